This design comes from an exercise in tuning for small area, a short achievable clock period and few clock cycles per item on the open sky130 flow, not from production work. At most, simulation tests tie the RTL to the original design; equivalence was not proved. Order is by start time. A run may have started before the one above it ended, and the first run may already hold edits. Not every run is shown, and edits may drop behaviour that the tests do not exercise. Only the layout flow was run in runs 2 to 8, 17, 20, 21, 24, 25, 28 and 29; the RTL was not checked for function there. No driver is modelled on the clock port, so clocking that relies on it looks cheaper here than on a real chip.

## flow/run.sh

```bash
#!/bin/bash
# synth_recipe.tcl (not shown) runs the flow's synth.tcl, then flattens the netlist and writes it again
# the make line also repeats each setting of config.mk as NAME=value (left out here)
make -C /OpenROAD-flow-scripts/flow DESIGN_CONFIG=/design/flow/config.mk WORK_HOME=/design/flow/orfs CLKGATE_MAP_FILE= SYNTH_SCRIPT=/design/flow/synth_recipe.tcl finish
```

## flow/config.mk

```make
export PLATFORM = sky130hd
export DESIGN_NAME = upsample_accelerator
export DESIGN_NICKNAME = upsample_accelerator
export VERILOG_FILES = /design/flow/design.v
export SDC_FILE = /design/flow/constraint.sdc
export NUM_CORES = 4
export LEC_CHECK = 0
export CAP_MARGIN = 20
export CORE_MARGIN = 2
export CORE_UTILIZATION = 40
export PLACE_DENSITY = 0.6
export SLEW_MARGIN = 20
```

## flow/constraint.sdc

```tcl
create_clock -name core_clock -period 13.0 [get_ports {clk}]
set_input_delay 2.6000 -clock core_clock [delete_from_list [all_inputs] [get_ports {clk}]]
set_output_delay 2.6000 -clock core_clock [all_outputs]
set_load 0.01 [all_outputs]
```

## flow/design.v

```verilog
module upsample_accelerator #(
    parameter integer DATA_WIDTH = 24,
    parameter integer MAX_WIDTH = 1920,
    parameter integer MAX_HEIGHT = 1080
)(
    input wire clk,
    input wire rst_n,
    input wire [DATA_WIDTH-1:0] input_pixel,
    input wire input_valid,
    output wire input_ready,
    input wire input_sof,       
    input wire input_eol,       
    output wire [DATA_WIDTH-1:0] output_pixel,
    output wire output_valid,
    input wire output_ready,
    output wire output_sof,
    output wire output_eol,
    input wire [1:0] scale_factor,     
    input wire [1:0] interp_method,    
    input wire [15:0] input_width,
    input wire [15:0] input_height
);
    wire bil  = (interp_method == 2'b01);
    wire sf3  = (scale_factor == 2'b11);
    wire stat = ~bil | sf3;                  
    wire [3:0] kk = (scale_factor == 2'b00) ? 4'd4 :
                    (scale_factor == 2'b01) ? 4'd2 :
                    (scale_factor == 2'b10) ? 4'd1 : 4'd8;
    reg [1:0] zc;         
    reg       ir;         
    reg       busy;       
    reg       full;       
    reg [2:0] step;
    reg       ov;         
    reg       pend;       
    reg       have;       
    reg       eolc, sofc;
    reg       ffirst;     
    reg [2:0] cb;         
    reg [23:0] p0, p1, p2, p3;
    reg [2:0]  eb;        
    reg        efirst;    
    reg [21:0] xr_v0;     
    reg [21:0] yr_d;      
    reg [21:0] u;         
    reg [21:0] d;
    reg [18:0] base;
    reg [7:0]  hi;
    reg [2:0]  a;         
    reg [15:0] xrem;      
    reg [15:0] yrem;      
    wire zf  = (zc != 2'd0);
    wire acc = input_valid & ir;
    always @(posedge clk) begin
        if (acc | zf) begin
            p0 <= p1;
            p1 <= p2;
            p2 <= p3;
            p3 <= input_pixel & {24{ir}};
        end
    end
    wire [3:0] cb_sum = {1'b0, cb} + kk;
    wire       cb_blk = cb_sum[3];
    wire       f_end  = cb_blk & (yrem == 16'd1);
    always @(posedge clk or negedge rst_n) begin
        if (!rst_n) begin
            cb <= 3'd0;
            ffirst <= 1'b1;
        end else if (acc) begin
            cb <= cb_sum[2:0];
            ffirst <= f_end;
        end
    end
    always @(posedge clk) begin
        if (zf | (acc & f_end))
            yrem <= input_height;
        else if (acc & cb_blk)
            yrem <= yrem - 16'd1;
        if (acc) begin
            eb <= stat ? 3'd0 : cb;
            efirst <= ffirst;
        end
    end
    wire s0 = (step == 3'd0);
    wire s1 = (step == 3'd1);
    wire s2 = (step == 3'd2);
    wire s3 = (step == 3'd3);
    wire s4 = (step == 3'd4);
    wire bit_sel = (s0 & eb[2]) | (s1 & eb[1]) | (s2 & eb[0]);
    wire [21:0] x_opa = s0 ? 22'd0 : (s1 | s2) ? {xr_v0[20:0], 1'b0} : xr_v0;
    wire [21:0] x_opb = bit_sel ? p2[21:0] : p0[21:0];
    wire [21:0] x_sum = x_opa + x_opb;
    wire [21:0] y_opa = s0 ? 22'd0 : (s1 | s2) ? {yr_d[20:0], 1'b0} : yr_d;
    wire [21:0] y_opb = s4 ? ~xr_v0 : (bit_sel ? p3[21:0] : p1[21:0]);
    wire [21:0] y_sum = y_opa + y_opb + {21'd0, s4};
    always @(posedge clk) begin
        if (busy) begin
            if (!s4) xr_v0 <= x_sum;
            yr_d <= y_sum;
        end
    end
    wire ho  = full & (~have | (ov & eolc));    
    wire adv = ov & ~eolc;                      
    wire [3:0] a_sum  = {1'b0, a} + kk;
    wire       a_blk  = a_sum[3];                
    wire [2:0] a_n    = a_sum[2:0];
    wire [3:0] an_sum = {1'b0, a_n} + kk;
    wire       an_blk = an_sum[3];               
    wire       xl_n   = a_blk ? (xrem == 16'd2) : (xrem == 16'd1);
    wire [21:0] dk = (scale_factor == 2'b00) ? {d[19:0], 2'b00} :
                     (scale_factor == 2'b01) ? {d[20:0], 1'b0} : d;
    always @(posedge clk) begin
        if (ho) begin
            u    <= {xr_v0[18:0], 3'b000};
            base <= xr_v0[18:0];
            d    <= yr_d;
            hi   <= bil ? 8'd0 : p0[23:16];
            a    <= 3'd0;
            xrem <= input_width;
        end else if (adv) begin
            if (!stat)
                u <= a_blk ? {base, 3'b000} : (u + dk);
            a <= a_n;
            if (a_blk) xrem <= xrem - 16'd1;
        end
    end
    wire pend_n = (pend | ov) & ~output_ready;
    wire have_n = ho | (have & ~(ov & eolc));
    wire ov_n   = have_n & ~pend_n;
    wire busy_n = acc | (busy & ~s4);
    wire full_n = (busy & s4) | (full & ~ho);
    wire [1:0] zc_n = zf ? zc - 2'd1 : 2'd0;
    wire eolc_n = ho ? (sf3 & (input_width == 16'd1)) : adv ? (an_blk & xl_n) : eolc;
    wire ho_n   = full_n & (~have_n | (ov_n & eolc_n));
    wire ir_n   = (zc_n == 2'd0) & ~busy_n & (~full_n | ho_n);
    always @(posedge clk or negedge rst_n) begin
        if (!rst_n) begin
            zc <= 2'd3;
            ir <= 1'b0;
            busy <= 1'b0;
            full <= 1'b0;
            step <= 3'd0;
            ov <= 1'b0;
            pend <= 1'b0;
            have <= 1'b0;
            eolc <= 1'b0;
            sofc <= 1'b0;
        end else begin
            zc <= zc_n;
            ir <= ir_n;
            busy <= busy_n;
            full <= full_n;
            step <= acc ? 3'd0 : busy ? step + 3'd1 : step;
            ov <= ov_n;
            pend <= pend_n;
            have <= have_n;
            eolc <= eolc_n;
            sofc <= ho ? efirst : adv ? 1'b0 : sofc;
        end
    end
    assign input_ready  = ir;
    assign output_valid = ov;
    assign output_sof   = sofc;
    assign output_eol   = eolc;
    assign output_pixel = {hi, u[21:6]};
endmodule
```

==> results.py, run 1 <==
metrics = {
    "drt": {
        "vias": 10100,
        "antenna_left": 0,
        "routed_wl_um": 31200,
        "drt_iter0_markers": 636,
        "first_pass_iters": 6,
        "viasPerCell": 5.26,
        "wl_per_cell_um": 16.2,
        "drc": 0,
    },
    "status": {
        "status": "timing/DRC/antenna clean",
    },
    "floorplanning": {
        "die_h_um": 197,
        "rows": 70,
        "dieWidth_um": 197,
        "die_area_um2": 38900,
        "num_io_pins": 94,
        "start_util_pct": 40.7,
        "design.core.area_um2": 36700,
    },
    "cells_and_area": {
        "final_common_cell": "edfxtp_1",
        "drive_gt1_share_pct": 8.98,
        "fin_area_um2": 17400,
        "final_cell_mix": "edfxtp_1, nand2_1, a21oi_1",
        "area_growth_pct": 16.5,
        "antennaDiodeCount": 0,
        "nNetsFinal": 1587,
    },
    "global_route": {
        "grt_pass1_vias": 9628,
        "overflow": 0,
        "grt_pass1_wl_um": 50200,
        "grt_util_all_layers_pct": 16.1,
        "antenna_found_initial": 0,
        "grt_max_degree": 88,
    },
    "yosys": {
        "synth.net_count": 1516,
        "synth-async-reset-ratio_pct": 6.37,
        "netlist_area_um2": 14900,
        "yosysUniqueCellTypes": 67,
        "synth_seq_cells": 267,
        "syn_inst": 1364,
        "syn_area_per_cell_um2": 10.9,
        "synth_flop_cell": "edfxtp_1",
        "synth_warnings": 1,
        "synth_edf_count": 244,
        "ys_seq_area_share_pct": 52.8,
    },
    "worst_hold_path": {
        "holdCritPathClass": "reg2reg",
    },
    "worst_setup_path": {
        "crit_path_cell_trace": "clkdlybuf4s50_1 -> buf_4 -> nand2b_1 -> inv_1 -> a22o_1 -> fa_1 -> a211oi_1 -> o21ai_0 -> a21oi_1 -> o21ai_0 -> a21oi_1 -> xor2_1 -> o21ai_0",
        "arrival_ns": 5.90,
        "cp-end-kind": "flip-flop",
        "cp_num_buf_inv": 3,
        "cp_common_cell": "o21ai_0",
        "path_delay_family": "compound AO/OA/AOI/OAI gates",
        "crit_fanout": 46,
        "critical_path_class": "in2reg",
        "worstPathRequired_ns": 13.30,
        "critPathMaxStageDelay_ns": 0.46,
        "crit_path_start_kind": "input pin",
        "cpMaxStageDelayCell": "clkdlybuf4s50_1",
    },
    "clock_tree": {
        "numCtsBuffers": 30,
        "numClockSinks": 267,
        "htreeDepth": 1,
        "clk-insertion-delay-late_ns": 0.56,
        "clk_pin_slew_ns": 0.06,
        "cts_root_buf": "clkbuf_16",
        "post_cts_buffers": 0,
        "cts_tree": "done",
        "postCtsHoldBufs": 0,
        "ctsLongestPathBuffers": 3,
        "cts-resized-gates": 0,
    },
    "timing": {
        "fmax_mhz": 178,
        "period_share_pct": 43.1,
        "setup_violations": 0,
        "grt_setup_unrepaired": "false",
        "finClkSkew_ns": 0.0149,
        "slew_viol_final": 0,
        "fin_tns_setup_ns": 0,
        "hold_viol_final": 0,
        "slew_headroom_pct": 30.9,
        "tightest_slew_ns": 1.04,
        "period_minus_slack_ns": 5.61,
    },
    "placed_design": {
        "gp_congestion": 0.882,
        "dp_hpwl_um": 22600,
        "place_area_um2": 16200,
        "port_buffers": 91,
    },
    "job": {
        "cap_violations": 0,
    },
}
==> synth_stat cells, types with 5 or more instances <==
| library cell | instances | area share [%] |
|---|---|---|
| edfxtp_1 | 244 | 49 |
| nand2_1 | 191 | 4.8 |
| a21oi_1 | 118 | 4.0 |
| o21ai_0 | 104 | 3.5 |
| ha_1 | 80 | 6.7 |
| nor2_1 | 77 | 1.9 |
| xnor2_1 | 60 | 3.5 |
| clkbuf_1 | 44 | 1.1 |
| mux2_2 | 44 | 3.3 |
| and2_1 | 38 | 1.6 |
| xor2_1 | 31 | 1.8 |
| inv_1 | 27 | 0.68 |
| nor3_1 | 27 | 0.91 |
| mux2i_1 | 24 | 1.6 |
| a21o_1 | 23 | 1.2 |
| buf_4 | 16 | 0.80 |
| a211oi_1 | 14 | 0.70 |
| dfrtp_1 | 14 | 2.3 |
| nand3_1 | 14 | 0.47 |
| a22oi_1 | 10 | 0.50 |
| nand4_1 | 10 | 0.42 |
| nor2b_1 | 10 | 0.42 |
| nor4_1 | 10 | 0.42 |
| o21a_1 | 10 | 0.50 |
| nand2b_1 | 8 | 0.34 |
| o21bai_1 | 8 | 0.40 |
| or3_1 | 8 | 0.34 |
| a31oi_1 | 7 | 0.29 |
| and3_1 | 7 | 0.29 |
| a22o_1 | 6 | 0.35 |
| dfxtp_1 | 6 | 0.80 |
| fa_1 | 6 | 0.80 |
| o211ai_1 | 5 | 0.25 |
==> area by class of cell <==
class                   instances  area [um^2]
clock buffers                  35          801
clock inverters                20          353
fillers                      3316        19300
inverters                      28          106
multi-input cells            1003         6660
flip-flops and latches        267         7880
well taps                     468          586
repair buffers                105         1020
==> worst register-to-register path, stage by stage (launching register included) <==
cell,delay (ns)
dfrtp_1,0.42
inv_1,0.09
ha_1,0.23
a222oi_1,0.46
nor2_4,0.03
buf_4,0.30
mux2_2,0.37
nand2_1,0.07
o21ai_0,0.13
fa_1,0.50
inv_1,0.10
fa_1,0.27
nor2b_4,0.06
o31a_1,0.28
o41a_1,0.41
a221o_2,0.41
a221o_1,0.32
a21oi_2,0.16
xnor2_1,0.08
==> layer usage <==
metal / GRT usage [%] / part of all wire, % / wire length, um
met1: 24.2 / 50 / 15500
met2: 24.9 / 44 / 13700
met3: 1.91 / 4.6 / 1420
met4: 3.76 / 1.6 / 505
met5: 0 / 0 / 0
==> path summary, 6_finish.rpt <==
| check | from | end | cells past startpoint | slack [ns] |
|---|---|---|---|---|
| min in group asynchronous | rst_n | step[1]$_DFFE_PN0P_ | 1 | 2.52 |
| worst max-delay path | scale_factor[1] | u[20]$_DFFE_PP_ | 13 | 7.39 |
| worst max register to register | step[0]$_DFFE_PN0P_ | yr_d[20]$_DFFE_PP_ | 18 | 8.10 |
| max in group asynchronous | rst_n | busy$_DFF_PN0_ | 1 | 9.96 |
| worst min-delay path | p2[22]$_DFFE_PP_ | p1[22]$_DFFE_PP_ | 0 | 0.42 |
| worst min register to register | p2[22]$_DFFE_PP_ | p1[22]$_DFFE_PP_ | 0 | 0.42 |
==> flip-flops by register name, indices dropped and copies added (netlist names), 2 cells and up <==
signal / cells
p3: 24
xr_v0: 22
yrem: 16
a: 3
step: 3
p0: 24
p1: 24
base: 19
u: 22
xrem: 16
eb: 3
cb: 3
zc: 2
d: 22
hi: 8
p2: 24
yr_d: 22
==> cells by family (layout without fill, tap and decap cells) <==
| logic type | count (synthesis) | after routing | share of synthesized area [%] |
|---|---|---|---|
| DFF | 267 | 267 | 52.8 |
| xor gates and xnor gates | 92 | 92 | 5.45 |
| muxes | 68 | 68 | 4.93 |
| buffers and inverters | 94 | 188 | 2.79 |
| AOI/OAI and AO/OA | 342 | 342 | 13.8 |
| and+or+nand+nor | 415 | 415 | 12.7 |
| adders and majority gates | 86 | 86 | 7.51 |
==> per-stage QoR <==
stage | util (%) | setup slack, ns | cells | hold slack [ns]
floorplan | - | 7.26 | 1364 | 0.400
global placement | 44.3 | 6.73 | 1871 | 0.401
detailed placement | 44.3 | 6.78 | 1871 | 0.405
CTS | 47.4 | 7.37 | 1926 | 0.419
global route | 47.4 | 7.04 | 1926 | 0.424
finish | 47.4 | 7.39 | 1926 | 0.418
Testbench counts, summed over its fixed seeds: cycles 15,336, items 14,904.
Power of run 1 is not shown: the default activity estimate is doubtful for this run.
==> run 2: changes to the inputs <==
--- a/flow/design.v
+++ b/flow/design.v
@@ -20,12 +20,15 @@
     input wire [15:0] input_width,
     input wire [15:0] input_height
 );
-    wire bil  = (interp_method == 2'b01);
-    wire sf3  = (scale_factor == 2'b11);
-    wire stat = ~bil | sf3;                  
-    wire [3:0] kk = (scale_factor == 2'b00) ? 4'd4 :
-                    (scale_factor == 2'b01) ? 4'd2 :
-                    (scale_factor == 2'b10) ? 4'd1 : 4'd8;
+    reg       bil, sf3, stat;
+    reg [3:0] kk;         
+    always @(posedge clk) begin
+        bil  <= (interp_method == 2'b01);
+        sf3  <= (scale_factor == 2'b11);
+        stat <= (interp_method != 2'b01) | (scale_factor == 2'b11);
+        kk   <= {scale_factor == 2'b11, scale_factor == 2'b00,
+                 scale_factor == 2'b01, scale_factor == 2'b10};
+    end
     reg [1:0] zc;         
     reg       ir;         
     reg       busy;       
@@ -43,7 +46,7 @@
     reg [21:0] xr_v0;     
     reg [21:0] yr_d;      
     reg [21:0] u;         
-    reg [21:0] d;
+    reg [21:0] d;         
     reg [18:0] base;
     reg [7:0]  hi;
     reg [2:0]  a;         
@@ -107,19 +110,17 @@
     wire [3:0] an_sum = {1'b0, a_n} + kk;
     wire       an_blk = an_sum[3];               
     wire       xl_n   = a_blk ? (xrem == 16'd2) : (xrem == 16'd1);
-    wire [21:0] dk = (scale_factor == 2'b00) ? {d[19:0], 2'b00} :
-                     (scale_factor == 2'b01) ? {d[20:0], 1'b0} : d;
     always @(posedge clk) begin
         if (ho) begin
             u    <= {xr_v0[18:0], 3'b000};
             base <= xr_v0[18:0];
-            d    <= yr_d;
+            d    <= kk[2] ? {yr_d[19:0], 2'b00} : kk[1] ? {yr_d[20:0], 1'b0} : yr_d;
             hi   <= bil ? 8'd0 : p0[23:16];
             a    <= 3'd0;
             xrem <= input_width;
         end else if (adv) begin
             if (!stat)
-                u <= a_blk ? {base, 3'b000} : (u + dk);
+                u <= a_blk ? {base, 3'b000} : (u + d);
             a <= a_n;
             if (a_blk) xrem <= xrem - 16'd1;
         end
==> results.py, run 2 <==
metrics = {
    "timing": {
        "period_share_pct": 39.3,
        "fin_tns_setup_ns": 0,
        "slew_headroom_pct": 34.0,
        "setup_violations": 0,
        "period_minus_slack_ns": 5.10,
        "hold_viol_final": 0,
        "fmax_mhz": 196,
        "grt_setup_unrepaired": "false",
        "tightest_slew_ns": 0.989,
        "slew_viol_final": 0,
        "finClkSkew_ns": 0.0124,
    },
    "cells_and_area": {
        "area_growth_pct": 15.2,
        "nNetsFinal": 1610,
        "drive_gt1_share_pct": 8.98,
        "final_common_cell": "edfxtp_1",
        "antennaDiodeCount": 0,
        "postLayoutCoreUtil_pct": 46.7,
        "final_cell_mix": "edfxtp_1, nand2_1, o21ai_0",
    },
    "clock_tree": {
        "numClockSinks": 273,
        "clk-insertion-delay-late_ns": 0.56,
        "post_cts_buffers": 0,
        "cts_tree": "done",
        "numCtsBuffers": 31,
        "clk_pin_slew_ns": 0.06,
        "htreeDepth": 1,
        "ctsLongestPathBuffers": 3,
        "cts-resized-gates": 0,
        "postCtsHoldBufs": 0,
        "cts_root_buf": "clkbuf_16",
    },
    "yosys": {
        "netlist_area_um2": 15300,
        "synthTopCellsByCount": "edfxtp_1, nand2_1, o21ai_0",
        "synth_warnings": 1,
        "synth_edf_count": 244,
        "ys_seq_area_share_pct": 52.3,
        "synth_area_leaders": "edfxtp_1, ha_1, nand2_1",
        "synth_seq_cells": 273,
        "yosysTopAreaCellShare_pct": 47.9,
        "yosysUniqueCellTypes": 69,
        "yosys.area.top_type": "edfxtp_1",
        "synth.net_count": 1544,
        "syn_inst": 1392,
        "syn_area_per_cell_um2": 11.0,
        "yosysMostFrequentCell": "edfxtp_1",
        "synth-async-reset-ratio_pct": 6.23,
        "synth_flop_cell": "edfxtp_1",
    },
    "floorplanning": {
        "rows": 71,
        "start_util_pct": 40.6,
        "die_h_um": 199,
        "dieWidth_um": 199,
        "die_area_um2": 39800,
        "num_io_pins": 94,
        "design.core.area_um2": 37700,
    },
    "job": {
        "cap_violations": 0,
    },
    "worst_setup_path": {
        "arrival_ns": 5.40,
        "r2r_slack_ns": 7.90,
        "crit_path_start_kind": "flip-flop",
        "worstPathRequired_ns": 13.30,
        "crit_fanout": 43,
        "cp-end-kind": "flip-flop",
        "critical_path_class": "reg2reg",
    },
    "global_route": {
        "grt_util_all_layers_pct": 15.8,
        "grt_pass1_vias": 9835,
        "overflow": 0,
        "antenna_found_initial": 0,
        "grt_pass1_wl_um": 50500,
        "grt_max_degree": 73,
    },
    "drt": {
        "vias": 10200,
        "viasPerCell": 5.10,
        "drc": 0,
        "routed_wl_um": 31300,
        "drt_iter0_markers": 649,
        "antenna_left": 0,
        "wl_per_cell_um": 15.7,
        "first_pass_iters": 7,
    },
    "status": {
        "status": "timing/DRC/antenna clean",
    },
    "worst_hold_path": {
        "holdCritPathClass": "reg2reg",
    },
    "placed_design": {
        "gp_congestion": 0.912,
        "dp_hpwl_um": 22500,
        "port_buffers": 91,
    },
}
## run 2: cells by family (layout without fill, tap and decap cells)
logic type / count (synthesis) / in the layout / share of synthesized area [%]
fa+ha+maj: 86 / 86 / 7.33
xor+xnor: 87 / 87 / 4.99
simple gates: 415 / 415 / 12.5
mux: 86 / 86 / 6.33
buf+inv: 110 / 199 / 3.20
flops: 273 / 273 / 52.3
compound gates: 335 / 335 / 13.3
## run 2: per-layer routing
layer | track usage (%) | up-vias | wire length (um)
li1 | - | 5207 | -
met1 | 23.4 | 4731 | 15700
met2 | 25.0 | 171 | 13800
met3 | 1.89 | 41 | 1350
met4 | 3.32 | 0 | 524
met5 | 0 | - | 0
## run 2: cell type report
type / count / area (um^2)
Clock buffer: 45 / 901
Clock inverter: 11 / 104
Fill cell: 3440 / 20100
Inverter: 42 / 159
Multi-Input combinational cell: 1009 / 6820
Sequential cell: 273 / 8000
Tap cell: 511 / 639
Timing Repair Buffer: 101 / 986
## run 2: stage by stage
step / cell area, um^2 / hold WS [ns] / setup slack [ns] / instances
after global routing: 17600 / 0.423 / 7.55 / 1992
after global placement: 16600 / 0.401 / 7.86 / 1936
after detailed placement: 16600 / 0.405 / 7.78 / 1936
final: 17600 / 0.417 / 7.90 / 1992
after CTS: 17600 / 0.419 / 7.87 / 1992
after floorplan: 15300 / 0.400 / 7.75 / 1392
## run 2: worst paths after layout
path                       cells past startpoint                 from                  to
max reg2reg                                   18  step[0]$_DFFE_PN0P_  yr_d[18]$_DFFE_PP_
min in group asynchronous                      1                rst_n   cb[0]$_DFFE_PN0P_
min                                            0     p2[23]$_DFFE_PP_    p1[23]$_DFFE_PP_
max                                           18  step[0]$_DFFE_PN0P_  yr_d[18]$_DFFE_PP_
min reg2reg                                    0     p2[23]$_DFFE_PP_    p1[23]$_DFFE_PP_
max in group asynchronous                      1                rst_n      busy$_DFF_PN0_
## run 2: critical path, stage by stage, from the launching register on
cell	delay, ns
dfrtp_1	0.41
inv_1	0.08
ha_1	0.26
a222oi_1	0.64
nor2_4	0.04
buf_4	0.31
mux2_2	0.35
nand2_1	0.07
o21ai_0	0.13
fa_1	0.49
inv_1	0.10
fa_1	0.21
nor2b_1	0.06
o31a_1	0.28
o21a_1	0.19
o31a_1	0.32
o21ai_0	0.48
a311oi_1	0.20
xor2_1	0.17
Power of run 2 is not shown: the default activity estimate is doubtful for this run.
==> run 3: changes to the inputs <==
--- a/flow/design.v
+++ b/flow/design.v
@@ -20,20 +20,19 @@
     input wire [15:0] input_width,
     input wire [15:0] input_height
 );
-    reg       bil, sf3, stat;
+    reg       bil;
     reg [3:0] kk;         
     always @(posedge clk) begin
         bil  <= (interp_method == 2'b01);
-        sf3  <= (scale_factor == 2'b11);
-        stat <= (interp_method != 2'b01) | (scale_factor == 2'b11);
         kk   <= {scale_factor == 2'b11, scale_factor == 2'b00,
                  scale_factor == 2'b01, scale_factor == 2'b10};
     end
+    wire sf3  = kk[3];
+    wire stat = ~bil | sf3;                  
     reg [1:0] zc;         
     reg       ir;         
-    reg       busy;       
+    reg [4:0] st;         
     reg       full;       
-    reg [2:0] step;
     reg       ov;         
     reg       pend;       
     reg       have;       
@@ -41,7 +40,6 @@
     reg       ffirst;     
     reg [2:0] cb;         
     reg [23:0] p0, p1, p2, p3;
-    reg [2:0]  eb;        
     reg        efirst;    
     reg [21:0] xr_v0;     
     reg [21:0] yr_d;      
@@ -62,6 +60,12 @@
             p3 <= input_pixel & {24{ir}};
         end
     end
+    wire s0 = st[0];
+    wire s1 = st[1];
+    wire s2 = st[2];
+    wire s3 = st[3];
+    wire s4 = st[4];
+    wire busy = |st;
     wire [3:0] cb_sum = {1'b0, cb} + kk;
     wire       cb_blk = cb_sum[3];
     wire       f_end  = cb_blk & (yrem == 16'd1);
@@ -69,33 +73,28 @@
         if (!rst_n) begin
             cb <= 3'd0;
             ffirst <= 1'b1;
-        end else if (acc) begin
+        end else if (s4) begin
             cb <= cb_sum[2:0];
             ffirst <= f_end;
         end
     end
     always @(posedge clk) begin
-        if (zf | (acc & f_end))
+        if (zf | (s4 & f_end))
             yrem <= input_height;
-        else if (acc & cb_blk)
+        else if (s4 & cb_blk)
             yrem <= yrem - 16'd1;
-        if (acc) begin
-            eb <= stat ? 3'd0 : cb;
+        if (s4)
             efirst <= ffirst;
-        end
     end
-    wire s0 = (step == 3'd0);
-    wire s1 = (step == 3'd1);
-    wire s2 = (step == 3'd2);
-    wire s3 = (step == 3'd3);
-    wire s4 = (step == 3'd4);
+    wire [2:0] eb = stat ? 3'd0 : cb;
     wire bit_sel = (s0 & eb[2]) | (s1 & eb[1]) | (s2 & eb[0]);
     wire [21:0] x_opa = s0 ? 22'd0 : (s1 | s2) ? {xr_v0[20:0], 1'b0} : xr_v0;
     wire [21:0] x_opb = bit_sel ? p2[21:0] : p0[21:0];
     wire [21:0] x_sum = x_opa + x_opb;
     wire [21:0] y_opa = s0 ? 22'd0 : (s1 | s2) ? {yr_d[20:0], 1'b0} : yr_d;
     wire [21:0] y_opb = s4 ? ~xr_v0 : (bit_sel ? p3[21:0] : p1[21:0]);
-    wire [21:0] y_sum = y_opa + y_opb + {21'd0, s4};
+    wire [22:0] y_sc  = {y_opa, 1'b1} + {y_opb, s4};
+    wire [21:0] y_sum = y_sc[22:1];
     always @(posedge clk) begin
         if (busy) begin
             if (!s4) xr_v0 <= x_sum;
@@ -128,8 +127,8 @@
     wire pend_n = (pend | ov) & ~output_ready;
     wire have_n = ho | (have & ~(ov & eolc));
     wire ov_n   = have_n & ~pend_n;
-    wire busy_n = acc | (busy & ~s4);
-    wire full_n = (busy & s4) | (full & ~ho);
+    wire busy_n = acc | s0 | s1 | s2 | s3;
+    wire full_n = s4 | (full & ~ho);
     wire [1:0] zc_n = zf ? zc - 2'd1 : 2'd0;
     wire eolc_n = ho ? (sf3 & (input_width == 16'd1)) : adv ? (an_blk & xl_n) : eolc;
     wire ho_n   = full_n & (~have_n | (ov_n & eolc_n));
@@ -138,9 +137,8 @@
         if (!rst_n) begin
             zc <= 2'd3;
             ir <= 1'b0;
-            busy <= 1'b0;
+            st <= 5'd0;
             full <= 1'b0;
-            step <= 3'd0;
             ov <= 1'b0;
             pend <= 1'b0;
             have <= 1'b0;
@@ -149,9 +147,8 @@
         end else begin
             zc <= zc_n;
             ir <= ir_n;
-            busy <= busy_n;
+            st <= {st[3:0], acc};
             full <= full_n;
-            step <= acc ? 3'd0 : busy ? step + 3'd1 : step;
             ov <= ov_n;
             pend <= pend_n;
             have <= have_n;
==> results.py, run 3 <==
metrics = {
    "yosys": {
        "synthTopCellsByCount": "edfxtp_1, nand2_1, a21oi_1",
        "syn_inst": 1362,
        "ys_seq_area_share_pct": 52.9,
        "synth_flop_cell": "edfxtp_1",
        "synth-async-reset-ratio_pct": 6.67,
        "yosysMostFrequentCell": "edfxtp_1",
        "synth.net_count": 1510,
        "netlist_area_um2": 15000,
        "synth_seq_cells": 270,
        "yosysTopAreaCellShare_pct": 48.4,
        "synth_area_leaders": "edfxtp_1, ha_1, a21oi_1",
        "yosys.area.top_type": "edfxtp_1",
        "synth_edf_count": 241,
        "synth_warnings": 1,
        "yosysUniqueCellTypes": 76,
        "syn_area_per_cell_um2": 11.0,
    },
    "timing": {
        "period_minus_slack_ns": 4.63,
        "finClkSkew_ns": 0.0126,
        "tightest_slew_ns": 0.938,
        "hold_viol_final": 0,
        "grt_setup_unrepaired": "false",
        "fin_tns_setup_ns": 0,
        "slew_headroom_pct": 37.4,
        "slew_viol_final": 0,
        "setup_violations": 0,
        "worst_hold_slack_ns": 0.396,
        "period_share_pct": 35.6,
        "fmax_mhz": 216,
    },
    "status": {
        "status": "timing/DRC/antenna clean",
    },
    "global_route": {
        "grt_pass1_vias": 10000,
        "grt_util_all_layers_pct": 16.5,
        "grt_max_degree": 74,
        "grt_pass1_wl_um": 51700,
        "overflow": 0,
        "antenna_found_initial": 0,
    },
    "worst_setup_path": {
        "crit_path_start_kind": "flip-flop",
        "crit_path_cell_trace": "clkdlybuf4s50_1",
        "critPathMaxStageDelay_ns": 0.77,
        "cpMaxStageDelayCell": "dfrtp_1",
        "cp_num_buf_inv": 1,
        "critical_path_class": "reg2out",
        "path_delay_family": "flip-flops",
        "worstPathRequired_ns": 10.40,
        "crit_fanout": 26,
        "r2r_start": "st[0]$_DFF_PN0_",
        "crit_path_start": "ir$_DFF_PN0_",
        "cp-end-kind": "output pin",
        "arrival_ns": 2.03,
    },
    "drt": {
        "wl_per_cell_um": 16.7,
        "drt_iter0_markers": 722,
        "antenna_left": 0,
        "drc": 0,
        "vias": 10100,
        "viasPerCell": 5.29,
        "routed_wl_um": 31900,
        "first_pass_iters": 7,
    },
    "cells_and_area": {
        "nNetsFinal": 1572,
        "final_common_cell": "edfxtp_1",
        "drive_gt1_share_pct": 7.73,
        "stdcell_count": 1917,
        "final_cell_mix": "edfxtp_1, nand2_1, a21oi_1",
        "fillers": 3296,
        "area_growth_pct": 16.0,
        "antennaDiodeCount": 0,
    },
    "worst_hold_path": {
        "holdCritPathClass": "reg2reg",
        "hp-start": "st[3]$_DFF_PN0_",
    },
    "placed_design": {
        "dp_hpwl_um": 22500,
        "gp_congestion": 0.866,
        "dp.cells": 1859,
        "port_buffers": 91,
    },
    "clock_tree": {
        "htreeDepth": 1,
        "cts_tree": "done",
        "clk-insertion-delay-late_ns": 0.59,
        "cts-resized-gates": 0,
        "cts_root_buf": "clkbuf_16",
        "post_cts_buffers": 0,
        "clk_pin_slew_ns": 0.06,
        "numCtsBuffers": 31,
        "numClockSinks": 270,
        "postCtsHoldBufs": 0,
        "ctsLongestPathBuffers": 3,
    },
    "floorplanning": {
        "die_area_um2": 39000,
        "rows": 70,
        "design.core.area_um2": 36700,
        "die_h_um": 197,
        "dieWidth_um": 197,
        "start_util_pct": 40.8,
        "num_io_pins": 94,
    },
    "job": {
        "cap_violations": 0,
    },
}
run 3: routing by layer:
metal	wire [um]	track usage, %	vias to the layer above
li1	-	-	5112
met1	16000	24.0	4803
met2	14000	25.9	188
met3	1310	2.51	45
met4	597	3.73	0
met5	0	0	-
run 3: worst reg2reg max path, delay by kind of cell, from the launching register on:
| kind | cells | cell delay, ns |
|---|---|---|
| DFF | 1 | 0.32 |
| AOI/OAI and AO/OA | 10 | 2.21 |
| and+or+nand+nor | 2 | 0.25 |
| adders and majority gates | 1 | 0.47 |
| buffers and inverters | 2 | 0.98 |
| xor gates and xnor gates | 1 | 0.11 |
run 3: cells by family (layout without fill, tap and decap cells):
kind of cell / after synthesis / in the layout / synth area share [%]
buf+inv: 100 / 187 / 3.22
fa+ha+maj: 82 / 82 / 7.11
simple gates: 419 / 419 / 13.5
flops: 270 / 270 / 52.9
mux: 52 / 52 / 3.72
xor+xnor: 81 / 81 / 4.74
compound gates: 358 / 358 / 14.9
run 3: area by class of cell:
class	instances	area, um^2	area share [%]
flip-flops and latches	270	7910	45.6
multi-input cells	992	6600	38.0
repair buffers	101	986	5.68
clock buffers	36	795	4.58
well taps	468	586	3.37
clock inverters	22	380	2.19
inverters	28	106	0.613
run 3: final timing paths:
path | endpoint | slack, ns | depth (start not counted)
max reg2reg | yr_d[21]$_DFFE_PP_ | 8.40 | 16
min | st[4]$_DFF_PN0_ | 0.40 | 0
min in group asynchronous | st[0]$_DFF_PN0_ | 2.51 | 1
min reg2reg | st[4]$_DFF_PN0_ | 0.40 | 0
max | input_ready | 8.37 | 1
max in group asynchronous | st[4]$_DFF_PN0_ | 9.91 | 1
run 3: per-stage QoR:
step           setup WS [ns]  utilization [%]  instance area, um^2
6_report                8.37             47.3                17400
4_1_cts                 8.28             47.3                17400
3_5_place_dp            8.18             44.1                16200
2_1_floorplan           7.44                -                15000
5_1_grt                 7.95             47.3                17400
3_3_place_gp            8.24             44.1                16200
Power of run 3 is not shown: the default activity estimate is doubtful for this run.
==> run 4: changes to the inputs <==
==> flow/flow/run.sh (new file) <==
#!/bin/bash
set -euo pipefail
bash standard.sh "BUFFER_PORTS_ARGS=-buffer_cell sky130_fd_sc_hd__buf_4" finish > standard.log 2>&1
==> flow/standard.sh (new file) <==
#!/bin/bash
# synth_recipe.tcl (not shown) runs the flow's synth.tcl, then flattens the netlist and writes it again
# the make line also repeats each setting of config.mk as NAME=value (left out here)
make -C /OpenROAD-flow-scripts/flow DESIGN_CONFIG=/design/flow/config.mk WORK_HOME=/design/flow/orfs CLKGATE_MAP_FILE= SYNTH_SCRIPT=/design/flow/synth_recipe.tcl "${@:-finish}"
removed: flow/run.sh
==> results.py, run 4 <==
metrics = {
    "timing": {
        "fmax_mhz": 221,
        "period_share_pct": 34.9,
        "fin_tns_setup_ns": 0,
        "slew_headroom_pct": 31.3,
        "setup_violations": 0,
        "hold_viol_final": 0,
        "grt_setup_unrepaired": "false",
        "slew_viol_final": 0,
        "finClkSkew_ns": 0.0204,
        "period_minus_slack_ns": 4.53,
        "tightest_slew_ns": 1.03,
    },
    "cells_and_area": {
        "area_growth_pct": 13.4,
        "final_cell_mix": "edfxtp_1, nand2_1, a21oi_1",
        "final_common_cell": "edfxtp_1",
        "antennaDiodeCount": 0,
        "drive_gt1_share_pct": 13.8,
        "nNetsFinal": 1571,
    },
    "worst_setup_path": {
        "arrival_ns": 4.85,
        "cpMaxStageDelayCell": "buf_4",
        "critPathMaxStageDelay_ns": 0.55,
        "crit_fanout": 66,
        "r2r_slack_ns": 8.47,
        "crit_path_cell_trace": "buf_4 -> a222oi_1 -> nor2_4 -> buf_4 -> nor2b_1 -> a211oi_1 -> a21oi_1 -> fa_1 -> a211oi_2 -> o21ai_1 -> a21o_1 -> a211o_1 -> a21o_1 -> a21o_1 -> a21oi_2 -> xnor2_1",
        "cp-end-kind": "flip-flop",
        "path_delay_family": "compound AO/OA/AOI/OAI gates",
        "worstPathRequired_ns": 13.31,
        "cp_num_buf_inv": 2,
        "crit_path_start_kind": "flip-flop",
        "cp_common_cell": "a21o_1",
        "critical_path_class": "reg2reg",
    },
    "global_route": {
        "overflow": 0,
        "grt_pass1_vias": 9812,
        "antenna_found_initial": 0,
        "grt_pass1_wl_um": 51100,
        "grt_max_degree": 85,
        "grt_util_all_layers_pct": 16.2,
    },
    "floorplanning": {
        "die_h_um": 197,
        "die_area_um2": 39000,
        "design.core.area_um2": 36700,
        "rows": 70,
        "start_util_pct": 40.8,
        "dieWidth_um": 197,
        "num_io_pins": 94,
    },
    "clock_tree": {
        "ctsLongestPathBuffers": 3,
        "clk_pin_slew_ns": 0.06,
        "clk-insertion-delay-late_ns": 0.56,
        "numCtsBuffers": 30,
        "numClockSinks": 270,
        "postCtsHoldBufs": 0,
        "htreeDepth": 1,
        "cts_root_buf": "clkbuf_16",
        "cts-resized-gates": 0,
        "post_cts_buffers": 0,
        "cts_tree": "done",
    },
    "worst_hold_path": {
        "holdCritPathClass": "reg2reg",
    },
    "yosys": {
        "yosysMostFrequentCell": "edfxtp_1",
        "ys_seq_area_share_pct": 52.9,
        "syn_area_per_cell_um2": 11.0,
        "synth_warnings": 1,
        "synth-async-reset-ratio_pct": 6.67,
        "yosysUniqueCellTypes": 76,
        "synth_edf_count": 241,
        "synth_area_leaders": "edfxtp_1, ha_1, a21oi_1",
        "yosys.area.top_type": "edfxtp_1",
        "synth.net_count": 1510,
        "synth_flop_cell": "edfxtp_1",
        "synthTopCellsByCount": "edfxtp_1, nand2_1, a21oi_1",
        "netlist_area_um2": 15000,
        "yosysTopAreaCellShare_pct": 48.4,
        "syn_inst": 1362,
        "synth_seq_cells": 270,
    },
    "placed_design": {
        "port_buffers": 91,
        "gp_congestion": 0.855,
        "dp_hpwl_um": 22700,
    },
    "drt": {
        "drc": 0,
        "drt_iter0_markers": 779,
        "wl_per_cell_um": 16.6,
        "routed_wl_um": 31800,
        "first_pass_iters": 5,
        "antenna_left": 0,
        "vias": 10100,
        "viasPerCell": 5.30,
    },
    "job": {
        "cap_violations": 0,
    },
    "status": {
        "status": "timing/DRC/antenna clean",
    },
}
[run 4: layout make-up]
type	count	area, um^2
clock buffers	43	852
clock inverters	12	159
fillers	3325	19700
inverters	28	106
multi-input cells	992	6600
flip-flops and latches	270	7910
well taps	468	586
repair buffers	101	758
[run 4: cell families after synthesis]
logic type / Yosys count / share of synthesized area [%]
flops: 270 / 52.9
buf+inv: 100 / 3.22
xor+xnor: 81 / 4.74
compound gates: 358 / 14.9
simple gates: 419 / 13.5
fa+ha+maj: 82 / 7.11
mux: 52 / 3.72
[run 4: stage by stage]
step / area, um^2 / util (%) / hold slack [ns] / worst slack (ns) / cells
finish: 17000 / 46.2 / 0.384 / 8.47 / 1914
global route: 17000 / 46.2 / 0.407 / 8.06 / 1914
CTS: 17000 / 46.2 / 0.389 / 8.48 / 1914
detailed placement: 16000 / 43.5 / 0.368 / 8.49 / 1859
global placement: 16000 / 43.5 / 0.358 / 8.45 / 1859
floorplan: 15000 / - / 0.348 / 7.44 / 1362
[run 4: worst paths after layout]
check | startpoint | end | cells past startpoint
setup / recovery | st[0]$_DFF_PN0_ | yr_d[11]$_DFFE_PP_ | 16
hold / removal | st[3]$_DFF_PN0_ | st[4]$_DFF_PN0_ | 0
setup reg to reg | st[0]$_DFF_PN0_ | yr_d[11]$_DFFE_PP_ | 16
hold reg to reg | st[3]$_DFF_PN0_ | st[4]$_DFF_PN0_ | 0
max in group asynchronous | rst_n | zc[0]$_DFF_PN1_ | 1
min in group asynchronous | rst_n | pend$_DFF_PN0_ | 1
[run 4: layer usage]
layer,share of wire (%),GRT usage (%)
met4,1.8,3.37
met3,3.9,2.07
met2,44,25.1
met5,0,0
met1,51,24.4
Power of run 4 is not shown: the default activity estimate is doubtful for this run.
==> run 5: changes to the inputs <==
--- a/flow/design.v
+++ b/flow/design.v
@@ -29,7 +29,7 @@
     end
     wire sf3  = kk[3];
     wire stat = ~bil | sf3;                  
-    reg [1:0] zc;         
+    reg [2:0] zc;         
     reg       ir;         
     reg [4:0] st;         
     reg       full;       
@@ -50,14 +50,14 @@
     reg [2:0]  a;         
     reg [15:0] xrem;      
     reg [15:0] yrem;      
-    wire zf  = (zc != 2'd0);
+    wire zf  = zc[0];
     wire acc = input_valid & ir;
     always @(posedge clk) begin
         if (acc | zf) begin
             p0 <= p1;
             p1 <= p2;
             p2 <= p3;
-            p3 <= input_pixel & {24{ir}};
+            p3 <= zf ? 24'd0 : input_pixel;
         end
     end
     wire s0 = st[0];
@@ -86,12 +86,17 @@
         if (s4)
             efirst <= ffirst;
     end
+    reg bit_sel;          
+    reg dbl;              
     wire [2:0] eb = stat ? 3'd0 : cb;
-    wire bit_sel = (s0 & eb[2]) | (s1 & eb[1]) | (s2 & eb[0]);
-    wire [21:0] x_opa = s0 ? 22'd0 : (s1 | s2) ? {xr_v0[20:0], 1'b0} : xr_v0;
+    always @(posedge clk) begin
+        bit_sel <= (acc & eb[2]) | (s0 & eb[1]) | (s1 & eb[0]);
+        dbl     <= s0 | s1;
+    end
+    wire [21:0] x_opa = s0 ? 22'd0 : dbl ? {xr_v0[20:0], 1'b0} : xr_v0;
     wire [21:0] x_opb = bit_sel ? p2[21:0] : p0[21:0];
     wire [21:0] x_sum = x_opa + x_opb;
-    wire [21:0] y_opa = s0 ? 22'd0 : (s1 | s2) ? {yr_d[20:0], 1'b0} : yr_d;
+    wire [21:0] y_opa = s0 ? 22'd0 : dbl ? {yr_d[20:0], 1'b0} : yr_d;
     wire [21:0] y_opb = s4 ? ~xr_v0 : (bit_sel ? p3[21:0] : p1[21:0]);
     wire [22:0] y_sc  = {y_opa, 1'b1} + {y_opb, s4};
     wire [21:0] y_sum = y_sc[22:1];
@@ -129,13 +134,13 @@
     wire ov_n   = have_n & ~pend_n;
     wire busy_n = acc | s0 | s1 | s2 | s3;
     wire full_n = s4 | (full & ~ho);
-    wire [1:0] zc_n = zf ? zc - 2'd1 : 2'd0;
+    wire [2:0] zc_n = {1'b0, zc[2:1]};
     wire eolc_n = ho ? (sf3 & (input_width == 16'd1)) : adv ? (an_blk & xl_n) : eolc;
     wire ho_n   = full_n & (~have_n | (ov_n & eolc_n));
-    wire ir_n   = (zc_n == 2'd0) & ~busy_n & (~full_n | ho_n);
+    wire ir_n   = ~zc[1] & ~busy_n & (~full_n | ho_n);
     always @(posedge clk or negedge rst_n) begin
         if (!rst_n) begin
-            zc <= 2'd3;
+            zc <= 3'b111;
             ir <= 1'b0;
             st <= 5'd0;
             full <= 1'b0;
==> flow/run.sh (new file) <==
#!/bin/bash
# synth_recipe.tcl (not shown) runs the flow's synth.tcl, then flattens the netlist and writes it again
# the make line also repeats each setting of config.mk as NAME=value (left out here)
make -C /OpenROAD-flow-scripts/flow DESIGN_CONFIG=/design/flow/config.mk WORK_HOME=/design/flow/orfs CLKGATE_MAP_FILE= SYNTH_SCRIPT=/design/flow/synth_recipe.tcl finish
removed: flow/flow/run.sh
removed: flow/standard.sh
==> results.py, run 5 <==
metrics = {
    "global_route": {
        "grt_pass1_vias": 9655,
        "grt_pass1_wl_um": 49100,
        "antenna_found_initial": 0,
        "grt_util_all_layers_pct": 15.6,
        "overflow": 0,
        "grt_max_degree": 77,
    },
    "worst_setup_path": {
        "arrival_ns": 4.47,
        "crit_fanout": 76,
        "cp-end-kind": "flip-flop",
        "worstPathRequired_ns": 13.16,
        "cpMaxStageDelayCell": "buf_4",
        "crit_path_start_kind": "input pin",
        "critPathMaxStageDelay_ns": 0.76,
        "crit_path_cell_trace": "clkdlybuf4s50_1 -> and2_1 -> or2_4 -> buf_4",
        "critical_path_class": "in2reg",
        "r2r.worst_path.cells": 13,
    },
    "timing": {
        "fin_tns_setup_ns": 0,
        "period_minus_slack_ns": 4.31,
        "setup_violations": 0,
        "tightest_slew_ns": 1.02,
        "finClkSkew_ns": 0.0146,
        "period_share_pct": 33.1,
        "grt_setup_unrepaired": "false",
        "hold_viol_final": 0,
        "worst_slack_ns": 8.69,
        "fmax_mhz": 232,
        "slew_viol_final": 0,
        "slew_headroom_pct": 31.8,
        "worst_hold_slack_ns": 0.355,
    },
    "placed_design": {
        "dp.cells": 1796,
        "port_buffers": 91,
        "dp_hpwl_um": 21500,
        "pre_cts_ws_ns": 8.08,
        "gp_congestion": 0.851,
    },
    "yosys": {
        "synth_area_leaders": "edfxtp_1, ha_1, mux2i_1",
        "synthTopCellsByCount": "edfxtp_1, nor2_1, a21oi_1",
        "synth_flop_cell": "edfxtp_1",
        "ys_seq_area_share_pct": 53.7,
        "yosysTopAreaCellShare_pct": 48.8,
        "synth.net_count": 1436,
        "netlist_area_um2": 14800,
        "synth_seq_cells": 273,
        "yosys.area.top_type": "edfxtp_1",
        "yosysMostFrequentCell": "edfxtp_1",
        "syn_area_per_cell_um2": 11.5,
        "synth-async-reset-ratio_pct": 6.96,
        "syn_inst": 1288,
        "synth_warnings": 1,
        "synth_edf_count": 241,
        "yosysUniqueCellTypes": 67,
    },
    "cells_and_area": {
        "antennaDiodeCount": 0,
        "nNetsFinal": 1509,
        "final_cell_mix": "edfxtp_1, nor2_1, clkdlybuf4s50_1",
        "drive_gt1_share_pct": 7.44,
        "final_common_cell": "edfxtp_1",
        "stdcell_count": 1852,
        "area_growth_pct": 15.2,
        "fillers": 3340,
    },
    "drt": {
        "first_pass_iters": 4,
        "wl_per_cell_um": 16.3,
        "drt_iter0_markers": 517,
        "antenna_left": 0,
        "routed_wl_um": 30100,
        "drc": 0,
        "vias": 9612,
        "viasPerCell": 5.19,
    },
    "floorplanning": {
        "start_util_pct": 40.5,
        "die_area_um2": 38700,
        "design.core.area_um2": 36600,
        "die_h_um": 197,
        "dieWidth_um": 197,
        "num_io_pins": 94,
        "rows": 70,
    },
    "clock_tree": {
        "cts_tree": "done",
        "cts_root_buf": "clkbuf_16",
        "postCtsHoldBufs": 0,
        "clk_pin_slew_ns": 0.06,
        "numCtsBuffers": 31,
        "clk-insertion-delay-late_ns": 0.55,
        "cts-resized-gates": 0,
        "htreeDepth": 1,
        "ctsLongestPathBuffers": 3,
        "numClockSinks": 273,
        "post_cts_buffers": 0,
    },
    "worst_hold_path": {
        "holdCritPathClass": "reg2reg",
        "min_path_cells": 0,
    },
    "status": {
        "status": "timing/DRC/antenna clean",
    },
    "job": {
        "cap_violations": 0,
    },
}
-- run 5: cell count changes after synthesis, moves of 6 or more --
cell	previous run	this run
a21oi_1	139	87
nand2_1	158	83
xor2_1	29	35
inv_1	27	33
and2_1	29	6
buf_2	7	1
nand2b_1	16	8
nor2b_1	46	63
mux2i_1	26	69
nor2_1	83	109
nand3_1	22	11
-- run 5: layout make-up --
class	count	area [um^2]	share of cell area, %
clock inverter	16	115	0.673
tap	468	586	3.42
multi-input combinational	921	6470	37.8
sequential	273	7980	46.7
inverter	33	124	0.724
timing repair buffer	101	986	5.76
clock buffer	40	841	4.92
-- run 5: cells by family after synthesis --
| family | after synthesis | share of synthesized area, % |
|---|---|---|
| AND/OR/NAND/NOR | 340 | 11.0 |
| AO/OA/AOI/OAI | 319 | 13.7 |
| flip-flops | 273 | 53.7 |
| buffers and inverters | 94 | 2.79 |
| multiplexers | 93 | 6.47 |
| XOR/XNOR | 86 | 5.07 |
| adder cells (fa/ha/maj) | 82 | 7.17 |
| other | 1 | 0.0253 |
-- run 5: worst paths after layout --
kind                            startpoint  slack [ns]                  to
hold reg to reg            zc[2]$_DFF_PN1_        0.35     zc[1]$_DFF_PN1_
max in group asynchronous            rst_n        9.85     st[4]$_DFF_PN0_
setup / recovery               input_valid        8.69    p2[15]$_DFFE_PP_
min in group asynchronous            rst_n        2.55     st[0]$_DFF_PN0_
setup reg to reg           bit_sel$_DFF_P_        8.94  yr_d[20]$_DFFE_PP_
hold / removal             zc[2]$_DFF_PN1_        0.35     zc[1]$_DFF_PN1_
-- run 5: per-stage QoR --
stage	util [%]	cell area (um^2)
after floorplan	-	14800
after global placement	44.1	16100
after detailed placement	44.1	16100
after CTS	46.7	17100
after global routing	46.7	17100
final	46.7	17100
-- run 5: per-layer routing --
metal,GRT usage [%],routed length (um),up-vias
li1,-,-,4932
met1,22.4,15200,4526
met2,25.3,13600,118
met3,2.17,893,36
met4,3.34,458,0
met5,0,0,-
-- run 5: critical path: cells and delay by family --
| family | cells | cell delay (ns) |
|---|---|---|
| AND/OR/NAND/NOR | 2 | 0.57 |
| buffers and inverters | 2 | 1.21 |
Power of run 5 is not shown: the default activity estimate is doubtful for this run.
==> run 6: changes to the inputs <==
--- a/flow/design.v
+++ b/flow/design.v
@@ -29,7 +29,7 @@
     end
     wire sf3  = kk[3];
     wire stat = ~bil | sf3;                  
-    reg [2:0] zc;         
+    reg [1:0] zc;         
     reg       ir;         
     reg [4:0] st;         
     reg       full;       
@@ -50,14 +50,14 @@
     reg [2:0]  a;         
     reg [15:0] xrem;      
     reg [15:0] yrem;      
-    wire zf  = zc[0];
+    wire zf  = (zc != 2'd0);
     wire acc = input_valid & ir;
     always @(posedge clk) begin
         if (acc | zf) begin
             p0 <= p1;
             p1 <= p2;
             p2 <= p3;
-            p3 <= zf ? 24'd0 : input_pixel;
+            p3 <= input_pixel & {24{ir}};
         end
     end
     wire s0 = st[0];
@@ -86,17 +86,12 @@
         if (s4)
             efirst <= ffirst;
     end
-    reg bit_sel;          
-    reg dbl;              
     wire [2:0] eb = stat ? 3'd0 : cb;
-    always @(posedge clk) begin
-        bit_sel <= (acc & eb[2]) | (s0 & eb[1]) | (s1 & eb[0]);
-        dbl     <= s0 | s1;
-    end
-    wire [21:0] x_opa = s0 ? 22'd0 : dbl ? {xr_v0[20:0], 1'b0} : xr_v0;
+    wire bit_sel = (s0 & eb[2]) | (s1 & eb[1]) | (s2 & eb[0]);
+    wire [21:0] x_opa = s0 ? 22'd0 : (s1 | s2) ? {xr_v0[20:0], 1'b0} : xr_v0;
     wire [21:0] x_opb = bit_sel ? p2[21:0] : p0[21:0];
     wire [21:0] x_sum = x_opa + x_opb;
-    wire [21:0] y_opa = s0 ? 22'd0 : dbl ? {yr_d[20:0], 1'b0} : yr_d;
+    wire [21:0] y_opa = s0 ? 22'd0 : (s1 | s2) ? {yr_d[20:0], 1'b0} : yr_d;
     wire [21:0] y_opb = s4 ? ~xr_v0 : (bit_sel ? p3[21:0] : p1[21:0]);
     wire [22:0] y_sc  = {y_opa, 1'b1} + {y_opb, s4};
     wire [21:0] y_sum = y_sc[22:1];
@@ -134,13 +129,13 @@
     wire ov_n   = have_n & ~pend_n;
     wire busy_n = acc | s0 | s1 | s2 | s3;
     wire full_n = s4 | (full & ~ho);
-    wire [2:0] zc_n = {1'b0, zc[2:1]};
+    wire [1:0] zc_n = zf ? zc - 2'd1 : 2'd0;
     wire eolc_n = ho ? (sf3 & (input_width == 16'd1)) : adv ? (an_blk & xl_n) : eolc;
     wire ho_n   = full_n & (~have_n | (ov_n & eolc_n));
-    wire ir_n   = ~zc[1] & ~busy_n & (~full_n | ho_n);
+    wire ir_n   = (zc_n == 2'd0) & ~busy_n & (~full_n | ho_n);
     always @(posedge clk or negedge rst_n) begin
         if (!rst_n) begin
-            zc <= 3'b111;
+            zc <= 2'd3;
             ir <= 1'b0;
             st <= 5'd0;
             full <= 1'b0;
==> flow/flow/run.sh (new file) <==
#!/bin/bash
set -euo pipefail
bash standard.sh "BUFFER_PORTS_ARGS=-buffer_cell sky130_fd_sc_hd__buf_4" SETUP_SLACK_MARGIN=9.2 finish > standard.log 2>&1
==> flow/standard.sh (new file) <==
#!/bin/bash
# synth_recipe.tcl (not shown) runs the flow's synth.tcl, then flattens the netlist and writes it again
# the make line also repeats each setting of config.mk as NAME=value (left out here)
make -C /OpenROAD-flow-scripts/flow DESIGN_CONFIG=/design/flow/config.mk WORK_HOME=/design/flow/orfs CLKGATE_MAP_FILE= SYNTH_SCRIPT=/design/flow/synth_recipe.tcl "${@:-finish}"
removed: flow/run.sh
==> results.py, run 6 <==
metrics = {
    "timing": {
        "tightest_slew_ns": 0.931,
        "worst_slack_ns": 9.21,
        "period_minus_slack_ns": 3.79,
        "hold_viol_final": 0,
        "period_share_pct": 29.2,
        "slew_headroom_pct": 37.9,
        "finClkSkew_ns": 0.0322,
        "fin_tns_setup_ns": 0,
        "fmax_mhz": 264,
        "setup_violations": 0,
        "grt_setup_unrepaired": "true",
        "slew_viol_final": 0,
    },
    "cells_and_area": {
        "antennaDiodeCount": 0,
        "drive_gt1_share_pct": 22.1,
        "area_growth_pct": 19.9,
        "final_common_cell": "edfxtp_1",
        "final_cell_mix": "edfxtp_1, nand2_1, buf_4",
        "nNetsFinal": 1621,
        "stdcell_count": 1964,
    },
    "worst_setup_path": {
        "r2r.worst_path.cells": 16,
        "crit_fanout": 2,
        "reg2reg_to": "yr_d[19]$_DFFE_PP_",
        "cpMaxStageDelayCell": "dfrtp_4",
        "crit_path_start_kind": "flip-flop",
        "crit_path_start": "ir$_DFF_PN0_",
        "crit_cells": 1,
        "path_delay_family": "flip-flops",
        "cp_num_buf_inv": 1,
        "critPathMaxStageDelay_ns": 0.51,
        "cp-end-kind": "output pin",
        "arrival_ns": 1.19,
        "endpoint": "input_ready",
        "r2r_slack_ns": 9.21,
        "crit_path_cell_trace": "buf_6",
        "r2r_start": "st[0]$_DFF_PN0_",
        "critical_path_class": "reg2out",
        "worstPathRequired_ns": 10.40,
    },
    "clock_tree": {
        "cts_tree": "done",
        "cts_root_buf": "clkbuf_16",
        "numCtsBuffers": 30,
        "numClockSinks": 270,
        "htreeDepth": 1,
        "clk-insertion-delay-late_ns": 0.58,
        "ctsLongestPathBuffers": 3,
        "clk_pin_slew_ns": 0.06,
    },
    "yosys": {
        "synth.net_count": 1510,
        "ys_seq_area_share_pct": 52.9,
        "yosysMostFrequentCell": "edfxtp_1",
        "netlist_area_um2": 15000,
        "synth_area_leaders": "edfxtp_1, ha_1, a21oi_1",
        "synthTopCellsByCount": "edfxtp_1, nand2_1, a21oi_1",
        "synth-async-reset-ratio_pct": 6.67,
        "syn_area_per_cell_um2": 11.0,
        "yosysTopAreaCellShare_pct": 48.4,
        "synth_warnings": 1,
        "synth_edf_count": 241,
        "yosysUniqueCellTypes": 76,
        "synth_seq_cells": 270,
        "syn_inst": 1362,
        "synth_flop_cell": "edfxtp_1",
        "yosys.area.top_type": "edfxtp_1",
    },
    "worst_hold_path": {
        "hp-start": "st[3]$_DFF_PN0_",
        "holdCritPathClass": "reg2reg",
    },
    "drt": {
        "viasPerCell": 5.31,
        "m1WireLength_um": 16700,
        "dr.max_layer_used": "met4",
        "first_pass_iters": 5,
        "routed_wl_um": 34200,
        "antenna_left": 0,
        "vias": 10400,
        "wl_met2_um": 15600,
        "wl_met3_um": 1180,
        "wl_per_cell_um": 17.4,
        "drc": 0,
        "drt_iter0_markers": 453,
    },
    "global_route": {
        "antenna_found_initial": 0,
        "grt_pass1_vias": 10400,
        "grt_max_degree": 76,
        "overflow": 0,
        "grt_util_all_layers_pct": 17.3,
        "grt_pass1_wl_um": 54100,
    },
    "placed_design": {
        "pre_cts_ws_ns": 8.50,
        "port_buffers": 91,
        "dp_hpwl_um": 22800,
        "gp_congestion": 0.900,
        "dp.cells": 1858,
    },
    "floorplanning": {
        "num_io_pins": 94,
        "die_h_um": 197,
        "rows": 70,
        "die_area_um2": 39000,
        "start_util_pct": 40.8,
        "dieWidth_um": 197,
        "design.core.area_um2": 36700,
    },
    "status": {
        "status": "timing/DRC/antenna clean",
    },
    "job": {
        "cap_violations": 0,
    },
}
run 6: cell types whose count changed after synthesis, moves of 17 or more:
cell     change
nand2_1     +75
and2_1      +23
a21oi_1     +52
nor2b_1     -17
mux2i_1     -43
nor2_1      -26
run 6: cells by family after synthesis:
logic type	share of synthesized area [%]
buf+inv	3.22
flops	52.9
mux	3.72
xor+xnor	4.74
simple gates	13.5
compound gates	14.9
fa+ha+maj	7.11
run 6: through the flow:
| stage | hold slack (ns) | instance area, um^2 | utilization (%) |
|---|---|---|---|
| after floorplan | 0.348 | 15000 | - |
| after global placement | 0.356 | 16000 | 43.5 |
| after detailed placement | 0.355 | 16000 | 43.5 |
| after CTS | 0.387 | 17400 | 47.5 |
| after global routing | 0.408 | 17900 | 48.9 |
| final | 0.391 | 17900 | 48.9 |
run 6: how the worst min path moves through the flow:
stage                            endpoint  slack [ns]  depth (start not counted)
after CTS                 st[4]$_DFF_PN0_        0.39                          0
after detailed placement  st[4]$_DFF_PN0_        0.36                          0
after floorplan           st[4]$_DFF_PN0_        0.35                          0
after global routing      st[4]$_DFF_PN0_        0.41                          0
final                     st[4]$_DFF_PN0_        0.39                          0
after global placement    st[4]$_DFF_PN0_        0.36                          0
run 6: repair_timing:
item | CTS | global route
hold buffers | 0 | 0
buffers inserted | 24 | 21
gates cloned | 4 | 2
gates resized for setup | 46 | 72
endpoints found under the setup margin | 34 | 101
pin swaps | 14 | 34
run 6: area by class of cell:
cell class | instances | area [um^2]
Clock buffer | 35 | 769
Fill cell | 3281 | 18800
Clock inverter | 20 | 216
Multi-Input combinational cell | 992 | 7040
Timing Repair Buffer | 151 | 1300
Tap cell | 468 | 586
Sequential cell | 270 | 7920
Inverter | 28 | 106
run 6: layer usage:
layer | GRT usage (%) | vias to the layer above
met1 | 24.8 | 4985
met4 | 3.95 | 0
li1 | - | 5207
met2 | 28.1 | 192
met5 | 0 | -
met3 | 2.08 | 47
Power of run 6 is not shown: the default activity estimate is doubtful for this run.
==> run 7: changes to the inputs <==
--- a/flow/design.v
+++ b/flow/design.v
@@ -29,7 +29,7 @@
     end
     wire sf3  = kk[3];
     wire stat = ~bil | sf3;                  
-    reg [1:0] zc;         
+    reg [2:0] zc;         
     reg       ir;         
     reg [4:0] st;         
     reg       full;       
@@ -50,14 +50,14 @@
     reg [2:0]  a;         
     reg [15:0] xrem;      
     reg [15:0] yrem;      
-    wire zf  = (zc != 2'd0);
+    wire zf  = zc[0];
     wire acc = input_valid & ir;
     always @(posedge clk) begin
         if (acc | zf) begin
             p0 <= p1;
             p1 <= p2;
             p2 <= p3;
-            p3 <= input_pixel & {24{ir}};
+            p3 <= zf ? 24'd0 : input_pixel;
         end
     end
     wire s0 = st[0];
@@ -86,12 +86,17 @@
         if (s4)
             efirst <= ffirst;
     end
+    reg bit_sel;          
+    reg dbl;              
     wire [2:0] eb = stat ? 3'd0 : cb;
-    wire bit_sel = (s0 & eb[2]) | (s1 & eb[1]) | (s2 & eb[0]);
-    wire [21:0] x_opa = s0 ? 22'd0 : (s1 | s2) ? {xr_v0[20:0], 1'b0} : xr_v0;
+    always @(posedge clk) begin
+        bit_sel <= (acc & eb[2]) | (s0 & eb[1]) | (s1 & eb[0]);
+        dbl     <= s0 | s1;
+    end
+    wire [21:0] x_opa = s0 ? 22'd0 : dbl ? {xr_v0[20:0], 1'b0} : xr_v0;
     wire [21:0] x_opb = bit_sel ? p2[21:0] : p0[21:0];
     wire [21:0] x_sum = x_opa + x_opb;
-    wire [21:0] y_opa = s0 ? 22'd0 : (s1 | s2) ? {yr_d[20:0], 1'b0} : yr_d;
+    wire [21:0] y_opa = s0 ? 22'd0 : dbl ? {yr_d[20:0], 1'b0} : yr_d;
     wire [21:0] y_opb = s4 ? ~xr_v0 : (bit_sel ? p3[21:0] : p1[21:0]);
     wire [22:0] y_sc  = {y_opa, 1'b1} + {y_opb, s4};
     wire [21:0] y_sum = y_sc[22:1];
@@ -129,13 +134,13 @@
     wire ov_n   = have_n & ~pend_n;
     wire busy_n = acc | s0 | s1 | s2 | s3;
     wire full_n = s4 | (full & ~ho);
-    wire [1:0] zc_n = zf ? zc - 2'd1 : 2'd0;
+    wire [2:0] zc_n = {1'b0, zc[2:1]};
     wire eolc_n = ho ? (sf3 & (input_width == 16'd1)) : adv ? (an_blk & xl_n) : eolc;
     wire ho_n   = full_n & (~have_n | (ov_n & eolc_n));
-    wire ir_n   = (zc_n == 2'd0) & ~busy_n & (~full_n | ho_n);
+    wire ir_n   = ~zc[1] & ~busy_n & (~full_n | ho_n);
     always @(posedge clk or negedge rst_n) begin
         if (!rst_n) begin
-            zc <= 2'd3;
+            zc <= 3'b111;
             ir <= 1'b0;
             st <= 5'd0;
             full <= 1'b0;
==> results.py, run 7 <==
metrics = {
    "status": {
        "status": "timing/DRC/antenna clean",
    },
    "global_route": {
        "grt_max_degree": 81,
        "grt_pass1_vias": 9754,
        "overflow": 0,
        "grt_util_all_layers_pct": 15.6,
        "grt_pass1_wl_um": 48800,
        "antenna_found_initial": 0,
    },
    "clock_tree": {
        "numClockSinks": 273,
        "numCtsBuffers": 31,
        "htreeDepth": 1,
        "clk_pin_slew_ns": 0.06,
        "cts_root_buf": "clkbuf_16",
        "clk-insertion-delay-late_ns": 0.56,
        "cts_tree": "done",
        "ctsLongestPathBuffers": 3,
    },
    "drt": {
        "drc": 0,
        "antenna_left": 0,
        "viasPerCell": 5.22,
        "drt_iter0_markers": 523,
        "wl_per_cell_um": 16.2,
        "routed_wl_um": 30000,
        "vias": 9683,
        "first_pass_iters": 5,
    },
    "floorplanning": {
        "start_util_pct": 40.5,
        "dieWidth_um": 197,
        "rows": 70,
        "design.core.area_um2": 36600,
        "num_io_pins": 94,
        "die_h_um": 197,
        "die_area_um2": 38700,
    },
    "cells_and_area": {
        "nNetsFinal": 1510,
        "area_growth_pct": 14.4,
        "final_common_cell": "edfxtp_1",
        "antennaDiodeCount": 0,
        "multiInputGateArea_um2": 6510,
        "fillers": 3333,
        "seq_area_um2": 7990,
        "drive_gt1_share_pct": 14.6,
        "final_cell_mix": "edfxtp_1, nor2_1, buf_4",
    },
    "worst_setup_path": {
        "path_delay_family": "flip-flops",
        "crit_path_cell_trace": "buf_6",
        "cp-end-kind": "output pin",
        "worstPathRequired_ns": 10.40,
        "crit_fanout": 2,
        "critical_path_class": "reg2out",
        "critPathMaxStageDelay_ns": 0.46,
        "crit_path_start_kind": "flip-flop",
        "arrival_ns": 1.17,
        "cpMaxStageDelayCell": "edfxtp_1",
        "cp_num_buf_inv": 1,
    },
    "timing": {
        "fmax_mhz": 265,
        "slew_viol_final": 0,
        "period_share_pct": 29.0,
        "fin_tns_setup_ns": 0,
        "slew_headroom_pct": 34.6,
        "grt_setup_unrepaired": "true",
        "hold_viol_final": 0,
        "setup_violations": 0,
        "finClkSkew_ns": 0.0158,
        "tightest_slew_ns": 0.981,
        "period_minus_slack_ns": 3.77,
    },
    "yosys": {
        "synth_compound_area_share_pct": 13.7,
        "synthTopCellsByCount": "edfxtp_1, nor2_1, a21oi_1",
        "synth_xor_area_share_pct": 5.07,
        "synth.net_count": 1436,
        "synthAdderAreaFrac_pct": 7.17,
        "muxShareOfSynthArea_pct": 6.47,
        "synth_edf_count": 241,
        "netlist_area_um2": 14800,
        "synth-async-reset-ratio_pct": 6.96,
        "synth_warnings": 1,
        "synth_area_leaders": "edfxtp_1, ha_1, mux2i_1",
        "ys_seq_area_share_pct": 53.7,
        "syn_area_per_cell_um2": 11.5,
        "synthSimpleGateAreaFrac_pct": 11.0,
        "synth_seq_cells": 273,
        "syn_inst": 1288,
        "synth_top_family_by_area": "compound AO/OA/AOI/OAI gates",
        "yosysUniqueCellTypes": 67,
        "yosysTopAreaCellShare_pct": 48.8,
        "yosysMostFrequentCell": "edfxtp_1",
        "synth_flop_cell": "edfxtp_1",
        "yosys.area.top_type": "edfxtp_1",
    },
    "placed_design": {
        "dp_hpwl_um": 21500,
        "gp_congestion": 0.880,
        "port_buffers": 91,
    },
    "worst_hold_path": {
        "holdCritPathClass": "reg2reg",
    },
    "job": {
        "cap_violations": 0,
    },
}
[run 7: timing repair]
action	in CTS	in global routing
buffers inserted	1	1
setup endpoints to repair	9	93
pin swaps	0	0
resized for setup	6	11
hold buffers	0	0
[run 7: layer usage]
| metal | global-route usage, % | part of all wire, % | vias up |
|---|---|---|---|
| met5 | 0 | 0 | - |
| met4 | 4.32 | 2.1 | 0 |
| met3 | 2.04 | 3.1 | 43 |
| met2 | 25.4 | 45 | 139 |
| met1 | 21.9 | 50 | 4573 |
| li1 | - | - | 4928 |
[run 7: cells by family (layout without fill, tap and decap cells)]
logic type      Yosys count  after routing
fa+ha+maj                82             82
compound gates          319            319
mux                      93             93
xor+xnor                 86             86
buf+inv                  94            193
other cells               1              1
simple gates            340            340
flops                   273            273
[run 7: path summary, 6_finish.rpt]
check | start | end | slack [ns] | cells after the start
min in group asynchronous | rst_n | eolc$_DFF_PN0_ | 1.91 | 1
worst max register to register | st[4]$_DFF_PN0_ | yr_d[21]$_DFFE_PP_ | 9.37 | 12
worst min-delay path | zc[2]$_DFF_PN1_ | zc[1]$_DFF_PN1_ | 0.36 | 0
worst min register to register | zc[2]$_DFF_PN1_ | zc[1]$_DFF_PN1_ | 0.36 | 0
max in group asynchronous | rst_n | zc[2]$_DFF_PN1_ | 10.83 | 1
worst max-delay path | u[16]$_DFFE_PP_ | output_pixel[10] | 9.23 | 1
[run 7: stage by stage]
| stage | cells | setup slack (ns) | hold slack [ns] | util (%) | area, um^2 |
|---|---|---|---|---|---|
| 6_report | 1855 | 9.23 | 0.356 | 46.4 | 17000 |
| 5_1_grt | 1855 | 9.13 | 0.363 | 46.4 | 17000 |
| 4_1_cts | 1854 | 9.20 | 0.357 | 46.2 | 16900 |
| 3_5_place_dp | 1795 | 8.62 | 0.349 | 43.5 | 15900 |
| 3_3_place_gp | 1795 | 8.65 | 0.346 | 43.5 | 15900 |
| 2_1_floorplan | 1288 | 9.12 | 0.345 | - | 14800 |
[run 7: final cells by class]
| class | count | area share (%) |
|---|---|---|
| flip-flops and latches | 273 | 47.0 |
| clock inverters | 13 | 0.589 |
| well taps | 468 | 3.45 |
| clock buffers | 45 | 5.18 |
| inverters | 33 | 0.729 |
| multi-input cells | 921 | 38.3 |
| repair buffers | 102 | 4.69 |
Power of run 7 is not shown: the default activity estimate is doubtful for this run.
==> run 8: changes to the inputs <==
--- a/flow/design.v
+++ b/flow/design.v
@@ -31,7 +31,7 @@
     wire stat = ~bil | sf3;                  
     reg [2:0] zc;         
     reg       ir;         
-    reg [4:0] st;         
+    reg [7:0] st;         
     reg       full;       
     reg       ov;         
     reg       pend;       
@@ -51,6 +51,7 @@
     reg [15:0] xrem;      
     reg [15:0] yrem;      
     wire zf  = zc[0];
+    wire full_n;
     wire acc = input_valid & ir;
     always @(posedge clk) begin
         if (acc | zf) begin
@@ -60,11 +61,7 @@
             p3 <= zf ? 24'd0 : input_pixel;
         end
     end
-    wire s0 = st[0];
-    wire s1 = st[1];
-    wire s2 = st[2];
-    wire s3 = st[3];
-    wire s4 = st[4];
+    wire s4 = st[7];                         
     wire busy = |st;
     wire [3:0] cb_sum = {1'b0, cb} + kk;
     wire       cb_blk = cb_sum[3];
@@ -88,23 +85,26 @@
     end
     reg bit_sel;          
     reg dbl;              
+    reg zro;              
+    reg xph;              
+    reg sub;              
     wire [2:0] eb = stat ? 3'd0 : cb;
     always @(posedge clk) begin
-        bit_sel <= (acc & eb[2]) | (s0 & eb[1]) | (s1 & eb[0]);
-        dbl     <= s0 | s1;
+        bit_sel <= ((acc | st[3]) & eb[2]) | ((st[0] | st[4]) & eb[1]) | ((st[1] | st[5]) & eb[0]);
+        dbl     <= st[0] | st[1] | st[4] | st[5];
+        zro     <= acc | st[3];
+        xph     <= acc | st[0] | st[1] | st[2];
+        sub     <= full_n;
     end
-    wire [21:0] x_opa = s0 ? 22'd0 : dbl ? {xr_v0[20:0], 1'b0} : xr_v0;
-    wire [21:0] x_opb = bit_sel ? p2[21:0] : p0[21:0];
-    wire [21:0] x_sum = x_opa + x_opb;
-    wire [21:0] y_opa = s0 ? 22'd0 : dbl ? {yr_d[20:0], 1'b0} : yr_d;
-    wire [21:0] y_opb = s4 ? ~xr_v0 : (bit_sel ? p3[21:0] : p1[21:0]);
-    wire [22:0] y_sc  = {y_opa, 1'b1} + {y_opb, s4};
-    wire [21:0] y_sum = y_sc[22:1];
+    wire [21:0] e_opa = zro ? 22'd0 : dbl ? {yr_d[20:0], 1'b0} : yr_d;
+    wire [21:0] e_pa  = xph ? p0[21:0] : p1[21:0];
+    wire [21:0] e_pb  = xph ? p2[21:0] : p3[21:0];
+    wire [21:0] e_opb = sub ? ~xr_v0 : (bit_sel ? e_pb : e_pa);
+    wire [22:0] e_sc  = {e_opa, 1'b1} + {e_opb, sub};
+    wire [21:0] e_sum = e_sc[22:1];
     always @(posedge clk) begin
-        if (busy) begin
-            if (!s4) xr_v0 <= x_sum;
-            yr_d <= y_sum;
-        end
+        if (st[3]) xr_v0 <= e_sum;
+        if (busy) yr_d <= e_sum;
     end
     wire ho  = full & (~have | (ov & eolc));    
     wire adv = ov & ~eolc;                      
@@ -118,7 +118,7 @@
         if (ho) begin
             u    <= {xr_v0[18:0], 3'b000};
             base <= xr_v0[18:0];
-            d    <= kk[2] ? {yr_d[19:0], 2'b00} : kk[1] ? {yr_d[20:0], 1'b0} : yr_d;
+            d    <= kk[2] ? {e_sum[19:0], 2'b00} : kk[1] ? {e_sum[20:0], 1'b0} : e_sum;
             hi   <= bil ? 8'd0 : p0[23:16];
             a    <= 3'd0;
             xrem <= input_width;
@@ -132,8 +132,8 @@
     wire pend_n = (pend | ov) & ~output_ready;
     wire have_n = ho | (have & ~(ov & eolc));
     wire ov_n   = have_n & ~pend_n;
-    wire busy_n = acc | s0 | s1 | s2 | s3;
-    wire full_n = s4 | (full & ~ho);
+    wire busy_n = acc | (|st[6:0]);
+    assign full_n = s4 | (full & ~ho);
     wire [2:0] zc_n = {1'b0, zc[2:1]};
     wire eolc_n = ho ? (sf3 & (input_width == 16'd1)) : adv ? (an_blk & xl_n) : eolc;
     wire ho_n   = full_n & (~have_n | (ov_n & eolc_n));
@@ -142,7 +142,7 @@
         if (!rst_n) begin
             zc <= 3'b111;
             ir <= 1'b0;
-            st <= 5'd0;
+            st <= 8'd0;
             full <= 1'b0;
             ov <= 1'b0;
             pend <= 1'b0;
@@ -152,7 +152,7 @@
         end else begin
             zc <= zc_n;
             ir <= ir_n;
-            st <= {st[3:0], acc};
+            st <= {st[6:0], acc};
             full <= full_n;
             ov <= ov_n;
             pend <= pend_n;
==> results.py, run 8 <==
metrics = {
    "cells_and_area": {
        "fin_area_um2": 16400,
        "nNetsFinal": 1364,
        "drive_gt1_share_pct": 18.7,
        "antennaDiodeCount": 0,
        "final_cell_mix": "edfxtp_1, buf_4, nor2_1",
        "area_growth_pct": 17.7,
        "final_common_cell": "edfxtp_1",
    },
    "placed_design": {
        "port_buffers": 91,
        "gp_congestion": 0.870,
        "dp_hpwl_um": 19300,
        "place_area_um2": 15000,
    },
    "global_route": {
        "overflow": 0,
        "antenna_found_initial": 0,
        "grt_pass1_wl_um": 45800,
        "grt_max_degree": 87,
        "grt_pass1_vias": 8687,
        "grt_util_all_layers_pct": 15.6,
    },
    "worst_setup_path": {
        "crit_fanout": 5,
        "cp-end-kind": "flip-flop",
        "critical_path_class": "reg2reg",
        "crit_path_start_kind": "flip-flop",
        "arrival_ns": 4.05,
        "worstPathRequired_ns": 13.29,
    },
    "floorplanning": {
        "die_area_um2": 36300,
        "dieWidth_um": 190,
        "design.core.area_um2": 34400,
        "rows": 68,
        "start_util_pct": 40.5,
        "die_h_um": 190,
        "num_io_pins": 94,
    },
    "yosys": {
        "yosysMostFrequentCell": "edfxtp_1",
        "netlist_area_um2": 13900,
        "yosysUniqueCellTypes": 61,
        "synth_seq_cells": 279,
        "ys_seq_area_share_pct": 58.3,
        "syn_area_per_cell_um2": 12.1,
        "synthTopCellsByCount": "edfxtp_1, nor2_1, o21ai_0",
        "syn_inst": 1146,
        "yosys.area.top_type": "edfxtp_1",
        "synth_area_leaders": "edfxtp_1, ha_1, mux4_2",
        "synth_edf_count": 241,
        "synth_warnings": 1,
        "yosysTopAreaCellShare_pct": 52.0,
        "synth.net_count": 1272,
        "synth_flop_cell": "edfxtp_1",
        "synth-async-reset-ratio_pct": 7.89,
    },
    "clock_tree": {
        "cts_tree": "done",
        "cts_root_buf": "clkbuf_16",
        "numCtsBuffers": 31,
        "postCtsHoldBufs": 0,
        "clk-insertion-delay-late_ns": 0.55,
        "ctsLongestPathBuffers": 3,
        "numClockSinks": 279,
        "htreeDepth": 1,
        "clk_pin_slew_ns": 0.06,
    },
    "timing": {
        "fin_tns_setup_ns": 0,
        "period_share_pct": 28.9,
        "slew_headroom_pct": 33.7,
        "hold_viol_final": 0,
        "period_minus_slack_ns": 3.76,
        "finClkSkew_ns": 0.00684,
        "tightest_slew_ns": 0.987,
        "setup_violations": 0,
        "worst_hold_slack_ns": 0.358,
        "fmax_mhz": 266,
        "slew_viol_final": 0,
        "grt_setup_unrepaired": "true",
    },
    "drt": {
        "viasPerCell": 5.16,
        "antenna_left": 0,
        "routed_wl_um": 28000,
        "first_pass_iters": 5,
        "wl_per_cell_um": 16.3,
        "drt_iter0_markers": 650,
        "vias": 8855,
        "drc": 0,
    },
    "status": {
        "status": "timing/DRC/antenna clean",
    },
    "worst_hold_path": {
        "holdCritPathClass": "reg2reg",
    },
    "job": {
        "cap_violations": 0,
    },
}
==> run 8: cells by family (layout without fill, tap and decap cells) <==
kind of cell / Yosys count / after routing / share of synthesized area (%)
AND/OR/NAND/NOR: 329 / 329 / 11.3
multiplexers: 63 / 63 / 6.54
other: 1 / 1 / 0.0270
buffers and inverters: 87 / 203 / 2.78
adder cells (fa/ha/maj): 60 / 60 / 5.61
XOR/XNOR: 67 / 67 / 4.22
flip-flops: 279 / 279 / 58.3
AO/OA/AOI/OAI: 260 / 260 / 11.2
==> run 8: worst paths after layout <==
kind / to / slack (ns) / start / cells past startpoint
max in group asynchronous: ffirst$_DFFE_PN1P_ / 10.76 / rst_n / 1
max reg2reg: d[20]$_DFFE_PP_ / 9.24 / xph$_DFF_P_ / 12
min in group asynchronous: st[3]$_DFF_PN0_ / 1.95 / rst_n / 1
max: d[20]$_DFFE_PP_ / 9.24 / xph$_DFF_P_ / 12
min reg2reg: zc[1]$_DFF_PN1_ / 0.36 / zc[2]$_DFF_PN1_ / 0
min: zc[1]$_DFF_PN1_ / 0.36 / zc[2]$_DFF_PN1_ / 0
==> run 8: routing by layer <==
layer	GRT usage (%)	wire length, um
met5	0	0
met4	3.55	397
met3	1.93	877
met2	24.0	12600
met1	23.5	14100
==> run 8: cell type report <==
cell class | count | area, um^2
clock buffer | 36 | 795
clock inverter | 21 | 269
fill | 3153 | 18000
inverter | 29 | 113
multi-input combinational | 780 | 5570
sequential | 279 | 8120
tap | 455 | 569
timing repair buffer | 117 | 937
==> run 8: what timing repair did <==
item                                    in CTS  in global routing
resized for setup                           17                 26
hold endpoints to repair                     0                  0
pin swaps                                    7                 13
setup buffers                                7                  8
endpoints found under the setup margin      35                103
cloned                                       1                  1
==> run 8: stage by stage <==
step | worst slack, ns | utilization (%) | cells
6_report | 9.24 | 47.6 | 1717
5_1_grt | 9.07 | 47.6 | 1717
4_1_cts | 9.17 | 47.1 | 1708
3_5_place_dp | 8.33 | 43.5 | 1643
3_3_place_gp | 8.39 | 43.5 | 1643
2_1_floorplan | 9.12 | - | 1146
==> run 8: worst max-delay path, cell delays in order, from the launching register on <==
cell     delay (ns)
dfxtp_4        0.40
buf_12         0.13
mux4_2         0.49
nand2_1        0.09
o21ai_0        0.10
ha_2           0.23
or3_4          0.38
o31ai_4        0.30
a21oi_4        0.09
a311o_1        0.39
nor3b_2        0.17
a311o_2        0.42
a221o_1        0.32
Power of run 8 is not shown: the default activity estimate is doubtful for this run.
==> run 9: changes to the inputs <==
--- a/flow/design.v
+++ b/flow/design.v
@@ -29,7 +29,10 @@
     end
     wire sf3  = kk[3];
     wire stat = ~bil | sf3;                  
-    reg [2:0] zc;         
+    reg [1:0] zc;         
+    reg       skip;       
+    reg       zr;         
+    reg       zs;         
     reg       ir;         
     reg [7:0] st;         
     reg       full;       
@@ -62,6 +65,7 @@
         end
     end
     wire s4 = st[7];                         
+    wire rdone = s4 | (acc & skip);          
     wire busy = |st;
     wire [3:0] cb_sum = {1'b0, cb} + kk;
     wire       cb_blk = cb_sum[3];
@@ -70,17 +74,17 @@
         if (!rst_n) begin
             cb <= 3'd0;
             ffirst <= 1'b1;
-        end else if (s4) begin
+        end else if (rdone) begin
             cb <= cb_sum[2:0];
             ffirst <= f_end;
         end
     end
     always @(posedge clk) begin
-        if (zf | (s4 & f_end))
+        if (zf | (rdone & f_end))
             yrem <= input_height;
-        else if (s4 & cb_blk)
+        else if (rdone & cb_blk)
             yrem <= yrem - 16'd1;
-        if (s4)
+        if (rdone)
             efirst <= ffirst;
     end
     reg bit_sel;          
@@ -116,14 +120,14 @@
     wire       xl_n   = a_blk ? (xrem == 16'd2) : (xrem == 16'd1);
     always @(posedge clk) begin
         if (ho) begin
-            u    <= {xr_v0[18:0], 3'b000};
+            u    <= {xr_v0[18:0] & {19{~zr}}, 3'b000};
             base <= xr_v0[18:0];
             d    <= kk[2] ? {e_sum[19:0], 2'b00} : kk[1] ? {e_sum[20:0], 1'b0} : e_sum;
-            hi   <= bil ? 8'd0 : p0[23:16];
+            hi   <= (bil | zr) ? 8'd0 : p0[23:16];
             a    <= 3'd0;
             xrem <= input_width;
         end else if (adv) begin
-            if (!stat)
+            if (!stat & !zs)
                 u <= a_blk ? {base, 3'b000} : (u + d);
             a <= a_n;
             if (a_blk) xrem <= xrem - 16'd1;
@@ -132,15 +136,18 @@
     wire pend_n = (pend | ov) & ~output_ready;
     wire have_n = ho | (have & ~(ov & eolc));
     wire ov_n   = have_n & ~pend_n;
-    wire busy_n = acc | (|st[6:0]);
-    assign full_n = s4 | (full & ~ho);
-    wire [2:0] zc_n = {1'b0, zc[2:1]};
+    wire busy_n = (acc & ~skip) | (|st[6:0]);
+    assign full_n = rdone | (full & ~ho);
+    wire [1:0] zc_n = {1'b0, zc[1]};
     wire eolc_n = ho ? (sf3 & (input_width == 16'd1)) : adv ? (an_blk & xl_n) : eolc;
     wire ho_n   = full_n & (~have_n | (ov_n & eolc_n));
     wire ir_n   = ~zc[1] & ~busy_n & (~full_n | ho_n);
     always @(posedge clk or negedge rst_n) begin
         if (!rst_n) begin
-            zc <= 3'b111;
+            zc <= 2'b11;
+            skip <= 1'b1;
+            zr <= 1'b0;
+            zs <= 1'b0;
             ir <= 1'b0;
             st <= 8'd0;
             full <= 1'b0;
@@ -151,8 +158,11 @@
             sofc <= 1'b0;
         end else begin
             zc <= zc_n;
+            skip <= skip & ~acc;
+            zr <= (acc & skip) | (zr & ~ho);
+            zs <= ho ? zr : zs;
             ir <= ir_n;
-            st <= {st[6:0], acc};
+            st <= {st[6:0], acc & ~skip};
             full <= full_n;
             ov <= ov_n;
             pend <= pend_n;
==> results.py, run 9 <==
metrics = {
    "clock_tree": {
        "ctsLongestPathBuffers": 3,
        "cts_root_buf": "clkbuf_16",
        "htreeDepth": 1,
        "numCtsBuffers": 31,
        "clk-insertion-delay-late_ns": 0.56,
        "numClockSinks": 281,
        "cts_tree": "done",
        "clk_pin_slew_ns": 0.06,
    },
    "worst_setup_path": {
        "worstPathRequired_ns": 13.45,
        "cp_num_buf_inv": 1,
        "crit_path_cell_trace": "buf_6 -> or4b_4 -> or4_4 -> a21oi_4 -> o21ai_2 -> a2111oi_2",
        "arrival_ns": 4.28,
        "r2r_start": "xph$_DFF_P_",
        "crit_path_start": "input_width[12]",
        "critical_path_class": "in2reg",
        "crit_path_start_kind": "input pin",
        "crit_fanout": 2,
        "path_delay_family": "simple AND/OR/NAND/NOR gates",
        "cp-end-kind": "flip-flop",
        "critPathMaxStageDelay_ns": 0.55,
        "cpMaxStageDelayCell": "or4_4",
    },
    "yosys": {
        "synth-async-reset-ratio_pct": 8.54,
        "synth_warnings": 1,
        "synth_flop_cell": "edfxtp_1",
        "yosysMostFrequentCell": "edfxtp_1",
        "ys_seq_area_share_pct": 58.5,
        "synth_area_leaders": "edfxtp_1, ha_1, dfrtp_1",
        "synth.net_count": 1273,
        "synthTopCellsByCount": "edfxtp_1, nand2_1, nor2_1",
        "yosys.area.top_type": "edfxtp_1",
        "yosysUniqueCellTypes": 65,
        "yosysTopAreaCellShare_pct": 51.9,
        "syn_area_per_cell_um2": 12.2,
        "synth_edf_count": 241,
        "netlist_area_um2": 13900,
        "syn_inst": 1147,
        "synth_seq_cells": 281,
    },
    "timing": {
        "setup_violations": 0,
        "worst_slack_ns": 9.17,
        "tightest_slew_ns": 1.07,
        "period_share_pct": 29.5,
        "slew_headroom_pct": 28.6,
        "fmax_mhz": 261,
        "hold_viol_final": 0,
        "slew_viol_final": 0,
        "grt_setup_unrepaired": "true",
        "period_minus_slack_ns": 3.83,
        "fin_tns_setup_ns": 0,
        "worst_hold_slack_ns": 0.377,
        "finClkSkew_ns": 0.0107,
    },
    "global_route": {
        "grt_pass1_wl_um": 47100,
        "grt_max_degree": 89,
        "grt_util_all_layers_pct": 16.1,
        "antenna_found_initial": 0,
        "grt_pass1_vias": 8861,
        "overflow": 0,
    },
    "drt": {
        "drt_iter0_markers": 525,
        "vias": 9019,
        "antenna_left": 0,
        "drc": 0,
        "viasPerCell": 5.24,
        "routed_wl_um": 29600,
        "wl_per_cell_um": 17.2,
        "first_pass_iters": 5,
    },
    "worst_hold_path": {
        "hp-start": "zc[1]$_DFF_PN1_",
        "holdCritPathClass": "reg2reg",
    },
    "placed_design": {
        "port_buffers": 91,
        "dp_hpwl_um": 19700,
        "pre_cts_ws_ns": 8.42,
        "gp_congestion": 0.813,
        "dp.cells": 1644,
    },
    "floorplanning": {
        "die_h_um": 191,
        "num_io_pins": 94,
        "dieWidth_um": 191,
        "die_area_um2": 36400,
        "start_util_pct": 40.5,
        "design.core.area_um2": 34500,
        "rows": 68,
    },
    "cells_and_area": {
        "final_cell_mix": "edfxtp_1, buf_4, nand2_1",
        "drive_gt1_share_pct": 21.0,
        "final_common_cell": "edfxtp_1",
        "nNetsFinal": 1371,
        "area_growth_pct": 18.4,
        "stdcell_count": 1722,
        "antennaDiodeCount": 0,
    },
    "job": {
        "cap_violations": 0,
    },
    "status": {
        "status": "timing/DRC/antenna clean",
    },
}
-- run 9: changes by cell type after synthesis, sizes merged, moves of 5 or more --
cell	change
nand2	+27
and2	+9
o21ai	-9
a22oi	-13
nor2b	-13
a21oi	-11
a22o	+6
xor2	-7
or2	-5
-- run 9: what timing repair did --
item,in CTS,in global routing
setup endpoints to repair,27,18
buffers inserted,0,20
hold buffers,0,0
resized for setup,23,42
pin swaps,8,32
endpoints found under the hold margin,0,0
gates cloned,1,2
-- run 9: cell families (layout without fill, tap and decap cells) --
family                     count (synthesis)  in the layout  synth area share [%]
and+or+nand+nor                          357            357                  12.2
DFF                                      281            281                  58.5
xor gates and xnor gates                  60             60                  3.77
AOI/OAI and AO/OA                        240            240                  10.6
adders and majority gates                 61             61                  5.67
other                                      1              1                0.0269
muxes                                     63             63                  6.51
buffers and inverters                     84            204                  2.70
-- run 9: area by class of cell --
cell class,count,area [um^2]
Timing Repair Buffer,125,1040
Clock inverter,13,61.3
Fill cell,3101,17900
Clock buffer,42,878
Multi-Input combinational cell,782,5700
Tap cell,455,569
Inverter,24,93.8
Sequential cell,281,8170
-- run 9: through the flow --
stage          cell area, um^2  utilization [%]
2_1_floorplan            14100                -
3_3_place_gp             15100             43.8
3_5_place_dp             15100             43.8
4_1_cts                  16200             46.9
5_1_grt                  16500             47.9
6_report                 16500             47.9
-- run 9: worst register-to-register path, delay by kind of cell, from the launching register on --
kind	cells	cell delay [ns]
buffers and inverters	2	0.30
AOI/OAI and AO/OA	6	1.09
adders and majority gates	1	0.39
muxes	1	0.56
and+or+nand+nor	5	0.74
DFF	1	0.39
-- run 9: per-layer routing --
layer	vias up	routed length [um]	track usage, %
li1	4441	-	-
met1	4391	14700	23.7
met2	146	13100	24.9
met3	41	1220	2.52
met4	0	515	4.03
met5	-	0	0
-- run 9: worst paths after layout --
kind / slack, ns / cells past startpoint / to
min reg2reg: 0.38 / 0 / zc[0]$_DFF_PN1_
min in group asynchronous: 1.94 / 1 / st[0]$_DFF_PN0_
max: 9.17 / 6 / ir$_DFF_PN0_
max in group asynchronous: 10.77 / 1 / skip$_DFF_PN1_
max reg2reg: 9.28 / 15 / d[21]$_DFFE_PP_
min: 0.38 / 0 / zc[0]$_DFF_PN1_
Testbench counts for the RTL of run 9, summed over its fixed seeds: cycles 15,263, items 14,904.
Power of run 9 is not shown: the default activity estimate is doubtful for this run.
==> run 10: changes to the inputs <==
--- a/flow/design.v
+++ b/flow/design.v
@@ -35,6 +35,7 @@
     reg       zs;         
     reg       ir;         
     reg [7:0] st;         
+    reg       wt;         
     reg       full;       
     reg       ov;         
     reg       pend;       
@@ -66,7 +67,6 @@
     end
     wire s4 = st[7];                         
     wire rdone = s4 | (acc & skip);          
-    wire busy = |st;
     wire [3:0] cb_sum = {1'b0, cb} + kk;
     wire       cb_blk = cb_sum[3];
     wire       f_end  = cb_blk & (yrem == 16'd1);
@@ -90,25 +90,23 @@
     reg bit_sel;          
     reg dbl;              
     reg zro;              
-    reg xph;              
     reg sub;              
     wire [2:0] eb = stat ? 3'd0 : cb;
+    wire go_a = ho;                          
+    wire go_b = acc & ~skip;                 
     always @(posedge clk) begin
-        bit_sel <= ((acc | st[3]) & eb[2]) | ((st[0] | st[4]) & eb[1]) | ((st[1] | st[5]) & eb[0]);
+        bit_sel <= ((go_a | go_b) & eb[2]) | ((st[0] | st[4]) & eb[1]) | ((st[1] | st[5]) & eb[0]);
         dbl     <= st[0] | st[1] | st[4] | st[5];
-        zro     <= acc | st[3];
-        xph     <= acc | st[0] | st[1] | st[2];
+        zro     <= go_a | go_b;
         sub     <= full_n;
     end
     wire [21:0] e_opa = zro ? 22'd0 : dbl ? {yr_d[20:0], 1'b0} : yr_d;
-    wire [21:0] e_pa  = xph ? p0[21:0] : p1[21:0];
-    wire [21:0] e_pb  = xph ? p2[21:0] : p3[21:0];
-    wire [21:0] e_opb = sub ? ~xr_v0 : (bit_sel ? e_pb : e_pa);
+    wire [21:0] e_opb = sub ? ~xr_v0 : (bit_sel ? p3[21:0] : p1[21:0]);
     wire [22:0] e_sc  = {e_opa, 1'b1} + {e_opb, sub};
     wire [21:0] e_sum = e_sc[22:1];
     always @(posedge clk) begin
         if (st[3]) xr_v0 <= e_sum;
-        if (busy) yr_d <= e_sum;
+        if (|st) yr_d <= e_sum;
     end
     wire ho  = full & (~have | (ov & eolc));    
     wire adv = ov & ~eolc;                      
@@ -136,12 +134,11 @@
     wire pend_n = (pend | ov) & ~output_ready;
     wire have_n = ho | (have & ~(ov & eolc));
     wire ov_n   = have_n & ~pend_n;
-    wire busy_n = (acc & ~skip) | (|st[6:0]);
     assign full_n = rdone | (full & ~ho);
     wire [1:0] zc_n = {1'b0, zc[1]};
     wire eolc_n = ho ? (sf3 & (input_width == 16'd1)) : adv ? (an_blk & xl_n) : eolc;
-    wire ho_n   = full_n & (~have_n | (ov_n & eolc_n));
-    wire ir_n   = ~zc[1] & ~busy_n & (~full_n | ho_n);
+    wire wt_n   = (st[3] | wt) & ~acc;
+    wire ir_n   = st[2] | wt_n | (skip & ~acc & ~zc[1]);
     always @(posedge clk or negedge rst_n) begin
         if (!rst_n) begin
             zc <= 2'b11;
@@ -150,6 +147,7 @@
             zs <= 1'b0;
             ir <= 1'b0;
             st <= 8'd0;
+            wt <= 1'b0;
             full <= 1'b0;
             ov <= 1'b0;
             pend <= 1'b0;
@@ -162,7 +160,8 @@
             zr <= (acc & skip) | (zr & ~ho);
             zs <= ho ? zr : zs;
             ir <= ir_n;
-            st <= {st[6:0], acc & ~skip};
+            st <= {st[6:4], go_b, st[2:0], go_a};
+            wt <= wt_n;
             full <= full_n;
             ov <= ov_n;
             pend <= pend_n;
==> results.py, run 10 <==
metrics = {
    "timing": {
        "period_minus_slack_ns": 3.75,
        "tightest_slew_ns": 1.06,
        "grt_setup_unrepaired": "true",
        "fin_tns_setup_ns": 0,
        "slew_viol_final": 0,
        "fmax_mhz": 267,
        "setup_violations": 0,
        "hold_viol_final": 0,
        "period_share_pct": 28.8,
        "finClkSkew_ns": 0.0167,
        "slew_headroom_pct": 28.9,
    },
    "clock_tree": {
        "numCtsBuffers": 30,
        "htreeDepth": 1,
        "ctsLongestPathBuffers": 3,
        "numClockSinks": 265,
        "cts_root_buf": "clkbuf_16",
        "cts_tree": "done",
        "clk_pin_slew_ns": 0.06,
        "clk-insertion-delay-late_ns": 0.55,
    },
    "worst_hold_path": {
        "holdCritPathClass": "reg2reg",
    },
    "drt": {
        "drc": 0,
        "routed_wl_um": 27000,
        "antenna_left": 0,
        "drt_iter0_markers": 464,
        "vias": 8517,
        "first_pass_iters": 5,
        "wl_per_cell_um": 16.2,
        "viasPerCell": 5.11,
    },
    "worst_setup_path": {
        "critical_path_class": "reg2out",
        "cp-end-kind": "output pin",
        "crit_fanout": 2,
        "cpMaxStageDelayCell": "edfxtp_1",
        "worstPathRequired_ns": 10.40,
        "critPathMaxStageDelay_ns": 0.43,
        "crit_path_start_kind": "flip-flop",
        "path_delay_family": "flip-flops",
        "crit_path_cell_trace": "buf_4",
        "cp_num_buf_inv": 1,
        "arrival_ns": 1.15,
    },
    "placed_design": {
        "gp_congestion": 0.842,
        "port_buffers": 91,
        "place_area_um2": 14300,
        "dp_hpwl_um": 18700,
    },
    "yosys": {
        "synth.net_count": 1241,
        "synthTopCellsByCount": "edfxtp_1, nor2_1, a21oi_1",
        "synth_seq_cells": 265,
        "syn_inst": 1115,
        "synth_xor_area_share_pct": 4.51,
        "synth_flop_cell": "edfxtp_1",
        "yosysUniqueCellTypes": 73,
        "synthSimpleGateAreaFrac_pct": 11.7,
        "yosys.area.top_type": "edfxtp_1",
        "yosysTopAreaCellShare_pct": 51.2,
        "synth_warnings": 1,
        "muxShareOfSynthArea_pct": 2.97,
        "synth_top_family_by_area": "compound AO/OA/AOI/OAI gates",
        "synthAdderAreaFrac_pct": 5.92,
        "synth-async-reset-ratio_pct": 9.43,
        "synth_area_leaders": "edfxtp_1, ha_1, dfrtp_1",
        "syn_area_per_cell_um2": 11.8,
        "synth_edf_count": 225,
        "ys_seq_area_share_pct": 58.3,
        "yosysMostFrequentCell": "edfxtp_1",
        "netlist_area_um2": 13200,
        "synth_compound_area_share_pct": 13.5,
    },
    "cells_and_area": {
        "area_growth_pct": 16.6,
        "nNetsFinal": 1327,
        "postLayoutCoreUtil_pct": 47.3,
        "final_cell_mix": "edfxtp_1, buf_4, nor2_1",
        "drive_gt1_share_pct": 15.5,
        "reg_top3": "p1 x24, p2 x24, p3 x24",
        "antennaDiodeCount": 0,
        "fin_area_um2": 15400,
        "final_common_cell": "edfxtp_1",
    },
    "floorplanning": {
        "design.core.area_um2": 32500,
        "rows": 66,
        "start_util_pct": 40.5,
        "die_h_um": 186,
        "die_area_um2": 34400,
        "dieWidth_um": 186,
        "num_io_pins": 94,
    },
    "global_route": {
        "grt_max_degree": 82,
        "antenna_found_initial": 0,
        "overflow": 0,
        "grt_pass1_vias": 8489,
        "grt_util_all_layers_pct": 16.1,
        "grt_pass1_wl_um": 44600,
    },
    "status": {
        "status": "timing/DRC/antenna clean",
    },
    "job": {
        "cap_violations": 0,
    },
}
[run 10: cell count changes in the layout (fill, tap and decap cells not counted), sizes merged, moves of 16 or more]
cell,before,now
nand2,115,79
a21oi,61,83
mux4,22,0
nor2b,34,56
o21ai,89,69
a211oi,11,28
edfxtp,241,225
[run 10: timing repair]
action | CTS | global route
setup endpoints to repair | 19 | 21
pin swaps | 1 | 2
gates cloned | 1 | 0
hold buffers | 0 | 0
resized for setup | 2 | 12
setup buffers | 1 | 5
[run 10: cell type report]
class                           count  area (um^2)
Inverter                           31          116
Multi-Input combinational cell    766         5170
Tap cell                          442          553
Clock inverter                     24          265
Fill cell                        3021        17200
Clock buffer                       32          758
Sequential cell                   265         7690
Timing Repair Buffer              107          820
[run 10: final timing paths]
path                            startpoint         endpoint  slack (ns)  cells after the start
max                        u[11]$_DFFE_PP_  output_pixel[5]        9.25                      1
min                        zc[1]$_DFF_PN1_  zc[0]$_DFF_PN1_        0.36                      0
max reg2reg                bit_sel$_DFF_P_  d[21]$_DFFE_PP_        9.39                     13
min reg2reg                zc[1]$_DFF_PN1_  zc[0]$_DFF_PN1_        0.36                      0
max in group asynchronous            rst_n  zc[1]$_DFF_PN1_       10.75                      1
min in group asynchronous            rst_n     zr$_DFF_PN0_        1.95                      1
[run 10: logic make-up (layout without fill, tap and decap cells)]
| group | after synthesis | after routing |
|---|---|---|
| AO/OA/AOI/OAI | 280 | 280 |
| multiplexers | 39 | 39 |
| adder cells (fa/ha/maj) | 60 | 60 |
| AND/OR/NAND/NOR | 318 | 319 |
| XOR/XNOR | 67 | 67 |
| other | 1 | 1 |
| buffers and inverters | 85 | 194 |
| flip-flops | 265 | 265 |
[run 10: layer usage]
metal,part of all wire (%),wire length [um],track usage [%]
met1,50,13400,23.7
met2,44,11900,25.4
met3,4.5,1210,2.23
met4,1.6,438,3.59
met5,0,0,0
[run 10: through the flow]
stage          setup slack, ns  hold slack (ns)  instances
6_report                  9.25            0.363       1667
5_1_grt                   9.19            0.365       1667
4_1_cts                   9.20            0.364       1662
3_5_place_dp              8.17            0.355       1604
3_3_place_gp              8.20            0.357       1604
2_1_floorplan             9.17            0.352       1115
Testbench counts for the RTL of run 10, summed over its fixed seeds: cycles 15,263, items 14,904.
Power of run 10 is not shown: the default activity estimate is doubtful for this run.
==> run 11: changes to the inputs <==
==> flow/flow/run.sh (replaced) <==
#!/bin/bash
set -euo pipefail
bash standard.sh "BUFFER_PORTS_ARGS=-buffer_cell sky130_fd_sc_hd__buf_2" SETUP_SLACK_MARGIN=9.2 finish > standard.log 2>&1
--- a/flow/config.mk
+++ b/flow/config.mk
@@ -7,6 +7,8 @@
 export LEC_CHECK = 0
 export CAP_MARGIN = 20
 export CORE_MARGIN = 2
-export CORE_UTILIZATION = 40
-export PLACE_DENSITY = 0.6
+export CORE_UTILIZATION = 60
+export CTS_BUF_LIST = sky130_fd_sc_hd__clkbuf_8
+export CTS_CLUSTER_SIZE = 20
+export PLACE_DENSITY = 0.7
 export SLEW_MARGIN = 20
==> results.py, run 11 <==
metrics = {
    "cells_and_area": {
        "final_common_cell": "edfxtp_1",
        "area_growth_pct": 12.6,
        "drive_gt1_share_pct": 16.2,
        "antennaDiodeCount": 0,
        "reg_top3": "p1 x24, p2 x24, p3 x24",
        "fin_area_um2": 14800,
        "final_cell_mix": "edfxtp_1, nor2_1, buf_2",
        "fillers": 1629,
        "nNetsFinal": 1334,
    },
    "clock_tree": {
        "clk-insertion-delay-late_ns": 0.56,
        "cts_tree": "done",
        "cts_root_buf": "clkbuf_8",
        "htreeDepth": 2,
        "clk_pin_slew_ns": 0.06,
        "numCtsBuffers": 43,
        "ctsLongestPathBuffers": 3,
        "numClockSinks": 265,
    },
    "worst_setup_path": {
        "arrival_ns": 1.14,
        "crit_path_cell_trace": "buf_2",
        "cp-end-kind": "output pin",
        "worstPathRequired_ns": 10.40,
        "critical_path_class": "reg2out",
        "crit_path_start_kind": "flip-flop",
        "critPathMaxStageDelay_ns": 0.42,
        "path_delay_family": "flip-flops",
        "crit_fanout": 2,
        "cp_num_buf_inv": 1,
        "cpMaxStageDelayCell": "edfxtp_1",
    },
    "drt": {
        "viasPerCell": 5.60,
        "first_pass_iters": 4,
        "routed_wl_um": 25400,
        "drc": 0,
        "vias": 8530,
        "antenna_left": 0,
        "wl_per_cell_um": 16.7,
        "drt_iter0_markers": 492,
    },
    "yosys": {
        "synth_flop_cell": "edfxtp_1",
        "synthTopCellsByCount": "edfxtp_1, nor2_1, a21oi_1",
        "synth_seq_cells": 265,
        "yosysTopAreaCellShare_pct": 51.2,
        "synth-async-reset-ratio_pct": 9.43,
        "syn_area_per_cell_um2": 11.8,
        "yosysUniqueCellTypes": 73,
        "synth_edf_count": 225,
        "yosys.area.top_type": "edfxtp_1",
        "synth_area_leaders": "edfxtp_1, ha_1, dfrtp_1",
        "ys_seq_area_share_pct": 58.3,
        "synth_warnings": 1,
        "yosysMostFrequentCell": "edfxtp_1",
        "synth.net_count": 1241,
        "netlist_area_um2": 13200,
        "syn_inst": 1115,
    },
    "global_route": {
        "grt_util_all_layers_pct": 22.2,
        "overflow": 0,
        "grt_pass1_wl_um": 41900,
        "grt_pass1_vias": 8378,
        "grt_max_degree": 83,
        "antenna_found_initial": 0,
    },
    "status": {
        "status": "timing/DRC/antenna clean",
    },
    "timing": {
        "fin_tns_setup_ns": 0,
        "setup_violations": 0,
        "tightest_slew_ns": 1.07,
        "slew_viol_final": 0,
        "grt_setup_unrepaired": "false",
        "slew_headroom_pct": 28.6,
        "finClkSkew_ns": 0.0228,
        "period_share_pct": 28.8,
        "hold_viol_final": 0,
        "fmax_mhz": 267,
        "period_minus_slack_ns": 3.74,
    },
    "floorplanning": {
        "start_util_pct": 60.8,
        "die_area_um2": 23200,
        "rows": 54,
        "die_h_um": 152,
        "num_io_pins": 94,
        "design.core.area_um2": 21700,
        "dieWidth_um": 152,
    },
    "placed_design": {
        "port_buffers": 91,
        "dp_hpwl_um": 17500,
        "gp_congestion": 0.862,
        "place_area_um2": 13800,
    },
    "job": {
        "cap_violations": 0,
    },
    "worst_hold_path": {
        "holdCritPathClass": "reg2reg",
    },
}
## run 11: layout make-up
| class | count | area (um^2) | area share [%] |
|---|---|---|---|
| Clock buffer | 48 | 661 | 4.45 |
| Sequential cell | 265 | 7690 | 51.8 |
| Tap cell | 280 | 350 | 2.36 |
| Multi-Input combinational cell | 766 | 5180 | 34.9 |
| Clock inverter | 32 | 285 | 1.92 |
| Timing Repair Buffer | 101 | 561 | 3.78 |
| Inverter | 31 | 116 | 0.784 |
## run 11: cells by family (layout without fill, tap and decap cells)
kind of cell / Yosys count / count (layout) / synth area share (%)
AND/OR/NAND/NOR: 318 / 319 / 11.7
AO/OA/AOI/OAI: 280 / 280 / 13.5
flip-flops: 265 / 265 / 58.3
buffers and inverters: 85 / 212 / 3.04
XOR/XNOR: 67 / 67 / 4.51
adder cells (fa/ha/maj): 60 / 60 / 5.92
multiplexers: 39 / 39 / 2.97
other: 1 / 1 / 0.0284
## run 11: path summary, 6_finish.rpt
path	slack, ns	from	end	depth (start not counted)
max in group asynchronous	10.54	rst_n	ov$_DFF_PN0_	1
worst min-delay path	0.36	zc[1]$_DFF_PN1_	zc[0]$_DFF_PN1_	0
worst min register to register	0.36	zc[1]$_DFF_PN1_	zc[0]$_DFF_PN1_	0
worst max register to register	9.40	bit_sel$_DFF_P_	d[21]$_DFFE_PP_	13
worst max-delay path	9.26	u[21]$_DFFE_PP_	output_pixel[15]	1
min in group asynchronous	2.04	rst_n	have$_DFF_PN0_	1
## run 11: stage by stage
stage | instances | setup WS, ns | utilization [%] | hold WS [ns]
after floorplan | 1115 | 9.17 | - | 0.352
after global placement | 1440 | 8.24 | 63.7 | 0.357
after detailed placement | 1440 | 8.17 | 63.7 | 0.355
after CTS | 1521 | 9.21 | 68.1 | 0.368
after global routing | 1523 | 9.21 | 68.5 | 0.382
final | 1523 | 9.26 | 68.5 | 0.365
## run 11: repair_timing
| item | 4_1_cts | 5_1_grt |
|---|---|---|
| buffers inserted | 0 | 1 |
| hold buffers | 0 | 0 |
| cloned | 1 | 1 |
| pin swaps | 1 | 2 |
| setup endpoints to repair | 19 | 12 |
| gates resized for setup | 2 | 12 |
## run 11: metal layers
metal | share of wire, % | global-route usage, % | vias to the layer above | wire length (um)
met5 | 0 | 0 | - | 0
met4 | 1.3 | 5.61 | 0 | 329
met3 | 5.7 | 3.56 | 31 | 1440
met2 | 45 | 34.6 | 231 | 11500
met1 | 48 | 32.9 | 3973 | 12100
li1 | - | - | 4295 | -
Power of run 11 is not shown: the default activity estimate is doubtful for this run.
==> run 12: changes to the inputs <==
--- a/flow/design.v
+++ b/flow/design.v
@@ -66,7 +66,7 @@
         end
     end
     wire s4 = st[7];                         
-    wire rdone = s4 | (acc & skip);          
+    wire rdone = s4 | (zc == 2'b01);         
     wire [3:0] cb_sum = {1'b0, cb} + kk;
     wire       cb_blk = cb_sum[3];
     wire       f_end  = cb_blk & (yrem == 16'd1);
@@ -80,7 +80,7 @@
         end
     end
     always @(posedge clk) begin
-        if (zf | (rdone & f_end))
+        if (zc[1] | (rdone & f_end))
             yrem <= input_height;
         else if (rdone & cb_blk)
             yrem <= yrem - 16'd1;
@@ -134,7 +134,7 @@
     wire pend_n = (pend | ov) & ~output_ready;
     wire have_n = ho | (have & ~(ov & eolc));
     wire ov_n   = have_n & ~pend_n;
-    assign full_n = rdone | (full & ~ho);
+    assign full_n = s4 | (acc & skip) | (full & ~ho);
     wire [1:0] zc_n = {1'b0, zc[1]};
     wire eolc_n = ho ? (sf3 & (input_width == 16'd1)) : adv ? (an_blk & xl_n) : eolc;
     wire wt_n   = (st[3] | wt) & ~acc;
==> flow/flow/run.sh (replaced) <==
#!/bin/bash
set -euo pipefail
bash standard.sh "BUFFER_PORTS_ARGS=-buffer_cell sky130_fd_sc_hd__buf_2" SETUP_SLACK_MARGIN=9.25 finish > standard.log 2>&1
--- a/flow/config.mk
+++ b/flow/config.mk
@@ -7,8 +7,8 @@
 export LEC_CHECK = 0
 export CAP_MARGIN = 20
 export CORE_MARGIN = 2
-export CORE_UTILIZATION = 60
-export CTS_BUF_LIST = sky130_fd_sc_hd__clkbuf_8
-export CTS_CLUSTER_SIZE = 20
-export PLACE_DENSITY = 0.7
+export CORE_UTILIZATION = 65
+export CTS_CLUSTER_DIAMETER = 200
+export CTS_CLUSTER_SIZE = 26
+export PLACE_DENSITY = 0.72
 export SLEW_MARGIN = 20
==> results.py, run 12 <==
metrics = {
    "status": {
        "status": "timing/DRC/antenna clean",
    },
    "worst_setup_path": {
        "cp_num_buf_inv": 1,
        "arrival_ns": 1.11,
        "critical_path_class": "reg2out",
        "crit_path_cell_trace": "buf_2",
        "cp-end-kind": "output pin",
        "cpMaxStageDelayCell": "edfxtp_1",
        "crit_fanout": 2,
        "path_delay_family": "flip-flops",
        "worstPathRequired_ns": 10.40,
        "crit_path_start": "u[19]$_DFFE_PP_",
        "r2r_start": "bit_sel$_DFF_P_",
        "r2r_slack_ns": 9.39,
        "crit_path_start_kind": "flip-flop",
        "reg2reg_to": "d[19]$_DFFE_PP_",
        "r2r.worst_path.cells": 14,
        "critPathMaxStageDelay_ns": 0.44,
    },
    "yosys": {
        "yosysUniqueCellTypes": 75,
        "yosysMostFrequentCell": "edfxtp_1",
        "syn_inst": 1129,
        "netlist_area_um2": 13200,
        "synth_edf_count": 225,
        "yosysTopAreaCellShare_pct": 51.1,
        "synth-async-reset-ratio_pct": 9.43,
        "yosys.area.top_type": "edfxtp_1",
        "synth_warnings": 1,
        "ys_seq_area_share_pct": 58.2,
        "synth.net_count": 1255,
        "syn_area_per_cell_um2": 11.7,
        "synth_area_leaders": "edfxtp_1, ha_1, dfrtp_1",
        "synth_seq_cells": 265,
        "synth_flop_cell": "edfxtp_1",
        "synthTopCellsByCount": "edfxtp_1, nor2_1, a21oi_1",
    },
    "floorplanning": {
        "dieWidth_um": 147,
        "design.core.area_um2": 20100,
        "num_io_pins": 94,
        "die_h_um": 147,
        "die_area_um2": 21500,
        "rows": 52,
        "start_util_pct": 65.8,
    },
    "timing": {
        "slew_headroom_pct": 33.3,
        "fmax_mhz": 270,
        "grt_setup_unrepaired": "true",
        "finClkSkew_ns": 0.0244,
        "slew_viol_final": 0,
        "tightest_slew_ns": 1.00,
        "period_share_pct": 28.5,
        "setup_violations": 0,
        "fin_tns_setup_ns": 0,
        "hold_viol_final": 0,
        "period_minus_slack_ns": 3.71,
    },
    "clock_tree": {
        "clk_pin_slew_ns": 0.10,
        "cts_tree": "done",
        "cts_root_buf": "clkbuf_16",
        "postCtsHoldBufs": 0,
        "ctsLongestPathBuffers": 3,
        "htreeDepth": 1,
        "numClockSinks": 265,
        "clk-insertion-delay-late_ns": 0.50,
        "numCtsBuffers": 14,
    },
    "cells_and_area": {
        "antennaDiodeCount": 0,
        "area_growth_pct": 8.86,
        "nNetsFinal": 1315,
        "final_cell_mix": "edfxtp_1, nor2_1, a21oi_1",
        "fillers": 1471,
        "drive_gt1_share_pct": 13.3,
        "reg_top3": "p1 x24, p2 x24, p3 x24",
        "final_common_cell": "edfxtp_1",
    },
    "worst_hold_path": {
        "hp-start": "st[6]$_DFF_PN0_",
        "min_path_cells": 0,
        "holdCritPathClass": "reg2reg",
        "hold_end": "st[7]$_DFF_PN0_",
    },
    "drt": {
        "first_pass_iters": 5,
        "drt_iter0_markers": 525,
        "wl_per_cell_um": 17.7,
        "routed_wl_um": 25900,
        "vias": 8682,
        "drc": 0,
        "antenna_left": 0,
        "viasPerCell": 5.92,
    },
    "global_route": {
        "overflow": 0,
        "grt_pass1_wl_um": 42000,
        "grt_pass1_vias": 8277,
        "grt_max_degree": 82,
        "antenna_found_initial": 0,
        "grt_util_all_layers_pct": 24.1,
    },
    "placed_design": {
        "port_buffers": 91,
        "dp_hpwl_um": 17700,
        "gp_congestion": 0.859,
    },
    "job": {
        "cap_violations": 0,
    },
}
[run 12: cell count changes in the layout (fill, tap and decap cells not counted), moves of 7 or more]
cell	change
inv_1	-14
a22oi_1	-11
a21o_1	-7
clkbuf_1	+8
clkbuf_8	-48
a21oi_1	+11
xor2_1	-8
clkbuf_16	+15
[run 12: what timing repair did]
item                                    4_1_cts  5_1_grt
buffers inserted                              0        3
endpoints found under the setup margin       13       13
resized for setup                            10       13
gates cloned                                  0        1
pin swaps                                     1        3
[run 12: final cells by class]
| type | count | area (um^2) | area share [%] |
|---|---|---|---|
| Tap cell | 270 | 338 | 2.35 |
| Timing Repair Buffer | 103 | 583 | 4.05 |
| Clock inverter | 1 | 30.0 | 0.209 |
| Sequential cell | 265 | 7690 | 53.4 |
| Multi-Input combinational cell | 773 | 5220 | 36.3 |
| Clock buffer | 23 | 405 | 2.82 |
| Inverter | 32 | 120 | 0.835 |
[run 12: metal layers]
metal | track usage (%) | wire [um] | up-vias
li1 | - | - | 4260
met1 | 36.3 | 12400 | 4200
met2 | 39.6 | 12100 | 197
met3 | 2.00 | 1120 | 25
met4 | 3.79 | 301 | 0
met5 | 0 | 0 | -
[run 12: worst max path at each step]
stage	end	slack, ns	cells after the start
floorplan	eolc$_DFFE_PN0P_	9.17	3
global placement	p3[13]$_SDFFCE_PP0P_	8.90	3
detailed placement	p3[13]$_SDFFCE_PP0P_	8.89	3
CTS	d[19]$_DFFE_PP_	9.25	14
global route	d[19]$_DFFE_PP_	9.15	13
finish	output_pixel[13]	9.29	1
[run 12: logic make-up (layout without fill, tap and decap cells)]
kind of cell / Yosys count / in the layout / synth area share, %
AND/OR/NAND/NOR: 328 / 328 / 12.2
AO/OA/AOI/OAI: 283 / 283 / 13.6
flip-flops: 265 / 265 / 58.2
buffers and inverters: 91 / 159 / 3.05
XOR/XNOR: 64 / 64 / 4.24
adder cells (fa/ha/maj): 60 / 60 / 5.91
multiplexers: 37 / 37 / 2.82
other: 1 / 1 / 0.0284
[run 12: per-stage QoR]
step | setup WS, ns | util (%) | hold WS, ns | instance area, um^2 | std cells
after floorplan | 9.17 | - | 0.355 | 13200 | 1129
after global placement | 8.90 | 68.7 | 0.360 | 13800 | 1439
after detailed placement | 8.89 | 68.7 | 0.374 | 13800 | 1439
after CTS | 9.25 | 71.1 | 0.388 | 14300 | 1463
after global routing | 9.15 | 71.6 | 0.407 | 14400 | 1467
final | 9.29 | 71.6 | 0.390 | 14400 | 1467
Testbench counts for the RTL of run 12, summed over its fixed seeds: cycles 15,263, items 14,904.
Power of run 12 is not shown: the default activity estimate is doubtful for this run.
==> run 13: changes to the inputs <==
==> flow/flow/run.sh (replaced) <==
#!/bin/bash
set -euo pipefail
ARGS=("BUFFER_PORTS_ARGS=-buffer_cell sky130_fd_sc_hd__buf_2" SETUP_SLACK_MARGIN=9.25)
bash standard.sh "${ARGS[@]}" cts > standard_cts.log 2>&1
RESULTS=$PWD/orfs/results/$FLOW_PLATFORM/upsample_accelerator/base openroad -no_init -exit flow/bypass_clk.tcl > bypass_clk.log 2>&1
bash standard.sh "${ARGS[@]}" finish > standard.log 2>&1
==> flow/flow/bypass_clk.tcl (new file) <==
# Remove the clock tree's intermediate buffers: the root buffer then drives the
# leaf buffers directly (same depth for every register).
proc bypass_mid_clkbufs {} {
  set blk [ord::get_db_block]
  set root_out ""
  foreach inst [$blk getInsts] {
    if {[string match clkbuf_0_* [$inst getName]]} { set root_out [[$inst findITerm X] getNet] }
  }
  if {$root_out eq ""} { return 0 }
  set n 0
  foreach it [$root_out getITerms] {
    set inst [$it getInst]
    if {[$it isOutputSignal]} { continue }
    set m [[$inst getMaster] getName]
    if {![string match sky130_fd_sc_hd__clkbuf_* $m]} { continue }
    set out [[$inst findITerm X] getNet]
    # only bypass buffers that drive other clock buffers
    set loads {}
    set ok 1
    foreach lt [$out getITerms] {
      if {[$lt getInst] == $inst} { continue }
      if {![string match sky130_fd_sc_hd__clkbuf_* [[[$lt getInst] getMaster] getName]]} { set ok 0 }
      lappend loads $lt
    }
    if {!$ok} { continue }
    foreach lt $loads { $lt disconnect; $lt connect $root_out }
    [$inst findITerm A] disconnect
    [$inst findITerm X] disconnect
    odb::dbInst_destroy $inst
    odb::dbNet_destroy $out
    incr n
  }
  return $n
}

set results $::env(RESULTS)
read_db $results/4_cts.odb
puts "bypassed [bypass_mid_clkbufs] intermediate clock buffers"
write_db $results/4_cts.odb
==> results.py, run 13 <==
metrics = {
    "worst_hold_path": {
        "holdCritPathClass": "reg2reg",
    },
    "cells_and_area": {
        "area_growth_pct": 8.48,
        "antennaDiodeCount": 0,
        "reg_top3": "p1 x24, p2 x24, p3 x24",
        "stdcell_count": 1465,
        "postLayoutCoreUtil_pct": 71.3,
        "drive_gt1_share_pct": 13.1,
        "fillers": 1477,
        "final_common_cell": "edfxtp_1",
        "nNetsFinal": 1313,
        "final_cell_mix": "edfxtp_1, nor2_1, a21oi_1",
    },
    "clock_tree": {
        "numClockSinks": 265,
        "clk-insertion-delay-late_ns": 0.44,
        "clk_pin_slew_ns": 0.10,
        "postCtsHoldBufs": 0,
        "htreeDepth": 1,
        "cts_root_buf": "clkbuf_16",
        "numCtsBuffers": 14,
        "cts_tree": "done",
        "ctsLongestPathBuffers": 3,
    },
    "yosys": {
        "synth_top_family_by_area": "compound AO/OA/AOI/OAI gates",
        "netlist_area_um2": 13200,
        "synth_warnings": 1,
        "yosysMostFrequentCell": "edfxtp_1",
        "synth_edf_count": 225,
        "yosysUniqueCellTypes": 75,
        "synth_compound_area_share_pct": 13.6,
        "yosys.area.top_type": "edfxtp_1",
        "synthAdderAreaFrac_pct": 5.91,
        "synthSimpleGateAreaFrac_pct": 12.2,
        "syn_inst": 1129,
        "synth.net_count": 1255,
        "synthTopCellsByCount": "edfxtp_1, nor2_1, a21oi_1",
        "synth_flop_cell": "edfxtp_1",
        "syn_area_per_cell_um2": 11.7,
        "synth-async-reset-ratio_pct": 9.43,
        "synth_xor_area_share_pct": 4.24,
        "ys_seq_area_share_pct": 58.2,
        "muxShareOfSynthArea_pct": 2.82,
        "yosysTopAreaCellShare_pct": 51.1,
        "synth_seq_cells": 265,
        "synth_area_leaders": "edfxtp_1, ha_1, dfrtp_1",
    },
    "worst_setup_path": {
        "path_delay_family": "flip-flops",
        "critPathMaxStageDelay_ns": 0.44,
        "crit_path_start_kind": "flip-flop",
        "cp_num_buf_inv": 1,
        "arrival_ns": 1.05,
        "crit_path_cell_trace": "buf_2",
        "critical_path_class": "reg2out",
        "worstPathRequired_ns": 10.40,
        "cp-end-kind": "output pin",
        "crit_fanout": 2,
        "cpMaxStageDelayCell": "edfxtp_1",
    },
    "timing": {
        "finClkSkew_ns": 0.0224,
        "period_share_pct": 28.1,
        "slew_viol_final": 0,
        "setup_violations": 0,
        "slew_headroom_pct": 32.8,
        "fmax_mhz": 274,
        "worst_hold_slack_ns": 0.387,
        "tightest_slew_ns": 1.01,
        "period_minus_slack_ns": 3.65,
        "grt_setup_unrepaired": "true",
        "fin_tns_setup_ns": 0,
        "hold_viol_final": 0,
    },
    "floorplanning": {
        "start_util_pct": 65.8,
        "rows": 52,
        "num_io_pins": 94,
        "die_area_um2": 21500,
        "design.core.area_um2": 20100,
        "dieWidth_um": 147,
        "die_h_um": 147,
    },
    "global_route": {
        "grt_max_degree": 82,
        "grt_pass1_vias": 8245,
        "antenna_found_initial": 0,
        "grt_util_all_layers_pct": 24.8,
        "grt_pass1_wl_um": 41900,
        "overflow": 0,
    },
    "placed_design": {
        "dp.cells": 1439,
        "dp_hpwl_um": 17700,
        "gp_congestion": 0.859,
        "port_buffers": 91,
    },
    "status": {
        "status": "timing/DRC/antenna clean",
    },
    "drt": {
        "first_pass_iters": 6,
        "antenna_left": 0,
        "routed_wl_um": 25800,
        "drc": 0,
        "drt_iter0_markers": 540,
        "wl_per_cell_um": 17.6,
        "viasPerCell": 5.91,
        "vias": 8664,
    },
    "job": {
        "cap_violations": 0,
    },
}
## run 13: cell counts after synthesis
Identical to the previous run, type by type.
## run 13: routing by layer
metal  up-vias  wire [um]  track usage [%]
li1       4255          -                -
met1      4185      12400             36.3
met2       204      12000             39.6
met3        20       1180             3.81
met4         0        302             5.97
met5         -          0                0
## run 13: repair_timing
| item | CTS | global route |
|---|---|---|
| endpoints found under the setup margin | 13 | 13 |
| buffers inserted | 0 | 3 |
| pin swaps | 1 | 3 |
| gates cloned | 0 | 1 |
| resized for setup | 10 | 13 |
## run 13: path summary, 6_finish.rpt
kind                                      start                to  slack [ns]  cells after the start
worst max register to register  bit_sel$_DFF_P_   d[19]$_DFFE_PP_        9.37                     14
worst max-delay path            u[19]$_DFFE_PP_  output_pixel[13]        9.35                      1
max in group asynchronous                 rst_n   st[3]$_DFF_PN0_       10.47                      1
min in group asynchronous                 rst_n  eolc$_DFFE_PN0P_        2.13                      1
worst min-delay path            st[6]$_DFF_PN0_   st[7]$_DFF_PN0_        0.39                      0
worst min register to register  st[6]$_DFF_PN0_   st[7]$_DFF_PN0_        0.39                      0
## run 13: area by class of cell
class / instances / area, um^2 / area share, %
clock buffer: 21 / 355 / 2.48
clock inverter: 1 / 30.0 / 0.209
inverter: 32 / 120 / 0.838
multi-input combinational: 773 / 5220 / 36.4
sequential: 265 / 7690 / 53.6
tap: 270 / 338 / 2.36
timing repair buffer: 103 / 583 / 4.07
## run 13: logic make-up after synthesis
| kind of cell | Yosys count |
|---|---|
| AND/OR/NAND/NOR | 328 |
| AO/OA/AOI/OAI | 283 |
| flip-flops | 265 |
| buffers and inverters | 91 |
| XOR/XNOR | 64 |
| adder cells (fa/ha/maj) | 60 |
| multiplexers | 37 |
| other | 1 |
## run 13: stage by stage
step / setup slack [ns] / instance area [um^2]
final: 9.35 / 14300
after floorplan: 9.17 / 13200
after global routing: 9.15 / 14300
after CTS: 9.25 / 14300
after global placement: 8.90 / 13800
after detailed placement: 8.89 / 13800
Power of run 13 is not shown: the default activity estimate is doubtful for this run.
==> run 14: changes to the inputs <==
==> flow/flow/run.sh (replaced) <==
#!/bin/bash
set -euo pipefail
ARGS=("BUFFER_PORTS_ARGS=-buffer_cell sky130_fd_sc_hd__buf_2" SETUP_SLACK_MARGIN=9.55)
bash standard.sh "${ARGS[@]}" cts > standard_cts.log 2>&1
RESULTS=$PWD/orfs/results/$FLOW_PLATFORM/upsample_accelerator/base openroad -no_init -exit flow/bypass_clk.tcl > bypass_clk.log 2>&1
bash standard.sh "${ARGS[@]}" finish > standard.log 2>&1
==> results.py, run 14 <==
metrics = {
    "drt": {
        "first_pass_iters": 5,
        "drt_iter0_markers": 598,
        "drc": 0,
        "routed_wl_um": 27200,
        "viasPerCell": 5.97,
        "vias": 8943,
        "wl_per_cell_um": 18.1,
        "antenna_left": 0,
    },
    "yosys": {
        "yosysMostFrequentCell": "edfxtp_1",
        "synth_edf_count": 225,
        "synthTopCellsByCount": "edfxtp_1, nor2_1, a21oi_1",
        "yosysUniqueCellTypes": 75,
        "synth_flop_cell": "edfxtp_1",
        "syn_inst": 1129,
        "synth_area_leaders": "edfxtp_1, ha_1, dfrtp_1",
        "synth_seq_cells": 265,
        "yosys.area.top_type": "edfxtp_1",
        "synth-async-reset-ratio_pct": 9.43,
        "syn_area_per_cell_um2": 11.7,
        "ys_seq_area_share_pct": 58.2,
        "netlist_area_um2": 13200,
        "synth_warnings": 1,
        "synth.net_count": 1255,
        "yosysTopAreaCellShare_pct": 51.1,
    },
    "worst_setup_path": {
        "crit_fanout": 2,
        "critical_path_class": "reg2out",
        "r2r.worst_path.cells": 13,
        "critPathMaxStageDelay_ns": 0.44,
        "crit_path_start_kind": "flip-flop",
        "crit_cells": 1,
        "path_delay_family": "flip-flops",
        "worstPathRequired_ns": 10.40,
        "r2r_slack_ns": 9.57,
        "cp_num_buf_inv": 1,
        "r2r_start": "sub$_DFF_P_",
        "cp-end-kind": "output pin",
        "crit_path_cell_trace": "buf_2",
        "arrival_ns": 1.05,
        "cpMaxStageDelayCell": "edfxtp_1",
        "crit_path_start": "u[14]$_DFFE_PP_",
    },
    "timing": {
        "setup_violations": 0,
        "grt_setup_unrepaired": "true",
        "tightest_slew_ns": 0.964,
        "fmax_mhz": 274,
        "period_share_pct": 28.0,
        "fin_tns_setup_ns": 0,
        "slew_viol_final": 0,
        "period_minus_slack_ns": 3.65,
        "hold_viol_final": 0,
        "slew_headroom_pct": 35.8,
        "finClkSkew_ns": 0.0231,
        "worst_hold_slack_ns": 0.397,
    },
    "clock_tree": {
        "ctsLongestPathBuffers": 3,
        "htreeDepth": 1,
        "clk-insertion-delay-late_ns": 0.44,
        "cts_tree": "done",
        "cts_root_buf": "clkbuf_16",
        "numCtsBuffers": 14,
        "postCtsHoldBufs": 0,
        "clk_pin_slew_ns": 0.10,
        "numClockSinks": 265,
    },
    "cells_and_area": {
        "final_cell_mix": "edfxtp_1, nor2_1, buf_2",
        "area_growth_pct": 12.8,
        "postLayoutCoreUtil_pct": 74.2,
        "final_common_cell": "edfxtp_1",
        "drive_gt1_share_pct": 18.2,
        "reg_top3": "p1 x24, p2 x24, p3 x24",
        "fillers": 1379,
        "antennaDiodeCount": 0,
        "multiInputGateArea_um2": 5440,
        "seq_area_um2": 7700,
        "nNetsFinal": 1348,
    },
    "global_route": {
        "antenna_found_initial": 0,
        "grt_pass1_vias": 8365,
        "overflow": 0,
        "grt_util_all_layers_pct": 25.2,
        "grt_pass1_wl_um": 42400,
        "grt_max_degree": 82,
    },
    "floorplanning": {
        "design.core.area_um2": 20100,
        "dieWidth_um": 147,
        "die_area_um2": 21500,
        "start_util_pct": 65.8,
        "die_h_um": 147,
        "rows": 52,
        "num_io_pins": 94,
    },
    "placed_design": {
        "gp_congestion": 0.865,
        "dp_hpwl_um": 17600,
        "port_buffers": 91,
    },
    "worst_hold_path": {
        "min_path_cells": 0,
        "holdCritPathClass": "reg2reg",
        "hp-start": "st[4]$_DFF_PN0_",
    },
    "job": {
        "cap_violations": 0,
    },
    "status": {
        "status": "timing/DRC/antenna clean",
    },
}
[run 14: cell counts after synthesis]
Identical to the previous run, type by type.
[run 14: metal layers]
layer	vias to the layer above	track usage, %	wire, um
li1	4329	-	-
met2	249	39.0	12700
met3	28	3.72	1550
met1	4337	36.9	12400
met5	-	0	0
met4	0	8.69	455
[run 14: kinds of logic after synthesis]
| kind of cell | after synthesis | synth area share, % |
|---|---|---|
| simple gates | 328 | 12.2 |
| compound gates | 283 | 13.6 |
| fa+ha+maj | 60 | 5.91 |
| mux | 37 | 2.82 |
| flops | 265 | 58.2 |
| buf+inv | 91 | 3.05 |
| other cells | 1 | 0.0284 |
| xor+xnor | 64 | 4.24 |
[run 14: timing repair]
item                                    4_1_cts  5_1_grt
pin swaps                                     8       16
resized for setup                            23       52
cloned                                        2        3
endpoints found under the setup margin      128       82
buffers inserted                             21       12
[run 14: worst register-to-register path, cell delays in order, from the launching register on]
cell,delay [ns]
dfxtp_2,0.38
buf_12,0.18
a211oi_4,0.27
a21oi_2,0.08
ha_1,0.34
a211oi_2,0.27
o21bai_2,0.13
o22a_1,0.25
nor4_4,0.20
o41ai_4,0.12
a221oi_2,0.33
xor2_2,0.29
nor2_1,0.09
a221o_1,0.26
[run 14: through the flow]
stage	area, um^2	worst slack (ns)	instances
after floorplan	13300	9.17	1129
after global placement	13800	8.98	1440
after detailed placement	13800	8.97	1440
after CTS	14600	9.27	1486
after global routing	14900	9.31	1499
final	14900	9.35	1499
[run 14: worst paths after layout]
| kind | to |
|---|---|
| setup / recovery | output_pixel[8] |
| hold / removal | st[5]$_DFF_PN0_ |
| setup reg to reg | d[19]$_DFFE_PP_ |
| hold reg to reg | st[5]$_DFF_PN0_ |
| max in group asynchronous | ir$_DFF_PN0_ |
| min in group asynchronous | sofc$_DFFE_PN0P_ |
[run 14: cell type report]
class	count	area share [%]
Sequential cell	265	51.6
Clock buffer	20	2.36
Tap cell	270	2.26
Multi-Input combinational cell	774	36.5
Clock inverter	1	0.201
Inverter	32	0.805
Timing Repair Buffer	137	6.27
Power of run 14 is not shown: the default activity estimate is doubtful for this run.
==> run 15: changes to the inputs <==
==> flow/flow/run.sh (replaced) <==
#!/bin/bash
set -euo pipefail
ARGS=("BUFFER_PORTS_ARGS=-buffer_cell sky130_fd_sc_hd__buf_2" SETUP_SLACK_MARGIN=9.40)
bash standard.sh "${ARGS[@]}" cts > standard_cts.log 2>&1
RESULTS=$PWD/orfs/results/$FLOW_PLATFORM/upsample_accelerator/base openroad -no_init -exit flow/bypass_clk.tcl > bypass_clk.log 2>&1
bash standard.sh "${ARGS[@]}" finish > standard.log 2>&1
==> results.py, run 15 <==
metrics = {
    "timing": {
        "worst_slack_ns": 9.37,
        "slew_headroom_pct": 35.5,
        "setup_violations": 0,
        "tightest_slew_ns": 0.968,
        "grt_setup_unrepaired": "true",
        "slew_viol_final": 0,
        "fmax_mhz": 276,
        "fin_tns_setup_ns": 0,
        "period_minus_slack_ns": 3.63,
        "period_share_pct": 27.9,
        "hold_viol_final": 0,
        "finClkSkew_ns": 0.0247,
    },
    "cells_and_area": {
        "antennaDiodeCount": 0,
        "stdcell_count": 1492,
        "final_common_cell": "edfxtp_1",
        "nNetsFinal": 1340,
        "final_cell_mix": "edfxtp_1, nor2_1, a21oi_1",
        "fin_area_um2": 14600,
        "area_growth_pct": 10.3,
        "drive_gt1_share_pct": 15.5,
        "reg_top3": "p1 x24, p2 x24, p3 x24",
    },
    "floorplanning": {
        "design.core.area_um2": 20100,
        "rows": 52,
        "die_area_um2": 21500,
        "num_io_pins": 94,
        "dieWidth_um": 147,
        "die_h_um": 147,
        "start_util_pct": 65.8,
    },
    "placed_design": {
        "place_area_um2": 13800,
        "pre_cts_ws_ns": 8.92,
        "dp.cells": 1440,
        "port_buffers": 91,
        "gp_congestion": 0.856,
        "dp_hpwl_um": 17700,
    },
    "status": {
        "status": "timing/DRC/antenna clean",
    },
    "yosys": {
        "yosys.area.top_type": "edfxtp_1",
        "syn_area_per_cell_um2": 11.7,
        "synthTopCellsByCount": "edfxtp_1, nor2_1, a21oi_1",
        "ys_seq_area_share_pct": 58.2,
        "yosysUniqueCellTypes": 75,
        "synth_seq_cells": 265,
        "synth_area_leaders": "edfxtp_1, ha_1, dfrtp_1",
        "yosysMostFrequentCell": "edfxtp_1",
        "synth_flop_cell": "edfxtp_1",
        "netlist_area_um2": 13200,
        "synth.net_count": 1255,
        "synth_edf_count": 225,
        "synth-async-reset-ratio_pct": 9.43,
        "syn_inst": 1129,
        "yosysTopAreaCellShare_pct": 51.1,
        "synth_warnings": 1,
    },
    "worst_setup_path": {
        "arrival_ns": 1.03,
        "crit_fanout": 1,
        "cpMaxStageDelayCell": "edfxtp_1",
        "cp-end-kind": "output pin",
        "reg2reg_to": "d[19]$_DFFE_PP_",
        "r2r.worst_path.cells": 13,
        "path_delay_family": "flip-flops",
        "crit_path_cell_trace": "buf_2",
        "cp_num_buf_inv": 1,
        "critical_path_class": "reg2out",
        "r2r_slack_ns": 9.52,
        "critPathMaxStageDelay_ns": 0.43,
        "r2r_start": "bit_sel$_DFF_P_",
        "worstPathRequired_ns": 10.40,
        "crit_path_start_kind": "flip-flop",
    },
    "clock_tree": {
        "ctsLongestPathBuffers": 3,
        "numCtsBuffers": 14,
        "clk_pin_slew_ns": 0.10,
        "clk-insertion-delay-late_ns": 0.44,
        "numClockSinks": 265,
        "cts_root_buf": "clkbuf_16",
        "htreeDepth": 1,
        "cts_tree": "done",
    },
    "worst_hold_path": {
        "holdCritPathClass": "reg2reg",
        "min_path_cells": 0,
        "hp-start": "zc[1]$_DFF_PN1_",
        "hold_end": "zc[0]$_DFF_PN1_",
    },
    "global_route": {
        "grt_pass1_wl_um": 41800,
        "grt_max_degree": 82,
        "antenna_found_initial": 0,
        "grt_util_all_layers_pct": 24.7,
        "overflow": 0,
        "grt_pass1_vias": 8319,
    },
    "drt": {
        "first_pass_iters": 5,
        "wl_per_cell_um": 17.5,
        "drt_iter0_markers": 562,
        "drc": 0,
        "routed_wl_um": 26100,
        "vias": 8802,
        "viasPerCell": 5.90,
        "antenna_left": 0,
    },
    "job": {
        "cap_violations": 0,
    },
}
## run 15: cell counts after synthesis
No cell type changed its count.
## run 15: kinds of logic (layout without fill, tap and decap cells)
family,Yosys count,after routing,synth area share [%]
flops,265,265,58.2
compound gates,283,283,13.6
other cells,1,1,0.0284
mux,37,37,2.82
buf+inv,91,183,3.05
simple gates,328,329,12.2
xor+xnor,64,64,4.24
fa+ha+maj,60,60,5.91
## run 15: worst max-delay path by stage
stage                                    from                   end  slack, ns  cells after the start
after floorplan               input_width[14]      eolc$_DFFE_PN0P_       9.17                      3
after global placement            input_valid  p3[13]$_SDFFCE_PP0P_       8.98                      3
after detailed placement      bit_sel$_DFF_P_       d[19]$_DFFE_PP_       8.92                     13
after CTS                 hi[4]$_SDFFCE_PP0P_      output_pixel[20]       9.31                      1
after global routing           u[7]$_DFFE_PP_       output_pixel[1]       9.33                      1
final                     hi[5]$_SDFFCE_PP0P_      output_pixel[21]       9.37                      1
## run 15: area by class of cell
class | count | area, um^2
clock inverters | 1 | 30.0
flip-flops and latches | 265 | 7690
repair buffers | 129 | 785
clock buffers | 21 | 355
multi-input cells | 774 | 5260
inverters | 32 | 120
well taps | 270 | 338
fillers | 1442 | 5520
## run 15: repair_timing
item	CTS	global route
gates cloned	0	2
setup endpoints to repair	47	93
buffers inserted	19	9
hold buffers	0	0
resized for setup	15	14
pin swaps	3	4
## run 15: layer usage
metal | routed length, um | vias to the layer above | global-route usage (%)
met5 | 0 | - | 0
met4 | 298 | 0 | 5.97
met3 | 1220 | 20 | 4.22
met2 | 12000 | 216 | 39.4
met1 | 12600 | 4247 | 36.1
li1 | - | 4319 | -
## run 15: per-stage QoR
stage | util, % | hold WS [ns]
global placement | 68.8 | 0.362
floorplan | - | 0.355
detailed placement | 68.8 | 0.371
CTS | 72.0 | 0.389
finish | 72.5 | 0.402
global route | 72.5 | 0.405
Power of run 15 is not shown: the default activity estimate is doubtful for this run.
==> run 16: changes to the inputs <==
--- a/flow/config.mk
+++ b/flow/config.mk
@@ -7,8 +7,8 @@
 export LEC_CHECK = 0
 export CAP_MARGIN = 20
 export CORE_MARGIN = 2
-export CORE_UTILIZATION = 65
+export CORE_UTILIZATION = 80
 export CTS_CLUSTER_DIAMETER = 200
 export CTS_CLUSTER_SIZE = 26
-export PLACE_DENSITY = 0.72
+export PLACE_DENSITY = 0.85
 export SLEW_MARGIN = 20
==> results.py, run 16 <==
metrics = {
    "cells_and_area": {
        "stdcell_count": 1445,
        "nNetsFinal": 1347,
        "reg_top3": "p1 x24, p2 x24, p3 x24",
        "area_growth_pct": 10.5,
        "postLayoutCoreUtil_pct": 91.3,
        "seq_area_um2": 7690,
        "fillers": 593,
        "drive_gt1_share_pct": 16.1,
        "final_cell_mix": "edfxtp_1, nor2_1, a21oi_1",
        "antennaDiodeCount": 0,
        "multiInputGateArea_um2": 5290,
        "final_common_cell": "edfxtp_1",
    },
    "clock_tree": {
        "postCtsHoldBufs": 0,
        "clk_pin_slew_ns": 0.10,
        "ctsLongestPathBuffers": 3,
        "cts_tree": "done",
        "numClockSinks": 265,
        "cts_root_buf": "clkbuf_16",
        "clk-insertion-delay-late_ns": 0.44,
        "numCtsBuffers": 14,
        "htreeDepth": 1,
    },
    "yosys": {
        "yosys.area.top_type": "edfxtp_1",
        "synth.net_count": 1255,
        "syn_area_per_cell_um2": 11.7,
        "synth-async-reset-ratio_pct": 9.43,
        "synth_area_leaders": "edfxtp_1, ha_1, dfrtp_1",
        "netlist_area_um2": 13200,
        "yosysUniqueCellTypes": 75,
        "yosysTopAreaCellShare_pct": 51.1,
        "synth_seq_cells": 265,
        "synth_edf_count": 225,
        "ys_seq_area_share_pct": 58.2,
        "synth_flop_cell": "edfxtp_1",
        "yosysMostFrequentCell": "edfxtp_1",
        "synthTopCellsByCount": "edfxtp_1, nor2_1, a21oi_1",
        "synth_warnings": 1,
        "syn_inst": 1129,
    },
    "timing": {
        "period_share_pct": 29.4,
        "finClkSkew_ns": 0.0277,
        "setup_violations": 0,
        "period_minus_slack_ns": 3.82,
        "fmax_mhz": 262,
        "tightest_slew_ns": 0.969,
        "fin_tns_setup_ns": 0,
        "hold_viol_final": 0,
        "grt_setup_unrepaired": "true",
        "slew_viol_final": 0,
        "slew_headroom_pct": 35.4,
    },
    "global_route": {
        "grt_util_all_layers_pct": 33.2,
        "grt_pass1_vias": 8952,
        "antenna_found_initial": 0,
        "grt_max_degree": 82,
        "overflow": 0,
        "met2_usage_pct": 55.0,
        "met3_usage_pct": 6.25,
        "grt_util_met1_pct": 44.4,
        "top_usage_layer": "met2",
        "grt_pass1_wl_um": 45200,
    },
    "worst_setup_path": {
        "worstPathRequired_ns": 13.19,
        "crit_fanout": 22,
        "critical_path_class": "reg2reg",
        "crit_path_start_kind": "flip-flop",
        "arrival_ns": 4.01,
        "cp-end-kind": "flip-flop",
    },
    "floorplanning": {
        "die_area_um2": 17600,
        "design.core.area_um2": 16000,
        "rows": 46,
        "start_util_pct": 82.6,
        "num_io_pins": 94,
        "dieWidth_um": 133,
        "die_h_um": 133,
    },
    "drt": {
        "first_pass_iters": 6,
        "drt_iter0_markers": 848,
        "vias": 9594,
        "drc": 0,
        "routed_wl_um": 30400,
        "antenna_left": 0,
        "wl_per_cell_um": 21.0,
        "viasPerCell": 6.64,
    },
    "placed_design": {
        "gp_congestion": 0.914,
        "dp_hpwl_um": 19200,
        "dp.cells": 1386,
        "port_buffers": 91,
    },
    "job": {
        "cap_violations": 0,
    },
    "status": {
        "status": "timing/DRC/antenna clean",
    },
    "worst_hold_path": {
        "holdCritPathClass": "reg2reg",
    },
}
[run 16: cell counts after synthesis]
Identical to the previous run, type by type.
[run 16: final timing paths]
| path | endpoint | from | cells past startpoint | slack, ns |
|---|---|---|---|---|
| hold / removal | p1[20]$_DFFE_PP_ | p2[20]$_DFFE_PP_ | 0 | 0.40 |
| hold reg to reg | p1[20]$_DFFE_PP_ | p2[20]$_DFFE_PP_ | 0 | 0.40 |
| setup reg to reg | d[21]$_DFFE_PP_ | bit_sel$_DFF_P_ | 15 | 9.18 |
| min in group asynchronous | eolc$_DFFE_PN0P_ | rst_n | 1 | 2.13 |
| max in group asynchronous | ir$_DFF_PN0_ | rst_n | 1 | 10.46 |
| setup / recovery | d[21]$_DFFE_PP_ | bit_sel$_DFF_P_ | 15 | 9.18 |
[run 16: kinds of logic after synthesis]
group | count (synthesis) | synth area share [%]
and+or+nand+nor | 328 | 12.2
AOI/OAI and AO/OA | 283 | 13.6
buffers and inverters | 91 | 3.05
other | 1 | 0.0284
muxes | 37 | 2.82
adders and majority gates | 60 | 5.91
xor gates and xnor gates | 64 | 4.24
DFF | 265 | 58.2
[run 16: worst max-delay path: stages, from the launching register on]
cell	delay [ns]
dfxtp_4	0.40
buf_12	0.17
nor2b_1	0.08
a211oi_2	0.24
a21oi_1	0.08
ha_1	0.37
buf_4	0.17
a211oi_1	0.36
nor2_1	0.18
a21oi_2	0.21
a21boi_2	0.11
o21ai_2	0.24
mux2i_1	0.30
o2111ai_2	0.27
o22a_1	0.28
o31a_1	0.11
[run 16: layout make-up]
cell class / instances / area share (%)
flip-flops and latches: 265 / 52.7
multi-input cells: 774 / 36.2
repair buffers: 136 / 5.81
clock buffers: 21 / 2.43
well taps: 216 / 1.85
inverters: 32 / 0.822
clock inverters: 1 / 0.206
[run 16: repair_timing]
action,in CTS,in global routing
setup buffers,21,14
cloned,0,2
endpoints found under the setup margin,42,86
pin swaps,2,6
resized for setup,14,24
[run 16: per-layer routing]
layer  share of wire [%]  vias up  routed length (um)
li1                    -     4324                   -
met1                  39     4567               11800
met2                  49      595               14900
met3                 8.6      108                2610
met4                 3.6        0                1090
met5                   0        -                   0
[run 16: metrics by stage]
| step | area [um^2] | setup slack (ns) | hold slack, ns |
|---|---|---|---|
| 2_1_floorplan | 13200 | 9.17 | 0.355 |
| 3_3_place_gp | 13800 | 9.00 | 0.360 |
| 3_5_place_dp | 13800 | 8.90 | 0.371 |
| 4_1_cts | 14400 | 9.32 | 0.388 |
| 5_1_grt | 14600 | 9.15 | 0.404 |
| 6_report | 14600 | 9.18 | 0.400 |
Power of run 16 is not shown: the default activity estimate is doubtful for this run.
==> run 17: changes to the inputs <==
--- a/flow/design.v
+++ b/flow/design.v
@@ -54,6 +54,39 @@
     reg [2:0]  a;         
     reg [15:0] xrem;      
     reg [15:0] yrem;      
+    function [21:0] add22(input [21:0] x, input [21:0] y, input ci);
+        reg [21:0] g, p, gg, pp;
+        integer i, k;
+        begin
+            g = x & y;
+            p = x ^ y;
+            g[0] = g[0] | (p[0] & ci);
+            gg = g;
+            pp = p;
+            for (k = 1; k < 22; k = k * 2)
+                for (i = 2 * k - 1; i < 22; i = i + 2 * k) begin
+                    gg[i] = gg[i] | (pp[i] & gg[i - k]);
+                    pp[i] = pp[i] & pp[i - k];
+                end
+            for (k = 8; k >= 1; k = k / 2)
+                for (i = 3 * k - 1; i < 22; i = i + 2 * k) begin
+                    gg[i] = gg[i] | (pp[i] & gg[i - k]);
+                    pp[i] = pp[i] & pp[i - k];
+                end
+            add22 = p ^ {gg[20:0], ci};
+        end
+    endfunction
+    function [15:0] dec16(input [15:0] v);
+        integer i;
+        reg z;
+        begin
+            z = 1'b1;
+            for (i = 0; i < 16; i = i + 1) begin
+                dec16[i] = v[i] ^ z;
+                z = z & ~v[i];
+            end
+        end
+    endfunction
     wire zf  = zc[0];
     wire full_n;
     wire acc = input_valid & ir;
@@ -83,7 +116,7 @@
         if (zc[1] | (rdone & f_end))
             yrem <= input_height;
         else if (rdone & cb_blk)
-            yrem <= yrem - 16'd1;
+            yrem <= dec16(yrem);
         if (rdone)
             efirst <= ffirst;
     end
@@ -102,8 +135,7 @@
     end
     wire [21:0] e_opa = zro ? 22'd0 : dbl ? {yr_d[20:0], 1'b0} : yr_d;
     wire [21:0] e_opb = sub ? ~xr_v0 : (bit_sel ? p3[21:0] : p1[21:0]);
-    wire [22:0] e_sc  = {e_opa, 1'b1} + {e_opb, sub};
-    wire [21:0] e_sum = e_sc[22:1];
+    wire [21:0] e_sum = add22(e_opa, e_opb, sub);
     always @(posedge clk) begin
         if (st[3]) xr_v0 <= e_sum;
         if (|st) yr_d <= e_sum;
@@ -126,9 +158,9 @@
             xrem <= input_width;
         end else if (adv) begin
             if (!stat & !zs)
-                u <= a_blk ? {base, 3'b000} : (u + d);
+                u <= a_blk ? {base, 3'b000} : add22(u, d, 1'b0);
             a <= a_n;
-            if (a_blk) xrem <= xrem - 16'd1;
+            if (a_blk) xrem <= dec16(xrem);
         end
     end
     wire pend_n = (pend | ov) & ~output_ready;
--- a/flow/config.mk
+++ b/flow/config.mk
@@ -7,8 +7,8 @@
 export LEC_CHECK = 0
 export CAP_MARGIN = 20
 export CORE_MARGIN = 2
-export CORE_UTILIZATION = 80
+export CORE_UTILIZATION = 65
 export CTS_CLUSTER_DIAMETER = 200
 export CTS_CLUSTER_SIZE = 26
-export PLACE_DENSITY = 0.85
+export PLACE_DENSITY = 0.72
 export SLEW_MARGIN = 20
==> results.py, run 17 <==
metrics = {
    "worst_setup_path": {
        "worstPathRequired_ns": 13.17,
        "critical_path_class": "reg2reg",
        "arrival_ns": 3.96,
        "crit_path_start_kind": "flip-flop",
        "cp-end-kind": "flip-flop",
        "cpMaxStageDelayCell": "dfxtp_4",
        "r2r.worst_path.cells": 15,
        "critPathMaxStageDelay_ns": 0.41,
        "crit_fanout": 11,
        "crit_path_cell_trace": "buf_4 -> nor2b_1 -> a211oi_1 -> a21o_1 -> inv_1 -> ha_1 -> nand2_1 -> o21ai_0 -> a221o_1 -> a31o_4 -> o31a_1 -> fa_2 -> xor2_4 -> mux2i_1 -> o21ai_1",
    },
    "timing": {
        "slew_viol_final": 0,
        "hold_viol_final": 0,
        "setup_violations": 0,
        "fin_tns_setup_ns": 0,
        "slew_headroom_pct": 30.1,
        "period_share_pct": 29.1,
        "fmax_mhz": 264,
        "grt_setup_unrepaired": "true",
        "tightest_slew_ns": 1.05,
        "finClkSkew_ns": 0.0297,
        "period_minus_slack_ns": 3.79,
    },
    "yosys": {
        "synth_area_leaders": "edfxtp_1, ha_1, mux2i_1",
        "synth_warnings": 1,
        "synth.net_count": 1187,
        "yosys.area.top_type": "edfxtp_1",
        "yosysUniqueCellTypes": 61,
        "syn_area_per_cell_um2": 12.8,
        "ys_seq_area_share_pct": 59.0,
        "yosysMostFrequentCell": "edfxtp_1",
        "synth_flop_cell": "edfxtp_1",
        "synth_edf_count": 225,
        "netlist_area_um2": 13000,
        "syn_inst": 1021,
        "synth-async-reset-ratio_pct": 9.43,
        "synth_seq_cells": 265,
        "yosysTopAreaCellShare_pct": 51.8,
        "synthTopCellsByCount": "edfxtp_1, nand2_1, ha_1",
    },
    "floorplanning": {
        "start_util_pct": 66.6,
        "rows": 51,
        "design.core.area_um2": 19600,
        "num_io_pins": 94,
        "die_area_um2": 21200,
        "dieWidth_um": 146,
        "die_h_um": 146,
    },
    "cells_and_area": {
        "antennaDiodeCount": 0,
        "reg_top3": "p1 x24, p2 x24, p3 x24",
        "final_common_cell": "edfxtp_1",
        "postLayoutCoreUtil_pct": 74.9,
        "nNetsFinal": 1303,
        "drive_gt1_share_pct": 22.5,
        "stdcell_count": 1406,
        "final_cell_mix": "edfxtp_1, buf_2, nand2_1",
        "area_growth_pct": 12.6,
    },
    "global_route": {
        "grt_util_all_layers_pct": 23.4,
        "grt_max_degree": 81,
        "grt_pass1_vias": 7757,
        "overflow": 0,
        "grt_pass1_wl_um": 39000,
        "antenna_found_initial": 0,
    },
    "placed_design": {
        "gp_congestion": 0.800,
        "dp.cells": 1333,
        "dp_hpwl_um": 15700,
        "port_buffers": 91,
    },
    "drt": {
        "routed_wl_um": 23600,
        "antenna_left": 0,
        "first_pass_iters": 7,
        "drc": 0,
        "wl_per_cell_um": 16.8,
        "drt_iter0_markers": 489,
        "vias": 7823,
        "viasPerCell": 5.56,
    },
    "status": {
        "status": "timing/DRC/antenna clean",
    },
    "clock_tree": {
        "numCtsBuffers": 14,
        "cts_tree": "done",
        "numClockSinks": 265,
        "clk_pin_slew_ns": 0.10,
        "ctsLongestPathBuffers": 3,
        "cts_root_buf": "clkbuf_16",
        "clk-insertion-delay-late_ns": 0.44,
        "htreeDepth": 1,
    },
    "job": {
        "cap_violations": 0,
    },
    "worst_hold_path": {
        "min_path_cells": 0,
        "holdCritPathClass": "reg2reg",
    },
}
-- run 17: worst paths after layout --
check | from | end | slack [ns]
worst min register to register | zc[1]$_DFF_PN1_ | zc[0]$_DFF_PN1_ | 0.37
worst max-delay path | bit_sel$_DFF_P_ | d[19]$_DFFE_PP_ | 9.21
worst max register to register | bit_sel$_DFF_P_ | d[19]$_DFFE_PP_ | 9.21
max in group asynchronous | rst_n | ir$_DFF_PN0_ | 10.46
worst min-delay path | zc[1]$_DFF_PN1_ | zc[0]$_DFF_PN1_ | 0.37
min in group asynchronous | rst_n | have$_DFF_PN0_ | 2.14
-- run 17: per-layer routing --
metal	vias up	GRT usage [%]	part of all wire, %
met4	0	7.21	1.3
met3	18	3.57	4.2
met1	3769	34.3	48
met2	167	36.8	47
li1	3869	-	-
met5	-	0	0
-- run 17: timing repair --
item                                   in CTS  in global routing
gates resized for setup                    36                 29
setup endpoints to repair                  73                 92
buffers inserted                           41                 12
endpoints found under the hold margin       0                  0
hold buffers                                0                  0
pin swaps                                  15                 11
gates cloned                                1                  1
-- run 17: cells by family after synthesis --
family,after synthesis,synth area share (%)
DFF,265,59.0
xor gates and xnor gates,27,1.98
and+or+nand+nor,254,9.74
AOI/OAI and AO/OA,198,9.69
other,1,0.0288
muxes,55,4.24
buffers and inverters,121,4.33
adders and majority gates,100,11.0
-- run 17: cell type report --
type / instances / area [um^2]
flip-flops and latches: 265 / 7690
clock buffers: 17 / 340
repair buffers: 152 / 992
inverters: 70 / 263
multi-input cells: 636 / 5030
clock inverters: 1 / 30.0
well taps: 265 / 332
fillers: 1314 / 4910
-- run 17: critical path, delay by kind of cell (launching register included) --
family | cells | cell delay [ns]
mux | 1 | 0.16
fa+ha+maj | 2 | 0.65
buf+inv | 2 | 0.25
simple gates | 2 | 0.14
flops | 1 | 0.41
xor+xnor | 1 | 0.21
compound gates | 7 | 1.69
-- run 17: per-stage QoR --
step                cell area (um^2)  hold WS (ns)  setup slack [ns]
floorplan                      13100         0.354              9.37
global placement               13600         0.356              8.68
detailed placement             13600         0.361              8.58
CTS                            14500         0.375              9.17
global route                   14700         0.380              9.05
finish                         14700         0.374              9.21
Power of run 17 is not shown: the default activity estimate is doubtful for this run.
==> run 18: changes to the inputs <==
--- a/flow/design.v
+++ b/flow/design.v
@@ -54,41 +54,10 @@
     reg [2:0]  a;         
     reg [15:0] xrem;      
     reg [15:0] yrem;      
-    function [21:0] add22(input [21:0] x, input [21:0] y, input ci);
-        reg [21:0] g, p, gg, pp;
-        integer i, k;
-        begin
-            g = x & y;
-            p = x ^ y;
-            g[0] = g[0] | (p[0] & ci);
-            gg = g;
-            pp = p;
-            for (k = 1; k < 22; k = k * 2)
-                for (i = 2 * k - 1; i < 22; i = i + 2 * k) begin
-                    gg[i] = gg[i] | (pp[i] & gg[i - k]);
-                    pp[i] = pp[i] & pp[i - k];
-                end
-            for (k = 8; k >= 1; k = k / 2)
-                for (i = 3 * k - 1; i < 22; i = i + 2 * k) begin
-                    gg[i] = gg[i] | (pp[i] & gg[i - k]);
-                    pp[i] = pp[i] & pp[i - k];
-                end
-            add22 = p ^ {gg[20:0], ci};
-        end
-    endfunction
-    function [15:0] dec16(input [15:0] v);
-        integer i;
-        reg z;
-        begin
-            z = 1'b1;
-            for (i = 0; i < 16; i = i + 1) begin
-                dec16[i] = v[i] ^ z;
-                z = z & ~v[i];
-            end
-        end
-    endfunction
     wire zf  = zc[0];
     wire full_n;
+    wire ho;              
+    wire adv;             
     wire acc = input_valid & ir;
     always @(posedge clk) begin
         if (acc | zf) begin
@@ -116,7 +85,7 @@
         if (zc[1] | (rdone & f_end))
             yrem <= input_height;
         else if (rdone & cb_blk)
-            yrem <= dec16(yrem);
+            yrem <= yrem - 16'd1;
         if (rdone)
             efirst <= ffirst;
     end
@@ -135,13 +104,14 @@
     end
     wire [21:0] e_opa = zro ? 22'd0 : dbl ? {yr_d[20:0], 1'b0} : yr_d;
     wire [21:0] e_opb = sub ? ~xr_v0 : (bit_sel ? p3[21:0] : p1[21:0]);
-    wire [21:0] e_sum = add22(e_opa, e_opb, sub);
+    wire [22:0] e_sc  = {e_opa, 1'b1} + {e_opb, sub};
+    wire [21:0] e_sum = e_sc[22:1];
     always @(posedge clk) begin
         if (st[3]) xr_v0 <= e_sum;
         if (|st) yr_d <= e_sum;
     end
-    wire ho  = full & (~have | (ov & eolc));    
-    wire adv = ov & ~eolc;                      
+    assign ho  = full & (~have | (ov & eolc));
+    assign adv = ov & ~eolc;
     wire [3:0] a_sum  = {1'b0, a} + kk;
     wire       a_blk  = a_sum[3];                
     wire [2:0] a_n    = a_sum[2:0];
@@ -158,9 +128,9 @@
             xrem <= input_width;
         end else if (adv) begin
             if (!stat & !zs)
-                u <= a_blk ? {base, 3'b000} : add22(u, d, 1'b0);
+                u <= a_blk ? {base, 3'b000} : (u + d);
             a <= a_n;
-            if (a_blk) xrem <= dec16(xrem);
+            if (a_blk) xrem <= xrem - 16'd1;
         end
     end
     wire pend_n = (pend | ov) & ~output_ready;
==> flow/flow/run.sh (replaced) <==
#!/bin/bash
set -euo pipefail
ARGS=("BUFFER_PORTS_ARGS=-inputs -buffer_cell sky130_fd_sc_hd__buf_1"
      "POST_GLOBAL_PLACE_TCL=$PWD/flow/outbuf.tcl"
      SETUP_SLACK_MARGIN=9.4)
bash standard.sh "${ARGS[@]}" cts > standard_cts.log 2>&1
RESULTS=$PWD/orfs/results/$FLOW_PLATFORM/upsample_accelerator/base openroad -no_init -exit flow/bypass_clk.tcl > bypass_clk.log 2>&1
bash standard.sh "${ARGS[@]}" finish > standard.log 2>&1
==> flow/flow/outbuf.tcl (new file) <==
# Output ports get their buffers here (after global placement); input ports
# are buffered by the standard step with a smaller cell.
buffer_ports -outputs -buffer_cell sky130_fd_sc_hd__buf_2
==> results.py, run 18 <==
metrics = {
    "drt": {
        "vias": 8764,
        "wl_per_cell_um": 17.9,
        "wl_met3_um": 1290,
        "m1WireLength_um": 12400,
        "wl_met2_um": 12800,
        "routed_wl_um": 26800,
        "drc": 0,
        "dr.max_layer_used": "met4",
        "first_pass_iters": 4,
        "viasPerCell": 5.85,
        "drt_iter0_markers": 613,
        "antenna_left": 0,
    },
    "yosys": {
        "yosys.area.top_type": "edfxtp_1",
        "synth_flop_cell": "edfxtp_1",
        "synth.net_count": 1254,
        "yosysUniqueCellTypes": 75,
        "yosysTopAreaCellShare_pct": 51.1,
        "syn_inst": 1128,
        "synth_area_leaders": "edfxtp_1, ha_1, dfrtp_1",
        "synth_warnings": 1,
        "ys_seq_area_share_pct": 58.1,
        "synth_edf_count": 225,
        "synth_seq_cells": 265,
        "netlist_area_um2": 13200,
        "synth-async-reset-ratio_pct": 9.43,
        "yosysMostFrequentCell": "edfxtp_1",
        "syn_area_per_cell_um2": 11.7,
        "synthTopCellsByCount": "edfxtp_1, nor2_1, a21oi_1",
    },
    "floorplanning": {
        "die_area_um2": 21500,
        "die_h_um": 147,
        "dieWidth_um": 147,
        "start_util_pct": 65.8,
        "num_io_pins": 94,
        "design.core.area_um2": 20100,
        "rows": 52,
    },
    "worst_setup_path": {
        "r2r_start": "sub$_DFF_P_",
        "cpMaxStageDelayCell": "edfxtp_1",
        "r2r_slack_ns": 9.56,
        "crit_path_cell_trace": "buf_2",
        "critical_path_class": "reg2out",
        "reg2reg_to": "d[21]$_DFFE_PP_",
        "critPathMaxStageDelay_ns": 0.42,
        "r2r.worst_path.cells": 14,
        "arrival_ns": 1.02,
        "cp_num_buf_inv": 1,
        "crit_fanout": 2,
        "worstPathRequired_ns": 10.40,
        "path_delay_family": "flip-flops",
        "cp-end-kind": "output pin",
        "crit_path_start_kind": "flip-flop",
    },
    "placed_design": {
        "dp_hpwl_um": 17600,
        "dp.cells": 1440,
        "place_area_um2": 13800,
        "port_buffers": 91,
        "pre_cts_ws_ns": 8.84,
    },
    "cells_and_area": {
        "final_common_cell": "edfxtp_1",
        "antennaDiodeCount": 0,
        "area_growth_pct": 11.1,
        "fillers": 1395,
        "reg_top3": "p1 x24, p2 x24, p3 x24",
        "fin_area_um2": 14700,
        "nNetsFinal": 1347,
        "drive_gt1_share_pct": 11.7,
        "stdcell_count": 1499,
        "final_cell_mix": "edfxtp_1, nor2_1, a21oi_1",
    },
    "global_route": {
        "grt_pass1_vias": 8377,
        "overflow": 0,
        "grt_pass1_wl_um": 41800,
        "grt_max_degree": 82,
        "antenna_found_initial": 0,
        "grt_util_all_layers_pct": 24.9,
    },
    "timing": {
        "tightest_slew_ns": 0.975,
        "fin_tns_setup_ns": 0,
        "slew_headroom_pct": 35.0,
        "slew_viol_final": 0,
        "period_minus_slack_ns": 3.62,
        "fmax_mhz": 276,
        "grt_setup_unrepaired": "true",
        "setup_violations": 0,
        "worst_slack_ns": 9.38,
        "hold_viol_final": 0,
        "finClkSkew_ns": 0.0217,
        "period_share_pct": 27.9,
    },
    "clock_tree": {
        "clk_pin_slew_ns": 0.10,
        "cts_root_buf": "clkbuf_16",
        "htreeDepth": 1,
        "numCtsBuffers": 14,
        "cts_tree": "done",
        "postCtsHoldBufs": 0,
        "ctsLongestPathBuffers": 3,
        "numClockSinks": 265,
        "clk-insertion-delay-late_ns": 0.44,
    },
    "worst_hold_path": {
        "hp-start": "st[1]$_DFF_PN0_",
        "hold_end": "st[2]$_DFF_PN0_",
        "holdCritPathClass": "reg2reg",
        "min_path_cells": 0,
    },
    "status": {
        "status": "timing/DRC/antenna clean",
    },
    "job": {
        "cap_violations": 0,
    },
}
-- run 18: cell count changes after synthesis, sizes merged, moves of 5 or more --
cell and change:
a21o +11, a21oi +32, a32oi +6, buf -13, clkbuf +21, fa -21
ha -19, inv -39, mux2i -18, nand3 +8, nor2 +40, nor3 +11
or2 -5, xnor2 +35
-- run 18: cells by family (layout without fill, tap and decap cells) --
logic type / after synthesis / after routing / share of synthesized area, %
and+or+nand+nor: 328 / 329 / 12.2
xor gates and xnor gates: 64 / 64 / 4.24
AOI/OAI and AO/OA: 283 / 283 / 13.6
adders and majority gates: 60 / 60 / 5.91
other: 1 / 1 / 0.0284
buffers and inverters: 90 / 190 / 3.02
muxes: 37 / 37 / 2.82
DFF: 265 / 265 / 58.1
-- run 18: worst max path at each step --
stage,startpoint,endpoint,depth (start not counted)
3_3_place_gp,input_valid,p2[13]$_DFFE_PP_,3
4_1_cts,u[20]$_DFFE_PP_,output_pixel[14],1
2_1_floorplan,input_width[14],eolc$_DFFE_PN0P_,3
6_report,u[20]$_DFFE_PP_,output_pixel[14],1
5_1_grt,u[9]$_DFFE_PP_,output_pixel[3],1
3_5_place_dp,bit_sel$_DFF_P_,d[19]$_DFFE_PP_,13
-- run 18: metal layers --
layer  vias to the layer above  GRT usage (%)
met3                        23           4.28
met2                       220           39.6
li1                       4325              -
met1                      4196           35.9
met5                         -              0
met4                         0           7.14
-- run 18: area by class of cell --
class / instances / area, um^2 / area share (%)
Sequential cell: 265 / 7690 / 52.4
Timing Repair Buffer: 137 / 792 / 5.39
Clock inverter: 1 / 30.0 / 0.204
Multi-Input combinational cell: 774 / 5360 / 36.5
Inverter: 31 / 116 / 0.792
Tap cell: 270 / 338 / 2.30
Clock buffer: 21 / 355 / 2.42
-- run 18: metrics by stage --
step           util [%]  hold WS, ns
2_1_floorplan         -        0.355
3_3_place_gp       67.8        0.359
3_5_place_dp       68.5        0.369
4_1_cts            71.7        0.386
5_1_grt            73.1        0.403
6_report           73.1        0.393
-- run 18: what timing repair did --
item                       CTS  global route
pin swaps                    2            11
setup endpoints to repair  124            83
setup buffers               20            14
cloned                       1             2
gates resized for setup     15            34
Testbench counts for the RTL of run 18, summed over its fixed seeds: cycles 15,263, items 14,904.
Power of run 18 is not shown: the default activity estimate is doubtful for this run.
==> run 19: changes to the inputs <==
==> flow/run.sh (new file) <==
#!/bin/bash
# synth_recipe.tcl (not shown) runs the flow's synth.tcl, then flattens the netlist and writes it again
# the make line also repeats each setting of config.mk as NAME=value (left out here)
make -C /OpenROAD-flow-scripts/flow DESIGN_CONFIG=/design/flow/config.mk WORK_HOME=/design/flow/orfs CLKGATE_MAP_FILE= SYNTH_SCRIPT=/design/flow/synth_recipe.tcl finish
removed: flow/flow/run.sh
removed: flow/flow/bypass_clk.tcl
removed: flow/flow/outbuf.tcl
removed: flow/standard.sh
==> results.py, run 19 <==
metrics = {
    "worst_setup_path": {
        "critical_path_class": "reg2reg",
        "crit_cells": 13,
        "worstPathRequired_ns": 13.25,
        "cp_num_buf_inv": 1,
        "crit_path_cell_trace": "buf_4 -> nor2b_1 -> a211oi_1 -> a21oi_1 -> fa_1 -> a211oi_1 -> nor2_1 -> a21oi_1 -> a21boi_1 -> o21ai_0 -> mux2i_1 -> o2111ai_1 -> a221o_1",
        "r2r_start": "bit_sel$_DFF_P_",
        "path_delay_family": "compound AO/OA/AOI/OAI gates",
        "crit_path_start_kind": "flip-flop",
        "critPathMaxStageDelay_ns": 0.49,
        "arrival_ns": 4.38,
        "endpoint": "d[19]$_DFFE_PP_",
        "r2r_slack_ns": 8.87,
        "cpMaxStageDelayCell": "o21ai_0",
        "reg2reg_to": "d[19]$_DFFE_PP_",
        "r2r.worst_path.cells": 13,
        "crit_fanout": 44,
        "cp-end-kind": "flip-flop",
        "crit_path_start": "bit_sel$_DFF_P_",
    },
    "yosys": {
        "synth_edf_count": 225,
        "synth_seq_cells": 265,
        "yosysTopAreaCellShare_pct": 51.1,
        "yosysMostFrequentCell": "edfxtp_1",
        "ys_seq_area_share_pct": 58.1,
        "synth_compound_area_share_pct": 13.6,
        "yosys.area.top_type": "edfxtp_1",
        "syn_area_per_cell_um2": 11.7,
        "netlist_area_um2": 13200,
        "synth_area_leaders": "edfxtp_1, ha_1, dfrtp_1",
        "synthTopCellsByCount": "edfxtp_1, nor2_1, a21oi_1",
        "syn_inst": 1128,
        "synthAdderAreaFrac_pct": 5.91,
        "synth_xor_area_share_pct": 4.24,
        "synth_top_family_by_area": "compound AO/OA/AOI/OAI gates",
        "yosysUniqueCellTypes": 75,
        "synth-async-reset-ratio_pct": 9.43,
        "synth_flop_cell": "edfxtp_1",
        "synth.net_count": 1254,
        "synth_warnings": 1,
        "muxShareOfSynthArea_pct": 2.82,
        "synthSimpleGateAreaFrac_pct": 12.2,
    },
    "clock_tree": {
        "ctsLongestPathBuffers": 3,
        "cts-resized-gates": 0,
        "cts_tree": "done",
        "numCtsBuffers": 14,
        "numClockSinks": 265,
        "cts_root_buf": "clkbuf_16",
        "clk_pin_slew_ns": 0.10,
        "postCtsHoldBufs": 0,
        "clk-insertion-delay-late_ns": 0.49,
        "post_cts_buffers": 0,
        "htreeDepth": 1,
    },
    "drt": {
        "drt_iter0_markers": 588,
        "routed_wl_um": 25300,
        "wl_per_cell_um": 17.3,
        "first_pass_iters": 5,
        "antenna_left": 0,
        "drc": 0,
        "viasPerCell": 5.88,
        "vias": 8607,
    },
    "cells_and_area": {
        "drive_gt1_share_pct": 4.27,
        "final_common_cell": "edfxtp_1",
        "reg_top3": "p1 x24, p2 x24, p3 x24",
        "final_cell_mix": "edfxtp_1, nor2_1, a21oi_1",
        "area_growth_pct": 11.3,
        "fillers": 1376,
        "nNetsFinal": 1311,
        "antennaDiodeCount": 0,
    },
    "global_route": {
        "overflow": 0,
        "grt_pass1_wl_um": 41800,
        "antenna_found_initial": 0,
        "met2_usage_pct": 37.0,
        "grt_util_all_layers_pct": 23.9,
        "grt_util_met1_pct": 37.3,
        "met3_usage_pct": 2.63,
        "grt_pass1_vias": 8207,
        "top_usage_layer": "met1",
        "grt_max_degree": 82,
    },
    "floorplanning": {
        "start_util_pct": 65.8,
        "design.core.area_um2": 20100,
        "num_io_pins": 94,
        "rows": 52,
        "dieWidth_um": 147,
        "die_h_um": 147,
        "die_area_um2": 21500,
    },
    "placed_design": {
        "pre_cts_ws_ns": 8.47,
        "port_buffers": 91,
        "dp_hpwl_um": 17600,
        "gp_congestion": 0.866,
    },
    "timing": {
        "worst_slack_ns": 8.87,
        "hold_viol_final": 0,
        "fin_tns_setup_ns": 0,
        "fmax_mhz": 242,
        "period_minus_slack_ns": 4.13,
        "worst_hold_slack_ns": 0.392,
        "setup_violations": 0,
        "tightest_slew_ns": 0.992,
        "slew_headroom_pct": 33.8,
        "grt_setup_unrepaired": "false",
        "period_share_pct": 31.7,
        "finClkSkew_ns": 0.0254,
        "slew_viol_final": 0,
    },
    "worst_hold_path": {
        "holdCritPathClass": "reg2reg",
    },
    "job": {
        "cap_violations": 0,
    },
    "status": {
        "status": "timing/DRC/antenna clean",
    },
}
==> run 19: metrics by stage <==
| stage | std cells | instance area [um^2] | util (%) |
|---|---|---|---|
| 3_5_place_dp | 1439 | 14300 | 71.0 |
| 6_report | 1463 | 14700 | 73.2 |
| 3_3_place_gp | 1439 | 14300 | 71.0 |
| 2_1_floorplan | 1128 | 13200 | - |
| 5_1_grt | 1463 | 14700 | 73.2 |
| 4_1_cts | 1463 | 14700 | 73.2 |
==> run 19: routing by layer <==
metal | routed length [um] | share of wire [%]
met5 | 0 | 0
met1 | 12100 | 48
met4 | 339 | 1.3
met2 | 11400 | 45
met3 | 1410 | 5.6
==> run 19: worst min-delay path by stage <==
| stage | from | endpoint | slack [ns] | depth (start not counted) |
|---|---|---|---|---|
| floorplan | st[6]$_DFF_PN0_ | st[7]$_DFF_PN0_ | 0.35 | 0 |
| global placement | st[6]$_DFF_PN0_ | st[7]$_DFF_PN0_ | 0.36 | 0 |
| detailed placement | st[6]$_DFF_PN0_ | st[7]$_DFF_PN0_ | 0.36 | 0 |
| CTS | zc[1]$_DFF_PN1_ | zc[0]$_DFF_PN1_ | 0.39 | 0 |
| global route | zc[1]$_DFF_PN1_ | zc[0]$_DFF_PN1_ | 0.40 | 0 |
| finish | zc[1]$_DFF_PN1_ | zc[0]$_DFF_PN1_ | 0.39 | 0 |
==> run 19: cells by family after synthesis <==
family	Yosys count
multiplexers	37
XOR/XNOR	64
other	1
AO/OA/AOI/OAI	283
adder cells (fa/ha/maj)	60
AND/OR/NAND/NOR	328
buffers and inverters	90
flip-flops	265
==> run 19: final cells by class <==
cell class / count / area, um^2 / area share (%)
Clock buffer: 23 / 405 / 2.76
Multi-Input combinational cell: 773 / 5160 / 35.1
Clock inverter: 1 / 30.0 / 0.204
Timing Repair Buffer: 100 / 973 / 6.62
Inverter: 31 / 116 / 0.791
Tap cell: 270 / 338 / 2.30
Sequential cell: 265 / 7690 / 52.3
Power of run 19 is not shown: the default activity estimate is doubtful for this run.
==> run 20: changes to the inputs <==
--- a/flow/design.v
+++ b/flow/design.v
@@ -54,6 +54,28 @@
     reg [2:0]  a;         
     reg [15:0] xrem;      
     reg [15:0] yrem;      
+    function [21:0] add22(input [21:0] x, input [21:0] y, input ci);
+        reg [21:0] g, p, gg, pp;
+        integer i, k;
+        begin
+            g = x & y;
+            p = x ^ y;
+            g[0] = g[0] | (p[0] & ci);
+            gg = g;
+            pp = p;
+            for (k = 1; k < 22; k = k * 2)
+                for (i = 2 * k - 1; i < 22; i = i + 2 * k) begin
+                    gg[i] = gg[i] | (pp[i] & gg[i - k]);
+                    pp[i] = pp[i] & pp[i - k];
+                end
+            for (k = 8; k >= 1; k = k / 2)
+                for (i = 3 * k - 1; i < 22; i = i + 2 * k) begin
+                    gg[i] = gg[i] | (pp[i] & gg[i - k]);
+                    pp[i] = pp[i] & pp[i - k];
+                end
+            add22 = p ^ {gg[20:0], ci};
+        end
+    endfunction
     wire zf  = zc[0];
     wire full_n;
     wire ho;              
@@ -104,8 +126,7 @@
     end
     wire [21:0] e_opa = zro ? 22'd0 : dbl ? {yr_d[20:0], 1'b0} : yr_d;
     wire [21:0] e_opb = sub ? ~xr_v0 : (bit_sel ? p3[21:0] : p1[21:0]);
-    wire [22:0] e_sc  = {e_opa, 1'b1} + {e_opb, sub};
-    wire [21:0] e_sum = e_sc[22:1];
+    wire [21:0] e_sum = add22(e_opa, e_opb, sub);
     always @(posedge clk) begin
         if (st[3]) xr_v0 <= e_sum;
         if (|st) yr_d <= e_sum;
@@ -118,17 +139,18 @@
     wire [3:0] an_sum = {1'b0, a_n} + kk;
     wire       an_blk = an_sum[3];               
     wire       xl_n   = a_blk ? (xrem == 16'd2) : (xrem == 16'd1);
+    wire [21:0] dk    = kk[2] ? {d[19:0], 2'b00} : kk[1] ? {d[20:0], 1'b0} : d;    
     always @(posedge clk) begin
         if (ho) begin
             u    <= {xr_v0[18:0] & {19{~zr}}, 3'b000};
             base <= xr_v0[18:0];
-            d    <= kk[2] ? {e_sum[19:0], 2'b00} : kk[1] ? {e_sum[20:0], 1'b0} : e_sum;
+            d    <= e_sum;
             hi   <= (bil | zr) ? 8'd0 : p0[23:16];
             a    <= 3'd0;
             xrem <= input_width;
         end else if (adv) begin
             if (!stat & !zs)
-                u <= a_blk ? {base, 3'b000} : (u + d);
+                u <= a_blk ? {base, 3'b000} : (u + dk);
             a <= a_n;
             if (a_blk) xrem <= xrem - 16'd1;
         end
==> flow/flow/run.sh (new file) <==
#!/bin/bash
set -euo pipefail
ARGS=("BUFFER_PORTS_ARGS=-buffer_cell sky130_fd_sc_hd__buf_2" SETUP_SLACK_MARGIN=9.40)
bash standard.sh "${ARGS[@]}" cts > standard_cts.log 2>&1
RESULTS=$PWD/orfs/results/$FLOW_PLATFORM/upsample_accelerator/base openroad -no_init -exit flow/bypass_clk.tcl > bypass_clk.log 2>&1
bash standard.sh "${ARGS[@]}" finish > standard.log 2>&1
==> flow/flow/bypass_clk.tcl (new file) <==
# Remove the clock tree's intermediate buffers: the root buffer then drives the
# leaf buffers directly (same depth for every register).
proc bypass_mid_clkbufs {} {
  set blk [ord::get_db_block]
  set root_out ""
  foreach inst [$blk getInsts] {
    if {[string match clkbuf_0_* [$inst getName]]} { set root_out [[$inst findITerm X] getNet] }
  }
  if {$root_out eq ""} { return 0 }
  set n 0
  foreach it [$root_out getITerms] {
    set inst [$it getInst]
    if {[$it isOutputSignal]} { continue }
    set m [[$inst getMaster] getName]
    if {![string match sky130_fd_sc_hd__clkbuf_* $m]} { continue }
    set out [[$inst findITerm X] getNet]
    # only bypass buffers that drive other clock buffers
    set loads {}
    set ok 1
    foreach lt [$out getITerms] {
      if {[$lt getInst] == $inst} { continue }
      if {![string match sky130_fd_sc_hd__clkbuf_* [[[$lt getInst] getMaster] getName]]} { set ok 0 }
      lappend loads $lt
    }
    if {!$ok} { continue }
    foreach lt $loads { $lt disconnect; $lt connect $root_out }
    [$inst findITerm A] disconnect
    [$inst findITerm X] disconnect
    odb::dbInst_destroy $inst
    odb::dbNet_destroy $out
    incr n
  }
  return $n
}

set results $::env(RESULTS)
read_db $results/4_cts.odb
puts "bypassed [bypass_mid_clkbufs] intermediate clock buffers"
write_db $results/4_cts.odb
==> flow/standard.sh (new file) <==
#!/bin/bash
# synth_recipe.tcl (not shown) runs the flow's synth.tcl, then flattens the netlist and writes it again
# the make line also repeats each setting of config.mk as NAME=value (left out here)
make -C /OpenROAD-flow-scripts/flow DESIGN_CONFIG=/design/flow/config.mk WORK_HOME=/design/flow/orfs CLKGATE_MAP_FILE= SYNTH_SCRIPT=/design/flow/synth_recipe.tcl "${@:-finish}"
removed: flow/run.sh
==> results.py, run 20 <==
metrics = {
    "cells_and_area": {
        "multiInputGateArea_um2": 5070,
        "reg_top3": "p1 x24, p2 x24, p3 x24",
        "nNetsFinal": 1299,
        "final_common_cell": "edfxtp_1",
        "drive_gt1_share_pct": 17.7,
        "fillers": 1362,
        "final_cell_mix": "edfxtp_1, buf_2, nand2_1",
        "antennaDiodeCount": 0,
        "seq_area_um2": 7700,
        "area_growth_pct": 12.0,
    },
    "yosys": {
        "syn_area_per_cell_um2": 12.2,
        "yosysTopAreaCellShare_pct": 52.0,
        "synth_xor_area_share_pct": 4.05,
        "synth-async-reset-ratio_pct": 9.43,
        "synthSimpleGateAreaFrac_pct": 11.5,
        "ys_seq_area_share_pct": 59.2,
        "synthAdderAreaFrac_pct": 7.42,
        "yosysMostFrequentCell": "edfxtp_1",
        "synth_edf_count": 225,
        "synth_top_family_by_area": "simple AND/OR/NAND/NOR gates",
        "synthTopCellsByCount": "edfxtp_1, nand2_1, nor2_1",
        "synth_seq_cells": 265,
        "synth_area_leaders": "edfxtp_1, ha_1, dfrtp_1",
        "muxShareOfSynthArea_pct": 3.59,
        "syn_inst": 1064,
        "synth_compound_area_share_pct": 11.1,
        "synth_warnings": 1,
        "synth_flop_cell": "edfxtp_1",
        "synth.net_count": 1198,
        "yosysUniqueCellTypes": 61,
        "yosys.area.top_type": "edfxtp_1",
        "netlist_area_um2": 13000,
    },
    "worst_setup_path": {
        "r2r_slack_ns": 9.52,
        "path_delay_family": "flip-flops",
        "critical_path_class": "reg2out",
        "cp_num_buf_inv": 1,
        "reg2reg_to": "xr_v0[21]$_DFFE_PP_",
        "crit_path_start_kind": "flip-flop",
        "crit_path_cell_trace": "buf_6",
        "cpMaxStageDelayCell": "edfxtp_1",
        "crit_cells": 1,
        "r2r.worst_path.cells": 15,
        "critPathMaxStageDelay_ns": 0.45,
        "worstPathRequired_ns": 10.40,
        "crit_fanout": 1,
        "r2r_start": "bit_sel$_DFF_P_",
        "cp-end-kind": "output pin",
        "arrival_ns": 1.04,
    },
    "floorplanning": {
        "die_h_um": 145,
        "dieWidth_um": 145,
        "num_io_pins": 94,
        "start_util_pct": 66.5,
        "die_area_um2": 21100,
        "rows": 51,
        "design.core.area_um2": 19500,
    },
    "timing": {
        "grt_setup_unrepaired": "true",
        "setup_violations": 0,
        "hold_viol_final": 0,
        "fin_tns_setup_ns": 0,
        "worst_slack_ns": 9.36,
        "period_share_pct": 28.0,
        "tightest_slew_ns": 0.939,
        "fmax_mhz": 275,
        "finClkSkew_ns": 0.0260,
        "slew_viol_final": 0,
        "period_minus_slack_ns": 3.64,
        "slew_headroom_pct": 37.4,
    },
    "global_route": {
        "grt_pass1_vias": 7831,
        "overflow": 0,
        "grt_util_all_layers_pct": 23.6,
        "antenna_found_initial": 0,
        "grt_max_degree": 81,
        "grt_pass1_wl_um": 39600,
    },
    "drt": {
        "drc": 0,
        "drt_iter0_markers": 589,
        "first_pass_iters": 6,
        "antenna_left": 0,
        "vias": 8235,
        "routed_wl_um": 24700,
        "wl_per_cell_um": 17.2,
        "viasPerCell": 5.74,
    },
    "worst_hold_path": {
        "hold_end": "zc[0]$_DFF_PN1_",
        "hp-start": "zc[1]$_DFF_PN1_",
        "holdCritPathClass": "reg2reg",
        "min_path_cells": 0,
    },
    "job": {
        "cap_violations": 0,
    },
    "clock_tree": {
        "numClockSinks": 265,
        "cts_tree": "done",
        "numCtsBuffers": 14,
        "htreeDepth": 1,
        "ctsLongestPathBuffers": 3,
        "postCtsHoldBufs": 0,
        "clk_pin_slew_ns": 0.10,
        "cts_root_buf": "clkbuf_16",
        "clk-insertion-delay-late_ns": 0.45,
    },
    "placed_design": {
        "pre_cts_ws_ns": 8.86,
        "port_buffers": 91,
        "gp_congestion": 0.839,
        "dp_hpwl_um": 16500,
    },
    "status": {
        "status": "timing/DRC/antenna clean",
    },
}
run 20: cell types whose count changed in the layout (fill, tap and decap cells not counted), moves of 14 or more:
cell             previous run  this run
a21oi_1                    94        55
buf_4                       9        41
buf_2                       1        89
xnor2_1                    49        35
clkdlybuf4s50_1            90         0
nor2_1                     95        78
run 20: worst max-delay path by stage:
stage / slack (ns) / endpoint / startpoint
global route: 9.33 / output_pixel[21] / hi[5]$_SDFFCE_PP0P_
global placement: 8.94 / xr_v0[21]$_DFFE_PP_ / bit_sel$_DFF_P_
CTS: 9.32 / output_pixel[21] / hi[5]$_SDFFCE_PP0P_
floorplan: 9.37 / p0[16]$_DFFE_PP_ / input_valid
finish: 9.36 / output_pixel[21] / hi[5]$_SDFFCE_PP0P_
detailed placement: 8.86 / d[21]$_DFFE_PP_ / bit_sel$_DFF_P_
run 20: metrics by stage:
stage / util [%] / instance area (um^2) / cells / hold slack [ns]
after floorplan: - / 13000 / 1064 / 0.354
after global placement: 69.6 / 13600 / 1375 / 0.356
after detailed placement: 69.6 / 13600 / 1375 / 0.358
after CTS: 73.4 / 14300 / 1420 / 0.372
after global routing: 74.5 / 14500 / 1434 / 0.376
final: 74.5 / 14500 / 1434 / 0.371
run 20: cell type report:
class	count	area share, %
Clock inverter	1	0.206
Timing Repair Buffer	139	6.44
Sequential cell	265	52.9
Inverter	36	0.929
Multi-Input combinational cell	711	34.9
Tap cell	265	2.28
Clock buffer	17	2.34
run 20: repair_timing:
item,CTS,global route
resized for setup,24,25
pin swaps,13,10
endpoints found under the setup margin,54,60
endpoints found under the hold margin,0,0
setup buffers,23,12
gates cloned,2,3
run 20: cell families (layout without fill, tap and decap cells):
group                      Yosys count  after routing
and+or+nand+nor                    302            303
DFF                                265            265
AOI/OAI and AO/OA                  233            233
buffers and inverters               89            193
adders and majority gates           68             68
xor gates and xnor gates            60             60
muxes                               46             46
other                                1              1
run 20: layer usage:
metal / track usage, % / wire length (um) / part of all wire, %
met1: 34.9 / 11700 / 47
met2: 35.8 / 11200 / 45
met3: 4.80 / 1270 / 5.2
met4: 7.45 / 556 / 2.3
met5: 0 / 0 / 0
Power of run 20 is not shown: the default activity estimate is doubtful for this run.
==> run 21: changes to the inputs <==
--- a/flow/design.v
+++ b/flow/design.v
@@ -54,28 +54,6 @@
     reg [2:0]  a;         
     reg [15:0] xrem;      
     reg [15:0] yrem;      
-    function [21:0] add22(input [21:0] x, input [21:0] y, input ci);
-        reg [21:0] g, p, gg, pp;
-        integer i, k;
-        begin
-            g = x & y;
-            p = x ^ y;
-            g[0] = g[0] | (p[0] & ci);
-            gg = g;
-            pp = p;
-            for (k = 1; k < 22; k = k * 2)
-                for (i = 2 * k - 1; i < 22; i = i + 2 * k) begin
-                    gg[i] = gg[i] | (pp[i] & gg[i - k]);
-                    pp[i] = pp[i] & pp[i - k];
-                end
-            for (k = 8; k >= 1; k = k / 2)
-                for (i = 3 * k - 1; i < 22; i = i + 2 * k) begin
-                    gg[i] = gg[i] | (pp[i] & gg[i - k]);
-                    pp[i] = pp[i] & pp[i - k];
-                end
-            add22 = p ^ {gg[20:0], ci};
-        end
-    endfunction
     wire zf  = zc[0];
     wire full_n;
     wire ho;              
@@ -126,7 +104,8 @@
     end
     wire [21:0] e_opa = zro ? 22'd0 : dbl ? {yr_d[20:0], 1'b0} : yr_d;
     wire [21:0] e_opb = sub ? ~xr_v0 : (bit_sel ? p3[21:0] : p1[21:0]);
-    wire [21:0] e_sum = add22(e_opa, e_opb, sub);
+    wire [22:0] e_sc  = {e_opa, 1'b1} + {e_opb, sub};
+    wire [21:0] e_sum = e_sc[22:1];
     always @(posedge clk) begin
         if (st[3]) xr_v0 <= e_sum;
         if (|st) yr_d <= e_sum;
==> results.py, run 21 <==
metrics = {
    "status": {
        "status": "timing/DRC/antenna clean",
    },
    "yosys": {
        "synthTopCellsByCount": "edfxtp_1, nand2_1, o21ai_0",
        "netlist_area_um2": 13400,
        "syn_inst": 1130,
        "yosys.area.top_type": "edfxtp_1",
        "synth_flop_cell": "edfxtp_1",
        "synth_warnings": 1,
        "synth_edf_count": 225,
        "synth.net_count": 1256,
        "yosysMostFrequentCell": "edfxtp_1",
        "yosysUniqueCellTypes": 70,
        "synth_area_leaders": "edfxtp_1, ha_1, dfrtp_1",
        "synth-async-reset-ratio_pct": 9.43,
        "ys_seq_area_share_pct": 57.4,
        "yosysTopAreaCellShare_pct": 50.5,
        "synth_seq_cells": 265,
        "syn_area_per_cell_um2": 11.8,
    },
    "worst_setup_path": {
        "worstPathRequired_ns": 10.40,
        "cpMaxStageDelayCell": "edfxtp_1",
        "crit_path_start_kind": "flip-flop",
        "critPathMaxStageDelay_ns": 0.44,
        "critical_path_class": "reg2out",
        "endpoint": "output_pixel[20]",
        "crit_path_cell_trace": "buf_2",
        "reg2reg_to": "xr_v0[19]$_DFFE_PP_",
        "r2r_start": "zro$_DFF_P_",
        "crit_path_start": "hi[4]$_SDFFCE_PP0P_",
        "cp_num_buf_inv": 1,
        "cp-end-kind": "output pin",
        "arrival_ns": 1.04,
        "crit_fanout": 1,
        "crit_cells": 1,
        "path_delay_family": "flip-flops",
        "r2r_slack_ns": 9.68,
        "r2r.worst_path.cells": 9,
    },
    "cells_and_area": {
        "nNetsFinal": 1341,
        "fillers": 1432,
        "antennaDiodeCount": 0,
        "drive_gt1_share_pct": 16.4,
        "postLayoutCoreUtil_pct": 71.9,
        "final_common_cell": "edfxtp_1",
        "final_cell_mix": "edfxtp_1, nand2_1, buf_2",
        "area_growth_pct": 8.74,
        "reg_top3": "p1 x24, p2 x24, p3 x24",
        "fin_area_um2": 14600,
    },
    "global_route": {
        "antenna_found_initial": 0,
        "grt_max_degree": 81,
        "overflow": 0,
        "grt_pass1_wl_um": 40500,
        "grt_pass1_vias": 8192,
        "grt_util_all_layers_pct": 23.6,
    },
    "clock_tree": {
        "htreeDepth": 1,
        "ctsLongestPathBuffers": 3,
        "postCtsHoldBufs": 0,
        "numClockSinks": 265,
        "numCtsBuffers": 14,
        "cts_root_buf": "clkbuf_16",
        "clk_pin_slew_ns": 0.10,
        "clk-insertion-delay-late_ns": 0.45,
        "cts_tree": "done",
    },
    "placed_design": {
        "gp_congestion": 0.866,
        "place_area_um2": 14000,
        "dp_hpwl_um": 17500,
        "port_buffers": 91,
    },
    "floorplanning": {
        "die_h_um": 148,
        "die_area_um2": 21800,
        "dieWidth_um": 148,
        "rows": 52,
        "num_io_pins": 94,
        "design.core.area_um2": 20200,
        "start_util_pct": 66.2,
    },
    "worst_hold_path": {
        "holdCritPathClass": "reg2reg",
    },
    "timing": {
        "fmax_mhz": 275,
        "worst_hold_slack_ns": 0.393,
        "slew_viol_final": 0,
        "hold_viol_final": 0,
        "finClkSkew_ns": 0.0251,
        "setup_violations": 0,
        "period_minus_slack_ns": 3.64,
        "grt_setup_unrepaired": "true",
        "tightest_slew_ns": 0.994,
        "slew_headroom_pct": 33.6,
        "period_share_pct": 28.0,
        "fin_tns_setup_ns": 0,
    },
    "drt": {
        "wl_per_cell_um": 16.7,
        "drc": 0,
        "routed_wl_um": 24800,
        "antenna_left": 0,
        "viasPerCell": 5.77,
        "drt_iter0_markers": 390,
        "vias": 8594,
        "first_pass_iters": 4,
    },
    "job": {
        "cap_violations": 0,
    },
}
[run 21: how the worst min path moves through the flow]
stage / startpoint / end / slack (ns) / cells after the start
after floorplan: st[6]$_DFF_PN0_ / st[7]$_DFF_PN0_ / 0.35 / 0
after global placement: st[6]$_DFF_PN0_ / st[7]$_DFF_PN0_ / 0.36 / 0
after detailed placement: st[6]$_DFF_PN0_ / st[7]$_DFF_PN0_ / 0.38 / 0
after CTS: st[6]$_DFF_PN0_ / st[7]$_DFF_PN0_ / 0.39 / 0
after global routing: st[6]$_DFF_PN0_ / st[7]$_DFF_PN0_ / 0.40 / 0
final: st[6]$_DFF_PN0_ / st[7]$_DFF_PN0_ / 0.39 / 0
[run 21: per-layer routing]
layer  wire [um]  track usage [%]
met1       12200             35.3
met2       11200             36.5
met3        1130             4.14
met4         275             5.53
met5           0                0
[run 21: kinds of logic after synthesis]
kind of cell             Yosys count  synth area share (%)
AO/OA/AOI/OAI                    283                  13.4
XOR/XNOR                          68                  4.45
adder cells (fa/ha/maj)           60                  5.83
buffers and inverters             76                  2.87
flip-flops                       265                  57.4
multiplexers                      47                  3.56
other                              1                0.0280
AND/OR/NAND/NOR                  330                  12.4
[run 21: final cells by class]
cell class / count / area, um^2 / area share (%)
tap: 270 / 338 / 2.32
clock buffer: 17 / 340 / 2.34
sequential: 265 / 7690 / 52.8
inverter: 20 / 75.1 / 0.516
timing repair buffer: 126 / 728 / 5.00
multi-input combinational: 790 / 5350 / 36.8
clock inverter: 1 / 30.0 / 0.206
[run 21: stage by stage]
stage          setup slack, ns  instances
6_report                  9.36       1489
5_1_grt                   9.32       1489
4_1_cts                   9.30       1484
3_5_place_dp              9.00       1446
3_3_place_gp              9.00       1446
2_1_floorplan             9.37       1130
[run 21: timing repair]
item                                    in CTS  in global routing
endpoints found under the setup margin      27                 67
buffers inserted                            18                  6
pin swaps                                    0                  0
gates cloned                                 0                  1
gates resized for setup                      1                  2
Power of run 21 is not shown: the default activity estimate is doubtful for this run.
==> run 22: changes to the inputs <==
--- a/flow/design.v
+++ b/flow/design.v
@@ -118,18 +118,17 @@
     wire [3:0] an_sum = {1'b0, a_n} + kk;
     wire       an_blk = an_sum[3];               
     wire       xl_n   = a_blk ? (xrem == 16'd2) : (xrem == 16'd1);
-    wire [21:0] dk    = kk[2] ? {d[19:0], 2'b00} : kk[1] ? {d[20:0], 1'b0} : d;    
     always @(posedge clk) begin
         if (ho) begin
             u    <= {xr_v0[18:0] & {19{~zr}}, 3'b000};
             base <= xr_v0[18:0];
-            d    <= e_sum;
+            d    <= kk[2] ? {e_sum[19:0], 2'b00} : kk[1] ? {e_sum[20:0], 1'b0} : e_sum;
             hi   <= (bil | zr) ? 8'd0 : p0[23:16];
             a    <= 3'd0;
             xrem <= input_width;
         end else if (adv) begin
             if (!stat & !zs)
-                u <= a_blk ? {base, 3'b000} : (u + dk);
+                u <= a_blk ? {base, 3'b000} : (u + d);
             a <= a_n;
             if (a_blk) xrem <= xrem - 16'd1;
         end
==> flow/flow/run.sh (replaced) <==
#!/bin/bash
set -euo pipefail
ARGS=("BUFFER_PORTS_ARGS=-buffer_cell sky130_fd_sc_hd__buf_2" SETUP_SLACK_MARGIN=9.4)
bash standard.sh "${ARGS[@]}" cts > standard_cts.log 2>&1
RESULTS=$PWD/orfs/results/$FLOW_PLATFORM/upsample_accelerator/base openroad -no_init -exit flow/clock_tree.tcl > clock_tree.log 2>&1
bash standard.sh "${ARGS[@]}" finish > standard.log 2>&1
==> flow/flow/clock_tree.tcl (new file) <==
# Remove the clock tree's intermediate buffers: the root buffer then drives the
# leaf buffers directly (same depth for every register).
proc bypass_mid_clkbufs {} {
  set blk [ord::get_db_block]
  set root_out ""
  foreach inst [$blk getInsts] {
    if {[string match clkbuf_0_* [$inst getName]]} { set root_out [[$inst findITerm X] getNet] }
  }
  if {$root_out eq ""} { return 0 }
  set n 0
  foreach it [$root_out getITerms] {
    set inst [$it getInst]
    if {[$it isOutputSignal]} { continue }
    set m [[$inst getMaster] getName]
    if {![string match sky130_fd_sc_hd__clkbuf_* $m]} { continue }
    set out [[$inst findITerm X] getNet]
    # only bypass buffers that drive other clock buffers
    set loads {}
    set ok 1
    foreach lt [$out getITerms] {
      if {[$lt getInst] == $inst} { continue }
      if {![string match sky130_fd_sc_hd__clkbuf_* [[[$lt getInst] getMaster] getName]]} { set ok 0 }
      lappend loads $lt
    }
    if {!$ok} { continue }
    foreach lt $loads { $lt disconnect; $lt connect $root_out }
    [$inst findITerm A] disconnect
    [$inst findITerm X] disconnect
    odb::dbInst_destroy $inst
    odb::dbNet_destroy $out
    incr n
  }
  return $n
}

# Split the clock root: the clock port drives NR root buffers directly, each
# placed at the centre of the leaf buffers it drives.
proc split_clock_root {nr} {
  set blk [ord::get_db_block]
  set root ""
  foreach inst [$blk getInsts] {
    if {[string match clkbuf_0_* [$inst getName]]} { set root $inst }
  }
  if {$root eq ""} { return 0 }
  set rnet [[$root findITerm X] getNet]
  set cnet [[$root findITerm A] getNet]
  set leaves {}
  foreach it [$rnet getITerms] {
    if {[$it getInst] == $root} { continue }
    set loc [[$it getInst] getLocation]
    lappend leaves [list [lindex $loc 0] [lindex $loc 1] $it]
  }
  set n [llength $leaves]
  if {$n < $nr} { return 0 }
  # group leaves by x position
  set leaves [lsort -integer -index 0 $leaves]
  set master [$root getMaster]
  for {set g 0} {$g < $nr} {incr g} {
    set lo [expr {$g * $n / $nr}]
    set hi [expr {($g + 1) * $n / $nr - 1}]
    set grp [lrange $leaves $lo $hi]
    if {$g == 0} {
      set b $root
      set net $rnet
    } else {
      set b [odb::dbInst_create $blk $master "clkbuf_0_${g}_clk"]
      set net [odb::dbNet_create $blk "clknet_0_${g}_clk"]
      $net setSigType CLOCK
      [$b findITerm A] connect $cnet
      [$b findITerm X] connect $net
    }
    set sx 0; set sy 0
    foreach l $grp {
      set sx [expr {$sx + [lindex $l 0]}]
      set sy [expr {$sy + [lindex $l 1]}]
      if {$g != 0} { set it [lindex $l 2]; $it disconnect; $it connect $net }
    }
    set cx [expr {$sx / [llength $grp]}]
    set cy [expr {$sy / [llength $grp]}]
    $b setLocation $cx $cy
    $b setPlacementStatus PLACED
  }
  return $nr
}

set results $::env(RESULTS)
read_db $results/4_cts.odb
puts "bypassed [bypass_mid_clkbufs] intermediate clock buffers"
puts "clock port now drives [split_clock_root 3] root buffers"
detailed_placement
check_placement
global_connect
write_db $results/4_cts.odb
removed: flow/flow/bypass_clk.tcl
==> results.py, run 22 <==
metrics = {
    "drt": {
        "first_pass_iters": 5,
        "viasPerCell": 5.91,
        "drc": 0,
        "wl_per_cell_um": 17.8,
        "drt_iter0_markers": 642,
        "antenna_left": 0,
        "vias": 8782,
        "routed_wl_um": 26400,
    },
    "yosys": {
        "synth_edf_count": 225,
        "syn_area_per_cell_um2": 11.7,
        "synthTopCellsByCount": "edfxtp_1, nor2_1, a21oi_1",
        "yosysUniqueCellTypes": 75,
        "synth_flop_cell": "edfxtp_1",
        "synth_seq_cells": 265,
        "synth.net_count": 1254,
        "yosysTopAreaCellShare_pct": 51.1,
        "synth-async-reset-ratio_pct": 9.43,
        "synth_warnings": 1,
        "synth_area_leaders": "edfxtp_1, ha_1, dfrtp_1",
        "yosys.area.top_type": "edfxtp_1",
        "netlist_area_um2": 13200,
        "ys_seq_area_share_pct": 58.1,
        "syn_inst": 1128,
        "yosysMostFrequentCell": "edfxtp_1",
    },
    "worst_hold_path": {
        "min_path_cells": 0,
        "holdCritPathClass": "reg2reg",
    },
    "global_route": {
        "overflow": 0,
        "grt_pass1_wl_um": 42300,
        "grt_max_degree": 82,
        "top_usage_layer": "met2",
        "grt_util_met1_pct": 37.0,
        "antenna_found_initial": 0,
        "grt_pass1_vias": 8373,
        "grt_util_all_layers_pct": 24.6,
        "met2_usage_pct": 39.2,
        "met3_usage_pct": 2.25,
    },
    "cells_and_area": {
        "postLayoutCoreUtil_pct": 72.9,
        "drive_gt1_share_pct": 15.7,
        "antennaDiodeCount": 0,
        "final_common_cell": "edfxtp_1",
        "area_growth_pct": 10.8,
        "multiInputGateArea_um2": 5280,
        "fillers": 1373,
        "final_cell_mix": "edfxtp_1, nor2_1, a21oi_1",
        "seq_area_um2": 7690,
        "nNetsFinal": 1339,
        "reg_top3": "p1 x24, p2 x24, p3 x24",
    },
    "worst_setup_path": {
        "crit_path_start_kind": "input pin",
        "crit_cells": 4,
        "worstPathRequired_ns": 13.27,
        "r2r.worst_path.cells": 14,
        "critPathMaxStageDelay_ns": 0.51,
        "cp-end-kind": "flip-flop",
        "crit_fanout": 2,
        "arrival_ns": 3.86,
        "cpMaxStageDelayCell": "or4b_4",
        "critical_path_class": "in2reg",
        "crit_path_cell_trace": "buf_6 -> or4b_4 -> or4_4 -> a21oi_2",
        "path_delay_family": "simple AND/OR/NAND/NOR gates",
        "cp_num_buf_inv": 1,
    },
    "placed_design": {
        "pre_cts_ws_ns": 8.92,
        "port_buffers": 91,
        "dp_hpwl_um": 17700,
        "gp_congestion": 0.879,
    },
    "timing": {
        "period_minus_slack_ns": 3.59,
        "fmax_mhz": 279,
        "finClkSkew_ns": 0.0287,
        "setup_violations": 0,
        "period_share_pct": 27.6,
        "tightest_slew_ns": 0.954,
        "worst_hold_slack_ns": 0.392,
        "slew_viol_final": 0,
        "hold_viol_final": 0,
        "grt_setup_unrepaired": "true",
        "fin_tns_setup_ns": 0,
        "worst_slack_ns": 9.41,
        "slew_headroom_pct": 36.4,
    },
    "floorplanning": {
        "die_h_um": 147,
        "start_util_pct": 65.8,
        "dieWidth_um": 147,
        "die_area_um2": 21500,
        "num_io_pins": 94,
        "rows": 52,
        "design.core.area_um2": 20100,
    },
    "clock_tree": {
        "cts_root_buf": "clkbuf_16",
        "htreeDepth": 1,
        "cts_tree": "done",
        "clk_pin_slew_ns": 0.11,
        "numCtsBuffers": 14,
        "numClockSinks": 265,
        "clk-insertion-delay-late_ns": 0.33,
        "ctsLongestPathBuffers": 3,
    },
    "job": {
        "cap_violations": 0,
    },
    "status": {
        "status": "timing/DRC/antenna clean",
    },
}
## run 22: cell types whose count changed after synthesis, moves of 11 or more
cell,change
a21o_1,+12
a21oi_1,+19
a21oi_2,-12
clkbuf_1,+12
inv_1,+11
nand2_1,-14
nor2_1,+20
nor2_2,-15
o21ai_0,-20
xnor2_1,+13
xor2_1,-17
## run 22: cell families (layout without fill, tap and decap cells)
kind of cell	after synthesis	after routing	share of synthesized area [%]
other	1	1	0.0284
XOR/XNOR	64	64	4.24
flip-flops	265	265	58.1
multiplexers	37	37	2.82
adder cells (fa/ha/maj)	60	60	5.91
AND/OR/NAND/NOR	328	329	12.2
AO/OA/AOI/OAI	283	283	13.6
buffers and inverters	90	178	3.02
## run 22: final cells by class
type,instances,share of cell area [%]
Sequential cell,265,52.5
Clock inverter,1,0.205
Inverter,31,0.794
Buffer,2,0.342
Clock buffer,17,2.32
Timing Repair Buffer,127,5.44
Tap cell,270,2.31
Multi-Input combinational cell,774,36.1
## run 22: what timing repair did
item | CTS | global route
setup endpoints to repair | 43 | 99
hold buffers | 0 | 0
pin swaps | 2 | 10
endpoints found under the hold margin | 0 | 0
gates cloned | 0 | 3
gates resized for setup | 13 | 22
buffers inserted | 20 | 5
## run 22: worst reg2reg max path, stage by stage, from the launching register on
cell and delay (ns):
dfxtp_4 0.42, buf_12 0.15, nor2b_1 0.06, a211oi_2 0.31, a21oi_1 0.08, ha_1 0.35
a21oi_1 0.21, o21ai_2 0.12, nor4_1 0.39, o41ai_2 0.18, a221oi_2 0.37, xor2_2 0.25
buf_4 0.16, o21ai_0 0.07, o21a_1 0.13
## run 22: final timing paths
| check | start | to | slack [ns] |
|---|---|---|---|
| worst max-delay path | input_width[12] | eolc$_DFFE_PN0P_ | 9.41 |
| worst min-delay path | st[6]$_DFF_PN0_ | st[7]$_DFF_PN0_ | 0.39 |
| worst max register to register | bit_sel$_DFF_P_ | d[18]$_DFFE_PP_ | 9.52 |
| worst min register to register | st[6]$_DFF_PN0_ | st[7]$_DFF_PN0_ | 0.39 |
| max in group asynchronous | rst_n | ir$_DFF_PN0_ | 10.35 |
| min in group asynchronous | rst_n | pend$_DFF_PN0_ | 2.24 |
## run 22: routing by layer
layer / share of wire (%) / vias to the layer above
li1: - / 4321
met1: 47 / 4208
met2: 47 / 225
met3: 4.5 / 28
met4: 1.6 / 0
met5: 0 / -
## run 22: through the flow
stage / cells / cell area [um^2]
floorplan: 1128 / 13200
global placement: 1439 / 13800
detailed placement: 1439 / 13800
CTS: 1479 / 14500
global route: 1487 / 14600
finish: 1487 / 14600
Testbench counts for the RTL of run 22, summed over its fixed seeds: cycles 15,263, items 14,904.
Power of run 22 is not shown: the default activity estimate is doubtful for this run.
==> run 23: changes to the inputs <==
==> flow/flow/run.sh (replaced) <==
#!/bin/bash
set -euo pipefail
ARGS=("BUFFER_PORTS_ARGS=-buffer_cell sky130_fd_sc_hd__buf_2" SETUP_SLACK_MARGIN=9.5)
bash standard.sh "${ARGS[@]}" cts > standard_cts.log 2>&1
RESULTS=$PWD/orfs/results/$FLOW_PLATFORM/upsample_accelerator/base openroad -no_init -exit flow/clock_tree.tcl > clock_tree.log 2>&1
bash standard.sh "${ARGS[@]}" finish > standard.log 2>&1
==> results.py, run 23 <==
metrics = {
    "status": {
        "status": "timing/DRC/antenna clean",
    },
    "worst_setup_path": {
        "r2r_start": "bit_sel$_DFF_P_",
        "arrival_ns": 3.86,
        "worstPathRequired_ns": 13.26,
        "crit_path_start": "input_width[12]",
        "crit_fanout": 2,
        "crit_path_cell_trace": "buf_6 -> or4b_4 -> or4_4 -> a21oi_2",
        "crit_path_start_kind": "input pin",
        "critPathMaxStageDelay_ns": 0.52,
        "critical_path_class": "in2reg",
        "cpMaxStageDelayCell": "or4b_4",
        "cp-end-kind": "flip-flop",
    },
    "yosys": {
        "syn_inst": 1128,
        "synth_seq_cells": 265,
        "synth.net_count": 1254,
        "yosysTopAreaCellShare_pct": 51.1,
        "yosysUniqueCellTypes": 75,
        "netlist_area_um2": 13200,
        "syn_area_per_cell_um2": 11.7,
        "synth_flop_cell": "edfxtp_1",
        "synth-async-reset-ratio_pct": 9.43,
        "synth_warnings": 1,
        "yosysMostFrequentCell": "edfxtp_1",
        "ys_seq_area_share_pct": 58.1,
        "synth_area_leaders": "edfxtp_1, ha_1, dfrtp_1",
        "yosys.area.top_type": "edfxtp_1",
        "synthTopCellsByCount": "edfxtp_1, nor2_1, a21oi_1",
        "synth_edf_count": 225,
    },
    "drt": {
        "viasPerCell": 5.89,
        "vias": 8867,
        "first_pass_iters": 4,
        "drc": 0,
        "routed_wl_um": 26900,
        "drt_iter0_markers": 579,
        "antenna_left": 0,
        "wl_per_cell_um": 17.8,
    },
    "cells_and_area": {
        "area_growth_pct": 12.8,
        "antennaDiodeCount": 0,
        "fillers": 1380,
        "final_common_cell": "edfxtp_1",
        "fin_area_um2": 14900,
        "reg_top3": "p1 x24, p2 x24, p3 x24",
        "final_cell_mix": "edfxtp_1, nor2_1, a21oi_1",
        "drive_gt1_share_pct": 17.7,
        "nNetsFinal": 1354,
    },
    "global_route": {
        "grt_pass1_wl_um": 42400,
        "antenna_found_initial": 0,
        "grt_util_all_layers_pct": 24.7,
        "grt_pass1_vias": 8410,
        "overflow": 0,
        "grt_max_degree": 82,
    },
    "worst_hold_path": {
        "hp-start": "st[6]$_DFF_PN0_",
        "holdCritPathClass": "reg2reg",
    },
    "floorplanning": {
        "start_util_pct": 65.8,
        "dieWidth_um": 147,
        "die_h_um": 147,
        "die_area_um2": 21500,
        "rows": 52,
        "design.core.area_um2": 20100,
        "num_io_pins": 94,
    },
    "timing": {
        "tightest_slew_ns": 0.944,
        "hold_viol_final": 0,
        "setup_violations": 0,
        "grt_setup_unrepaired": "true",
        "period_minus_slack_ns": 3.60,
        "fin_tns_setup_ns": 0,
        "finClkSkew_ns": 0.0355,
        "slew_viol_final": 0,
        "fmax_mhz": 278,
        "slew_headroom_pct": 37.0,
        "period_share_pct": 27.7,
    },
    "clock_tree": {
        "ctsLongestPathBuffers": 3,
        "postCtsHoldBufs": 0,
        "clk_pin_slew_ns": 0.11,
        "clk-insertion-delay-late_ns": 0.34,
        "numClockSinks": 265,
        "htreeDepth": 1,
        "numCtsBuffers": 14,
        "cts_tree": "done",
        "cts_root_buf": "clkbuf_16",
    },
    "placed_design": {
        "gp_congestion": 0.862,
        "place_area_um2": 13800,
        "dp_hpwl_um": 17600,
        "port_buffers": 91,
    },
    "job": {
        "cap_violations": 0,
    },
}
[run 23: cell types whose count changed in the layout (fill, tap and decap cells not counted), moves of 2 or more]
cell,previous run,this run
a211oi_1,25,17
xnor2_1,47,49
clkbuf_1,4,8
buf_4,31,45
a211oi_4,0,6
buf_12,1,3
xnor2_2,3,1
a211oi_2,6,8
[run 23: final cells by class]
type / count / area (um^2) / area share [%]
Multi-Input combinational cell: 774 / 5390 / 36.1
Clock buffer: 21 / 355 / 2.38
Sequential cell: 265 / 7690 / 51.6
Clock inverter: 1 / 30.0 / 0.201
Timing Repair Buffer: 142 / 943 / 6.33
Inverter: 31 / 116 / 0.780
Buffer: 2 / 50.0 / 0.336
Tap cell: 270 / 338 / 2.27
[run 23: worst paths after layout]
path	end	slack, ns	depth (start not counted)
hold reg to reg	st[7]$_DFF_PN0_	0.39	0
setup / recovery	eolc$_DFFE_PN0P_	9.40	4
hold / removal	st[7]$_DFF_PN0_	0.39	0
setup reg to reg	d[19]$_DFFE_PP_	9.53	14
max in group asynchronous	ir$_DFF_PN0_	10.37	1
min in group asynchronous	st[3]$_DFF_PN0_	2.24	1
[run 23: kinds of logic after synthesis]
logic type,count (synthesis),share of synthesized area [%]
flip-flops,265,58.1
adder cells (fa/ha/maj),60,5.91
buffers and inverters,90,3.02
AO/OA/AOI/OAI,283,13.6
XOR/XNOR,64,4.24
AND/OR/NAND/NOR,328,12.2
other,1,0.0284
multiplexers,37,2.82
[run 23: what timing repair did]
action	4_1_cts	5_1_grt
gates cloned	1	3
resized for setup	18	42
pin swaps	5	21
buffers inserted	21	18
endpoints found under the setup margin	88	111
[run 23: metal layers]
layer | share of wire (%) | wire (um) | GRT usage (%)
met5 | 0 | 0 | 0
met4 | 1.9 | 497 | 5.68
met1 | 47 | 12500 | 36.8
met2 | 47 | 12700 | 40.1
met3 | 4.3 | 1170 | 2.25
[run 23: critical path: cells and delay by family]
| family | cells | cell delay [ns] |
|---|---|---|
| and+or+nand+nor | 2 | 1.02 |
| AOI/OAI and AO/OA | 1 | 0.15 |
| buffers and inverters | 1 | 0.09 |
[run 23: stage by stage]
| step | util (%) | instances | setup slack [ns] | hold WS [ns] |
|---|---|---|---|---|
| 2_1_floorplan | - | 1128 | 9.17 | 0.355 |
| 3_3_place_gp | 68.8 | 1439 | 8.98 | 0.362 |
| 3_5_place_dp | 68.8 | 1439 | 8.91 | 0.368 |
| 4_1_cts | 72.2 | 1485 | 9.31 | 0.393 |
| 5_1_grt | 74.2 | 1506 | 9.38 | 0.402 |
| 6_report | 74.2 | 1506 | 9.40 | 0.393 |
Power of run 23 is not shown: the default activity estimate is doubtful for this run.
==> run 24: changes to the inputs <==
--- a/flow/design.v
+++ b/flow/design.v
@@ -22,8 +22,10 @@
 );
     reg       bil;
     reg [3:0] kk;         
+    reg       ow1;        
     always @(posedge clk) begin
         bil  <= (interp_method == 2'b01);
+        ow1  <= (scale_factor == 2'b11) & (input_width == 16'd1);
         kk   <= {scale_factor == 2'b11, scale_factor == 2'b00,
                  scale_factor == 2'b01, scale_factor == 2'b10};
     end
@@ -138,7 +140,7 @@
     wire ov_n   = have_n & ~pend_n;
     assign full_n = s4 | (acc & skip) | (full & ~ho);
     wire [1:0] zc_n = {1'b0, zc[1]};
-    wire eolc_n = ho ? (sf3 & (input_width == 16'd1)) : adv ? (an_blk & xl_n) : eolc;
+    wire eolc_n = ho ? ow1 : adv ? (an_blk & xl_n) : eolc;
     wire wt_n   = (st[3] | wt) & ~acc;
     wire ir_n   = st[2] | wt_n | (skip & ~acc & ~zc[1]);
     always @(posedge clk or negedge rst_n) begin
==> results.py, run 24 <==
metrics = {
    "yosys": {
        "yosysMostFrequentCell": "edfxtp_1",
        "synthTopCellsByCount": "edfxtp_1, nor2_1, a21oi_1",
        "netlist_area_um2": 13100,
        "synth_warnings": 1,
        "synth-async-reset-ratio_pct": 9.40,
        "synth_area_leaders": "edfxtp_1, ha_1, dfrtp_1",
        "synth_flop_cell": "edfxtp_1",
        "ys_seq_area_share_pct": 58.7,
        "synth_seq_cells": 266,
        "yosys.area.top_type": "edfxtp_1",
        "yosysTopAreaCellShare_pct": 51.5,
        "yosysUniqueCellTypes": 73,
        "syn_area_per_cell_um2": 11.9,
        "synth.net_count": 1230,
        "synth_edf_count": 225,
        "syn_inst": 1104,
    },
    "timing": {
        "slew_viol_final": 0,
        "tightest_slew_ns": 0.929,
        "fmax_mhz": 284,
        "fin_tns_setup_ns": 0,
        "period_minus_slack_ns": 3.52,
        "setup_violations": 0,
        "worst_hold_slack_ns": 0.397,
        "slew_headroom_pct": 38.1,
        "finClkSkew_ns": 0.0313,
        "hold_viol_final": 0,
        "period_share_pct": 27.1,
        "grt_setup_unrepaired": "true",
    },
    "drt": {
        "drc": 0,
        "routed_wl_um": 26100,
        "wl_per_cell_um": 17.5,
        "vias": 8659,
        "drt_iter0_markers": 496,
        "first_pass_iters": 5,
        "viasPerCell": 5.81,
        "antenna_left": 0,
    },
    "placed_design": {
        "gp_congestion": 0.875,
        "place_area_um2": 13800,
        "port_buffers": 91,
        "dp_hpwl_um": 17500,
    },
    "floorplanning": {
        "design.core.area_um2": 19700,
        "num_io_pins": 94,
        "start_util_pct": 66.8,
        "rows": 51,
        "die_area_um2": 21300,
        "dieWidth_um": 146,
        "die_h_um": 146,
    },
    "clock_tree": {
        "ctsLongestPathBuffers": 3,
        "numCtsBuffers": 14,
        "clk_pin_slew_ns": 0.10,
        "clk-insertion-delay-late_ns": 0.33,
        "cts_tree": "done",
        "htreeDepth": 1,
        "numClockSinks": 266,
        "cts_root_buf": "clkbuf_16",
    },
    "worst_hold_path": {
        "min_path_cells": 0,
        "hold_end": "p1[19]$_DFFE_PP_",
        "holdCritPathClass": "reg2reg",
        "hp-start": "p2[19]$_DFFE_PP_",
    },
    "worst_setup_path": {
        "r2r_start": "bit_sel$_DFF_P_",
        "r2r.worst_path.cells": 14,
        "crit_path_start_kind": "flip-flop",
        "cp_num_buf_inv": 1,
        "crit_fanout": 2,
        "critPathMaxStageDelay_ns": 0.43,
        "cpMaxStageDelayCell": "edfxtp_1",
        "path_delay_family": "flip-flops",
        "reg2reg_to": "d[17]$_DFFE_PP_",
        "r2r_slack_ns": 9.49,
        "critical_path_class": "reg2out",
        "worstPathRequired_ns": 10.40,
        "crit_path_cell_trace": "buf_2",
        "cp-end-kind": "output pin",
        "arrival_ns": 0.92,
    },
    "status": {
        "status": "timing/DRC/antenna clean",
    },
    "global_route": {
        "grt_max_degree": 81,
        "grt_pass1_wl_um": 41700,
        "overflow": 0,
        "grt_util_all_layers_pct": 24.3,
        "grt_pass1_vias": 8253,
        "antenna_found_initial": 0,
    },
    "job": {
        "cap_violations": 0,
    },
    "cells_and_area": {
        "postLayoutCoreUtil_pct": 75.3,
        "reg_top3": "p1 x24, p2 x24, p3 x24",
        "final_cell_mix": "edfxtp_1, nor2_1, buf_2",
        "antennaDiodeCount": 0,
        "final_common_cell": "edfxtp_1",
        "fin_area_um2": 14800,
        "area_growth_pct": 12.8,
        "nNetsFinal": 1344,
        "drive_gt1_share_pct": 17.1,
    },
}
run 24: per-layer routing:
metal	up-vias	track usage, %	part of all wire [%]	wire length (um)
li1	4284	-	-	-
met1	4135	36.8	48	12600
met2	206	38.7	45	11800
met3	34	2.28	4.6	1190
met4	0	6.02	2.0	512
met5	-	0	0	0
run 24: logic make-up after synthesis:
logic type,synth area share (%)
XOR/XNOR,4.33
buffers and inverters,2.77
flip-flops,58.7
other,0.0286
adder cells (fa/ha/maj),5.95
AO/OA/AOI/OAI,13.2
multiplexers,3.00
AND/OR/NAND/NOR,12.0
run 24: how the worst max path moves through the flow:
stage / from / to / slack, ns / cells past startpoint
final: u[7]$_DFFE_PP_ / output_pixel[1] / 9.48 / 1
after global routing: bit_sel$_DFF_P_ / d[17]$_DFFE_PP_ / 9.36 / 14
after CTS: hi[6]$_SDFFCE_PP0P_ / output_pixel[22] / 9.32 / 1
after detailed placement: input_valid / p1[2]$_DFFE_PP_ / 8.99 / 3
after global placement: input_valid / p3[1]$_SDFFCE_PP0P_ / 9.01 / 3
after floorplan: input_valid / p0[16]$_DFFE_PP_ / 9.37 / 2
run 24: area by class of cell:
type                            count  area [um^2]
Inverter                           28          105
Clock inverter                      1         20.0
Fill cell                        1333         4850
Clock buffer                       21          355
Tap cell                          265          332
Timing Repair Buffer              148          991
Buffer                              2         50.0
Sequential cell                   266         7710
Multi-Input combinational cell    760         5240
run 24: worst reg2reg max path: stages (launching register included):
cell and delay (ns):
dfxtp_4 0.42, buf_12 0.13, nor2b_1 0.07, a211oi_4 0.24, a21oi_2 0.08, fa_2 0.39
a211oi_2 0.18, o21bai_1 0.13, o311a_1 0.35, a31o_4 0.29, a41o_1 0.27, a21oi_2 0.18
xnor2_2 0.13, a22o_1 0.25, a31o_1 0.18
run 24: stage by stage:
| stage | std cells | setup WS (ns) |
|---|---|---|
| 6_report | 1491 | 9.48 |
| 5_1_grt | 1491 | 9.36 |
| 4_1_cts | 1467 | 9.32 |
| 3_5_place_dp | 1418 | 8.99 |
| 3_3_place_gp | 1418 | 9.01 |
| 2_1_floorplan | 1104 | 9.37 |
run 24: timing repair:
action                                 CTS  global route
setup buffers                           24            20
hold buffers                             0             0
setup endpoints to repair               51           106
endpoints found under the hold margin    0             0
cloned                                   1             3
resized for setup                       18            19
pin swaps                                7            13
Power of run 24 is not shown: the default activity estimate is doubtful for this run.
==> run 25: changes to the inputs <==
==> flow/flow/run.sh (replaced) <==
#!/bin/bash
set -euo pipefail
ARGS=("BUFFER_PORTS_ARGS=-buffer_cell sky130_fd_sc_hd__buf_2" SETUP_SLACK_MARGIN=9.4)
bash standard.sh "${ARGS[@]}" cts > standard_cts.log 2>&1
RESULTS=$PWD/orfs/results/$FLOW_PLATFORM/upsample_accelerator/base openroad -no_init -exit flow/clock_tree.tcl > clock_tree.log 2>&1
bash standard.sh "${ARGS[@]}" finish > standard.log 2>&1
==> results.py, run 25 <==
metrics = {
    "cells_and_area": {
        "area_growth_pct": 13.0,
        "drive_gt1_share_pct": 17.8,
        "final_cell_mix": "edfxtp_1, nor2_1, buf_2",
        "reg_top3": "p1 x24, p2 x24, p3 x24",
        "antennaDiodeCount": 0,
        "seq_area_um2": 7720,
        "fillers": 1354,
        "multiInputGateArea_um2": 5260,
        "final_common_cell": "edfxtp_1",
        "nNetsFinal": 1342,
    },
    "yosys": {
        "syn_inst": 1104,
        "synth_seq_cells": 266,
        "synth.net_count": 1230,
        "synth_edf_count": 225,
        "synthTopCellsByCount": "edfxtp_1, nor2_1, a21oi_1",
        "synth-async-reset-ratio_pct": 9.40,
        "yosysUniqueCellTypes": 73,
        "yosys.area.top_type": "edfxtp_1",
        "synth_warnings": 1,
        "yosysTopAreaCellShare_pct": 51.5,
        "netlist_area_um2": 13100,
        "synth_area_leaders": "edfxtp_1, ha_1, dfrtp_1",
        "synth_flop_cell": "edfxtp_1",
        "ys_seq_area_share_pct": 58.7,
        "syn_area_per_cell_um2": 11.9,
        "yosysMostFrequentCell": "edfxtp_1",
    },
    "drt": {
        "routed_wl_um": 26700,
        "antenna_left": 0,
        "wl_per_cell_um": 17.9,
        "vias": 8761,
        "viasPerCell": 5.88,
        "drc": 0,
        "drt_iter0_markers": 477,
        "first_pass_iters": 5,
    },
    "timing": {
        "period_share_pct": 27.4,
        "hold_viol_final": 0,
        "worst_hold_slack_ns": 0.389,
        "tightest_slew_ns": 0.964,
        "fmax_mhz": 281,
        "slew_viol_final": 0,
        "setup_violations": 0,
        "period_minus_slack_ns": 3.56,
        "fin_tns_setup_ns": 0,
        "finClkSkew_ns": 0.0375,
        "grt_setup_unrepaired": "true",
        "slew_headroom_pct": 35.7,
    },
    "global_route": {
        "grt_pass1_vias": 8055,
        "antenna_found_initial": 0,
        "grt_pass1_wl_um": 40600,
        "grt_util_all_layers_pct": 23.6,
        "grt_max_degree": 81,
        "overflow": 0,
    },
    "placed_design": {
        "gp_congestion": 0.861,
        "dp_hpwl_um": 17600,
        "port_buffers": 91,
    },
    "status": {
        "status": "timing/DRC/antenna clean",
    },
    "job": {
        "cap_violations": 0,
    },
    "worst_setup_path": {
        "critical_path_class": "reg2reg",
        "crit_path_start_kind": "flip-flop",
        "worstPathRequired_ns": 13.10,
        "crit_fanout": 6,
        "arrival_ns": 3.66,
        "cp-end-kind": "flip-flop",
    },
    "clock_tree": {
        "htreeDepth": 1,
        "cts_tree": "done",
        "ctsLongestPathBuffers": 3,
        "numCtsBuffers": 14,
        "clk-insertion-delay-late_ns": 0.33,
        "numClockSinks": 266,
        "cts_root_buf": "clkbuf_16",
        "clk_pin_slew_ns": 0.11,
    },
    "floorplanning": {
        "die_area_um2": 21300,
        "design.core.area_um2": 19700,
        "die_h_um": 146,
        "dieWidth_um": 146,
        "start_util_pct": 66.8,
        "num_io_pins": 94,
        "rows": 51,
    },
    "worst_hold_path": {
        "holdCritPathClass": "reg2reg",
    },
}
## run 25: cell count changes in the layout (fill, tap and decap cells not counted), moves of 2 or more
cell,delta
buf_4,-4
a21oi_2,+3
o21ai_1,+2
buf_12,+2
a21oi_1,-3
ha_2,+2
buf_8,-3
clkbuf_16,+2
a31oi_2,+3
ha_1,-3
a31oi_1,-2
## run 25: stage by stage
step	instances	area (um^2)	worst slack (ns)	util, %
6_report	1489	14800	9.44	75.5
2_1_floorplan	1104	13100	9.37	-
4_1_cts	1461	14400	9.29	73.1
3_3_place_gp	1418	13800	9.00	70.0
3_5_place_dp	1418	13800	9.00	70.0
5_1_grt	1489	14800	9.34	75.5
## run 25: final cells by class
| class | count | area share [%] |
|---|---|---|
| flip-flops and latches | 266 | 52.0 |
| multi-input cells | 760 | 35.5 |
| repair buffers | 146 | 6.67 |
| clock buffers | 21 | 2.40 |
| well taps | 265 | 2.24 |
| inverters | 28 | 0.709 |
| plain buffers | 2 | 0.337 |
| clock inverters | 1 | 0.135 |
## run 25: layer usage
metal | vias up | global-route usage [%] | wire length, um | share of wire (%)
li1 | 4279 | - | - | -
met1 | 4196 | 35.9 | 12500 | 47
met2 | 257 | 37.6 | 12300 | 46
met3 | 29 | 2.38 | 1320 | 5.0
met4 | 0 | 5.10 | 498 | 1.9
met5 | - | 0 | 0 | 0
## run 25: worst max-delay path, cell delays in order (launching register included)
cell      delay, ns
dfxtp_4        0.44
buf_12         0.14
nor2b_4        0.04
a211oi_4       0.21
a21oi_2        0.09
fa_2           0.41
a211oi_2       0.19
o21bai_1       0.12
o311a_1        0.40
a31o_4         0.28
a41o_1         0.25
a21oi_2        0.18
xnor2_2        0.13
a22o_1         0.24
a31o_1         0.18
## run 25: worst paths after layout
path,startpoint,to,slack (ns),cells after the start
min in group asynchronous,rst_n,ir$_DFF_PN0_,2.24,1
worst min register to register,st[6]$_DFF_PN0_,st[7]$_DFF_PN0_,0.39,0
max in group asynchronous,rst_n,st[3]$_DFF_PN0_,10.37,1
worst max register to register,bit_sel$_DFF_P_,d[17]$_DFFE_PP_,9.44,14
worst min-delay path,st[6]$_DFF_PN0_,st[7]$_DFF_PN0_,0.39,0
worst max-delay path,bit_sel$_DFF_P_,d[17]$_DFFE_PP_,9.44,14
## run 25: cells by family (layout without fill, tap and decap cells)
group	count (synthesis)	after routing	synth area share, %
and+or+nand+nor	323	324	12.0
adders and majority gates	60	60	5.95
AOI/OAI and AO/OA	272	272	13.2
muxes	39	39	3.00
xor gates and xnor gates	64	64	4.33
DFF	266	266	58.7
buffers and inverters	79	198	2.77
other	1	1	0.0286
## run 25: what timing repair did
action / 4_1_cts / 5_1_grt
setup buffers: 19 / 22
resized for setup: 9 / 43
setup endpoints to repair: 38 / 91
gates cloned: 0 / 6
hold buffers: 0 / 0
pin swaps: 0 / 29
Power of run 25 is not shown: the default activity estimate is doubtful for this run.
==> run 26: changes to the inputs <==
--- a/flow/design.v
+++ b/flow/design.v
@@ -120,17 +120,18 @@
     wire [3:0] an_sum = {1'b0, a_n} + kk;
     wire       an_blk = an_sum[3];               
     wire       xl_n   = a_blk ? (xrem == 16'd2) : (xrem == 16'd1);
+    wire [21:0] dk    = kk[2] ? {d[19:0], 2'b00} : kk[1] ? {d[20:0], 1'b0} : d;    
     always @(posedge clk) begin
         if (ho) begin
             u    <= {xr_v0[18:0] & {19{~zr}}, 3'b000};
             base <= xr_v0[18:0];
-            d    <= kk[2] ? {e_sum[19:0], 2'b00} : kk[1] ? {e_sum[20:0], 1'b0} : e_sum;
+            d    <= e_sum;
             hi   <= (bil | zr) ? 8'd0 : p0[23:16];
             a    <= 3'd0;
             xrem <= input_width;
         end else if (adv) begin
             if (!stat & !zs)
-                u <= a_blk ? {base, 3'b000} : (u + d);
+                u <= a_blk ? {base, 3'b000} : (u + dk);
             a <= a_n;
             if (a_blk) xrem <= xrem - 16'd1;
         end
==> flow/flow/run.sh (replaced) <==
#!/bin/bash
set -euo pipefail
ARGS=("BUFFER_PORTS_ARGS=-buffer_cell sky130_fd_sc_hd__buf_2" SETUP_SLACK_MARGIN=9.5)
bash standard.sh "${ARGS[@]}" cts > standard_cts.log 2>&1
RESULTS=$PWD/orfs/results/$FLOW_PLATFORM/upsample_accelerator/base openroad -no_init -exit flow/clock_tree.tcl > clock_tree.log 2>&1
bash standard.sh "${ARGS[@]}" finish > standard.log 2>&1
==> results.py, run 26 <==
metrics = {
    "status": {
        "status": "timing/DRC/antenna clean",
    },
    "drt": {
        "first_pass_iters": 5,
        "wl_met3_um": 1120,
        "routed_wl_um": 24600,
        "drt_iter0_markers": 513,
        "antenna_left": 0,
        "dr.max_layer_used": "met4",
        "m1WireLength_um": 12100,
        "wl_met2_um": 11100,
        "drc": 0,
        "viasPerCell": 5.81,
        "vias": 8491,
        "wl_per_cell_um": 16.9,
    },
    "cells_and_area": {
        "reg_top3": "p1 x24, p2 x24, p3 x24",
        "antennaDiodeCount": 0,
        "final_common_cell": "edfxtp_1",
        "nNetsFinal": 1314,
        "fillers": 1383,
        "drive_gt1_share_pct": 14.9,
        "final_cell_mix": "edfxtp_1, buf_2, nor2_1",
        "seq_area_um2": 7710,
        "multiInputGateArea_um2": 5240,
        "area_growth_pct": 9.28,
    },
    "yosys": {
        "yosysTopAreaCellShare_pct": 51.0,
        "synth_edf_count": 225,
        "muxShareOfSynthArea_pct": 3.57,
        "synth_warnings": 1,
        "ys_seq_area_share_pct": 58.2,
        "synth_flop_cell": "edfxtp_1",
        "synth_area_leaders": "edfxtp_1, ha_1, dfrtp_1",
        "syn_inst": 1105,
        "synthSimpleGateAreaFrac_pct": 11.7,
        "synthAdderAreaFrac_pct": 5.90,
        "syn_area_per_cell_um2": 12.0,
        "yosysUniqueCellTypes": 78,
        "yosysMostFrequentCell": "edfxtp_1",
        "synth_xor_area_share_pct": 4.56,
        "synthTopCellsByCount": "edfxtp_1, nor2_1, a21oi_1, nand2_1, o21ai_0",
        "synth-async-reset-ratio_pct": 9.40,
        "synth_top_family_by_area": "compound AO/OA/AOI/OAI gates",
        "synth.net_count": 1231,
        "netlist_area_um2": 13200,
        "synth_compound_area_share_pct": 13.3,
        "synth_seq_cells": 266,
        "yosys.area.top_type": "edfxtp_1",
    },
    "clock_tree": {
        "clk-insertion-delay-late_ns": 0.33,
        "postCtsHoldBufs": 0,
        "htreeDepth": 1,
        "numCtsBuffers": 14,
        "ctsLongestPathBuffers": 3,
        "cts_root_buf": "clkbuf_16",
        "cts_tree": "done",
        "clk_pin_slew_ns": 0.11,
        "numClockSinks": 266,
    },
    "timing": {
        "setup_violations": 0,
        "tightest_slew_ns": 0.967,
        "grt_setup_unrepaired": "true",
        "worst_hold_slack_ns": 0.386,
        "slew_viol_final": 0,
        "slew_headroom_pct": 35.3,
        "fin_tns_setup_ns": 0,
        "fmax_mhz": 285,
        "period_minus_slack_ns": 3.51,
        "finClkSkew_ns": 0.0335,
        "period_share_pct": 27.0,
        "hold_viol_final": 0,
    },
    "global_route": {
        "grt_pass1_wl_um": 39900,
        "grt_util_all_layers_pct": 23.2,
        "grt_max_degree": 82,
        "antenna_found_initial": 0,
        "overflow": 0,
        "grt_pass1_vias": 8058,
    },
    "floorplanning": {
        "start_util_pct": 65.9,
        "die_area_um2": 21500,
        "rows": 52,
        "design.core.area_um2": 20100,
        "num_io_pins": 94,
        "die_h_um": 147,
        "dieWidth_um": 147,
    },
    "worst_setup_path": {
        "cp-end-kind": "output pin",
        "arrival_ns": 0.91,
        "crit_path_start_kind": "flip-flop",
        "cpMaxStageDelayCell": "edfxtp_1",
        "crit_path_start": "u[12]$_DFFE_PP_",
        "crit_fanout": 2,
        "cp_num_buf_inv": 1,
        "crit_path_cell_trace": "buf_2",
        "worstPathRequired_ns": 10.40,
        "critPathMaxStageDelay_ns": 0.42,
        "r2r_start": "bit_sel$_DFF_P_",
        "path_delay_family": "flip-flops",
        "critical_path_class": "reg2out",
    },
    "placed_design": {
        "dp_hpwl_um": 17100,
        "gp_congestion": 0.876,
        "port_buffers": 91,
    },
    "worst_hold_path": {
        "hp-start": "st[6]$_DFF_PN0_",
        "holdCritPathClass": "reg2reg",
    },
    "job": {
        "cap_violations": 0,
    },
}
[run 26: cell count changes after synthesis, sizes merged, moves of 7 or more]
cell / delta
mux2i: +9
nand2: +7
nor2: -8
buf: +8
a21oi: -9
a31oi: -7
a22oi: +7
xor2: +8
o21ai: +13
[run 26: path summary, 6_finish.rpt]
kind	endpoint	slack, ns	cells after the start
hold reg to reg	st[7]$_DFF_PN0_	0.39	0
min in group asynchronous	st[4]$_DFF_PN0_	2.24	1
setup / recovery	output_pixel[6]	9.49	1
setup reg to reg	yr_d[19]$_DFFE_PP_	9.66	11
max in group asynchronous	ir$_DFF_PN0_	10.37	1
hold / removal	st[7]$_DFF_PN0_	0.39	0
[run 26: cell type report]
| class | instances | area share [%] |
|---|---|---|
| plain buffers | 2 | 0.346 |
| clock buffers | 17 | 2.35 |
| clock inverters | 1 | 0.138 |
| inverters | 25 | 0.648 |
| multi-input cells | 761 | 36.2 |
| flip-flops and latches | 266 | 53.3 |
| well taps | 270 | 2.33 |
| repair buffers | 120 | 4.69 |
[run 26: cell families after synthesis]
| kind of cell | Yosys count |
|---|---|
| buffers and inverters | 79 |
| XOR/XNOR | 69 |
| adder cells (fa/ha/maj) | 60 |
| other | 1 |
| AO/OA/AOI/OAI | 275 |
| multiplexers | 47 |
| flip-flops | 266 |
| AND/OR/NAND/NOR | 308 |
[run 26: what timing repair did]
action	4_1_cts	5_1_grt
resized for setup	1	8
setup buffers	19	3
setup endpoints to repair	28	117
gates cloned	0	1
[run 26: per-stage QoR]
stage / area (um^2) / std cells / worst slack, ns / util [%]
5_1_grt: 14500 / 1462 / 9.45 / 72.0
3_5_place_dp: 13800 / 1419 / 8.99 / 68.9
2_1_floorplan: 13300 / 1105 / 9.37 / -
4_1_cts: 14400 / 1458 / 9.33 / 71.6
6_report: 14500 / 1462 / 9.49 / 72.0
3_3_place_gp: 13800 / 1419 / 8.99 / 68.9
[run 26: metal layers]
layer | global-route usage, % | vias up
met5 | 0 | -
met4 | 5.97 | 0
met3 | 2.76 | 25
met2 | 36.9 | 202
met1 | 34.7 | 4028
li1 | - | 4236
Testbench counts for the RTL of run 26, summed over its fixed seeds: cycles 15,263, items 14,904.
Power of run 26 is not shown: the default activity estimate is doubtful for this run.
==> run 27: changes to the inputs <==
==> flow/flow/run.sh (replaced) <==
#!/bin/bash
set -euo pipefail
ARGS=("BUFFER_PORTS_ARGS=-buffer_cell sky130_fd_sc_hd__buf_2" SETUP_SLACK_MARGIN=9.55)
bash standard.sh "${ARGS[@]}" cts > standard_cts.log 2>&1
RESULTS=$PWD/orfs/results/$FLOW_PLATFORM/upsample_accelerator/base openroad -no_init -exit flow/clock_tree.tcl > clock_tree.log 2>&1
bash standard.sh "${ARGS[@]}" finish > standard.log 2>&1
--- a/flow/flow/clock_tree.tcl
+++ b/flow/flow/clock_tree.tcl
@@ -86,7 +86,7 @@
 set results $::env(RESULTS)
 read_db $results/4_cts.odb
 puts "bypassed [bypass_mid_clkbufs] intermediate clock buffers"
-puts "clock port now drives [split_clock_root 3] root buffers"
+puts "clock port now drives [split_clock_root 4] root buffers"
 detailed_placement
 check_placement
 global_connect
==> results.py, run 27 <==
metrics = {
    "status": {
        "status": "timing/DRC/antenna clean",
    },
    "worst_hold_path": {
        "min_path_cells": 0,
        "hp-start": "st[6]$_DFF_PN0_",
        "holdCritPathClass": "reg2reg",
        "hold_end": "st[7]$_DFF_PN0_",
    },
    "drt": {
        "first_pass_iters": 5,
        "drc": 0,
        "routed_wl_um": 24700,
        "wl_per_cell_um": 16.9,
        "antenna_left": 0,
        "vias": 8469,
        "drt_iter0_markers": 502,
        "viasPerCell": 5.78,
    },
    "global_route": {
        "overflow": 0,
        "grt_max_degree": 82,
        "grt_util_all_layers_pct": 23.3,
        "grt_pass1_vias": 8116,
        "grt_pass1_wl_um": 40100,
        "antenna_found_initial": 0,
    },
    "clock_tree": {
        "clk_pin_slew_ns": 0.10,
        "cts_root_buf": "clkbuf_16",
        "numCtsBuffers": 14,
        "cts_tree": "done",
        "ctsLongestPathBuffers": 3,
        "numClockSinks": 266,
        "clk-insertion-delay-late_ns": 0.32,
        "htreeDepth": 1,
    },
    "cells_and_area": {
        "antennaDiodeCount": 0,
        "final_common_cell": "edfxtp_1",
        "final_cell_mix": "edfxtp_1, buf_2, nor2_1",
        "area_growth_pct": 9.74,
        "drive_gt1_share_pct": 15.3,
        "fillers": 1379,
        "reg_top3": "p1 x24, p2 x24, p3 x24",
        "nNetsFinal": 1317,
    },
    "floorplanning": {
        "start_util_pct": 65.9,
        "die_h_um": 147,
        "dieWidth_um": 147,
        "design.core.area_um2": 20100,
        "num_io_pins": 94,
        "rows": 52,
        "die_area_um2": 21500,
    },
    "worst_setup_path": {
        "cp_num_buf_inv": 1,
        "worstPathRequired_ns": 10.40,
        "arrival_ns": 0.91,
        "cpMaxStageDelayCell": "edfxtp_1",
        "critPathMaxStageDelay_ns": 0.43,
        "crit_path_cell_trace": "buf_2",
        "r2r_start": "bit_sel$_DFF_P_",
        "cp-end-kind": "output pin",
        "path_delay_family": "flip-flops",
        "reg2reg_to": "yr_d[18]$_DFFE_PP_",
        "r2r_slack_ns": 9.75,
        "crit_fanout": 1,
        "crit_path_start_kind": "flip-flop",
        "r2r.worst_path.cells": 12,
        "critical_path_class": "reg2out",
    },
    "timing": {
        "slew_headroom_pct": 33.0,
        "fmax_mhz": 285,
        "finClkSkew_ns": 0.0331,
        "slew_viol_final": 0,
        "fin_tns_setup_ns": 0,
        "tightest_slew_ns": 1.00,
        "hold_viol_final": 0,
        "period_minus_slack_ns": 3.51,
        "setup_violations": 0,
        "grt_setup_unrepaired": "true",
        "period_share_pct": 27.0,
    },
    "yosys": {
        "synth_warnings": 1,
        "synth_seq_cells": 266,
        "synth-async-reset-ratio_pct": 9.40,
        "syn_inst": 1105,
        "synth_area_leaders": "edfxtp_1, ha_1, dfrtp_1",
        "synth_flop_cell": "edfxtp_1",
        "ys_seq_area_share_pct": 58.2,
        "synth.net_count": 1231,
        "synthTopCellsByCount": "edfxtp_1, nor2_1, a21oi_1, nand2_1, o21ai_0",
        "synth_edf_count": 225,
        "netlist_area_um2": 13200,
        "yosys.area.top_type": "edfxtp_1",
        "syn_area_per_cell_um2": 12.0,
        "yosysTopAreaCellShare_pct": 51.0,
        "yosysMostFrequentCell": "edfxtp_1",
        "yosysUniqueCellTypes": 78,
    },
    "job": {
        "cap_violations": 0,
    },
    "placed_design": {
        "dp_hpwl_um": 17100,
        "port_buffers": 91,
        "gp_congestion": 0.876,
    },
}
## run 27: layout make-up
class                      instances  area, um^2  share of cell area (%)
tap                              270         338                    2.32
sequential                       266        7710                    53.1
buffer                             3        75.1                   0.517
inverter                          25        93.8                   0.646
multi-input combinational        761        5250                    36.1
clock inverter                     1        20.0                   0.138
clock buffer                      17         340                    2.34
timing repair buffer             122         707                    4.86
## run 27: worst max-delay path by stage
stage / slack, ns / cells past startpoint / end / startpoint
6_report: 9.49 / 1 / output_pixel[20] / hi[4]$_SDFFCE_PP0P_
5_1_grt: 9.47 / 1 / output_pixel[20] / hi[4]$_SDFFCE_PP0P_
4_1_cts: 9.33 / 1 / output_pixel[20] / hi[4]$_SDFFCE_PP0P_
3_5_place_dp: 8.99 / 3 / p0[22]$_DFFE_PP_ / input_valid
3_3_place_gp: 8.99 / 3 / p0[22]$_DFFE_PP_ / input_valid
2_1_floorplan: 9.37 / 2 / p0[16]$_DFFE_PP_ / input_valid
## run 27: layer usage
metal | global-route usage [%] | wire length, um
met3 | 2.24 | 949
met2 | 37.2 | 11200
met5 | 0 | 0
met4 | 6.65 | 458
met1 | 34.7 | 12100
## run 27: logic make-up after synthesis
family,synth area share (%)
XOR/XNOR,4.56
multiplexers,3.57
AO/OA/AOI/OAI,13.3
buffers and inverters,2.77
other,0.0283
AND/OR/NAND/NOR,11.7
flip-flops,58.2
adder cells (fa/ha/maj),5.90
## run 27: through the flow
step                      util (%)  instances  hold WS [ns]  area (um^2)  setup slack [ns]
after global routing          72.3       1465         0.394        14500              9.47
after global placement        68.9       1419         0.362        13800              8.99
final                         72.3       1465         0.386        14500              9.49
after floorplan                  -       1105         0.355        13300              9.37
after CTS                     71.7       1459         0.388        14400              9.33
after detailed placement      68.9       1419         0.367        13800              8.99
## run 27: worst register-to-register path: cells and delay by family (launching register included)
| family | cells | cell delay, ns |
|---|---|---|
| DFF | 1 | 0.37 |
| buffers and inverters | 1 | 0.22 |
| AOI/OAI and AO/OA | 6 | 1.58 |
| and+or+nand+nor | 4 | 0.55 |
| adders and majority gates | 1 | 0.31 |
## run 27: what timing repair did
item | CTS | global route
endpoints found under the setup margin | 108 | 88
hold buffers | 0 | 0
gates cloned | 1 | 0
buffers inserted | 19 | 5
resized for setup | 1 | 13
Power of run 27 is not shown: the default activity estimate is doubtful for this run.
==> run 28: changes to the inputs <==
--- a/flow/design.v
+++ b/flow/design.v
@@ -33,7 +33,6 @@
     wire stat = ~bil | sf3;                  
     reg [1:0] zc;         
     reg       skip;       
-    reg       zr;         
     reg       zs;         
     reg       ir;         
     reg [7:0] st;         
@@ -59,6 +58,8 @@
     wire zf  = zc[0];
     wire full_n;
     wire ho;              
+    wire hv;              
+    wire hoe = ho | hv;
     wire adv;             
     wire acc = input_valid & ir;
     always @(posedge clk) begin
@@ -96,7 +97,7 @@
     reg zro;              
     reg sub;              
     wire [2:0] eb = stat ? 3'd0 : cb;
-    wire go_a = ho;                          
+    wire go_a = hoe;                         
     wire go_b = acc & ~skip;                 
     always @(posedge clk) begin
         bit_sel <= ((go_a | go_b) & eb[2]) | ((st[0] | st[4]) & eb[1]) | ((st[1] | st[5]) & eb[0]);
@@ -113,6 +114,7 @@
         if (|st) yr_d <= e_sum;
     end
     assign ho  = full & (~have | (ov & eolc));
+    assign hv  = acc & skip;
     assign adv = ov & ~eolc;
     wire [3:0] a_sum  = {1'b0, a} + kk;
     wire       a_blk  = a_sum[3];                
@@ -122,11 +124,11 @@
     wire       xl_n   = a_blk ? (xrem == 16'd2) : (xrem == 16'd1);
     wire [21:0] dk    = kk[2] ? {d[19:0], 2'b00} : kk[1] ? {d[20:0], 1'b0} : d;    
     always @(posedge clk) begin
-        if (ho) begin
-            u    <= {xr_v0[18:0] & {19{~zr}}, 3'b000};
+        if (hoe) begin
+            u    <= {xr_v0[18:0] & {19{~hv}}, 3'b000};
             base <= xr_v0[18:0];
             d    <= e_sum;
-            hi   <= (bil | zr) ? 8'd0 : p0[23:16];
+            hi   <= (bil | hv) ? 8'd0 : p0[23:16];
             a    <= 3'd0;
             xrem <= input_width;
         end else if (adv) begin
@@ -137,18 +139,17 @@
         end
     end
     wire pend_n = (pend | ov) & ~output_ready;
-    wire have_n = ho | (have & ~(ov & eolc));
+    wire have_n = hoe | (have & ~(ov & eolc));
     wire ov_n   = have_n & ~pend_n;
-    assign full_n = s4 | (acc & skip) | (full & ~ho);
+    assign full_n = s4 | (full & ~ho);
     wire [1:0] zc_n = {1'b0, zc[1]};
-    wire eolc_n = ho ? ow1 : adv ? (an_blk & xl_n) : eolc;
+    wire eolc_n = hoe ? ow1 : adv ? (an_blk & xl_n) : eolc;
     wire wt_n   = (st[3] | wt) & ~acc;
     wire ir_n   = st[2] | wt_n | (skip & ~acc & ~zc[1]);
     always @(posedge clk or negedge rst_n) begin
         if (!rst_n) begin
             zc <= 2'b11;
             skip <= 1'b1;
-            zr <= 1'b0;
             zs <= 1'b0;
             ir <= 1'b0;
             st <= 8'd0;
@@ -162,8 +163,7 @@
         end else begin
             zc <= zc_n;
             skip <= skip & ~acc;
-            zr <= (acc & skip) | (zr & ~ho);
-            zs <= ho ? zr : zs;
+            zs <= hoe ? hv : zs;
             ir <= ir_n;
             st <= {st[6:4], go_b, st[2:0], go_a};
             wt <= wt_n;
@@ -172,7 +172,7 @@
             pend <= pend_n;
             have <= have_n;
             eolc <= eolc_n;
-            sofc <= ho ? efirst : adv ? 1'b0 : sofc;
+            sofc <= hoe ? efirst : adv ? 1'b0 : sofc;
         end
     end
     assign input_ready  = ir;
==> flow/flow/run.sh (replaced) <==
#!/bin/bash
set -euo pipefail
ARGS=("BUFFER_PORTS_ARGS=-buffer_cell sky130_fd_sc_hd__buf_2" SETUP_SLACK_MARGIN=9.5)
bash standard.sh "${ARGS[@]}" cts > standard_cts.log 2>&1
RESULTS=$PWD/orfs/results/$FLOW_PLATFORM/upsample_accelerator/base openroad -no_init -exit flow/clock_tree.tcl > clock_tree.log 2>&1
bash standard.sh "${ARGS[@]}" finish > standard.log 2>&1
--- a/flow/flow/clock_tree.tcl
+++ b/flow/flow/clock_tree.tcl
@@ -86,7 +86,7 @@
 set results $::env(RESULTS)
 read_db $results/4_cts.odb
 puts "bypassed [bypass_mid_clkbufs] intermediate clock buffers"
-puts "clock port now drives [split_clock_root 4] root buffers"
+puts "clock port now drives [split_clock_root 3] root buffers"
 detailed_placement
 check_placement
 global_connect
==> results.py, run 28 <==
metrics = {
    "drt": {
        "drt_iter0_markers": 558,
        "routed_wl_um": 29100,
        "vias": 9277,
        "drc": 0,
        "wl_per_cell_um": 19.0,
        "first_pass_iters": 5,
        "viasPerCell": 6.05,
        "antenna_left": 0,
    },
    "worst_hold_path": {
        "min_path_cells": 0,
        "hold_end": "zc[0]$_DFF_PN1_",
        "holdCritPathClass": "reg2reg",
        "hp-start": "zc[1]$_DFF_PN1_",
    },
    "floorplanning": {
        "design.core.area_um2": 20200,
        "start_util_pct": 65.9,
        "die_h_um": 147,
        "rows": 52,
        "num_io_pins": 94,
        "die_area_um2": 21600,
        "dieWidth_um": 147,
    },
    "cells_and_area": {
        "area_growth_pct": 16.9,
        "final_common_cell": "edfxtp_1",
        "reg_top3": "p1 x24, p2 x24, p3 x24",
        "drive_gt1_share_pct": 21.3,
        "antennaDiodeCount": 0,
        "nNetsFinal": 1382,
        "final_cell_mix": "edfxtp_1, buf_2, nor2_1",
        "stdcell_count": 1533,
    },
    "placed_design": {
        "gp_congestion": 0.856,
        "dp.cells": 1445,
        "pre_cts_ws_ns": 8.47,
        "port_buffers": 91,
        "dp_hpwl_um": 17800,
    },
    "timing": {
        "worst_slack_ns": 9.25,
        "tightest_slew_ns": 0.696,
        "period_minus_slack_ns": 3.75,
        "slew_headroom_pct": 53.6,
        "setup_violations": 0,
        "slew_viol_final": 0,
        "finClkSkew_ns": 0.0307,
        "period_share_pct": 28.9,
        "fin_tns_setup_ns": 0,
        "fmax_mhz": 267,
        "grt_setup_unrepaired": "true",
        "hold_viol_final": 0,
    },
    "yosys": {
        "syn_inst": 1129,
        "ys_seq_area_share_pct": 57.8,
        "synth_flop_cell": "edfxtp_1",
        "yosysMostFrequentCell": "edfxtp_1",
        "yosysUniqueCellTypes": 68,
        "synth-async-reset-ratio_pct": 9.06,
        "synth_seq_cells": 265,
        "synth_edf_count": 225,
        "synthTopCellsByCount": "edfxtp_1, nor2_1, nand2_1",
        "syn_area_per_cell_um2": 11.8,
        "synth_area_leaders": "edfxtp_1, ha_1, dfrtp_1",
        "yosysTopAreaCellShare_pct": 50.8,
        "synth_warnings": 1,
        "netlist_area_um2": 13300,
        "synth.net_count": 1255,
        "yosys.area.top_type": "edfxtp_1",
    },
    "clock_tree": {
        "clk_pin_slew_ns": 0.11,
        "ctsLongestPathBuffers": 3,
        "cts_root_buf": "clkbuf_16",
        "numCtsBuffers": 14,
        "cts_tree": "done",
        "htreeDepth": 1,
        "clk-insertion-delay-late_ns": 0.34,
        "numClockSinks": 265,
    },
    "worst_setup_path": {
        "r2r.worst_path.cells": 12,
        "critical_path_class": "in2reg",
        "reg2reg_to": "u[15]$_DFFE_PP_",
        "arrival_ns": 3.95,
        "cp-end-kind": "flip-flop",
        "crit_path_start_kind": "input pin",
        "crit_fanout": 7,
        "r2r_slack_ns": 9.59,
        "worstPathRequired_ns": 13.20,
        "r2r_start": "kk[1]$_DFF_P_",
    },
    "global_route": {
        "grt_max_degree": 81,
        "grt_util_all_layers_pct": 25.2,
        "grt_pass1_vias": 8730,
        "overflow": 0,
        "antenna_found_initial": 0,
        "grt_pass1_wl_um": 43500,
    },
    "job": {
        "cap_violations": 0,
    },
    "status": {
        "status": "timing/DRC/antenna clean",
    },
}
[run 28: cell types whose count changed after synthesis, moves of 6 or more]
| cell | previous run | this run |
|---|---|---|
| nand3_1 | 9 | 15 |
| o21ai_1 | 13 | 20 |
| a211oi_1 | 25 | 31 |
| nand2_1 | 78 | 84 |
| a21oi_2 | 1 | 11 |
| nor3_1 | 10 | 18 |
| xor2_1 | 28 | 22 |
| a21oi_1 | 78 | 69 |
[run 28: kinds of logic after synthesis]
| group | share of synthesized area [%] |
|---|---|
| AOI/OAI and AO/OA | 13.2 |
| xor gates and xnor gates | 4.35 |
| adders and majority gates | 5.88 |
| buffers and inverters | 2.84 |
| DFF | 57.8 |
| muxes | 3.64 |
| other | 0.0282 |
| and+or+nand+nor | 12.2 |
[run 28: layout make-up]
| cell class | instances | area, um^2 |
|---|---|---|
| plain buffers | 2 | 50.0 |
| flip-flops and latches | 265 | 7690 |
| fillers | 1292 | 4640 |
| clock buffers | 20 | 352 |
| multi-input cells | 786 | 5570 |
| clock inverters | 1 | 30.0 |
| well taps | 270 | 338 |
| repair buffers | 165 | 1420 |
| inverters | 24 | 90.1 |
[run 28: worst max path at each step]
| stage | endpoint | startpoint | slack, ns |
|---|---|---|---|
| final | u[8]$_DFFE_PP_ | input_valid | 9.25 |
| after global placement | u[20]$_DFFE_PP_ | input_valid | 8.51 |
| after floorplan | u[18]$_DFFE_PP_ | input_valid | 9.05 |
| after CTS | output_pixel[20] | hi[4]$_SDFFCE_PP0N_ | 9.30 |
| after detailed placement | u[20]$_DFFE_PP_ | input_valid | 8.47 |
| after global routing | u[18]$_DFFE_PP_ | input_valid | 9.21 |
[run 28: stage by stage]
stage | hold WS (ns) | util, % | instance area, um^2
after global routing | 0.386 | 77.0 | 15500
after detailed placement | 0.368 | 69.1 | 13900
after floorplan | 0.355 | - | 13400
after CTS | 0.384 | 73.7 | 14900
after global placement | 0.358 | 69.1 | 13900
final | 0.373 | 77.0 | 15500
[run 28: what timing repair did]
action / CTS / global route
resized for setup: 36 / 82
cloned: 4 / 15
pin swaps: 8 / 25
buffers inserted: 33 / 13
hold buffers: 0 / 0
setup endpoints to repair: 151 / 236
[run 28: critical path, cell delays in order]
cell	delay, ns
buf_8	0.11
and3_4	0.16
a21oi_4	0.13
inv_2	0.06
or2_4	0.25
buf_6	0.12
nor2_4	0.16
clkbuf_16	0.19
a22oi_2	0.06
o21ai_1	0.09
[run 28: metal layers]
metal	vias to the layer above	track usage, %	part of all wire [%]
met5	-	0	0
met4	0	7.07	2.1
met3	39	1.93	5.4
met2	326	41.0	47
met1	4504	37.1	45
li1	4408	-	-
Power of run 28 is not shown: the default activity estimate is doubtful for this run.
==> run 29: changes to the inputs <==
--- a/flow/design.v
+++ b/flow/design.v
@@ -33,6 +33,7 @@
     wire stat = ~bil | sf3;                  
     reg [1:0] zc;         
     reg       skip;       
+    reg       zr;         
     reg       zs;         
     reg       ir;         
     reg [7:0] st;         
@@ -55,11 +56,41 @@
     reg [2:0]  a;         
     reg [15:0] xrem;      
     reg [15:0] yrem;      
+    function [21:0] add22(input [21:0] x, input [21:0] y);
+        reg [21:0] g, p, gg, pp;
+        integer i, k;
+        begin
+            g = x & y;
+            p = x ^ y;
+            gg = g;
+            pp = p;
+            for (k = 1; k < 22; k = k * 2)
+                for (i = 2 * k - 1; i < 22; i = i + 2 * k) begin
+                    gg[i] = gg[i] | (pp[i] & gg[i - k]);
+                    pp[i] = pp[i] & pp[i - k];
+                end
+            for (k = 8; k >= 1; k = k / 2)
+                for (i = 3 * k - 1; i < 22; i = i + 2 * k) begin
+                    gg[i] = gg[i] | (pp[i] & gg[i - k]);
+                    pp[i] = pp[i] & pp[i - k];
+                end
+            add22 = p ^ {gg[20:0], 1'b0};
+        end
+    endfunction
+    function [15:0] dec16(input [15:0] v);
+        integer i;
+        reg z;
+        begin
+            z = 1'b1;
+            for (i = 0; i < 16; i = i + 1) begin
+                dec16[i] = v[i] ^ z;
+                z = z & ~v[i];
+            end
+        end
+    endfunction
     wire zf  = zc[0];
     wire full_n;
     wire ho;              
-    wire hv;              
-    wire hoe = ho | hv;
     wire adv;             
     wire acc = input_valid & ir;
     always @(posedge clk) begin
@@ -88,7 +119,7 @@
         if (zc[1] | (rdone & f_end))
             yrem <= input_height;
         else if (rdone & cb_blk)
-            yrem <= yrem - 16'd1;
+            yrem <= dec16(yrem);
         if (rdone)
             efirst <= ffirst;
     end
@@ -97,7 +128,7 @@
     reg zro;              
     reg sub;              
     wire [2:0] eb = stat ? 3'd0 : cb;
-    wire go_a = hoe;                         
+    wire go_a = ho;                          
     wire go_b = acc & ~skip;                 
     always @(posedge clk) begin
         bit_sel <= ((go_a | go_b) & eb[2]) | ((st[0] | st[4]) & eb[1]) | ((st[1] | st[5]) & eb[0]);
@@ -114,7 +145,6 @@
         if (|st) yr_d <= e_sum;
     end
     assign ho  = full & (~have | (ov & eolc));
-    assign hv  = acc & skip;
     assign adv = ov & ~eolc;
     wire [3:0] a_sum  = {1'b0, a} + kk;
     wire       a_blk  = a_sum[3];                
@@ -124,32 +154,33 @@
     wire       xl_n   = a_blk ? (xrem == 16'd2) : (xrem == 16'd1);
     wire [21:0] dk    = kk[2] ? {d[19:0], 2'b00} : kk[1] ? {d[20:0], 1'b0} : d;    
     always @(posedge clk) begin
-        if (hoe) begin
-            u    <= {xr_v0[18:0] & {19{~hv}}, 3'b000};
+        if (ho) begin
+            u    <= {xr_v0[18:0] & {19{~zr}}, 3'b000};
             base <= xr_v0[18:0];
             d    <= e_sum;
-            hi   <= (bil | hv) ? 8'd0 : p0[23:16];
+            hi   <= (bil | zr) ? 8'd0 : p0[23:16];
             a    <= 3'd0;
             xrem <= input_width;
         end else if (adv) begin
             if (!stat & !zs)
-                u <= a_blk ? {base, 3'b000} : (u + dk);
+                u <= a_blk ? {base, 3'b000} : add22(u, dk);
             a <= a_n;
-            if (a_blk) xrem <= xrem - 16'd1;
+            if (a_blk) xrem <= dec16(xrem);
         end
     end
     wire pend_n = (pend | ov) & ~output_ready;
-    wire have_n = hoe | (have & ~(ov & eolc));
+    wire have_n = ho | (have & ~(ov & eolc));
     wire ov_n   = have_n & ~pend_n;
-    assign full_n = s4 | (full & ~ho);
+    assign full_n = s4 | (acc & skip) | (full & ~ho);
     wire [1:0] zc_n = {1'b0, zc[1]};
-    wire eolc_n = hoe ? ow1 : adv ? (an_blk & xl_n) : eolc;
+    wire eolc_n = ho ? ow1 : adv ? (an_blk & xl_n) : eolc;
     wire wt_n   = (st[3] | wt) & ~acc;
     wire ir_n   = st[2] | wt_n | (skip & ~acc & ~zc[1]);
     always @(posedge clk or negedge rst_n) begin
         if (!rst_n) begin
             zc <= 2'b11;
             skip <= 1'b1;
+            zr <= 1'b0;
             zs <= 1'b0;
             ir <= 1'b0;
             st <= 8'd0;
@@ -163,7 +194,8 @@
         end else begin
             zc <= zc_n;
             skip <= skip & ~acc;
-            zs <= hoe ? hv : zs;
+            zr <= (acc & skip) | (zr & ~ho);
+            zs <= ho ? zr : zs;
             ir <= ir_n;
             st <= {st[6:4], go_b, st[2:0], go_a};
             wt <= wt_n;
@@ -172,7 +204,7 @@
             pend <= pend_n;
             have <= have_n;
             eolc <= eolc_n;
-            sofc <= hoe ? efirst : adv ? 1'b0 : sofc;
+            sofc <= ho ? efirst : adv ? 1'b0 : sofc;
         end
     end
     assign input_ready  = ir;
==> results.py, run 29 <==
metrics = {
    "timing": {
        "finClkSkew_ns": 0.0267,
        "slew_headroom_pct": 37.2,
        "setup_violations": 0,
        "fin_tns_setup_ns": 0,
        "grt_setup_unrepaired": "true",
        "fmax_mhz": 274,
        "period_minus_slack_ns": 3.65,
        "hold_viol_final": 0,
        "period_share_pct": 28.1,
        "tightest_slew_ns": 0.941,
        "slew_viol_final": 0,
    },
    "yosys": {
        "netlist_area_um2": 13000,
        "yosysTopAreaCellShare_pct": 51.9,
        "synthSimpleGateAreaFrac_pct": 10.2,
        "synth_area_leaders": "edfxtp_1, ha_1, dfrtp_1",
        "synth_xor_area_share_pct": 2.75,
        "yosysUniqueCellTypes": 60,
        "synth_seq_cells": 266,
        "syn_inst": 1063,
        "synthAdderAreaFrac_pct": 9.64,
        "synth.net_count": 1221,
        "synth-async-reset-ratio_pct": 9.40,
        "synth_warnings": 1,
        "synthTopCellsByCount": "edfxtp_1, nand2_1, a21oi_1",
        "muxShareOfSynthArea_pct": 3.93,
        "synth_compound_area_share_pct": 10.6,
        "syn_area_per_cell_um2": 12.3,
        "synth_flop_cell": "edfxtp_1",
        "yosysMostFrequentCell": "edfxtp_1",
        "yosys.area.top_type": "edfxtp_1",
        "ys_seq_area_share_pct": 59.2,
        "synth_edf_count": 225,
        "synth_top_family_by_area": "compound AO/OA/AOI/OAI gates",
    },
    "floorplanning": {
        "die_h_um": 146,
        "num_io_pins": 94,
        "die_area_um2": 21200,
        "design.core.area_um2": 19600,
        "rows": 51,
        "start_util_pct": 66.5,
        "dieWidth_um": 146,
    },
    "worst_setup_path": {
        "cp_common_cell": "buf_4",
        "arrival_ns": 3.72,
        "crit_fanout": 10,
        "critical_path_class": "reg2reg",
        "cp_num_buf_inv": 3,
        "critPathMaxStageDelay_ns": 0.47,
        "r2r.worst_path.cells": 16,
        "cpMaxStageDelayCell": "dfxtp_4",
        "crit_cells": 16,
        "worstPathRequired_ns": 13.07,
        "crit_path_start_kind": "flip-flop",
        "path_delay_family": "compound AO/OA/AOI/OAI gates",
        "cp-end-kind": "flip-flop",
        "crit_path_cell_trace": "buf_4 -> mux2i_1 -> o21ai_0 -> ha_1 -> nand4_1 -> nor2_1 -> a211oi_2 -> o31ai_4 -> buf_4 -> buf_4 -> a31o_2 -> fa_1 -> xnor2_1 -> nor2_1 -> a21oi_1 -> o21ai_1",
    },
    "clock_tree": {
        "postCtsHoldBufs": 0,
        "clk-insertion-delay-late_ns": 0.33,
        "cts_root_buf": "clkbuf_16",
        "numClockSinks": 266,
        "clk_pin_slew_ns": 0.10,
        "cts_tree": "done",
        "htreeDepth": 1,
        "numCtsBuffers": 14,
        "ctsLongestPathBuffers": 3,
    },
    "cells_and_area": {
        "final_cell_mix": "edfxtp_1, buf_2, nand2_1",
        "drive_gt1_share_pct": 18.9,
        "antennaDiodeCount": 0,
        "final_common_cell": "edfxtp_1",
        "area_growth_pct": 12.4,
        "reg_top3": "p1 x24, p2 x24, p3 x24",
        "nNetsFinal": 1326,
    },
    "drt": {
        "wl_met3_um": 1150,
        "drc": 0,
        "wl_per_cell_um": 17.3,
        "antenna_left": 0,
        "viasPerCell": 5.71,
        "vias": 8211,
        "drt_iter0_markers": 411,
        "m1WireLength_um": 11700,
        "wl_met2_um": 11700,
        "routed_wl_um": 24900,
        "dr.max_layer_used": "met4",
        "first_pass_iters": 5,
    },
    "placed_design": {
        "dp_hpwl_um": 16600,
        "gp_congestion": 0.834,
        "port_buffers": 91,
    },
    "global_route": {
        "grt_max_degree": 81,
        "overflow": 0,
        "grt_pass1_vias": 7903,
        "grt_pass1_wl_um": 39600,
        "antenna_found_initial": 0,
        "grt_util_all_layers_pct": 23.4,
    },
    "status": {
        "status": "timing/DRC/antenna clean",
    },
    "worst_hold_path": {
        "min_path_cells": 0,
        "holdCritPathClass": "reg2reg",
    },
    "job": {
        "cap_violations": 0,
    },
}
## run 29: path summary, 6_finish.rpt
kind	startpoint	endpoint	slack, ns
min	st[6]$_DFF_PN0_	st[7]$_DFF_PN0_	0.38
max reg2reg	kk[1]$_DFF_P_	u[15]$_DFFE_PP_	9.35
max in group asynchronous	rst_n	st[3]$_DFF_PN0_	10.35
min reg2reg	st[6]$_DFF_PN0_	st[7]$_DFF_PN0_	0.38
max	kk[1]$_DFF_P_	u[15]$_DFFE_PP_	9.35
min in group asynchronous	rst_n	eolc$_DFFE_PN0P_	2.25
## run 29: cells by family after synthesis
group           count (synthesis)
xor+xnor                       40
mux                            51
compound gates                229
flops                         266
buf+inv                       108
fa+ha+maj                      92
other cells                     1
simple gates                  276
## run 29: cell type report
| type | count | area, um^2 |
|---|---|---|
| tap | 265 | 332 |
| fill | 1297 | 4960 |
| buffer | 2 | 50.0 |
| timing repair buffer | 144 | 936 |
| multi-input combinational | 690 | 5040 |
| clock buffer | 17 | 340 |
| clock inverter | 1 | 20.0 |
| inverter | 52 | 195 |
| sequential | 266 | 7720 |
## run 29: repair_timing
action                                  in CTS  in global routing
setup buffers                               23                 18
pin swaps                                    5                 11
gates cloned                                 0                  3
endpoints found under the setup margin      50                136
resized for setup                           15                 33
## run 29: routing by layer
metal	vias to the layer above	track usage, %
met5	-	0
met4	0	6.13
met3	24	2.57
met2	192	36.5
met1	3978	35.6
li1	4017	-
## run 29: through the flow
| step | area [um^2] | std cells | utilization [%] | setup WS, ns | hold WS (ns) |
|---|---|---|---|---|---|
| after global placement | 13600 | 1372 | 69.7 | 8.59 | 0.361 |
| after detailed placement | 13700 | 1373 | 69.8 | 8.55 | 0.363 |
| after CTS | 14300 | 1416 | 73.1 | 9.27 | 0.383 |
| after floorplan | 13100 | 1063 | - | 9.37 | 0.355 |
| after global routing | 14600 | 1437 | 74.7 | 9.18 | 0.389 |
| final | 14600 | 1437 | 74.7 | 9.35 | 0.384 |
Power of run 29 is not shown: the default activity estimate is doubtful for this run.
==> run 30: changes to the inputs <==
--- a/flow/design.v
+++ b/flow/design.v
@@ -56,38 +56,6 @@
     reg [2:0]  a;         
     reg [15:0] xrem;      
     reg [15:0] yrem;      
-    function [21:0] add22(input [21:0] x, input [21:0] y);
-        reg [21:0] g, p, gg, pp;
-        integer i, k;
-        begin
-            g = x & y;
-            p = x ^ y;
-            gg = g;
-            pp = p;
-            for (k = 1; k < 22; k = k * 2)
-                for (i = 2 * k - 1; i < 22; i = i + 2 * k) begin
-                    gg[i] = gg[i] | (pp[i] & gg[i - k]);
-                    pp[i] = pp[i] & pp[i - k];
-                end
-            for (k = 8; k >= 1; k = k / 2)
-                for (i = 3 * k - 1; i < 22; i = i + 2 * k) begin
-                    gg[i] = gg[i] | (pp[i] & gg[i - k]);
-                    pp[i] = pp[i] & pp[i - k];
-                end
-            add22 = p ^ {gg[20:0], 1'b0};
-        end
-    endfunction
-    function [15:0] dec16(input [15:0] v);
-        integer i;
-        reg z;
-        begin
-            z = 1'b1;
-            for (i = 0; i < 16; i = i + 1) begin
-                dec16[i] = v[i] ^ z;
-                z = z & ~v[i];
-            end
-        end
-    endfunction
     wire zf  = zc[0];
     wire full_n;
     wire ho;              
@@ -119,7 +87,7 @@
         if (zc[1] | (rdone & f_end))
             yrem <= input_height;
         else if (rdone & cb_blk)
-            yrem <= dec16(yrem);
+            yrem <= yrem - 16'd1;
         if (rdone)
             efirst <= ffirst;
     end
@@ -163,9 +131,9 @@
             xrem <= input_width;
         end else if (adv) begin
             if (!stat & !zs)
-                u <= a_blk ? {base, 3'b000} : add22(u, dk);
+                u <= a_blk ? {base, 3'b000} : (u + dk);
             a <= a_n;
-            if (a_blk) xrem <= dec16(xrem);
+            if (a_blk) xrem <= xrem - 16'd1;
         end
     end
     wire pend_n = (pend | ov) & ~output_ready;
==> flow/flow/run.sh (replaced) <==
#!/bin/bash
set -euo pipefail
ARGS=("BUFFER_PORTS_ARGS=-buffer_cell sky130_fd_sc_hd__buf_2" SETUP_SLACK_MARGIN=9.45)
bash standard.sh "${ARGS[@]}" cts > standard_cts.log 2>&1
RESULTS=$PWD/orfs/results/$FLOW_PLATFORM/upsample_accelerator/base openroad -no_init -exit flow/clock_tree.tcl > clock_tree.log 2>&1
bash standard.sh "${ARGS[@]}" finish > standard.log 2>&1
--- a/flow/config.mk
+++ b/flow/config.mk
@@ -12,3 +12,4 @@
 export CTS_CLUSTER_SIZE = 26
 export PLACE_DENSITY = 0.72
 export SLEW_MARGIN = 20
+export TNS_END_PERCENT = 0
==> results.py, run 30 <==
metrics = {
    "drt": {
        "routed_wl_um": 24400,
        "wl_per_cell_um": 16.8,
        "viasPerCell": 5.80,
        "first_pass_iters": 5,
        "antenna_left": 0,
        "drc": 0,
        "drt_iter0_markers": 446,
        "vias": 8417,
    },
    "yosys": {
        "synth_warnings": 1,
        "synth_flop_cell": "edfxtp_1",
        "yosysTopAreaCellShare_pct": 51.0,
        "synth_area_leaders": "edfxtp_1, ha_1, dfrtp_1",
        "synth.net_count": 1231,
        "yosysUniqueCellTypes": 78,
        "netlist_area_um2": 13200,
        "syn_inst": 1105,
        "synthTopCellsByCount": "edfxtp_1, nor2_1, a21oi_1, nand2_1, o21ai_0",
        "ys_seq_area_share_pct": 58.2,
        "synth-async-reset-ratio_pct": 9.40,
        "synth_seq_cells": 266,
        "syn_area_per_cell_um2": 12.0,
        "yosysMostFrequentCell": "edfxtp_1",
        "synth_edf_count": 225,
        "yosys.area.top_type": "edfxtp_1",
    },
    "worst_hold_path": {
        "holdCritPathClass": "reg2reg",
    },
    "cells_and_area": {
        "final_cell_mix": "edfxtp_1, buf_2, nor2_1",
        "drive_gt1_share_pct": 13.6,
        "final_common_cell": "edfxtp_1",
        "area_growth_pct": 8.33,
        "nNetsFinal": 1302,
        "reg_top3": "p1 x24, p2 x24, p3 x24",
        "antennaDiodeCount": 0,
    },
    "floorplanning": {
        "die_area_um2": 21500,
        "start_util_pct": 65.9,
        "die_h_um": 147,
        "dieWidth_um": 147,
        "rows": 52,
        "num_io_pins": 94,
        "design.core.area_um2": 20100,
    },
    "clock_tree": {
        "htreeDepth": 1,
        "clk-insertion-delay-late_ns": 0.33,
        "numCtsBuffers": 14,
        "ctsLongestPathBuffers": 3,
        "postCtsHoldBufs": 0,
        "cts_tree": "done",
        "clk_pin_slew_ns": 0.10,
        "numClockSinks": 266,
        "cts_root_buf": "clkbuf_16",
    },
    "timing": {
        "period_minus_slack_ns": 3.56,
        "worst_slack_ns": 9.44,
        "slew_headroom_pct": 34.6,
        "fmax_mhz": 281,
        "period_share_pct": 27.4,
        "hold_viol_final": 0,
        "finClkSkew_ns": 0.0316,
        "setup_violations": 0,
        "tightest_slew_ns": 0.978,
        "grt_setup_unrepaired": "true",
        "fin_tns_setup_ns": 0,
        "slew_viol_final": 0,
    },
    "placed_design": {
        "port_buffers": 91,
        "dp_hpwl_um": 17100,
        "gp_congestion": 0.876,
        "pre_cts_ws_ns": 8.99,
    },
    "job": {
        "cap_violations": 0,
    },
    "global_route": {
        "grt_pass1_vias": 8033,
        "antenna_found_initial": 0,
        "grt_pass1_wl_um": 39800,
        "grt_max_degree": 82,
        "grt_util_all_layers_pct": 23.1,
        "overflow": 0,
    },
    "worst_setup_path": {
        "crit_fanout": 40,
        "worstPathRequired_ns": 12.95,
        "crit_path_start_kind": "input pin",
        "arrival_ns": 3.51,
        "cp-end-kind": "flip-flop",
        "critical_path_class": "in2reg",
    },
    "status": {
        "status": "timing/DRC/antenna clean",
    },
}
-- run 30: cell types whose count changed after synthesis, moves of 14 or more --
cell | previous run | this run
o21ai_1 | 35 | 13
xor2_1 | 13 | 28
nor2_1 | 74 | 88
ha_1 | 78 | 56
xnor2_1 | 26 | 41
a22oi_1 | 0 | 15
o21ai_0 | 34 | 59
inv_1 | 52 | 24
-- run 30: cell type report --
type / instances / area [um^2]
clock inverters: 1 / 20.0
well taps: 270 / 338
inverters: 25 / 93.8
flip-flops and latches: 266 / 7710
multi-input cells: 761 / 5210
repair buffers: 108 / 583
plain buffers: 2 / 50.0
clock buffers: 17 / 340
fillers: 1395 / 5760
-- run 30: repair_timing --
action,in CTS,in global routing
setup buffers,10,0
resized for setup,1,0
setup endpoints to repair,28,92
cloned,0,1
-- run 30: worst paths after layout --
kind	startpoint	to	slack [ns]	depth (start not counted)
setup / recovery	input_valid	p2[23]$_DFFE_PP_	9.44	3
hold / removal	st[6]$_DFF_PN0_	st[7]$_DFF_PN0_	0.39	0
setup reg to reg	bit_sel$_DFF_P_	d[20]$_DFFE_PP_	9.51	12
hold reg to reg	st[6]$_DFF_PN0_	st[7]$_DFF_PN0_	0.39	0
max in group asynchronous	rst_n	ir$_DFF_PN0_	10.36	1
min in group asynchronous	rst_n	st[4]$_DFF_PN0_	2.24	1
-- run 30: metrics by stage --
step	instance area, um^2	cells	hold WS [ns]	utilization [%]
floorplan	13300	1105	0.355	-
global placement	13800	1419	0.362	68.9
detailed placement	13800	1419	0.367	68.9
CTS	14300	1449	0.388	71.3
global route	14300	1450	0.394	71.4
finish	14300	1450	0.386	71.4
-- run 30: worst max-delay path: stages --
cell and delay, ns:
buf_2 0.15, nand2_8 0.08, nand2b_2 0.67
-- run 30: routing by layer --
metal	vias up	share of wire (%)	global-route usage, %	routed length (um)
met5	-	0	0	0
met4	0	1.5	5.97	365
met3	23	4.5	2.76	1090
met2	203	45	36.7	11000
met1	3978	49	34.6	11900
li1	4213	-	-	-
-- run 30: cells by family (layout without fill, tap and decap cells) --
kind of cell | Yosys count | in the layout | share of synthesized area, %
xor+xnor | 69 | 69 | 4.56
other cells | 1 | 1 | 0.0283
flops | 266 | 266 | 58.2
compound gates | 275 | 275 | 13.3
simple gates | 308 | 309 | 11.7
mux | 47 | 47 | 3.57
buf+inv | 79 | 153 | 2.77
fa+ha+maj | 60 | 60 | 5.90
Testbench counts for the RTL of run 30, summed over its fixed seeds: cycles 15,263, items 14,904.
Power of run 30 is not shown: the default activity estimate is doubtful for this run.
==> run 31: changes to the inputs <==
==> flow/flow/run.sh (replaced) <==
#!/bin/bash
set -euo pipefail
ARGS=("BUFFER_PORTS_ARGS=-buffer_cell sky130_fd_sc_hd__buf_2" SETUP_SLACK_MARGIN=9.5)
bash standard.sh "${ARGS[@]}" cts > standard_cts.log 2>&1
RESULTS=$PWD/orfs/results/$FLOW_PLATFORM/upsample_accelerator/base openroad -no_init -exit flow/clock_tree.tcl > clock_tree.log 2>&1
bash standard.sh "${ARGS[@]}" finish > standard.log 2>&1
==> results.py, run 31 <==
metrics = {
    "status": {
        "status": "timing/DRC/antenna clean",
    },
    "worst_setup_path": {
        "arrival_ns": 3.51,
        "crit_cells": 3,
        "critical_path_class": "in2reg",
        "r2r_slack_ns": 9.51,
        "crit_path_start_kind": "input pin",
        "crit_path_cell_trace": "buf_2 -> nand2_8 -> nand2b_2",
        "cpMaxStageDelayCell": "nand2b_2",
        "cp_num_buf_inv": 1,
        "reg2reg_to": "d[20]$_DFFE_PP_",
        "r2r.worst_path.cells": 12,
        "cp-end-kind": "flip-flop",
        "endpoint": "p2[23]$_DFFE_PP_",
        "crit_fanout": 40,
        "worstPathRequired_ns": 12.95,
        "crit_path_start": "input_valid",
        "critPathMaxStageDelay_ns": 0.67,
        "r2r_start": "bit_sel$_DFF_P_",
        "path_delay_family": "simple AND/OR/NAND/NOR gates",
    },
    "yosys": {
        "synth_area_leaders": "edfxtp_1, ha_1, dfrtp_1",
        "yosysTopAreaCellShare_pct": 51.0,
        "synth_seq_cells": 266,
        "yosysMostFrequentCell": "edfxtp_1",
        "ys_seq_area_share_pct": 58.2,
        "syn_inst": 1105,
        "yosysUniqueCellTypes": 78,
        "synth_warnings": 1,
        "synthTopCellsByCount": "edfxtp_1, nor2_1, a21oi_1, nand2_1, o21ai_0",
        "syn_area_per_cell_um2": 12.0,
        "synth.net_count": 1231,
        "synth-async-reset-ratio_pct": 9.40,
        "yosys.area.top_type": "edfxtp_1",
        "synth_edf_count": 225,
        "netlist_area_um2": 13200,
        "synth_flop_cell": "edfxtp_1",
    },
    "global_route": {
        "grt_max_degree": 82,
        "overflow": 0,
        "grt_pass1_vias": 8033,
        "antenna_found_initial": 0,
        "grt_util_all_layers_pct": 23.1,
        "grt_pass1_wl_um": 39800,
    },
    "clock_tree": {
        "clk-insertion-delay-late_ns": 0.33,
        "numClockSinks": 266,
        "cts_root_buf": "clkbuf_16",
        "clk_pin_slew_ns": 0.10,
        "cts_tree": "done",
        "numCtsBuffers": 14,
        "htreeDepth": 1,
        "ctsLongestPathBuffers": 3,
    },
    "cells_and_area": {
        "final_common_cell": "edfxtp_1",
        "fillers": 1395,
        "area_growth_pct": 8.33,
        "drive_gt1_share_pct": 13.6,
        "final_cell_mix": "edfxtp_1, buf_2, nor2_1",
        "nNetsFinal": 1302,
        "seq_area_um2": 7710,
        "reg_top3": "p1 x24, p2 x24, p3 x24",
        "antennaDiodeCount": 0,
        "multiInputGateArea_um2": 5210,
    },
    "job": {
        "cap_violations": 0,
    },
    "floorplanning": {
        "die_h_um": 147,
        "start_util_pct": 65.9,
        "rows": 52,
        "die_area_um2": 21500,
        "dieWidth_um": 147,
        "design.core.area_um2": 20100,
        "num_io_pins": 94,
    },
    "drt": {
        "vias": 8417,
        "routed_wl_um": 24400,
        "viasPerCell": 5.80,
        "wl_per_cell_um": 16.8,
        "drt_iter0_markers": 446,
        "antenna_left": 0,
        "drc": 0,
        "first_pass_iters": 5,
    },
    "timing": {
        "tightest_slew_ns": 0.978,
        "fin_tns_setup_ns": 0,
        "grt_setup_unrepaired": "true",
        "slew_headroom_pct": 34.6,
        "hold_viol_final": 0,
        "finClkSkew_ns": 0.0316,
        "period_share_pct": 27.4,
        "period_minus_slack_ns": 3.56,
        "fmax_mhz": 281,
        "setup_violations": 0,
        "slew_viol_final": 0,
    },
    "placed_design": {
        "gp_congestion": 0.876,
        "dp_hpwl_um": 17100,
        "port_buffers": 91,
    },
    "worst_hold_path": {
        "holdCritPathClass": "reg2reg",
    },
}
run 31: worst min path at each step:
stage | start | to | slack [ns] | cells after the start
finish | st[6]$_DFF_PN0_ | st[7]$_DFF_PN0_ | 0.39 | 0
global placement | st[6]$_DFF_PN0_ | st[7]$_DFF_PN0_ | 0.36 | 0
global route | st[6]$_DFF_PN0_ | st[7]$_DFF_PN0_ | 0.39 | 0
CTS | zc[1]$_DFF_PN1_ | zc[0]$_DFF_PN1_ | 0.39 | 0
floorplan | st[6]$_DFF_PN0_ | st[7]$_DFF_PN0_ | 0.35 | 0
detailed placement | st[6]$_DFF_PN0_ | st[7]$_DFF_PN0_ | 0.37 | 0
run 31: worst reg2reg max path: cells and delay by family, from the launching register on:
kind            cells  cell delay, ns
fa+ha+maj           1            0.37
simple gates        3            0.55
flops               1            0.33
buf+inv             1            0.37
compound gates      7            1.61
run 31: what timing repair did:
action,in CTS,in global routing
hold buffers,0,0
pin swaps,0,0
cloned,0,1
setup endpoints to repair,28,118
gates resized for setup,1,0
buffers inserted,10,0
run 31: per-layer routing:
layer / vias up / GRT usage (%) / share of wire, %
li1: 4213 / - / -
met2: 203 / 36.7 / 45
met1: 3978 / 34.6 / 49
met3: 23 / 2.76 / 4.5
met5: - / 0 / 0
met4: 0 / 5.97 / 1.5
run 31: per-stage QoR:
| stage | utilization, % | worst slack (ns) | instance area (um^2) | hold slack [ns] | instances |
|---|---|---|---|---|---|
| floorplan | - | 9.37 | 13300 | 0.355 | 1105 |
| global placement | 68.9 | 8.99 | 13800 | 0.362 | 1419 |
| CTS | 71.3 | 9.33 | 14300 | 0.388 | 1449 |
| global route | 71.4 | 9.26 | 14300 | 0.394 | 1450 |
| finish | 71.4 | 9.44 | 14300 | 0.386 | 1450 |
| detailed placement | 68.9 | 8.99 | 13800 | 0.367 | 1419 |
run 31: cell families (layout without fill, tap and decap cells):
logic type,Yosys count,in the layout,synth area share (%)
other,1,1,0.0283
buffers and inverters,79,153,2.77
adders and majority gates,60,60,5.90
and+or+nand+nor,308,309,11.7
AOI/OAI and AO/OA,275,275,13.3
DFF,266,266,58.2
muxes,47,47,3.57
xor gates and xnor gates,69,69,4.56
run 31: area by class of cell:
class	instances	area share, %
Buffer	2	0.349
Clock buffer	17	2.37
Clock inverter	1	0.140
Inverter	25	0.654
Multi-Input combinational cell	761	36.3
Sequential cell	266	53.7
Tap cell	270	2.35
Timing Repair Buffer	108	4.06
Power of run 31 is not shown: the default activity estimate is doubtful for this run.

## separate check: timing with driven ports
Ports are ideal in the flow. The routed layouts listed here were re-timed in OpenROAD. Step 1, drivers: a clkbuf_16 drives clk and a buf_2 each remaining input, both assumed. Step 2 times the ports against the registers' clock, not the clock port: input delays grow and output delays shrink by t, the midpoint of the rising clock arrivals with the driver on. Three values: no drivers, after step 1, after step 2; two values: the first two.
run	shift t [ns]	setup WS [ns]	worst hold slack (ns)	worst register clock-pin slew, ns	worst slew at a driven data input, ns
run 1	0.609	7.392 / 7.422 / 6.813	0.418 / 0.418 / 0.418	0.07 / 0.07	0.04
run 2	0.607	7.896 / 7.896 / 7.784	0.417 / 0.417 / 0.417	0.06 / 0.06	0.05
run 3	0.632	8.370 / 8.317 / 8.197	0.396 / 0.396 / 0.396	0.06 / 0.06	0.05
run 4	0.599	8.467 / 8.467 / 8.467	0.384 / 0.384 / 0.384	0.06 / 0.06	0.05
run 5	0.593	8.693 / 8.720 / 8.127	0.355 / 0.355 / 0.355	0.06 / 0.06	0.04
run 6	0.615	9.207 / 9.153 / 8.824	0.391 / 0.391 / 0.391	0.06 / 0.06	0.05
run 7	0.607	9.232 / 9.179 / 8.839	0.356 / 0.356 / 0.356	0.06 / 0.06	0.05
run 8	0.593	9.242 / 9.211 / 8.768	0.358 / 0.358 / 0.358	0.06 / 0.06	0.04
run 9	0.603	9.169 / 9.184 / 8.581	0.377 / 0.377 / 0.377	0.06 / 0.06	0.04
run 10	0.595	9.250 / 9.200 / 8.695	0.363 / 0.363 / 0.363	0.06 / 0.06	0.04
run 11	0.589	9.262 / 9.219 / 8.701	0.365 / 0.365 / 0.365	0.07 / 0.07	0.04
run 12	0.526	9.293 / 9.246 / 8.923	0.390 / 0.390 / 0.390	0.11 / 0.11	0.03
run 13	0.483	9.345 / 9.298 / 8.904	0.387 / 0.387 / 0.387	0.11 / 0.11	0.03
run 14	0.478	9.354 / 9.307 / 9.063	0.397 / 0.397 / 0.397	0.11 / 0.11	0.03
run 15	0.473	9.374 / 9.332 / 8.973	0.402 / 0.402 / 0.402	0.11 / 0.11	0.03
run 16	0.469	9.177 / 9.177 / 9.009	0.400 / 0.400 / 0.400	0.11 / 0.11	0.05
run 17	0.473	9.211 / 9.211 / 9.103	0.374 / 0.374 / 0.374	0.11 / 0.11	0.03
run 18	0.482	9.377 / 9.332 / 9.024	0.393 / 0.393 / 0.393	0.11 / 0.11	0.04
run 19	0.530	8.873 / 8.858 / 8.491	0.392 / 0.392 / 0.392	0.11 / 0.11	0.04
run 20	0.482	9.363 / 9.317 / 9.106	0.371 / 0.371 / 0.371	0.11 / 0.11	0.04
run 21	0.481	9.359 / 9.315 / 9.133	0.393 / 0.393 / 0.393	0.11 / 0.11	0.03
run 22	0.392	9.412 / 9.414 / 9.060	0.392 / 0.392 / 0.392	0.11 / 0.11	0.04
run 23	0.389	9.403 / 9.402 / 9.049	0.393 / 0.393 / 0.393	0.11 / 0.11	0.04
run 24	0.385	9.478 / 9.407 / 9.337	0.397 / 0.397 / 0.397	0.11 / 0.11	0.03
run 25	0.386	9.438 / 9.406 / 9.342	0.389 / 0.389 / 0.389	0.11 / 0.11	0.03
run 26	0.384	9.492 / 9.423 / 9.349	0.386 / 0.386 / 0.386	0.11 / 0.11	0.04
run 27	0.381	9.493 / 9.413 / 9.363	0.386 / 0.386 / 0.386	0.10 / 0.10	0.04
run 28	0.390	9.248 / 9.277 / 8.888	0.373 / 0.373 / 0.373	0.11 / 0.11	0.05
run 29	0.386	9.353 / 9.353 / 9.345	0.384 / 0.384 / 0.384	0.11 / 0.11	0.03
run 30	0.384	9.437 / 9.415 / 9.098	0.386 / 0.386 / 0.386	0.11 / 0.11	0.04
run 31	0.384	9.437 / 9.415 / 9.098	0.386 / 0.386 / 0.386	0.11 / 0.11	0.04
After both steps every run listed still meets setup and hold. For run 9, which loses most, drivers alone change the setup slack by +0.015 ns; drivers and shift together by -0.588 ns.
